This is an optimization exercise on Yosys and OpenROAD, whose aim is small area and a short achievable clock period, not a production implementation.
Where RTL was checked, it was by simulation tests only, not by an equivalence proof against the original.
Order is by start time. A run may have started before the one above it ended, and the first run may already hold edits.
Not every run is shown, and edits may drop behaviour that the tests do not exercise.
Only the layout flow was run in runs 2 and 22; the RTL was not checked for function there.
The clock cells of runs 8 to 26 come from the design's own scripts or RTL, not from TritonCTS.
No driver is modelled on the clock port, so clock power and skew are understated where the tree is cut down; a real chip needs a root buffer or a tree.
Power and IR drop assume default switching activity.

## flow/config.mk

```make
export PLATFORM = sky130hd
export DESIGN_NAME = Extra2LPTop
export DESIGN_NICKNAME = Extra2LPTop
export VERILOG_FILES = /design/flow/design.v
export SDC_FILE = /design/flow/constraint.sdc
export NUM_CORES = 4
export LEC_CHECK = 0
export CAP_MARGIN = 20
export CORE_MARGIN = 2
export CORE_UTILIZATION = 40
export SLEW_MARGIN = 20
```

## flow/constraint.sdc

```tcl
create_clock -name core_clock -period 4.0 [get_ports {clk}]
set_input_delay 0.8000 -clock core_clock [delete_from_list [all_inputs] [get_ports {clk}]]
set_output_delay 0.8000 -clock core_clock [all_outputs]
set_load 0.01 [all_outputs]
```

## flow/design.v

```verilog
`timescale 1ns / 1ps
module Extra2LPTop(
     input clk,
    input rst,
    input [31:0] A_in,
    input [31:0] B_in,
    input [31:0] C_in,
    output [35:0] Q
    );
     reg [35:0] result, res1;
     reg [31:0] A, B, C, Cdelay;
	  reg [0:0] count;
     always @(posedge clk)
     begin
         A<= A_in; 
         B<= B_in;
         C<= C_in;
			Cdelay<=C;
			if (rst)
				count<=0;
			else
			case(count) 
			0:begin
				res1 <= {4'b0000,A}+{4'b0000,B};
				count<=1;
				result<=res1;
			end
			1: begin
				res1<=(res1<<2) + Cdelay;
				count<=0;
			end
			endcase
     end
     assign Q = result; 
endmodule
```

## flow/run.sh

```bash
#!/bin/bash
# synth_recipe.tcl (not shown) runs the flow's synth.tcl, then flattens the netlist and writes it again
# the make line also repeats each setting of config.mk as NAME=value (left out here)
make -C /OpenROAD-flow-scripts/flow DESIGN_CONFIG=/design/flow/config.mk WORK_HOME=/design/flow/orfs CLKGATE_MAP_FILE= SYNTH_SCRIPT=/design/flow/synth_recipe.tcl finish
```

==> run summary, run 1 <==
- In the synthesized netlist the dominant register cell turns out to be sky130_fd_sc_hd__dfxtp_1.
- The filler cell count is 1782.
- Of the total power, the clock network draws 36.6%.
- The number of distinct library cell variants in the gate-level netlist after synthesis is 54.
- The total setup violations reported at the end of the flow is 0.
- The synthesized design contains 201 register bits.
- The placeable core area is 20200 µm².
- The post-CTS repair timing setup buffer count is 0.
- The most frequent cell on the critical path is sky130_fd_sc_hd__a21oi_1.
- The pre-antenna-repair detailed-routing pass consisted of 5 iterations.
- The kind of cell with the highest combined delay along the critical path is compound AO/OA/AOI/OAI gates.
- The final count of hold timing violations came to 0.
- The core utilization of the finished layout is 52.6%.
- The deepest level of the CTS H-tree is 1.
- The worst reg2reg path startpoint is A[0].
- The die span in x is 147 µm.
- The start-to-end type of the worst setup path is reg -> reg.
- The CTS tree is yes.
- Hold repair after CTS inserted 0 buffers.
- The initial antenna violation count is 0.
- The number of cell instances on the worst register-to-register path is 11.
- The post-synthesis to final-layout area growth is 29.2%.
- The worst setup path is launched from a flip-flop.
- On the critical path, the stage with the largest delay is an instance of sky130_fd_sc_hd__a2111oi_0.
- The worst hold slack after final layout is 322 ps.
- The cell internal power dissipation is 4070 µW.
- The setup slack of the worst register-to-register path is 810 ps.
- The flow ran to the end and the layout has no timing, DRC or antenna violations.
- The endpoint identified for the worst register-to-register timing path is res1[32].
- In the routed layout, each cell is associated on average with a via count of 5.00.
- Setup repair after global routing left no endpoint under its margin.
- The buffer and inverter count on the worst path is 0.
- The worst pin sits at a relative slew slack of 45.7%.
- The type of the most critical hold path is reg -> reg.
- The leakage dissipation is 0.00424 µW.
- The most frequent standard cell in the layout excluding fill and tap cells is sky130_fd_sc_hd__clkdlybuf4s50_1.
- Gates resized during post-CTS repair numbered 0.
- The initial cell density of the core is 40.8%.
- The total global routing overflow is 0.
- The total area of multi-input combinational cells is 3380 µm².
- For this block, the initial DRC count from the detailed router was 379.
- Derived from the worst setup path, the maximum achievable clock frequency is 314 MHz.
- The count of vias placed by the detailed router is 5713.
- The max-slew violation total from the final report is 0.
- The required arrival time at the worst endpoint is 4220 ps.
- The power density of the placed cells is 518 nW/µm².
- Counting flops with a built-in enable in the synthesized netlist gives 72.
- The share of total power dissipated in sequential elements is 43.8%.
- The count of nets left with antenna violations after detail routing is 0.
- In this run the clock root is driven by a sky130_fd_sc_hd__clkbuf_16.
- In the layout the commonest cells are sky130_fd_sc_hd__clkdlybuf4s50_1 (133), sky130_fd_sc_hd__dfxtp_1 (128), sky130_fd_sc_hd__edfxtp_1 (72), sky130_fd_sc_hd__ha_1 (62), sky130_fd_sc_hd__a21oi_1 (59).
- Clock tree synthesis inserted a total of 22 buffers.
- The total routing resource utilization after global routing is 15.9%.
- Tracing the worst setup path back leads to its startpoint at A[0].
- Wires add up to 17300 µm.
- The register area is 4750 µm².
- The pin count of the biggest net entering global routing is 43.
- Summed over all failing endpoints, the final setup total negative slack is 0 ps.
- The count of clock tree sinks is 201.
- The average detailed-routed wire length per instance is 15.2 µm.
- After clock tree synthesis, the clock-pin slew on the worst setup and hold paths is 60 ps.
- The share of the Yosys chip area taken by registers is 57.7%.
- The fraction of final layout cells sized beyond drive strength 1 is 5.38%.
- The kind of end point of the critical path is a flip-flop.
- The initialized floorplan defines 52 standard-cell rows.
- Of all flip-flops after synthesis, the portion carrying an async set or reset was 0%.
- The data arrival time at the worst-slack endpoint is 3400 ps.
- The total DRC errors in the routed layout is 0.
- The die height is 147 µm.
- For the pin with the worst max-slew slack, the measured transition is 815 ps.
- At the end of the flow, the number of nets in the layout was 1019.
- The power spent charging and discharging nets is 1430 µW.
- The portion of total power attributed to combinational logic is 19.7%.
- When the netlist entered floorplanning its net count stood at 874.
- Counting along the longest clock path gives a buffer depth of 3.
- For this design the top-level I/O count stands at 134.
- The cell count after synthesis came out at 712.
- The antenna diode count is 0.
- The critical path crosses 11 cells after its start point.
- The routed design could run at a clock period as short as 3190 ps.
- The via count of the first global-routing pass is 5799.
- The final weighted congestion in routability-driven placement is 0.869.
- In this run switching power makes up 26.0% of total power.
- The worst-case IR drop observed on VDD is 0.334 mV.
- The worst-skew pair later-pin latency is 500 ps.
- The die area is 21700 µm².
- The critical path goes through ha_1 > fa_1 > a21oi_1 > o22ai_1 > or3_4 > a311oi_4 > o2111ai_1 > nand2_1 > o21ai_1 > a2111oi_0 > a21oi_1.
- The final period utilization is 79.7%.
- The first global-routing pass estimated 28100 µm of wire.
- The clock tree skew after final layout is 12.8 ps.
- Summing every instance area after synthesis gives 8220 µm².
- The largest fanout on the critical path is 4.
- The half-perimeter wire length of the detailed placement result is 13100 µm.
- Dividing the synthesized area by the synthesized cell count gives 11.5 µm².
- The critical path ends at res1[32].
- During placement, the flow inserted port buffers numbering 133.
- The reported max-cap violation count is 0.
- The number of warnings issued by yosys is 1.
- The maximum single-stage delay on the critical path is 430 ps.
-- flip-flops by register name, summed over array words and instances (netlist names) --
signal,cells
A,32
B,32
C,32
result,36
Cdelay,32
res1,36
count,1
-- Yosys cell counts (9+ instances only) --
cell type / instances / share of area (%)
sky130_fd_sc_hd__a211oi_1: 9 / 0.82
sky130_fd_sc_hd__a21o_1: 24 / 2.2
sky130_fd_sc_hd__a21oi_1: 59 / 3.6
sky130_fd_sc_hd__clkbuf_1: 12 / 0.55
sky130_fd_sc_hd__dfxtp_1: 129 / 31
sky130_fd_sc_hd__edfxtp_1: 72 / 26
sky130_fd_sc_hd__ha_1: 62 / 9.4
sky130_fd_sc_hd__inv_1: 13 / 0.59
sky130_fd_sc_hd__nand2_1: 50 / 2.3
sky130_fd_sc_hd__nand2b_1: 12 / 0.91
sky130_fd_sc_hd__nand3_1: 14 / 0.85
sky130_fd_sc_hd__nand4_1: 9 / 0.68
sky130_fd_sc_hd__nor2_1: 45 / 2.1
sky130_fd_sc_hd__nor2b_1: 12 / 0.91
sky130_fd_sc_hd__o21ai_0: 40 / 2.4
sky130_fd_sc_hd__o21ai_1: 15 / 0.91
sky130_fd_sc_hd__xnor2_1: 27 / 2.9
sky130_fd_sc_hd__xor2_1: 24 / 2.6
-- final cells by class --
type                    count  share of cell area [%]
well taps                 270                    3.18
inverters                  13                   0.460
multi-input cells         483                    31.8
repair buffers            136                    12.9
clock buffers              28                    5.89
clock inverters            12                    1.10
flip-flops and latches    201                    44.7
-- through the flow --
stage / power [µW] / cells / instance area (µm²) / worst slack [ps]
CTS: 5540 / 1142 / 10600 / 817
global placement: 3500 / 1102 / 9860 / 857
global route: 5770 / 1143 / 10600 / 491
finish: 5500 / 1143 / 10600 / 813
detailed placement: 3510 / 1102 / 9860 / 832
floorplan: 3140 / 712 / 8220 / 1120
-- kinds of logic (layout without fill, tap and decap cells) --
logic type | after synthesis | count (layout) | synth area share (%)
adders and majority gates | 64 | 64 | 9.92
xor gates and xnor gates | 51 | 51 | 5.43
DFF | 201 | 201 | 57.7
buffers and inverters | 28 | 189 | 1.28
AOI/OAI and AO/OA | 200 | 200 | 15.5
and+or+nand+nor | 164 | 164 | 9.57
muxes | 4 | 4 | 0.533
-- how the worst min path moves through the flow --
| stage | cells after the start | start | slack (ps) | endpoint |
|---|---|---|---|---|
| floorplan | 0 | C[0] | 310 | Cdelay[0] |
| global placement | 0 | C[7] | 310 | Cdelay[7] |
| detailed placement | 0 | C[26] | 310 | Cdelay[26] |
| CTS | 0 | C[26] | 320 | Cdelay[26] |
| global route | 0 | C[1] | 330 | Cdelay[1] |
| finish | 0 | C[26] | 320 | Cdelay[26] |
-- per-layer routing --
layer	vias up	global-route usage, %	wire [µm]
met2	201	24.4	7330
met1	2591	22.9	8380
li1	2887	-	-
met5	-	0	0
met4	0	5.00	400
met3	34	3.07	1210
-- power groups by stage --
| stage | Combinational, µW | Sequential [µW] | Clock (µW) |
|---|---|---|---|
| floorplan | 710 | 2430 | 0 |
| global placement | 1050 | 2450 | 0 |
| detailed placement | 1060 | 2450 | 0 |
| CTS | 1070 | 2410 | 2060 |
| global route | 1200 | 2420 | 2140 |
| finish | 1080 | 2410 | 2010 |
==> inputs of run 2 (changes only) <==
==> flow/design.v (replaced) <==
`timescale 1ns / 1ps
module Extra2LPTop(
    input clk,
    input rst,
    input [31:0] A_in,
    input [31:0] B_in,
    input [31:0] C_in,
    output [35:0] Q
    );
    wire [31:0] c_sh = {2'b00, C_in[31:2]};
    wire [31:0] s0 = A_in ^ B_in ^ c_sh;
    wire [31:0] k0 = (A_in & B_in) | (A_in & c_sh) | (B_in & c_sh);
    reg [31:0] s1, k1;
    reg [1:0]  cl1;
    always @(posedge clk) begin
        s1  <= s0;
        k1  <= k0;
        cl1 <= C_in[1:0];
    end
    wire [17:0] lo = {1'b0, s1[16:0]} + {1'b0, k1[15:0], 1'b0};
    wire [16:0] hi = {2'b00, s1[31:17]} + {1'b0, k1[31:16]};
    reg        ph;
    reg [16:0] lo2, hi2;
    reg        c2;
    reg [1:0]  cl2;
    reg [35:0] result;
    always @(posedge clk) begin
        if (rst) ph <= 1'b1;
        else     ph <= ~ph;
        if (ph) begin
            lo2    <= lo[16:0];
            c2     <= lo[17];
            hi2    <= hi;
            cl2    <= cl1;
            result <= {hi2 + {16'd0, c2}, lo2, cl2};
        end
    end
    assign Q = result;
endmodule
==> run summary, run 2 <==
- The via count normalized by instance count is 4.86.
- The die span in x is 126 µm.
- The register with the highest flop count is result.
- The via count of the first global-routing pass is 3725.
- The highest-utilization routing layer at the global route stage is met2.
- The buffer and inverter count on the worst path is 0.
- In this run the most critical hold path is launched from cl1[0].
- In the routed design, unresolved DRC markers number 0.
- The pin count of the biggest net entering global routing is 75.
- The final weighted congestion in routability-driven placement is 0.813.
- The maximum single-stage delay on the critical path is 530 ps.
- The kind of end point of the critical path is a flip-flop.
- The analysis attributes to cell leakage a power of 0.00313 µW.
- After routing, the total negative slack on setup checks comes to 0 ps.
- In this design, the largest share of critical-path delay is due to compound AO/OA/AOI/OAI gates.
- The final setup slack of the worst path is 1440 ps.
- Global routing consumed, on the met3 layer, 3.87% of the routing resources.
- The worst reg2reg path startpoint is s1[1].
- The number of buffers added by the clock tree synthesis step is 17.
- The synthesized instance count is 418.
- The flow ran to the end and the layout has no timing, DRC or antenna violations.
- Sequential cells were found to cover 59.7% of the synthesized design area.
- The max-slew violation total from the final report is 0.
- Post-CTS repair changed the size of 0 cells.
- For this run, the number of Yosys warnings is 1.
- The count of standard-cell rows is 44.
- The total overflow left after global routing is 0.
- The post-CTS repair timing setup buffer count is 0.
- The worst hold path passes through 0 cells.
- In this run the cell area of the synthesized design comes to 5920 µm².
- The CTS tree is yes.
- The post-synthesis cell type with the largest combined area is sky130_fd_sc_hd__edfxtp_1.
- The initial utilization of the core area, before any placement, comes to 40.9%.
- The worst hold slack after final layout is 405 ps.
- The most common cell in the synthesized netlist is sky130_fd_sc_hd__edfxtp_1.
- The final count of hold timing violations is 0.
- The average detailed-routed wire length per instance is 13.7 µm.
- The reported max-cap violation count is 0.
- The global-route wire length before repair is 17200 µm.
- The die covers 15800 µm².
- The total routing resource utilization after global routing is 13.9%.
- The most frequent standard cell in the layout excluding fill and tap cells is sky130_fd_sc_hd__clkdlybuf4s50_1.
- The type of the most critical hold path is reg -> reg.
- In the layout the commonest cells are sky130_fd_sc_hd__clkdlybuf4s50_1 (133), sky130_fd_sc_hd__edfxtp_1 (73), sky130_fd_sc_hd__dfxtp_1 (66), sky130_fd_sc_hd__ha_1 (35), sky130_fd_sc_hd__fa_1 (32).
- The number of input and output port buffers inserted is 133.
- Of all nets on the critical path, the largest fanout is 4.
- Data on the critical path is required at its endpoint by 4140 ps.
- On the critical path, the stage with the largest delay is an instance of sky130_fd_sc_hd__or4_1.
- The layout net count is 731.
- The area share of the leading cell type in the synthesized netlist is 37.0%.
- In the final layout, the share of cells above drive strength 1 is 5.71%.
- The initial antenna violation count is 0.
- The antenna diode count is 0.
- The worst-case IR drop observed on VDD is 0.332 mV.
- The flip-flop count of the largest register, all copies and words added is 36.
- The endpoint identified for the worst register-to-register timing path is lo2[15].
- The number of enable flip-flop cells after synthesis is 73.
- Static timing analysis puts the maximum clock frequency at 390 MHz.
- The worst slew margin relative to its limit is 38.9%.
- Global routing consumed, on the met2 layer, 21.1% of the routing resources.
- The setup slack of the worst register-to-register path is 1440 ps.
- Clock latency on the worst-skew pair, taken at its later pin, is 410 ps.
- For this design the ratio of total power to cell area is 567 nW/µm².
- The count of nets left with antenna violations after detail routing is 0.
- Setup violations remaining at the end of the flow were counted as 0.
- The data arrival time at the worst-slack endpoint is 2710 ps.
- The number of different library cells used by synthesis comes to 47.
- For this block, the initial DRC count from the detailed router was 212.
- The worst hold path terminates at cl2[0].
- Detailed routing inserted a total of 3706 vias.
- The fraction of registers with async set or reset after synthesis is 0%.
- Setup repair after global routing left no endpoint under its margin.
- The clock tree synthesis step divided the H-tree into 4 levels.
- The clock root buffer is sky130_fd_sc_hd__clkbuf_16.
- The start-to-end type of the worst setup path is reg -> reg.
- Ranked by instance count, the synthesized netlist is headed by sky130_fd_sc_hd__edfxtp_1 (73), sky130_fd_sc_hd__dfxtp_1 (67), sky130_fd_sc_hd__ha_1 (35).
- For this design the top-level I/O count stands at 134.
- The post-cts hold buffer count is 0.
- The slew of the pin with the lowest slew margin is 916 ps.
- On the final layout, the worst clock skew is 7.34 ps.
- The critical path launch point type is a flip-flop.
- The die height is 126 µm.
- Dividing the final minimum period by the clock period gives 64.1%.
- The synthesized area per cell is 14.2 µm².
- Traced cell by cell, the critical path runs through ha_1 > fa_1 > a21o_1 > a311o_1 > nand3_2 > mux2i_1 > or4_1.
- After clock tree synthesis, the clock-pin slew on the worst setup and hold paths is 60 ps.
- Compared with the post-synthesis result, the final layout area differs by 35.8%.
- The number of cell instances on the worst register-to-register path is 7.
- Sorting the synthesized cells by area gives the leading types as sky130_fd_sc_hd__edfxtp_1 (37%), sky130_fd_sc_hd__dfxtp_1 (23%), sky130_fd_sc_hd__fa_1 (11%).
- Before CTS, the worst setup slack after placement is 1470 ps.
- The time the worst path needs with I/O delays and setup is 2560 ps.
- The placeable core area is 14500 µm².
- Global routing consumed, on the met1 layer, 18.4% of the routing resources.
- The number of iterations in the first detailed-routing pass is 4.
- The half-perimeter wire length of the detailed placement result is 8090 µm.
- The prevailing post-synth register cell is sky130_fd_sc_hd__edfxtp_1.
- The post-synth net total is 583.
- For this block, the routed nets add up to 10400 µm of wire.
- The synthesized design contains 140 register bits.
- The count of clock tree sinks is 140.
- No sink is reached through more buffers than the 2 on the longest clock path.
-- run 2: cell types whose count changed in the layout (fill, tap and decap cells not counted), moves of 7 or more --
cell and change:
sky130_fd_sc_hd__o21ai_1 -15, sky130_fd_sc_hd__clkbuf_16 -7, sky130_fd_sc_hd__nor2_1 -30, sky130_fd_sc_hd__fa_1 +30
sky130_fd_sc_hd__o21ai_0 -24, sky130_fd_sc_hd__a21o_1 -15, sky130_fd_sc_hd__dfxtp_1 -62, sky130_fd_sc_hd__a21oi_1 -34
sky130_fd_sc_hd__ha_1 -27, sky130_fd_sc_hd__nand2_1 -24, sky130_fd_sc_hd__nand2b_1 -10, sky130_fd_sc_hd__nor2b_1 -11
-- run 2: worst max path at each step --
stage                     start      end  slack [ps]  cells past startpoint
after floorplan           s1[1]  lo2[15]        1650                      7
after global placement    s1[1]  lo2[15]        1540                      7
after detailed placement  s1[1]  lo2[15]        1470                      7
after CTS                 s1[1]  lo2[15]        1450                      7
after global routing      s1[1]  lo2[15]        1380                      7
final                     s1[1]  lo2[15]        1440                      7
-- run 2: layer usage --
metal,wire length [µm],vias up,share of wire (%)
met5,0,-,0
met4,171,0,1.6
met3,624,17,6.0
met2,4840,134,46
met1,4800,1721,46
li1,-,1834,-
-- run 2: kinds of logic after synthesis --
| logic type | after synthesis | synth area share, % |
|---|---|---|
| simple gates | 83 | 7.12 |
| flops | 140 | 59.7 |
| compound gates | 76 | 8.01 |
| fa+ha+maj | 67 | 18.2 |
| mux | 1 | 0.169 |
| buf+inv | 11 | 0.888 |
| xor+xnor | 40 | 5.92 |
-- run 2: power by group --
group	leakage (µW)	switching [µW]	internal (µW)
sequential	0.00130	139	1900
combinational	0.00155	483	524
clock	0.000277	551	968
-- run 2: cell type report --
cell class,instances,area [µm²]
fillers,1203,6440
flip-flops and latches,140,3540
multi-input cells,267,2330
repair buffers,133,1330
clock buffers,18,429
well taps,184,230
clock inverters,13,153
inverters,7,26.3
-- run 2: stage by stage --
step / util (%) / std cells / cell area (µm²) / power (µW)
2_1_floorplan: - / 418 / 5920 / 2600
3_3_place_gp: 51.5 / 731 / 7460 / 3060
3_5_place_dp: 51.5 / 731 / 7460 / 3080
4_1_cts: 55.5 / 762 / 8040 / 4610
5_1_grt: 55.5 / 762 / 8040 / 4800
6_report: 55.5 / 762 / 8040 / 4560
==> inputs of run 3 (changes only) <==
==> flow/design.v (replaced) <==
`timescale 1ns / 1ps
module Extra2LPTop(
    input clk,
    input rst,
    input [31:0] A_in,
    input [31:0] B_in,
    input [31:0] C_in,
    output [35:0] Q
    );
    localparam B1 = 12;    
    localparam B2 = 23;
    wire [31:0] c_sh = {2'b00, C_in[31:2]};
    wire [31:0] s0 = A_in ^ B_in ^ c_sh;
    wire [31:0] k0 = (A_in & B_in) | (A_in & c_sh) | (B_in & c_sh);
    wire [33:0] x0 = {2'b00, s0};
    wire [33:0] y0 = {1'b0, k0, 1'b0};
    wire [33:0] g0 = x0 & y0;
    wire [33:0] p0 = x0 ^ y0;
    reg [32:0] g1;           
    reg [33:0] p1;
    reg [1:0]  cl1;
    always @(posedge clk) begin
        g1  <= g0[32:0];
        p1  <= p0;
        cl1 <= C_in[1:0];
    end
    reg [33:0] gg, pp;       
    reg [33:0] cin;          
    reg [2:0]  cout;         
    integer i, l, st;
    always @(*) begin
        gg = {1'b0, g1};
        pp = p1;
        for (l = 1; l < 32; l = l * 2) begin
            for (i = 33; i >= 0; i = i - 1) begin
                st = (i >= B2) ? B2 : (i >= B1) ? B1 : 0;
                if (((i - st) & l) != 0 && ((i - st) & ~(l - 1)) - 1 + st >= st) begin
                    gg[i] = gg[i] | (pp[i] & gg[((i - st) & ~(2*l - 1)) + l - 1 + st]);
                    pp[i] = pp[i] & pp[((i - st) & ~(2*l - 1)) + l - 1 + st];
                end
            end
        end
        cin = 34'd0;
        for (i = 1; i < 34; i = i + 1)
            if (i != B1 && i != B2) cin[i] = gg[i-1];
        cout[0] = gg[B1-1];
        cout[1] = gg[B2-1];
    end
    wire [33:0] u1 = p1 ^ cin;
    reg        ph;
    reg [33:0] u2;
    reg [1:0]  co2;
    reg [1:0]  cl2;
    reg [35:0] result;
    wire c_b1 = co2[0];
    wire c_b2 = co2[1] | (co2[0] & (&u2[B2-1:B1]));
    reg [B2-B1-1:0] mid;
    reg [33-B2:0]   top;
    integer j;
    always @(*) begin
        for (j = B1; j < B2; j = j + 1)
            mid[j-B1] = u2[j] ^ (c_b1 & (&(u2 | ~(((34'd1 << j) - 34'd1) & ~((34'd1 << B1) - 34'd1)))));
        for (j = B2; j < 34; j = j + 1)
            top[j-B2] = u2[j] ^ (c_b2 & (&(u2 | ~(((34'd1 << j) - 34'd1) & ~((34'd1 << B2) - 34'd1)))));
    end
    always @(posedge clk) begin
        if (rst) ph <= 1'b1;
        else     ph <= ~ph;
        if (ph) begin
            u2     <= u1;
            co2    <= cout[1:0];
            cl2    <= cl1;
            result <= {top, mid, u2[B1-1:0], cl2};
        end
    end
    assign Q = result;
endmodule
==> flow/flow/run.sh (new file) <==
#!/bin/bash
# Standard ORFS layout (standard.sh, standard synthesis), with:
#  - port buffers of sky130_fd_sc_hd__buf_1 instead of the default delay buffer
#  - clock tree from clkbuf_4 cells, without dummy balancing loads
cp standard.sh standard_sh.log
export BUFFER_PORTS_ARGS="-buffer_cell sky130_fd_sc_hd__buf_1"
export CTS_ARGS="-sink_clustering_enable -repair_clock_nets -dont_use_dummy_load -buf_list sky130_fd_sc_hd__clkbuf_4"
bash standard.sh > standard.log 2>&1
==> flow/standard.sh (new file) <==
#!/bin/bash
# synth_recipe.tcl (not shown) runs the flow's synth.tcl, then flattens the netlist and writes it again
# the make line also repeats each setting of config.mk as NAME=value (left out here)
make -C /OpenROAD-flow-scripts/flow DESIGN_CONFIG=/design/flow/config.mk WORK_HOME=/design/flow/orfs CLKGATE_MAP_FILE= SYNTH_SCRIPT=/design/flow/synth_recipe.tcl "${@:-finish}"
--- a/flow/config.mk
+++ b/flow/config.mk
@@ -5,6 +5,7 @@
 export SDC_FILE = /design/flow/constraint.sdc
 export NUM_CORES = 4
 export LEC_CHECK = 0
+export ABC_AREA = 1
 export CAP_MARGIN = 20
 export CORE_MARGIN = 2
 export CORE_UTILIZATION = 40
removed: flow/run.sh
==> run summary, run 3 <==
- The final weighted congestion in routability-driven placement is 0.782.
- By count the netlist is led by sky130_fd_sc_hd__nand2_1 (110), sky130_fd_sc_hd__edfxtp_1 (74), sky130_fd_sc_hd__dfxtp_1 (67).
- The total routing resource utilization after global routing is 13.3%.
- The mapped netlist covers 5870 µm².
- Once layout is complete, the utilization of the core stands at 46.6%.
- Buffers inserted during clock tree synthesis total 17.
- The global-route wire length before repair is 16100 µm.
- At the worst endpoint, the arrival time is 1080 ps.
- Dividing total power by cell area gives a power density of 501 nW/µm².
- In this run, the number of DRC markers left after iteration 0 of detailed routing was 120.
- The critical path launch point type is a flip-flop.
- The final count of hold timing violations is 0.
- After synthesis, the largest family of logic cells by area is adder cells.
- TritonCTS built the clock tree.
- From bottom edge to top edge, the die measures 125 µm.
- The clock passes through at most 2 buffers.
- The routed design has 9610 µm of wire.
- The maximum single-stage delay on the critical path is 420 ps.
- The most common cell in the synthesized netlist is sky130_fd_sc_hd__nand2_1.
- The share of the yosys chip area belonging to registers is 60.7%.
- The total DRC errors in the routed layout is 0.
- In this run the worst path has a maximum fanout of 1.
- Of the cells placed in the final design, the portion with a size suffix greater than 1 is 4.40%.
- The total setup violations reported at the end of the flow is 0.
- The portion of synthesized area spent on multiplexers is 0%.
- From left edge to right edge, the die measures 125 µm.
- Counting every instance in the synthesized netlist gives 465.
- Leaving out fill and tap cells, the most frequent cells in the layout are sky130_fd_sc_hd__buf_1 (133), sky130_fd_sc_hd__nand2_1 (110), sky130_fd_sc_hd__edfxtp_1 (74), sky130_fd_sc_hd__dfxtp_1 (66), sky130_fd_sc_hd__inv_1 (47).
- The initial antenna violation count is 0.
- The signal on the critical path passes through buf_1.
- Max-cap violations in this run came to 0.
- For this design the static power due to leakage is 0.00288 µW.
- The flow ran to the end and the layout has no timing, DRC or antenna violations.
- The number of antenna diodes in the final layout is 0.
- The area share of the leading cell type in the synthesized netlist is 37.8%.
- The pin count of the biggest net entering global routing is 76.
- For the worst setup path, the data required time is 3200 ps.
- The number of warnings issued by yosys is 1.
- The number of distinct library cell variants in the gate-level netlist after synthesis is 21.
- The library cell used most frequently in the layout, excluding fill and tap cells, is sky130_fd_sc_hd__buf_1.
- The multi-input combinational cells in the finished layout cover a total of 2120 µm².
- The post-cts hold buffer count is 0.
- The flip-flop count of the largest register, all copies and words added is 36.
- The synthesized netlist devotes 1.11% of its cell area to compound gates.
- After global routing the overflow that remains totals 0.
- The post-synthesis share of cell area spent on full adders, half adders and majority gates is 20.0%.
- Timing would allow up to 531 MHz.
- Setup repair after global routing left no endpoint under its margin.
- CTS saw 141 sinks.
- The start-to-end type of the worst setup path is reg -> out.
- Detailed placement ended at an HPWL of 7540 µm.
- The highest ir drop seen on vdd is 0.188 mV.
- The prevailing post-synth register cell is sky130_fd_sc_hd__edfxtp_1.
- The max-slew violation total from the final report is 0.
- The final period utilization is 47.1%.
- Once the floorplan was initialized, standard cells occupied 40.7% of the core.
- For the finished layout, the period the worst path requires is 1880 ps.
- In the post-synthesis netlist, the biggest area contributors are sky130_fd_sc_hd__edfxtp_1 (38%), sky130_fd_sc_hd__dfxtp_1 (23%), sky130_fd_sc_hd__fa_1 (10%).
- The worst pin sits at a relative slew slack of 35.6%.
- After filler insertion, the fill cell instance count of the layout stands at 1378.
- The slowest library cell on the worst path is sky130_fd_sc_hd__edfxtp_1.
- For this run, the post-layout net count is 790.
- The kind of end point of the critical path is a primary output.
- More flip-flops sit in one register than any other, and that register is result.
- The placement-stage worst setup slack is 2120 ps.
- The tightest min-delay check is of the in -> reg type.
- Dividing the detail-routed wire length by the instance count gives 12.0 µm.
- The count of standard-cell rows is 44.
- The post-synth net total is 639.
- At the pin with the least slew margin, the transition time is 966 ps.
- The deepest level of the CTS H-tree is 4.
- The post-synthesis cell type with the largest combined area is sky130_fd_sc_hd__edfxtp_1.
- Together, buffers and inverters on the worst path number 1.
- In this run the post-CTS setup repair buffer count came out at 0.
- Summing over every cut layer, the via total after detailed routing is 3580.
- The synthesized area per cell is 12.6 µm².
- The post-synthesis register bit count is 141.
- Summing the areas of all and, or, nand and nor instances in the mapped netlist gives 12.1% of the synthesized area.
- The die area is 15700 µm².
- Across the whole layout, storage elements account for 3570 µm².
- The CTS clock-pin slew for the worst setup and hold paths is 100 ps.
- The count of nets left with antenna violations after detail routing is 0.
- The via count of the first global-routing pass was 3651.
- The power after layout is 3360 µW.
- The share of the synthesized netlist area taken by xor and xnor gates is 2.83%.
- For the final routed database, the setup TNS stands at 0 ps.
- The number of resized instances in the post-cts repair step is 0.
- After floorplanning, the core was sized to cover 14400 µm².
- The clock tree skew after final layout is 36.6 ps.
- In the post-route analysis, the smallest setup slack over all paths is 2120 ps.
- On the critical path the largest part of the delay comes from flip-flops.
- In the routed layout, each cell is associated on average with a via count of 4.49.
- For the worst-skew pair, the clock arrives at the later sink with an insertion delay of 540 ps.
- In this run the tool buffered the top-level ports with 133 buffer cells.
- The clock root buffer is sky130_fd_sc_hd__clkbuf_4.
- The number of iterations in the first detailed-routing pass is 4.
- Counting flops with a built-in enable in the synthesized netlist gives 74.
- The fraction of registers with async set or reset after synthesis is 0%.
- The post-synthesis to final-layout area growth is 14.4%.
- The I/O pin total is 134.
==> run 3: changes by cell type in the layout (fill, tap and decap cells not counted), moves of 12 or more <==
cell                              previous run  this run
sky130_fd_sc_hd__nand2_1                    26       110
sky130_fd_sc_hd__xor2_1                     19         7
sky130_fd_sc_hd__inv_1                       7        47
sky130_fd_sc_hd__clkbuf_16                  17         0
sky130_fd_sc_hd__buf_1                       0       133
sky130_fd_sc_hd__clkdlybuf4s50_1           133         0
sky130_fd_sc_hd__o21ai_0                    16         0
sky130_fd_sc_hd__a21oi_1                    25        10
sky130_fd_sc_hd__clkbuf_4                    0        17
==> run 3: power by group <==
group,internal [µW],switching [µW]
logic,276,376
registers,1930,184
clock network,194,406
total,2400,965
==> run 3: area by class of cell <==
cell class	count	share of cell area [%]
Inverter	48	2.68
Multi-Input combinational cell	275	31.5
Timing Repair Buffer	133	7.43
Sequential cell	141	53.1
Tap cell	184	3.43
Clock buffer	17	1.90
==> run 3: kinds of logic (layout without fill, tap and decap cells) <==
kind of cell / count (synthesis) / count (layout)
AOI/OAI and AO/OA: 12 / 12
adders and majority gates: 76 / 76
and+or+nand+nor: 168 / 168
xor gates and xnor gates: 19 / 19
DFF: 141 / 141
buffers and inverters: 49 / 198
==> run 3: path summary, 6_finish.rpt <==
path	from	endpoint	slack (ps)	cells past startpoint
hold / removal	C_in[1]	cl1[1]	360	1
setup reg to reg	p1[24]	u2[32]	2250	9
setup / recovery	result[6]	Q[6]	2120	1
hold reg to reg	cl1[1]	cl2[1]	420	0
==> run 3: metal layers <==
layer | up-vias | part of all wire [%] | GRT usage, %
li1 | 1811 | - | -
met1 | 1675 | 39 | 14.0
met2 | 79 | 53 | 23.5
met3 | 15 | 5.4 | 5.26
met4 | 0 | 2.1 | 6.01
met5 | - | 0 | 0
==> run 3: stage by stage <==
stage / cell area (µm²) / hold WS (ps) / std cells
CTS: 6720 / 290 / 798
global placement: 6590 / 387 / 781
detailed placement: 6590 / 391 / 781
floorplan: 5870 / 386 / 465
global route: 6720 / 293 / 798
finish: 6720 / 361 / 798
==> inputs of run 4 (changes only) <==
--- a/flow/design.v
+++ b/flow/design.v
@@ -70,8 +70,8 @@
             u2     <= u1;
             co2    <= cout[1:0];
             cl2    <= cl1;
-            result <= {top, mid, u2[B1-1:0], cl2};
         end
+        result <= result ^ ({36{ph}} & (result ^ {top, mid, u2[B1-1:0], cl2}));
     end
     assign Q = result;
 endmodule
==> flow/flow/run.sh (replaced) <==
#!/bin/bash
# Standard ORFS layout (standard.sh, standard synthesis), with:
#  - port buffers of sky130_fd_sc_hd__buf_1 instead of the default delay buffer
#  - clock tree of clkbuf_4 cells under a clkbuf_16 root, without dummy balancing loads
cp standard.sh standard_sh.log
export BUFFER_PORTS_ARGS="-buffer_cell sky130_fd_sc_hd__buf_1"
export CTS_ARGS="-sink_clustering_enable -repair_clock_nets -dont_use_dummy_load -buf_list sky130_fd_sc_hd__clkbuf_4 -root_buf sky130_fd_sc_hd__clkbuf_16"
bash standard.sh > standard.log 2>&1
--- a/flow/config.mk
+++ b/flow/config.mk
@@ -9,4 +9,5 @@
 export CAP_MARGIN = 20
 export CORE_MARGIN = 2
 export CORE_UTILIZATION = 40
+export SETUP_SLACK_MARGIN = 2.3
 export SLEW_MARGIN = 20
==> run summary, run 4 <==
- The worst setup path is captured at a primary output.
- The fraction of registers with async set or reset after synthesis is 0%.
- Walking the worst path, the cells encountered are clkbuf_2.
- The slew of the pin with the lowest slew margin is 962 ps.
- The total DRC errors in the routed layout is 0.
- The filler cell count is 1335.
- The final critical path takes up 43.2% of the cycle.
- In the final layout, flip-flops and latches occupy 3570 µm².
- The die height is 125 µm.
- The number of distinct library cell variants in the gate-level netlist after synthesis is 22.
- For this design the static power due to leakage is 0.00299 µW.
- The CTS clock-pin slew for the worst setup and hold paths is 90 ps.
- The type of the most critical hold path is reg -> reg.
- In this run the standard cell core region covers 14400 µm².
- The worst setup path is of the reg -> out kind.
- The highest ir drop seen on vdd is 0.195 mV.
- The area share of the leading cell type in the synthesized netlist is 37.9%.
- The time the worst path needs with I/O delays and setup is 1730 ps.
- The number of antenna diodes in the final layout is 0.
- In the layout the commonest cells are sky130_fd_sc_hd__buf_1 (103), sky130_fd_sc_hd__nand2_1 (101), sky130_fd_sc_hd__edfxtp_1 (74), sky130_fd_sc_hd__dfxtp_1 (66).
- The most frequent standard cell in the layout excluding fill and tap cells is sky130_fd_sc_hd__buf_1.
- In this design, the largest share of critical-path delay is due to flip-flops.
- The largest fanout on the critical path is 1.
- The design draws 3450 µW.
- The half-perimeter wire length of the detailed placement result is 7170 µm.
- Entering global routing, the biggest net connects 76 pins.
- The commonest cells after synthesis are sky130_fd_sc_hd__nand2_1 (103), sky130_fd_sc_hd__edfxtp_1 (74), sky130_fd_sc_hd__dfxtp_1 (67).
- The deepest level of the CTS H-tree is 4.
- The clock arrives with 35.7 ps of skew.
- The die covers 15600 µm².
- The count of nets left with antenna violations once routing finished came out at 0.
- Across all setup checks in the final design, the least slack found is 2270 ps.
- Across every metal layer, demand over resource in global routing totals 12.8%.
- The number of buffers added by the clock tree synthesis step is 17.
- Counting flops and latches in the post-synthesis netlist gives 141.
- The cell count after synthesis came out at 458.
- Relative to the synthesized area, the layout overhead comes to 16.7%.
- By instance count, the leading cell after synthesis is sky130_fd_sc_hd__nand2_1.
- The post-synth net total is 632.
- The buffer and inverter count on the worst path is 1.
- For this block, the routed nets add up to 9300 µm of wire.
- For the final routed database, the setup TNS stands at 0 ps.
- The fraction of final layout cells sized beyond drive strength 1 is 10.4%.
- The iteration-0 DRC count of the detailed router is 144.
- The flow ran to the end and the layout has no timing, DRC or antenna violations.
- The number of enable flip-flop cells after synthesis is 74.
- The layout net count is 789.
- Buffers placed on the I/O ports in this run total 133.
- The via count of the first global-routing pass is 3545.
- Using the TritonRoute via totals, the vias-per-cell ratio works out to 4.43.
- Summing the sequential cell areas from Yosys gives 60.8% of the chip area.
- The max-slew violation total from the final report came to 0.
- The clock passes through at most 2 buffers.
- The final weighted congestion in routability-driven placement is 0.830.
- The count of vias placed by the detailed router is 3531.
- The initial cell density of the core is 40.6%.
- Dividing the detail-routed wire length by the instance count gives 11.7 µm.
- The largest single stage delay on the critical path is 420 ps.
- In this run the count of I/O pins placed on the die edge is 134.
- The count of standard-cell rows is 44.
- The number of iterations in the first detailed-routing pass is 4.
- After synthesis, the cell types taking the most area are sky130_fd_sc_hd__edfxtp_1 (38%), sky130_fd_sc_hd__dfxtp_1 (23%), sky130_fd_sc_hd__fa_1 (10%).
- Data on the critical path is required at its endpoint by 3200 ps.
- The number of warnings issued by yosys is 1.
- The cell area after synthesis is 5860 µm².
- Derived from the worst setup path, the maximum achievable clock frequency is 579 MHz.
- After global routing the overflow that remains totals 0.
- The initial antenna violation count is 0.
- Setup repair after global routing could not meet its margin everywhere.
- The slowest library cell on the worst path is sky130_fd_sc_hd__edfxtp_1.
- The data arrival time at the worst-slack endpoint is 930 ps.
- The post-synthesis cell type with the largest combined area is sky130_fd_sc_hd__edfxtp_1.
- Measured against its own limit, the worst slew margin works out to 35.9%.
- The die span in x is 125 µm.
- The global-route wire length before repair is 15600 µm.
- The worst-skew pair later-pin latency is 380 ps.
- STA classifies the critical path startpoint as a flip-flop.
- The tool flagged a number of max-cap violations equal to 0.
- Setup violations remaining at the end of the flow were counted as 0.
- In this run the power density over the cells is 504 nW/µm².
- The multi-input combinational cells in the finished layout cover a total of 2130 µm².
- The synthesized area per cell is 12.8 µm².
- TritonCTS built the clock tree.
- Prior to clock tree synthesis, the placed netlist has a worst setup slack of 2160 ps.
- The setup check on the worst reg-to-reg path leaves a slack of 2320 ps.
- The clock root buffer is sky130_fd_sc_hd__clkbuf_16.
- The prevailing post-synth register cell is sky130_fd_sc_hd__edfxtp_1.
- The clock net in this run drives a total of 141 sinks.
- The final count of hold timing violations came to 0.
-- run 4: cell types whose count changed in the layout (fill, tap and decap cells not counted), moves of 2 or more --
cell                       previous run  this run
sky130_fd_sc_hd__buf_4                0         5
sky130_fd_sc_hd__clkbuf_2             0        24
sky130_fd_sc_hd__buf_1              133       103
sky130_fd_sc_hd__nor2_1              25        22
sky130_fd_sc_hd__buf_2                0         6
sky130_fd_sc_hd__nand2_1            110       101
sky130_fd_sc_hd__xor2_1               7         9
sky130_fd_sc_hd__nor3_1               1         3
-- run 4: logic make-up (layout without fill, tap and decap cells) --
logic type	Yosys count	in the layout	synth area share (%)
flip-flops	141	141	60.8
buffers and inverters	47	202	3.14
AND/OR/NAND/NOR	160	160	11.5
adder cells (fa/ha/maj)	76	76	20.1
AO/OA/AOI/OAI	14	14	1.52
XOR/XNOR	20	20	2.99
-- run 4: what timing repair did --
action | 4_1_cts | 5_1_grt
gates cloned | 0 | 0
endpoints found under the setup margin | 19 | 44
pin swaps | 1 | 2
gates resized for setup | 6 | 30
hold buffers | 0 | 0
setup buffers | 2 | 4
-- run 4: metrics by stage --
| stage | instance area, µm² | hold WS (ps) | instances | utilization [%] |
|---|---|---|---|---|
| after CTS | 6770 | 408 | 793 | 46.9 |
| after floorplan | 5860 | 386 | 458 | - |
| after global routing | 6840 | 428 | 797 | 47.4 |
| after detailed placement | 6590 | 390 | 774 | 45.7 |
| after global placement | 6590 | 386 | 774 | 45.7 |
| final | 6840 | 408 | 797 | 47.4 |
-- run 4: power breakdown --
group          internal [µW]  leakage, µW  switching [µW]
clock                    232    0.0000859             408
sequential              1930      0.00131             174
combinational            317      0.00160             389
total                   2480      0.00299             971
-- run 4: worst paths after layout --
check             from  endpoint  cells past startpoint
min reg2reg     p1[23]    u2[23]                      0
max          flip-flop     Q[32]                      1
min             p1[23]    u2[23]                      0
max reg2reg     p1[24]    u2[32]                      9
-- run 4: layout make-up --
class	count	area share, %
Clock buffer	17	2.12
Timing Repair Buffer	139	8.69
Inverter	46	2.52
Sequential cell	141	52.1
Multi-Input combinational cell	270	31.2
Tap cell	184	3.36
-- run 4: metal layers --
metal / up-vias / wire length, µm / track usage (%)
met3: 13 / 469 / 4.96
met2: 83 / 4830 / 22.3
li1: 1805 / - / -
met4: 0 / 229 / 5.82
met1: 1630 / 3770 / 13.9
met5: - / 0 / 0
==> inputs of run 5 (changes only) <==
--- a/flow/design.v
+++ b/flow/design.v
@@ -7,8 +7,8 @@
     input [31:0] C_in,
     output [35:0] Q
     );
-    localparam B1 = 12;    
-    localparam B2 = 23;
+    localparam B1 = 11;    
+    localparam B2 = 22;
     wire [31:0] c_sh = {2'b00, C_in[31:2]};
     wire [31:0] s0 = A_in ^ B_in ^ c_sh;
     wire [31:0] k0 = (A_in & B_in) | (A_in & c_sh) | (B_in & c_sh);
--- a/flow/config.mk
+++ b/flow/config.mk
@@ -8,6 +8,7 @@
 export ABC_AREA = 1
 export CAP_MARGIN = 20
 export CORE_MARGIN = 2
-export CORE_UTILIZATION = 40
-export SETUP_SLACK_MARGIN = 2.3
+export CORE_UTILIZATION = 60
+export PLACE_DENSITY = 0.75
+export SETUP_SLACK_MARGIN = 2.45
 export SLEW_MARGIN = 20
==> run summary, run 5 <==
- Pin placement for this block handled 134 I/O pins.
- The post-synthesis to final-layout area growth is 19.7%.
- After the last flow step, the layout net total stands at 801.
- The iteration-0 DRC count of the detailed router is 110.
- The core region is 9640 µm².
- The max-slew violation total from the final report was 0.
- The maximum clock frequency is 591 MHz.
- In this design, the largest share of critical-path delay is due to flip-flops.
- Setup violations remaining at the end of the flow were counted as 0.
- The total global routing overflow is 0.
- The worst setup path is launched from a flip-flop.
- The pin count of the biggest net entering global routing is 76.
- For this run, the leading register cell type out of synthesis is sky130_fd_sc_hd__edfxtp_1.
- The die area is 10600 µm².
- After routing, the total negative slack on setup checks comes to 0 ps.
- For this run, global-route usage on met3 was measured as 5.90%.
- The worst-skew pair later-pin latency is 370 ps.
- Measured along the x axis, the die boundary spans 103 µm.
- In the post-synthesis netlist, the biggest area contributors are sky130_fd_sc_hd__edfxtp_1 (38%), sky130_fd_sc_hd__dfxtp_1 (23%), sky130_fd_sc_hd__fa_1 (10%).
- The worst slew margin relative to its limit is 38.7%.
- The reported max-cap violation count is 0.
- The smallest clock period supported by the final layout is computed as 1690 ps.
- Together, buffers and inverters on the worst path number 1.
- The total detailed-routing wirelength is 9430 µm.
- The slew of the pin with the lowest slew margin is 919 ps.
- After detailed routing, the number of remaining DRC violations is 0.
- The worst hold path begins at p1[1].
- The post-cts hold buffer count is 0.
- The startpoint identified for the worst register-to-register timing path is u2[11].
- The worst hold path belongs to the class reg -> reg.
- The hold-critical path depth is 0.
- The leakage dissipation is 0.00312 µW.
- The finished layout cell area is 7050 µm².
- The count of nets left with antenna violations after detail routing is 0.
- By count the netlist is led by sky130_fd_sc_hd__nand2_1 (111), sky130_fd_sc_hd__edfxtp_1 (74), sky130_fd_sc_hd__dfxtp_1 (67).
- The number of input and output port buffers inserted is 133.
- The post-synthesis register bit count is 141.
- The average detailed-routed wire length per instance is 12.4 µm.
- The initial antenna violation count is 0.
- The critical path is of the reg -> out type.
- Traced cell by cell, the critical path runs through buf_2.
- The required arrival time at the worst endpoint is 3200 ps.
- The clock tree synthesis step divided the H-tree into 4 levels.
- Synthesis produced 464 cells.
- Counting cells, the worst reg-to-reg path comes to 9.
- The congestion estimate from routability-driven global placement came to 0.793.
- In the layout the commonest cells are sky130_fd_sc_hd__buf_1 (97), sky130_fd_sc_hd__nand2_1 (86), sky130_fd_sc_hd__edfxtp_1 (74), sky130_fd_sc_hd__dfxtp_1 (63), sky130_fd_sc_hd__inv_1 (48).
- The worst setup path is captured at a primary output.
- TritonCTS built the clock tree.
- Data on the critical path arrives at its endpoint at 890 ps.
- The synthesized design contains 74 enable-type register cells.
- The worst hold slack after final layout is 398 ps.
- The number of warnings issued by yosys is 1.
- After synthesis the cells add up to 5890 µm².
- Along the worst path, the maximum fanout reaches 1.
- For this run, the detailed router's first-pass iteration total came to 4.
- Power spread over the standard cell area amounts to 503 nW/µm².
- Once placement finished, the instance area stood at 6540 µm².
- The largest single stage delay on the critical path is 370 ps.
- Setup repair after global routing could not meet its margin everywhere.
- The final count of hold timing violations is 0.
- The fraction of registers with async set or reset after synthesis is 0%.
- The fraction of final layout cells sized beyond drive strength 1 is 18.6%.
- The most common cell in the synthesized netlist is sky130_fd_sc_hd__nand2_1.
- The cell count after placement is 728.
- The number of distinct library cell variants in the gate-level netlist after synthesis is 20.
- On the final layout, the worst clock skew is 36.1 ps.
- Clock tree synthesis selected as its root buffer the cell sky130_fd_sc_hd__clkbuf_16.
- After global routing, the most crowded layer is met2.
- Power comes to 3550 µW.
- The slowest library cell on the worst path is sky130_fd_sc_hd__edfxtp_1.
- The via count of the first global-routing pass is 3505.
- The post-synthesis cell type with the largest combined area is sky130_fd_sc_hd__edfxtp_1.
- The number of buffers added by the clock tree synthesis step is 17.
- The count of clock tree sinks is 141.
- The CTS clock-pin slew for the worst setup and hold paths is 120 ps.
- Once the floorplan was initialized, standard cells occupied 61.1% of the core.
- The die is 103 µm tall.
- The maximum buffer depth of the clock tree is 2.
- VDD sags by at most 0.207 mV.
- The area share of the leading cell type in the synthesized netlist is 37.7%.
- The count of standard-cell rows is 36.
- The antenna diode count is 0.
- The final period utilization is 42.3%.
- The worst register-to-register path has a setup slack of 2490 ps.
- The via count normalized by instance count is 4.82.
- Global routing used 18.6% of the available tracks across all layers.
- For met2 alone, demand over resource in global routing was 33.6%.
- The filler cell count is 674.
- The average instance in the mapped netlist occupies 12.7 µm².
- Leaving out filler cells and counting taps, the final layout contains 758.
- Global routing consumed, on the met1 layer, 19.1% of the routing resources.
- The most frequent standard cell in the layout excluding fill and tap cells is sky130_fd_sc_hd__buf_1.
- The first global-routing pass estimated 14600 µm of wire.
- The post-synth net total is 638.
- The flow ran to the end and the layout has no timing, DRC or antenna violations.
- The half-perimeter wire length of the detailed placement result is 6760 µm.
- Detailed routing inserted a total of 3656 vias.
- The sink of the worst hold path is u2[1].
- The share of the Yosys chip area taken by registers is 60.5%.
[run 5: cell count changes after synthesis, sizes merged, moves of 2 or more]
cell and delta:
nand3 -5, nand2 +8, inv +6, a21o -2, nor3 -2
[run 5: cells by family after synthesis]
group / after synthesis / synth area share (%)
compound gates: 13 / 1.34
xor+xnor: 21 / 3.12
fa+ha+maj: 76 / 20.0
buf+inv: 54 / 3.69
flops: 141 / 60.5
simple gates: 159 / 11.4
[run 5: repair_timing]
action	4_1_cts	5_1_grt
gates cloned	2	0
setup buffers	7	4
gates resized for setup	12	83
endpoints found under the hold margin	0	0
setup endpoints to repair	50	52
pin swaps	5	21
[run 5: cell type report]
cell class                      count  area [µm²]  share of cell area, %
Clock buffer                       17         145                   2.06
Inverter                           52         195                   2.77
Multi-Input combinational cell    270        2300                   32.6
Sequential cell                   141        3570                   50.6
Tap cell                          133         166                   2.36
Timing Repair Buffer              145         678                   9.62
[run 5: how the worst max path moves through the flow]
stage               startpoint     to  slack, ps  cells after the start
CTS                  flip-flop  Q[24]       2280                      1
detailed placement     A_in[5]  p1[5]       2130                      3
finish               flip-flop  Q[24]       2310                      1
floorplan              A_in[1]  p1[1]       2350                      2
global placement       A_in[5]  p1[5]       2120                      3
global route         flip-flop  Q[24]       2240                      1
[run 5: metal layers]
layer | routed length [µm] | vias to the layer above
met5 | 0 | -
li1 | - | 1831
met1 | 3570 | 1702
met3 | 498 | 19
met2 | 5160 | 104
met4 | 207 | 0
[run 5: metrics by stage]
stage	setup WS [ps]	utilization (%)
floorplan	2350	-
global placement	2120	67.8
detailed placement	2130	67.8
CTS	2280	70.7
global route	2240	73.2
finish	2310	73.2
[run 5: power by group]
part | leakage [µW] | total [µW] | switching (µW) | internal (µW)
registers | 0.00131 | 2130 | 191 | 1930
clock network | 0.0000859 | 629 | 396 | 232
logic | 0.00173 | 792 | 430 | 362
total | 0.00312 | 3550 | 1020 | 2530
==> inputs of run 6 (changes only) <==
--- a/flow/design.v
+++ b/flow/design.v
@@ -48,6 +48,7 @@
     end
     wire [33:0] u1 = p1 ^ cin;
     reg        ph;
+    reg        qa, qb;
     reg [33:0] u2;
     reg [1:0]  co2;
     reg [1:0]  cl2;
@@ -64,14 +65,21 @@
             top[j-B2] = u2[j] ^ (c_b2 & (&(u2 | ~(((34'd1 << j) - 34'd1) & ~((34'd1 << B2) - 34'd1)))));
     end
     always @(posedge clk) begin
-        if (rst) ph <= 1'b1;
-        else     ph <= ~ph;
+        if (rst) begin
+            ph <= 1'b1;
+            qa <= 1'b1;
+            qb <= 1'b0;
+        end else begin
+            ph <= ~ph;
+            qa <= ~qa;
+            qb <= ~qb;
+        end
         if (ph) begin
-            u2     <= u1;
-            co2    <= cout[1:0];
-            cl2    <= cl1;
+            u2  <= u1;
+            co2 <= cout[1:0];
+            cl2 <= cl1;
         end
-        result <= result ^ ({36{ph}} & (result ^ {top, mid, u2[B1-1:0], cl2}));
+        result <= ({top, mid, u2[B1-1:0], cl2} & {36{qa}}) | (result & {36{qb}});
     end
     assign Q = result;
 endmodule
--- a/flow/config.mk
+++ b/flow/config.mk
@@ -8,7 +8,6 @@
 export ABC_AREA = 1
 export CAP_MARGIN = 20
 export CORE_MARGIN = 2
-export CORE_UTILIZATION = 60
-export PLACE_DENSITY = 0.75
-export SETUP_SLACK_MARGIN = 2.45
+export CORE_UTILIZATION = 40
+export SETUP_SLACK_MARGIN = 2.3
 export SLEW_MARGIN = 20
==> run summary, run 6 <==
- The run finished with no timing, DRC or antenna violations.
- The post-cts hold buffer count is 0.
- The worst path uses 41.3% of the clock period.
- The maximum clock frequency is 606 MHz.
- Internal power comes to 2500 µW.
- The mapped netlist covers 5890 µm².
- In this run the worst hold path is classified as reg -> reg.
- The worst slew margin relative to its limit is 35.3%.
- 134 I/O pins were placed.
- In the synthesized netlist the async set-or-reset flop fraction comes to 0%.
- The core utilization of the finished layout is 47.4%.
- At the worst endpoint, the required time is 3200 ps.
- The slowest library cell on the worst path is sky130_fd_sc_hd__dfxtp_2.
- The CTS tree is yes.
- The die area is 15700 µm².
- The startpoint identified for the worst hold timing path is p1[11].
- The worst reg2reg path startpoint is u2[11].
- The register with the highest flop count is result.
- The most frequent standard cell in the layout excluding fill and tap cells is sky130_fd_sc_hd__nand2_1.
- The final non-filler cell total is 859.
- The number of buffers added by the clock tree synthesis step is 17.
- The core region is 14500 µm².
- The global-route wire length before repair is 17200 µm.
- A synthesized cell averages 11.2 µm².
- The die height is 125 µm.
- The largest fanout on the critical path is 2.
- The slew of the pin with the lowest slew margin is 970 ps.
- IR analysis of the VDD net gives a maximum drop of 0.190 mV.
- The flip-flop count of the largest register, all copies and words added is 36.
- The power density of the placed cells is 519 nW/µm².
- Walking the worst path, the cells encountered are clkbuf_2.
- In the synthesized netlist the dominant register cell turns out to be sky130_fd_sc_hd__dfxtp_1.
- For this run, the slowest stage of the critical path takes 370 ps.
- After detailed routing, the number of vias per cell comes to 4.58.
- The power after layout is 3560 µW.
- The half-perimeter wire length of the detailed placement result is 7460 µm.
- The final count of hold timing violations was 0.
- The setup path with the least slack is of type reg -> out.
- The congestion estimate from routability-driven global placement came to 0.740.
- In this run, synthesis produced a sequential element count of 143.
- For the worst setup path, the data arrival time is 850 ps.
- In the final design database the tool counted 851 nets.
- The antenna diode count is 0.
- The number of input and output port buffers inserted is 133.
- Counting instances in the post-synthesis netlist gives the leading cell types as sky130_fd_sc_hd__nand2_1 (127), sky130_fd_sc_hd__dfxtp_1 (105), sky130_fd_sc_hd__inv_1 (49).
- The number of iterations in the first detailed-routing pass is 4.
- The worst path in the final design needs a cycle of 1650 ps, including I/O delays and setup.
- Of the total power, combinational logic draws 23.2%.
- By area the synthesized netlist is led by sky130_fd_sc_hd__dfxtp_1 (36%), sky130_fd_sc_hd__edfxtp_1 (19%), sky130_fd_sc_hd__fa_1 (10%).
- The clock tree synthesis step divided the H-tree into 4 levels.
- The kind of end point of the critical path is a primary output.
- The total DRC errors in the routed layout is 0.
- The tool flagged a number of max-cap violations equal to 0.
- In this run the power spent charging and discharging nets is 1060 µW.
- Synthesis handed over a netlist of 527 instances.
- Global routing consumed, over all layers together, 13.8% of the routing resources.
- The tree built by TritonCTS fans out to 143 sinks.
- Summed over all instances, the cell type with the most area after synthesis is sky130_fd_sc_hd__dfxtp_1.
- The maximum buffer depth of the clock tree is 2.
- Summed over all cells, the static leakage comes to 0.00314 µW.
- The initial cell density of the core is 40.7%.
- The clock root buffer is sky130_fd_sc_hd__clkbuf_16.
- For this run the aggregate overflow at the end of global routing stands at 0.
- Relative to the synthesized area, the layout overhead comes to 16.5%.
- The max-slew violation total from the final report is 0.
- The aggregate negative setup slack is 0 ps.
- In this run the worst setup path begins at result[17].
- Between clock sinks in the finished design, the worst skew comes to 30.7 ps.
- Of the total power, the share spent switching nets is 29.8%.
- Setup repair after global routing could not meet its margin everywhere.
- The via count of the first global-routing pass came to 4009.
- The detailed router finished its first iteration with 135 violations.
- The fraction of final layout cells sized beyond drive strength 1 is 13.8%.
- The critical path launch point type is a flip-flop.
- The total detailed-routing wirelength is 9850 µm.
- The CTS clock-pin slew for the worst setup and hold paths is 110 ps.
- The number of warnings issued by yosys is 1.
- The worst-skew pair later-pin latency is 370 ps.
- The area share of the leading cell type in the synthesized netlist is 35.7%.
- Counting tap cells, the placed design contains a total of 837 instances.
- In this run the remaining antenna-violating nets after routing total 0.
- The synthesized netlist contains 27 unique library cells.
- Entering global routing, the biggest net connects 40 pins.
- In the final routed layout, each cell accounts on average for 11.5 µm.
- The clock network accounts for 18.1% of the total power.
- The share of the yosys chip area belonging to registers is 55.1%.
- The synthesized design contains 38 enable-type register cells.
- Registers are responsible for 58.8% of the overall power.
- The count of vias placed by the detailed router is 3932.
- The kind of cell adding the most delay to the critical path is flip-flops.
- The most common cell in the synthesized netlist is sky130_fd_sc_hd__nand2_1.
- Across all register-to-register paths, the minimum setup slack is 2360 ps.
- The post-synth net total is 701.
- The count of standard-cell rows is 44.
- The total setup violations reported at the end of the flow is 0.
- The worst hold slack after final layout is 404 ps.
- The top cell types in the final layout, fill and taps aside, are sky130_fd_sc_hd__nand2_1 (126), sky130_fd_sc_hd__buf_1 (97), sky130_fd_sc_hd__dfxtp_1 (86), sky130_fd_sc_hd__inv_1 (49), sky130_fd_sc_hd__ha_1 (45).
- The buffer and inverter count on the worst path is 1.
- The initial antenna violation count is 0.
- The die span in x is 125 µm.
run 6: cell count changes in the layout (fill, tap and decap cells not counted), sizes merged, moves of 3 or more:
cell / previous run / this run
nor2: 25 / 33
nand3b: 6 / 0
nand2: 112 / 132
xor2: 10 / 4
inv: 52 / 49
a22o: 0 / 15
o21ai: 0 / 3
buf: 117 / 126
dfxtp: 67 / 105
clkbuf: 45 / 31
nand3: 15 / 33
edfxtp: 74 / 38
run 6: metal layers:
metal,global-route usage (%),part of all wire (%)
met5,0,0
met4,5.49,1.6
met3,4.84,5.3
met2,23.7,50
met1,15.8,43
run 6: power by group through the flow:
stage | clock (µW) | combinational [µW] | sequential (µW)
after floorplan | 0 | 477 | 2120
after global placement | 0 | 750 | 2110
after detailed placement | 0 | 778 | 2120
after CTS | 683 | 823 | 2090
after global routing | 741 | 970 | 2140
final | 645 | 825 | 2090
run 6: final cells by class:
| class | instances | area (µm²) |
|---|---|---|
| clock buffer | 17 | 145 |
| fill | 1356 | 7620 |
| inverter | 49 | 184 |
| multi-input combinational | 326 | 2430 |
| sequential | 143 | 3270 |
| tap | 184 | 230 |
| timing repair buffer | 140 | 599 |
run 6: worst paths after layout:
path,end,depth (start not counted)
worst max-delay path,Q[17],1
worst min-delay path,u2[11],0
worst max register to register,result[25],7
worst min register to register,u2[11],0
run 6: logic make-up after synthesis:
family	Yosys count	share of synthesized area, %
flops	143	55.1
compound gates	35	4.27
simple gates	202	14.9
fa+ha+maj	76	20.0
xor+xnor	13	1.93
buf+inv	58	3.87
run 6: metrics by stage:
stage                     setup WS (ps)  area (µm²)
after floorplan                    2340        5890
after global placement             2200        6590
after detailed placement           2190        6590
after CTS                          2300        6800
after global routing               2280        6860
final                              2350        6860
run 6: repair_timing:
action | in CTS | in global routing
pin swaps | 1 | 1
resized for setup | 24 | 35
endpoints found under the setup margin | 24 | 30
buffers inserted | 4 | 1
==> inputs of run 7 (changes only) <==
--- a/flow/design.v
+++ b/flow/design.v
@@ -49,6 +49,7 @@
     wire [33:0] u1 = p1 ^ cin;
     reg        ph;
     reg        qa, qb;
+    reg        pn;       
     reg [33:0] u2;
     reg [1:0]  co2;
     reg [1:0]  cl2;
@@ -67,18 +68,16 @@
     always @(posedge clk) begin
         if (rst) begin
             ph <= 1'b1;
+            pn <= 1'b0;
             qa <= 1'b1;
             qb <= 1'b0;
         end else begin
             ph <= ~ph;
+            pn <= ~pn;
             qa <= ~qa;
             qb <= ~qb;
         end
-        if (ph) begin
-            u2  <= u1;
-            co2 <= cout[1:0];
-            cl2 <= cl1;
-        end
+        {co2, cl2, u2} <= ({cout[1:0], cl1, u1} & {38{ph}}) | ({co2, cl2, u2} & {38{pn}});
         result <= ({top, mid, u2[B1-1:0], cl2} & {36{qa}}) | (result & {36{qb}});
     end
     assign Q = result;
==> run summary, run 7 <==
- More flip-flops sit in one register than any other, and that register is result.
- The slew of the pin with the lowest slew margin is 738 ps.
- The run finished with no timing, DRC or antenna violations.
- The floorplan step defined a die boundary enclosing 16000 µm².
- Counting along the longest clock path gives a buffer depth of 2.
- For the worst setup path, the data required time is 3200 ps.
- The leakage dissipation is 0.00330 µW.
- The highest ir drop seen on vdd is 0.243 mV.
- Buffers inserted during clock tree synthesis total 17.
- The number of enable flip-flop cells after synthesis is 0.
- The cell count after placement is 944.
- In the final layout, the share of cells above drive strength 1 is 13.6%.
- For this design, the CTS-stage hold fixing added 0 buffers.
- The first global-routing pass estimated 20800 µm of wire.
- The count of buffers added on input and output ports is 133.
- The filler cell count is 1434.
- Of all nets on the critical path, the largest fanout is 2.
- The start-to-end type of the worst setup path is reg -> out.
- 134 I/O pins were placed.
- The via count of the first global-routing pass is 4594.
- Setup repair after global routing could not meet its margin everywhere.
- The routed layout has 4560 vias.
- Synthesis produced a netlist whose cell count is 640.
- At the end of routability-driven placement, the weighted congestion stood at 0.746.
- The tool flagged a number of max-cap violations equal to 0.
- The final count of hold timing violations was 0.
- In this run, synthesis produced a sequential element count of 144.
- After synthesis, the cell types taking the most area are sky130_fd_sc_hd__dfxtp_1 (48%), sky130_fd_sc_hd__nand2_1 (11%), sky130_fd_sc_hd__fa_1 (10%).
- The count of standard-cell rows is 44.
- The initial utilization of the core area, before any placement, comes to 41.1%.
- Setup violations remaining at the end of the flow were counted as 0.
- The worst-skew pair later-pin latency is 360 ps.
- The critical path launch point type is a flip-flop.
- The die is 126 µm tall.
- The flip-flop count of the largest register, all copies and words added is 36.
- The kind of end point of the critical path is a primary output.
- The share of the Yosys chip area taken by registers is 48.1%.
- The cell area after synthesis is 6000 µm².
- The core region is 14600 µm².
- The total routing resource utilization after global routing is 16.5%.
- The number of iterations in the first detailed-routing pass is 5.
- The pin count of the biggest net entering global routing is 26.
- The maximum single-stage delay on the critical path is 370 ps.
- Summed over all nets, the half-perimeter wirelength after detailed placement is 9320 µm.
- After global routing the overflow that remains totals 0.
- The time the worst path needs with I/O delays and setup is 1660 ps.
- The final critical path takes up 41.5% of the cycle.
- The root buffer cell chosen for the clock tree is sky130_fd_sc_hd__clkbuf_16.
- Walking the worst path, the cells encountered are buf_2.
- The die is 126 µm wide.
- The total DRC errors in the routed layout is 0.
- The post-synthesis cell type with the largest combined area is sky130_fd_sc_hd__dfxtp_1.
- The via count normalized by instance count is 4.73.
- The initial antenna violation count came to 0.
- Counting distinct cell types in the post-synthesis netlist gives 31.
- The type of the most critical hold path is reg -> reg.
- The buffer and inverter count on the worst path is 1.
- The maximum clock frequency is 603 MHz.
- The iteration-0 DRC count of the detailed router is 165.
- The aggregate negative setup slack is 0 ps.
- The layout net count is 956.
- Headroom to the max-slew limit came out at 50.8%.
- The average detailed-routed wire length per instance is 12.6 µm.
- The max-slew violation total from the final report is 0.
- The deepest level of the CTS H-tree is 4.
- The post-synthesis to final-layout area growth is 15.8%.
- The CTS clock-pin slew for the worst setup and hold paths is 90 ps.
- The library cells used most frequently in the layout, excluding fill and tap cells, are sky130_fd_sc_hd__nand2_1 (175), sky130_fd_sc_hd__dfxtp_1 (117), sky130_fd_sc_hd__buf_1 (100), sky130_fd_sc_hd__inv_1 (66), sky130_fd_sc_hd__ha_1 (45).
- For this run, the number of standard cells in the final layout without fillers is 964.
- The fraction of registers with async set or reset after synthesis is 0%.
- The library cell used most frequently in the layout, excluding fill and tap cells, is sky130_fd_sc_hd__nand2_1.
- The number of nets handed over by synthesis was 814.
- The prevailing post-synth register cell is sky130_fd_sc_hd__dfxtp_1.
- The clock net in this run drives a total of 144 sinks.
- The CTS tree is yes.
- For this run, the number of Yosys warnings is 1.
- By count the netlist is led by sky130_fd_sc_hd__nand2_1 (177), sky130_fd_sc_hd__dfxtp_1 (144), sky130_fd_sc_hd__inv_1 (67).
- The power density of the placed cells is 527 nW/µm².
- The synthesized area per cell is 9.37 µm².
- Yosys instantiated no cell more often than sky130_fd_sc_hd__nand2_1.
- For the final database, setup skew stands at 36.3 ps.
- The area share of the leading cell type in the synthesized netlist is 48.1%.
- The data arrival time at the worst-slack endpoint is 860 ps.
- Wires add up to 12200 µm.
- 0 antenna diodes ended up in the layout.
- The count of nets left with antenna violations after detail routing is 0.
- In this design, the largest share of critical-path delay is due to flip-flops.
- The slowest library cell on the worst path is sky130_fd_sc_hd__dfxtp_1.
-- run 7: changes by cell type after synthesis, sizes merged, moves of 7 or more --
cell	previous run	this run
nor2	33	23
xnor2	9	0
dfxtp	105	144
nand2	132	182
inv	49	73
o32ai	0	8
nor3	0	12
a22o	15	8
edfxtp	38	0
o21ai	3	29
o21a	0	8
-- run 7: cell families after synthesis --
family | count (synthesis) | share of synthesized area [%]
flip-flops | 144 | 48.1
AND/OR/NAND/NOR | 261 | 18.9
AO/OA/AOI/OAI | 71 | 7.70
adder cells (fa/ha/maj) | 76 | 19.6
buffers and inverters | 88 | 5.72
-- run 7: report_power, final --
| group | leakage, µW | internal, µW | switching (µW) |
|---|---|---|---|
| clock | 0.0000859 | 233 | 416 |
| sequential | 0.00121 | 1810 | 235 |
| combinational | 0.00200 | 418 | 546 |
| total | 0.00330 | 2460 | 1200 |
-- run 7: path summary, 6_finish.rpt --
path	startpoint	end	slack, ps	cells past startpoint
worst max-delay path	result[11]	Q[11]	2340	1
worst max register to register	u2[11]	result[25]	2400	7
worst min-delay path	u2[10]	result[12]	450	1
worst min register to register	u2[10]	result[12]	450	1
-- run 7: timing repair --
action / 4_1_cts / 5_1_grt
setup endpoints to repair: 42 / 30
resized for setup: 25 / 43
gates cloned: 1 / 0
pin swaps: 0 / 1
hold endpoints to repair: 0 / 0
buffers inserted: 0 / 2
-- run 7: routing by layer --
metal  GRT usage, %  wire length, µm
met5              0                0
met4           4.78              126
met3           5.02              688
met1           19.6             5250
met2           28.7             6130
-- run 7: layout make-up --
cell class                      instances  area [µm²]  share of cell area [%]
Sequential cell                       144        2920                    42.0
Clock buffer                           17         145                    2.09
Inverter                               73         278                    4.00
Timing Repair Buffer                  137         577                    8.30
Tap cell                              184         230                    3.31
Multi-Input combinational cell        408        2790                    40.2
Timing Repair inverter                  1        7.51                   0.108
-- run 7: through the flow --
stage / setup slack, ps / area (µm²) / util (%) / power (µW) / hold slack (ps)
after floorplan: 2340 / 6000 / - / 2640 / 406
after global placement: 2160 / 6670 / 45.7 / 2950 / 423
after detailed placement: 2160 / 6670 / 45.7 / 3000 / 436
after CTS: 2300 / 6860 / 47.0 / 3680 / 460
after global routing: 2260 / 6950 / 47.6 / 3970 / 474
final: 2340 / 6950 / 47.6 / 3660 / 454
==> inputs of run 8 (changes only) <==
--- a/flow/design.v
+++ b/flow/design.v
@@ -49,7 +49,6 @@
     wire [33:0] u1 = p1 ^ cin;
     reg        ph;
     reg        qa, qb;
-    reg        pn;       
     reg [33:0] u2;
     reg [1:0]  co2;
     reg [1:0]  cl2;
@@ -68,16 +67,18 @@
     always @(posedge clk) begin
         if (rst) begin
             ph <= 1'b1;
-            pn <= 1'b0;
             qa <= 1'b1;
             qb <= 1'b0;
         end else begin
             ph <= ~ph;
-            pn <= ~pn;
             qa <= ~qa;
             qb <= ~qb;
         end
-        {co2, cl2, u2} <= ({cout[1:0], cl1, u1} & {38{ph}}) | ({co2, cl2, u2} & {38{pn}});
+        if (ph) begin
+            u2  <= u1;
+            co2 <= cout[1:0];
+            cl2 <= cl1;
+        end
         result <= ({top, mid, u2[B1-1:0], cl2} & {36{qa}}) | (result & {36{qb}});
     end
     assign Q = result;
==> flow/flow/run.sh (replaced) <==
#!/bin/bash
# Standard ORFS layout (standard.sh, standard synthesis), with:
#  - port buffers of sky130_fd_sc_hd__buf_1 instead of the default delay buffer
#  - a one-level clock tree (flow/clocktree.tcl, run as the CTS step's PRE hook):
#    the clock port drives four clkbuf_16, each driving a quarter of the
#    flip-flops; the CTS step's timing repair and placement run as usual
cp standard.sh standard_sh.log
export BUFFER_PORTS_ARGS="-buffer_cell sky130_fd_sc_hd__buf_1"
export PRE_CTS_TCL="$PWD/flow/clocktree.tcl"
bash standard.sh > standard.log 2>&1
==> flow/flow/clocktree.tcl (new file) <==
# PRE_CTS_TCL hook: a one-level clock tree built by hand, in place of
# clock_tree_synthesis. The clock port drives NBUF clkbuf_16 cells; each drives
# one of NBUF equal groups of flip-flops, split by position (halves in x, then
# halves in y), and sits at its group's centroid. All flip-flops see the same
# buffer depth (one), so the tree adds no intended skew.
set nbuf 4
set block [ord::get_db_block]
set db [ord::get_db]
set master [$db findMaster sky130_fd_sc_hd__clkbuf_16]
set clknet [$block findNet clk]
set sinks {}
foreach it [$clknet getITerms] {
  if {[$it isInputSignal]} {
    set xy [$it getAvgXY]
    lappend sinks [list $it [lindex $xy 1] [lindex $xy 2]]
  }
}
puts "manual clock tree: [llength $sinks] sinks"
proc split_half {lst idx} {
  set s [lsort -real -index $idx $lst]
  set n [expr {[llength $s] / 2}]
  return [list [lrange $s 0 [expr {$n - 1}]] [lrange $s $n end]]
}
set groups {}
foreach hx [split_half $sinks 1] {
  foreach hy [split_half $hx 2] { lappend groups $hy }
}
set i 0
foreach g $groups {
  set sx 0; set sy 0
  foreach s $g { set sx [expr {$sx + [lindex $s 1]}]; set sy [expr {$sy + [lindex $s 2]}] }
  set cx [expr {int($sx / [llength $g])}]
  set cy [expr {int($sy / [llength $g])}]
  set inst [odb::dbInst_create $block $master "clkbuf_man_$i"]
  $inst setLocation $cx $cy
  $inst setPlacementStatus PLACED
  set net [odb::dbNet_create $block "clknet_man_$i"]
  $net setSigType CLOCK
  [$inst findITerm A] connect $clknet
  [$inst findITerm X] connect $net
  foreach s $g {
    set it [lindex $s 0]
    $it disconnect
    $it connect $net
  }
  puts "manual clock tree: buffer $i at ($cx, $cy) drives [llength $g] sinks"
  incr i
}
$clknet setSigType CLOCK
set_propagated_clock [all_clocks]
# the tree is built: skip the tool's own clock tree synthesis
rename clock_tree_synthesis clock_tree_synthesis_unused
proc clock_tree_synthesis {args} { puts "clock_tree_synthesis skipped (manual tree)" }
--- a/flow/config.mk
+++ b/flow/config.mk
@@ -9,5 +9,5 @@
 export CAP_MARGIN = 20
 export CORE_MARGIN = 2
 export CORE_UTILIZATION = 40
-export SETUP_SLACK_MARGIN = 2.3
+export SETUP_SLACK_MARGIN = 2.4
 export SLEW_MARGIN = 20
==> run summary, run 8 <==
- The share of synthesized area spent on multiplexers is 0%.
- The worst hold path was traced through 0 stages.
- The prevailing post-synth register cell is sky130_fd_sc_hd__dfxtp_1.
- The synthesized design contains 38 enable-type register cells.
- The total detailed-routing wirelength is 10100 µm.
- Setup repair after global routing could not meet its margin everywhere.
- The capturing element of the worst setup path is p1[7].
- The kind of cell adding the most delay to the critical path is adder cells.
- The maximum single-stage delay on the critical path is 520 ps.
- Ranked by flip-flop count, first place goes to result.
- The placement-stage worst setup slack is 2160 ps.
- Across the routed clock network, the largest skew measured is 13.4 ps.
- The final setup slack of the worst path is 2350 ps.
- The filler cell count is 1342.
- Power spread over the standard cell area amounts to 502 nW/µm².
- The data arrival time at the worst-slack endpoint is 1730 ps.
- The layout net count is 848.
- The aggregate negative setup slack is 0 ps.
- The endpoint identified for the worst register-to-register timing path is result[14].
- The post-synthesis cell type with the largest combined area is sky130_fd_sc_hd__dfxtp_1.
- Headroom to the max-slew limit came out at 37.8%.
- The clock reaches the later pin of the worst-skew pair after 190 ps.
- Summing all multi-input logic gate instances after layout gives 2470 µm².
- The pin count of the biggest net entering global routing is 40.
- The most frequent standard cell in the layout excluding fill and tap cells is sky130_fd_sc_hd__buf_1.
- From bottom edge to top edge, the die measures 125 µm.
- The max-slew violation total from the final report is 0.
- The critical path goes through buf_6 > fa_1 > ha_1.
- The basic-gate share of the synthesized area counting and, or, nand and nor cells is 14.9%.
- By area, the combinational part of the netlist is dominated by adder cells.
- The final count of hold timing violations came to 0.
- The initial utilization of the core area, before any placement, comes to 40.7%.
- The slew of the pin with the lowest slew margin is 933 ps.
- Along the worst path, the maximum fanout reaches 1.
- Clock-pin slew was measured on the worst setup and hold paths at 120 ps.
- The run finished with no timing, DRC or antenna violations.
- The worst hold slack after final layout is 423 ps.
- The final weighted congestion in routability-driven placement is 0.789.
- Static timing analysis puts the maximum clock frequency at 608 MHz.
- The number of warnings issued by yosys is 1.
- Summing every instance area after synthesis gives 5890 µm².
- The placeable core area is 14500 µm².
- The setup slack of the worst register-to-register path is 2450 ps.
- The start-to-end type of the worst setup path is in -> reg.
- The number of distinct library cell variants in the gate-level netlist after synthesis is 27.
- Sequential elements use 55.1% of the synthesized area.
- The post-synth net total is 701.
- The largest individual stage delay along the critical path comes from the cell sky130_fd_sc_hd__fa_1.
- Sorting the synthesized cells by area gives the leading types as sky130_fd_sc_hd__dfxtp_1 (36%), sky130_fd_sc_hd__edfxtp_1 (19%), sky130_fd_sc_hd__fa_1 (10%).
- In the post-synthesis netlist, the cell with the most instances is sky130_fd_sc_hd__nand2_1.
- The required arrival time at the worst endpoint is 4080 ps.
- The via count normalized by instance count is 4.53.
- Detailed routing inserted a total of 3875 vias.
- The fraction of registers with async set or reset after synthesis is 0%.
- Together, buffers and inverters on the worst path number 1.
- Compared with the post-synthesis result, the final layout area differs by 16.9%.
- The synthesized instance count is 527.
- Max-cap violations in this run came to 0.
- The number of cells on the critical path is 3.
- In the final layout, the share of cells above drive strength 1 is 7.44%.
- The worst path needs 1650 ps of the cycle, external delays included.
- The die area is 15700 µm².
- After global routing the overflow that remains totals 0.
- After floorplanning, the core was divided into 44 placement rows.
- The global-route wire length before repair is 17300 µm.
- The initial antenna violation count was 0.
- Port buffering added 133 buffers.
- The worst hold path belongs to the class reg -> reg.
- The leakage dissipation is 0.00306 µW.
- The via count of the first global-routing pass was 3899.
- The repair_antennas step left the layout with diodes totalling 0.
- The half-perimeter wire length of the detailed placement result is 7780 µm.
- After Yosys synthesis, XOR and XNOR cells account for 1.93% of the synthesized area.
- The iteration-0 DRC count of the detailed router is 142.
- The synthesized area per cell is 11.2 µm².
- The number of cell instances on the worst register-to-register path is 5.
- The critical path launch point type is a primary input.
- Once detail routing completed, the nets flagged for antenna violations numbered 0.
- The total DRC errors in the routed layout is 0.
- The placed instances occupy a cell area of 6610 µm².
- The die span in x is 125 µm.
- VDD sags by at most 0.264 mV.
- The I/O pin total is 134.
- The finished layout cell area is 6880 µm².
- The final period utilization is 41.1%.
- STA classifies the critical path endpoint as a flip-flop.
- In the layout the commonest cells are sky130_fd_sc_hd__buf_1 (128), sky130_fd_sc_hd__nand2_1 (120), sky130_fd_sc_hd__dfxtp_1 (102), sky130_fd_sc_hd__inv_1 (49), sky130_fd_sc_hd__ha_1 (45).
- The area share of the leading cell type in the synthesized netlist is 35.7%.
- Before antenna repair, the detailed router went through 4 iterations.
- The post-synthesis share of cell area spent on full adders, half adders and majority gates is 20.0%.
- The total setup violations reported at the end of the flow is 0.
- The register with the most flip-flops in the layout has 36 of them.
- The commonest cells after synthesis are sky130_fd_sc_hd__nand2_1 (127), sky130_fd_sc_hd__dfxtp_1 (105), sky130_fd_sc_hd__inv_1 (49).
- Across every metal layer, demand over resource in global routing totals 12.8%.
- The complex-gate fraction of the synthesized area is 4.27%.
- The post-cts hold buffer count is 0.
- Counting flops and latches in the post-synthesis netlist gives 143.
- Summing all flip-flop and latch instances after layout gives 3250 µm².
- The average detailed-routed wire length per instance is 11.8 µm.
- The worst reg2reg path startpoint is u2[11].
- The worst setup path startpoint is C_in[9].
run 8: cell count changes in the layout (fill, tap and decap cells not counted), moves of 13 or more:
cell and change:
sky130_fd_sc_hd__clkbuf_4 -16, sky130_fd_sc_hd__buf_4 +13, sky130_fd_sc_hd__dfxtp_2 -24, sky130_fd_sc_hd__dfxtp_1 -15, sky130_fd_sc_hd__nand2_1 -55, sky130_fd_sc_hd__inv_1 -17
sky130_fd_sc_hd__edfxtp_1 +38, sky130_fd_sc_hd__clkbuf_2 -15, sky130_fd_sc_hd__buf_1 +28, sky130_fd_sc_hd__buf_2 -15, sky130_fd_sc_hd__o21ai_0 -27
run 8: per-layer routing:
metal | GRT usage [%] | wire, µm | share of wire [%] | vias up
met3 | 1.84 | 499 | 4.9 | 6
met4 | 0.980 | 92 | 0.91 | 0
met2 | 24.8 | 5110 | 51 | 70
met5 | 0 | 0 | 0 | -
li1 | - | - | - | 2001
met1 | 15.6 | 4390 | 43 | 1798
run 8: cell families after synthesis:
logic type               after synthesis
adder cells (fa/ha/maj)               76
AND/OR/NAND/NOR                      202
flip-flops                           143
buffers and inverters                 58
XOR/XNOR                              13
AO/OA/AOI/OAI                         35
run 8: report_power, final:
| group | switching [µW] | internal, µW | total [µW] |
|---|---|---|---|
| clock network | 342 | 188 | 530 |
| logic | 458 | 376 | 834 |
| registers | 211 | 1880 | 2090 |
| total | 1010 | 2440 | 3450 |
run 8: how the worst min path moves through the flow:
stage	slack, ps	end	start
detailed placement	390	u2[0]	p1[0]
CTS	420	u2[0]	p1[0]
floorplan	390	cl2[0]	cl1[0]
global placement	390	u2[0]	p1[0]
global route	430	u2[0]	p1[0]
finish	420	u2[0]	p1[0]
run 8: layout make-up:
cell class | instances | share of cell area, %
plain buffers | 4 | 1.45
inverters | 49 | 2.67
multi-input cells | 326 | 35.9
flip-flops and latches | 143 | 47.2
well taps | 184 | 3.35
repair buffers | 150 | 9.47
run 8: timing repair:
action,in CTS,in global routing
pin swaps,1,13
buffers inserted,4,11
setup endpoints to repair,4,13
resized for setup,1,19
run 8: stage by stage:
stage,power (µW),utilization (%),std cells
5_1_grt,3700,47.5,856
2_1_floorplan,2600,-,527
6_report,3450,47.5,856
3_5_place_dp,2920,45.6,837
4_1_cts,3460,46.6,845
3_3_place_gp,2870,45.6,837
run 8: worst reg2reg max path, stage by stage (launching register included):
cell	delay, ps
sky130_fd_sc_hd__edfxtp_1	460
sky130_fd_sc_hd__buf_4	160
sky130_fd_sc_hd__buf_4	120
sky130_fd_sc_hd__ha_1	200
sky130_fd_sc_hd__or2_2	300
sky130_fd_sc_hd__a32o_1	220
==> inputs of run 9 (changes only) <==
--- a/flow/config.mk
+++ b/flow/config.mk
@@ -8,6 +8,7 @@
 export ABC_AREA = 1
 export CAP_MARGIN = 20
 export CORE_MARGIN = 2
-export CORE_UTILIZATION = 40
+export CORE_UTILIZATION = 60
+export PLACE_DENSITY = 0.75
 export SETUP_SLACK_MARGIN = 2.4
 export SLEW_MARGIN = 20
==> run summary, run 9 <==
- The layout net count is 840.
- Setup repair after global routing could not meet its margin everywhere.
- For this design the static power due to leakage is 0.00303 µW.
- The die height is 103 µm.
- The first global-routing pass estimated 15800 µm of wire.
- The worst register-to-register path ends at result[25].
- The detailed router put a total of 3990 µm of wire on met1.
- The data arrival time at the worst-slack endpoint is 1700 ps.
- The count of standard-cell rows is 36.
- Data on the critical path is required at its endpoint by 4070 ps.
- The total DRC errors in the routed layout is 0.
- Wire segments on met2 add up to 5120 µm in the final route.
- Summing the sequential cell areas from Yosys gives 55.1% of the chip area.
- In the synthesized netlist, the cells that appear most often are sky130_fd_sc_hd__nand2_1 (127), sky130_fd_sc_hd__dfxtp_1 (105), sky130_fd_sc_hd__inv_1 (49).
- Following the worst setup path forward leads to its endpoint at p1[3].
- The area share of the leading cell type in the synthesized netlist is 35.7%.
- The prevailing post-synth register cell is sky130_fd_sc_hd__dfxtp_1.
- The floorplan step defined a core boundary enclosing 9640 µm².
- The first TritonRoute pass finished after 4 iterations.
- The half-perimeter wire length of the detailed placement result is 7780 µm.
- The most common cell in the synthesized netlist is sky130_fd_sc_hd__nand2_1.
- In this run the most critical hold path is launched from p1[0].
- The cell area after synthesis is 5890 µm².
- Setup slack on the worst reg-to-reg path comes out at 2450 ps.
- The via count of the first global-routing pass is 3760.
- For this run, the number of Yosys warnings is 1.
- The library cells used most frequently in the layout, excluding fill and tap cells, are sky130_fd_sc_hd__buf_1 (126), sky130_fd_sc_hd__nand2_1 (121), sky130_fd_sc_hd__dfxtp_1 (101), sky130_fd_sc_hd__inv_1 (49), sky130_fd_sc_hd__ha_1 (43).
- At the end of routability-driven placement, the weighted congestion stood at 0.802.
- The critical path launch point type is a primary input.
- Adding up every negative setup slack in the final design gives 0 ps.
- In the final layout, the multi-input gates occupy 2480 µm².
- The worst setup path startpoint is C_in[5].
- The die area is 10600 µm².
- In the post-synthesis netlist, the biggest area contributors are sky130_fd_sc_hd__dfxtp_1 (36%), sky130_fd_sc_hd__edfxtp_1 (19%), sky130_fd_sc_hd__fa_1 (10%).
- The pin count of the biggest net entering global routing is 40.
- The count of vias placed by the detailed router is 3908.
- Across every metal layer, demand over resource in global routing totals 18.4%.
- The register area is 3250 µm².
- On the critical path, the stage with the largest delay is an instance of sky130_fd_sc_hd__fa_1.
- The highest ir drop seen on vdd is 0.402 mV.
- The floorplan step set the die width to 103 µm.
- The critical path goes through buf_6 > fa_1 > ha_1.
- The maximum single-stage delay on the critical path is 480 ps.
- For the worst flop-to-flop path, the logic depth is 7.
- The maximum clock frequency is 615 MHz.
- The fraction of final layout cells sized beyond drive strength 1 is 7.38%.
- On the final layout, the worst hold slack is 421 ps.
- The initial antenna violation count is 0.
- The detailed-routed wire length on met3 is 449 µm.
- The iteration-0 DRC count of the detailed router is 101.
- The post-synthesis to final-layout area growth is 15.2%.
- Signal routing reaches up to met4.
- The filler cells instantiated in the layout total 762.
- After synthesis, the mean cell area works out to 11.2 µm².
- The run finished with no timing, DRC or antenna violations.
- Setup slack closes at 2370 ps.
- The initial cell density of the core is 61.1%.
- The worst reg2reg path startpoint is u2[11].
- The final count of hold timing violations is 0.
- The post-synthesis cell type with the largest combined area is sky130_fd_sc_hd__dfxtp_1.
- Max-cap violations in this run came to 0.
- After layout, the minimum clock period comes to 1630 ps.
- Along the worst path, the maximum fanout reaches 1.
- The number of input and output port buffers inserted is 133.
- At the later pin of the worst-skew pair, clock insertion delay measures 180 ps.
- The worst pin sits at a relative slew slack of 38.8%.
- The total setup violations reported at the end of the flow is 0.
- The antenna diode count is 0.
- The synthesized design contains 38 enable-type register cells.
- The final non-filler cell total is 797.
- The CTS clock-pin slew for the worst setup and hold paths is 120 ps.
- Synthesis produced a netlist with a net count of 701.
- Dividing total power by cell area gives a power density of 507 nW/µm².
- The register with the highest flop count is result.
- The most frequent standard cell in the layout excluding fill and tap cells is sky130_fd_sc_hd__buf_1.
- The average detailed-routed wire length per instance is 12.3 µm.
- 134 I/O pins were placed.
- For this block, the routed nets add up to 9780 µm of wire.
- In this run the worst hold path is classified as reg -> reg.
- In the finished design, the share of the clock period the worst path needs comes to 40.6%.
- The number of distinct library cell variants in the gate-level netlist after synthesis is 27.
- The kind of end point of the critical path is a flip-flop.
- The slew of the pin with the lowest slew margin is 917 ps.
- The total global routing overflow is 0.
- The placement-stage worst setup slack is 2160 ps.
- In the routed layout, each cell is associated on average with a via count of 4.90.
- The start-to-end type of the worst setup path is in -> reg.
- The cell count after placement is 786.
- Cells fill 70.4% of the core in the end.
- Counting flops with an async set or reset pin after synthesis yields a share of 0%.
- The max-slew violation total from the final report is 0.
- The post-synthesis register bit count is 143.
- The clock tree skew after final layout is 11.1 ps.
- The count of nets left with antenna violations after detail routing is 0.
- The register with the most flip-flops in the layout has 36 of them.
- The synthesized instance count is 527.
## run 9: cell counts after synthesis
Identical to the previous run, type by type.
## run 9: worst min-delay path by stage
stage	endpoint	slack (ps)	depth (start not counted)
floorplan	cl2[0]	390	0
global placement	cl2[0]	390	0
detailed placement	u2[22]	400	0
CTS	cl2[0]	430	0
global route	cl2[1]	420	0
finish	u2[0]	420	0
## run 9: cell type report
cell class / instances / area share [%]
multi-input cells: 326 / 36.5
flip-flops and latches: 143 / 47.9
inverters: 49 / 2.71
plain buffers: 4 / 1.48
well taps: 133 / 2.45
repair buffers: 142 / 8.95
## run 9: power breakdown
part           total, µW  leakage (µW)  internal (µW)  switching (µW)
clock                524     0.0000493            188             336
sequential          2090       0.00127           1880             214
combinational        825       0.00172            368             456
## run 9: metrics by stage
stage	instance area [µm²]	total power, µW
floorplan	5910	2600
global route	6780	3690
detailed placement	6540	2910
CTS	6680	3440
finish	6780	3440
global placement	6540	2850
## run 9: repair_timing
| action | in CTS | in global routing |
|---|---|---|
| endpoints found under the setup margin | 6 | 18 |
| hold buffers | 0 | 0 |
| gates resized for setup | 4 | 27 |
| endpoints found under the hold margin | 0 | 0 |
| buffers inserted | 2 | 5 |
| pin swaps | 3 | 14 |
## run 9: logic make-up after synthesis
group                    share of synthesized area, %
buffers and inverters                            3.87
flip-flops                                       55.1
adder cells (fa/ha/maj)                          20.0
AO/OA/AOI/OAI                                    4.27
XOR/XNOR                                         1.93
AND/OR/NAND/NOR                                  14.9
## run 9: critical path, delay by kind of cell
kind / cells / cell delay, ps
fa+ha+maj: 2 / 800
buf+inv: 1 / 90
## run 9: per-layer routing
metal  vias to the layer above  track usage [%]
met5                         -                0
met4                         0             3.74
met3                        16             1.22
met2                        92             35.8
met1                      1820             22.3
li1                       1980                -
==> inputs of run 10 (changes only) <==
--- a/flow/config.mk
+++ b/flow/config.mk
@@ -8,7 +8,7 @@
 export ABC_AREA = 1
 export CAP_MARGIN = 20
 export CORE_MARGIN = 2
-export CORE_UTILIZATION = 60
-export PLACE_DENSITY = 0.75
+export CORE_UTILIZATION = 70
+export PLACE_DENSITY = 0.85
 export SETUP_SLACK_MARGIN = 2.4
 export SLEW_MARGIN = 20
==> run summary, run 10 <==
- The flip-flop count of the largest register, all copies and words added is 36.
- IR analysis of the VDD net gives a maximum drop of 0.377 mV.
- The cell area after synthesis is 5890 µm².
- For this run, the number of Yosys warnings is 1.
- The register with the highest flop count is result.
- The largest single stage delay on the critical path is 590 ps.
- Setup violations remaining at the end of the flow were counted as 0.
- The max-slew violation total from the final report was 0.
- The time the worst path needs with I/O delays and setup is 1650 ps.
- In the routed layout, each cell is associated on average with a via count of 5.21.
- 0 antenna diodes ended up in the layout.
- The netlist uses 27 different library cells.
- Ranked by total cell area, the synthesized netlist is headed by sky130_fd_sc_hd__dfxtp_1 (36%), sky130_fd_sc_hd__edfxtp_1 (19%), sky130_fd_sc_hd__fa_1 (10%).
- Routability-driven placement finished with a final weighted congestion of 0.800.
- The run finished with no timing, DRC or antenna violations.
- After synthesis, the share of flip-flops with an asynchronous set or reset is 0%.
- The final count of hold timing violations is 0.
- In the synthesized netlist the dominant register cell turns out to be sky130_fd_sc_hd__dfxtp_1.
- In the finished design, the share of the clock period the worst path needs comes to 41.1%.
- The die is 95.7 µm tall.
- Timing analysis after detailed placement gives a worst setup slack of 2150 ps.
- The via count of the first global-routing pass came to 4002.
- The synthesized area per cell is 11.2 µm².
- After technology mapping, the gate count stands at 527.
- The placeable core area is 8180 µm².
- For this block, the routed nets add up to 10400 µm of wire.
- In the final design database the tool counted 841 nets.
- The post-cts hold buffer count is 0.
- The clock tree skew after final layout is 16.2 ps.
- The CTS clock-pin slew for the worst setup and hold paths is 120 ps.
- Measured on the finished design, the core utilization comes to 82.4%.
- The worst path meets setup with 2350 ps of slack.
- The tool flagged a number of max-cap violations equal to 0.
- The required arrival time at the worst endpoint is 4080 ps.
- In this run the worst path has a maximum fanout of 1.
- The count of vias placed by the detailed router is 4010.
- Counting flops and latches in the post-synthesis netlist gives 143.
- In the final routed layout, each cell accounts on average for 13.6 µm.
- The largest total area in the synthesized netlist belongs to sky130_fd_sc_hd__dfxtp_1.
- Yosys mapped a number of flops with a built-in enable equal to 38.
- The total routing resource utilization after global routing is 22.4%.
- The design draws 3460 µW.
- The type of the most critical hold path is reg -> reg.
- The initial utilization of the core area, before any placement, comes to 72.0%.
- Leaving out fill and tap cells, the most frequent cell in the layout is sky130_fd_sc_hd__buf_1.
- The initial antenna violation count came to 0.
- The slowest library cell on the worst path is sky130_fd_sc_hd__fa_1.
- The die area is 9160 µm².
- Sorting the synthesized cells by how often they occur yields sky130_fd_sc_hd__nand2_1 (127), sky130_fd_sc_hd__dfxtp_1 (105), sky130_fd_sc_hd__inv_1 (49).
- The area share of the leading cell type in the synthesized netlist is 35.7%.
- At the pin with the least slew margin, the transition time is 895 ps.
- The iteration-0 DRC count of the detailed router is 114.
- The fraction of final layout cells sized beyond drive strength 1 is 6.77%.
- In this run the remaining antenna-violating nets after routing total 0.
- Setup repair after global routing could not meet its margin everywhere.
- Port buffering added 133 buffers.
- The most common cell in the synthesized netlist is sky130_fd_sc_hd__nand2_1.
- From left edge to right edge, the die measures 95.7 µm.
- The critical path launch point type is a primary input.
- The instance area at placement is 6510 µm².
- The library cells used most frequently in the layout, excluding fill and tap cells, are sky130_fd_sc_hd__buf_1 (129), sky130_fd_sc_hd__nand2_1 (119), sky130_fd_sc_hd__dfxtp_1 (102), sky130_fd_sc_hd__inv_1 (49), sky130_fd_sc_hd__ha_1 (44).
- After detailed routing, the number of remaining DRC violations is 0.
- The total global routing overflow is 0.
- The aggregate negative setup slack is 0 ps.
- Traced cell by cell, the critical path runs through buf_1 > fa_1 > ha_1.
- After floorplanning, the core was divided into 33 placement rows.
- The pin count of the biggest net entering global routing is 40.
- Summed over all cells, the static leakage comes to 0.00302 µW.
- The post-synthesis to final-layout area growth is 14.4%.
- The maximum clock frequency is 608 MHz.
- The post-synth net total is 701.
- At the worst endpoint, the arrival time is 1720 ps.
- The worst-skew pair later-pin latency is 180 ps.
- Summing all non-filler instances in the final layout gives an area of 6740 µm².
- Sequential elements use 55.1% of the synthesized area.
- STA classifies the critical path endpoint as a flip-flop.
- Power spread over the standard cell area amounts to 514 nW/µm².
- The half-perimeter wire length of the detailed placement result is 8040 µm.
- The worst pin sits at a relative slew slack of 40.4%.
- The global-route wire length before repair is 16400 µm.
- The start-to-end type of the worst setup path is in -> reg.
- The number of iterations in the first detailed-routing pass is 4.
- The I/O pin total is 134.
[run 10: cell counts after synthesis]
No cell type changed its count.
[run 10: metrics by stage]
stage	instances	hold slack, ps
floorplan	527	386
CTS	766	420
global placement	758	387
finish	770	421
global route	770	432
detailed placement	758	391
[run 10: per-layer routing]
metal / vias up / GRT usage (%) / wire [µm]
met2: 107 / 45.3 / 5790
li1: 1992 / - / -
met4: 0 / 5.71 / 212
met3: 19 / 1.96 / 519
met1: 1892 / 24.9 / 3920
met5: - / 0 / 0
[run 10: power breakdown]
part           total (µW)  leakage [µW]  internal, µW  switching (µW)
combinational         850       0.00171           371             479
clock                 518     0.0000493           188             331
sequential           2090       0.00127          1880             217
total                3460       0.00302          2440            1030
[run 10: final timing paths]
| check | startpoint | endpoint | slack, ps | cells after the start |
|---|---|---|---|---|
| setup / recovery | C_in[12] | p1[10] | 2350 | 3 |
| hold / removal | p1[0] | u2[0] | 420 | 0 |
| setup reg to reg | co2[0] | result[25] | 2440 | 7 |
| hold reg to reg | p1[0] | u2[0] | 420 | 0 |
[run 10: repair_timing]
item	in CTS	in global routing
endpoints found under the setup margin	8	15
gates resized for setup	4	19
setup buffers	4	4
pin swaps	7	12
[run 10: critical path, delay by kind of cell]
family                     cells  cell delay, ps
adders and majority gates      2             830
buffers and inverters          1              90
[run 10: cells by family after synthesis]
kind of cell | after synthesis | synth area share, %
compound gates | 35 | 4.27
fa+ha+maj | 76 | 20.0
simple gates | 202 | 14.9
xor+xnor | 13 | 1.93
flops | 143 | 55.1
buf+inv | 58 | 3.87
[run 10: cell type report]
cell class,count,area (µm²)
Timing Repair Buffer,143,596
Tap cell,105,131
Sequential cell,143,3250
Fill cell,502,1440
Buffer,4,100
Multi-Input combinational cell,326,2480
Inverter,49,184
==> inputs of run 11 (changes only) <==
==> flow/flow/run.sh (replaced) <==
#!/bin/bash
# Standard ORFS layout (standard.sh, standard synthesis), with:
#  - port buffers of sky130_fd_sc_hd__buf_1 instead of the default delay buffer
#  - a two-level clock tree (flow/clocktree.tcl, run as the CTS step's PRE hook):
#    the clock port drives four clkbuf_16, each driving two clkbuf_8 that drive
#    an eighth of the flip-flops each; the CTS step's timing repair and placement
#    run as usual
cp standard.sh standard_sh.log
export BUFFER_PORTS_ARGS="-buffer_cell sky130_fd_sc_hd__buf_1"
export PRE_CTS_TCL="$PWD/flow/clocktree.tcl"
bash standard.sh > standard.log 2>&1
==> flow/flow/clocktree.tcl (replaced) <==
# PRE_CTS_TCL hook: a two-level clock tree built by hand, in place of
# clock_tree_synthesis. The clock port drives four top buffers; each drives
# the leaf buffers of one quarter of the flip-flops (split at the median x,
# then the median y); each leaf buffer drives an equal share of its quarter
# (split again at medians) and sits at its group's centroid. Every
# flip-flop is two buffers from the port, so the tree adds no intended skew.
set top_cell  sky130_fd_sc_hd__clkbuf_16
set leaf_cell sky130_fd_sc_hd__clkbuf_8
set nleaf 2                   ;# leaf buffers per quarter: 1, 2 or 4
set block [ord::get_db_block]
set db [ord::get_db]
set clknet [$block findNet clk]
set sinks {}
foreach it [$clknet getITerms] {
  if {[$it isInputSignal]} {
    set xy [$it getAvgXY]
    lappend sinks [list $it [lindex $xy 1] [lindex $xy 2]]
  }
}
puts "manual clock tree: [llength $sinks] sinks"
proc split_half {lst idx} {
  set s [lsort -real -index $idx $lst]
  set n [expr {[llength $s] / 2}]
  return [list [lrange $s 0 [expr {$n - 1}]] [lrange $s $n end]]
}
# split along the wider side of the group's bounding box
proc split_wide {lst} {
  set xs [lsort -real [lmap s $lst {lindex $s 1}]]
  set ys [lsort -real [lmap s $lst {lindex $s 2}]]
  if {[lindex $xs end] - [lindex $xs 0] >= [lindex $ys end] - [lindex $ys 0]} {
    return [split_half $lst 1]
  }
  return [split_half $lst 2]
}
proc centroid {lst} {
  set sx 0; set sy 0
  foreach s $lst { set sx [expr {$sx + [lindex $s 1]}]; set sy [expr {$sy + [lindex $s 2]}] }
  return [list [expr {int($sx / [llength $lst])}] [expr {int($sy / [llength $lst])}]]
}
proc add_buffer {cell name loc innet} {
  set block [ord::get_db_block]
  set db [ord::get_db]
  set inst [odb::dbInst_create $block [$db findMaster $cell] $name]
  $inst setLocation [lindex $loc 0] [lindex $loc 1]
  $inst setPlacementStatus PLACED
  set net [odb::dbNet_create $block "${name}_net"]
  $net setSigType CLOCK
  [$inst findITerm A] connect $innet
  [$inst findITerm X] connect $net
  return $net
}
set quarters {}
foreach hx [split_half $sinks 1] {
  foreach hy [split_half $hx 2] { lappend quarters $hy }
}
set q 0
foreach g $quarters {
  set leaves [list $g]
  while {[llength $leaves] < $nleaf} {
    set next {}
    foreach l $leaves { lappend next {*}[split_wide $l] }
    set leaves $next
  }
  set topnet [add_buffer $top_cell "clkbuf_man_$q" [centroid $g] $clknet]
  set k 0
  foreach l $leaves {
    set net [add_buffer $leaf_cell "clkbuf_man_${q}_$k" [centroid $l] $topnet]
    foreach s $l {
      set it [lindex $s 0]
      $it disconnect
      $it connect $net
    }
    puts "manual clock tree: leaf buffer ${q}_$k drives [llength $l] sinks"
    incr k
  }
  incr q
}
$clknet setSigType CLOCK
set_propagated_clock [all_clocks]
# the tree is built: skip the tool's own clock tree synthesis
rename clock_tree_synthesis clock_tree_synthesis_unused
proc clock_tree_synthesis {args} { puts "clock_tree_synthesis skipped (manual tree)" }
--- a/flow/config.mk
+++ b/flow/config.mk
@@ -8,7 +8,7 @@
 export ABC_AREA = 1
 export CAP_MARGIN = 20
 export CORE_MARGIN = 2
-export CORE_UTILIZATION = 70
-export PLACE_DENSITY = 0.85
+export CORE_UTILIZATION = 40
+export PLACE_DENSITY = 0.55
 export SETUP_SLACK_MARGIN = 2.4
 export SLEW_MARGIN = 20
==> run summary, run 11 <==
- Cells with a size suffix above 1 make up 17.4% of the layout.
- Static timing analysis puts the maximum clock frequency at 638 MHz.
- At the end of the flow, the number of nets in the layout was 856.
- Across the run, the number of max-cap violations was 0.
- The startpoint identified for the worst register-to-register timing path is u2[11].
- The via count normalized by instance count is 4.53.
- Setup repair after global routing could not meet its margin everywhere.
- The register with the highest flop count is result.
- The total global routing overflow is 0.
- The first global-routing pass estimated 17300 µm of wire.
- The commonest cells after synthesis are sky130_fd_sc_hd__nand2_1 (127), sky130_fd_sc_hd__dfxtp_1 (105), sky130_fd_sc_hd__inv_1 (49).
- The via count of the first global-routing pass is 3858.
- The initial cell density of the core is 40.7%.
- The highest ir drop seen on vdd is 0.231 mV.
- The filler cells instantiated in the layout total 1391.
- The fraction of registers with async set or reset after synthesis is 0%.
- Detailed placement finished with a half-perimeter wire length of 7660 µm.
- After technology mapping, the gate count stands at 527.
- At the placement stage, the worst setup path has a slack of 2160 ps.
- Averaged over all synthesized cells, the footprint is 11.2 µm².
- At the later pin of the worst-skew pair, clock insertion delay measures 280 ps.
- The final count of hold timing violations is 0.
- Across all setup checks in the final design, the least slack found is 2430 ps.
- Once detail routing completed, the nets flagged for antenna violations numbered 0.
- The initial antenna violation count is 0.
- The total DRC errors in the routed layout is 0.
- The required arrival time at the worst endpoint is 3200 ps.
- The die covers 15700 µm².
- The maximum single-stage delay on the critical path is 350 ps.
- For the pin with the worst max-slew slack, the measured transition is 957 ps.
- The die span in x is 125 µm.
- The synthesized design contains 143 register bits.
- For this design the static power due to leakage is 0.00321 µW.
- The count of standard-cell rows is 44.
- Power spread over the standard cell area amounts to 528 nW/µm².
- Walking the worst path, the cells encountered are buf_4.
- From synthesis to final layout, the design area changed by 20.1%.
- Cells fill 48.8% of the core in the end.
- The routed design has 10200 µm of wire.
- The slowest library cell on the worst path is sky130_fd_sc_hd__dfxtp_1.
- The number of enable flip-flop cells after synthesis is 38.
- The worst setup path is captured at a primary output.
- Sequential cells were found to cover 55.1% of the synthesized design area.
- Leaving out fill and tap cells, the most frequent cell in the layout is sky130_fd_sc_hd__nand2_1.
- The completed layout was analyzed and its total power is 3730 µW.
- The prevailing post-synth register cell is sky130_fd_sc_hd__dfxtp_1.
- The number of iterations in the first detailed-routing pass is 4.
- The count of buffers added on input and output ports is 133.
- The largest fanout on the critical path is 2.
- In the layout the commonest cells are sky130_fd_sc_hd__nand2_1 (120), sky130_fd_sc_hd__buf_1 (97), sky130_fd_sc_hd__dfxtp_1 (77), sky130_fd_sc_hd__inv_1 (49), sky130_fd_sc_hd__ha_1 (43).
- The pin count of the biggest net entering global routing is 40.
- At the end of routability-driven placement, the weighted congestion stood at 0.755.
- The post-synth net total is 701.
- The most common cell in the synthesized netlist is sky130_fd_sc_hd__nand2_1.
- Among cell families on the critical path, the largest total delay comes from flip-flops.
- The buffer and inverter count on the worst path is 1.
- The count of vias placed by the detailed router is 3910.
- The time the worst path needs with I/O delays and setup is 1570 ps.
- After detailed routing, the average wire length per cell comes to 11.8 µm.
- The cell area after synthesis is 5890 µm².
- The total setup violations reported at the end of the flow is 0.
- The die height is 125 µm.
- For this run, the number of Yosys warnings is 1.
- Synthesis instantiated 27 different standard cells from the library.
- Sorting the synthesized cells by area gives the leading types as sky130_fd_sc_hd__dfxtp_1 (36%), sky130_fd_sc_hd__edfxtp_1 (19%), sky130_fd_sc_hd__fa_1 (10%).
- The critical path launch point type is a flip-flop.
- The aggregate negative setup slack is 0 ps.
- The area share of the leading cell type in the synthesized netlist is 35.7%.
- The clock tree skew after final layout is 10.9 ps.
- The flow ran to the end and the layout has no timing, DRC or antenna violations.
- The placeable core area is 14500 µm².
- After layout, the worst path uses 39.2% of the clock period.
- The register with the most flip-flops in the layout has 36 of them.
- The antenna diode count is 0.
- Global routing consumed, over all layers together, 13.0% of the routing resources.
- Including well taps, the total number of placed cells is 837.
- The worst slew margin relative to its limit is 36.2%.
- The synthesized design spends more area on one cell type than any other, namely sky130_fd_sc_hd__dfxtp_1.
- The final non-filler cell total is 864.
- Buffers inserted to repair hold after CTS numbered 0.
- The iteration-0 DRC count of the detailed router is 182.
- The worst hold path begins at p1[0].
- The I/O pin total is 134.
- The worst setup path startpoint is result[25].
- The type of the most critical hold path is reg -> reg.
- Clock-pin slew was measured on the worst setup and hold paths at 100 ps.
- The max-slew violation total from the final report came to 0.
- STA puts the critical path data arrival time at 770 ps.
- The critical path is of the reg -> out type.
[run 11: cell counts after synthesis]
Identical to the previous run, type by type.
[run 11: logic make-up after synthesis]
family / count (synthesis) / share of synthesized area [%]
flops: 143 / 55.1
simple gates: 202 / 14.9
buf+inv: 58 / 3.87
xor+xnor: 13 / 1.93
fa+ha+maj: 76 / 20.0
compound gates: 35 / 4.27
[run 11: final cells by class]
class	count	area [µm²]	area share (%)
multi-input cells	326	2490	35.2
inverters	49	184	2.60
repair buffers	150	682	9.64
plain buffers	12	210	2.97
well taps	184	230	3.26
flip-flops and latches	143	3280	46.4
[run 11: per-layer routing]
metal,share of wire (%),vias to the layer above,track usage [%]
li1,-,2014,-
met1,43,1808,16.3
met2,51,76,24.4
met3,4.3,12,1.45
met4,1.3,0,1.90
met5,0,-,0
[run 11: final timing paths]
kind,slack [ps],end,depth (start not counted)
setup / recovery,2430,Q[25],1
hold / removal,410,u2[0],0
setup reg to reg,2440,result[14],5
hold reg to reg,410,u2[0],0
[run 11: per-stage QoR]
| stage | area, µm² | hold WS, ps |
|---|---|---|
| floorplan | 5910 | 386 |
| global placement | 6610 | 390 |
| detailed placement | 6610 | 391 |
| CTS | 6880 | 417 |
| global route | 7070 | 421 |
| finish | 7070 | 413 |
[run 11: power breakdown]
part | internal (µW) | switching [µW] | total (µW)
clock | 357 | 394 | 751
sequential | 1890 | 200 | 2090
combinational | 422 | 466 | 888
[run 11: timing repair]
item                                    4_1_cts  5_1_grt
pin swaps                                     1        5
setup buffers                                 2       13
gates cloned                                  0        0
gates resized for setup                      35       47
endpoints found under the setup margin       33       34
==> inputs of run 12 (changes only) <==
--- a/flow/config.mk
+++ b/flow/config.mk
@@ -8,7 +8,7 @@
 export ABC_AREA = 1
 export CAP_MARGIN = 20
 export CORE_MARGIN = 2
-export CORE_UTILIZATION = 40
-export PLACE_DENSITY = 0.55
+export CORE_UTILIZATION = 60
+export PLACE_DENSITY = 0.75
 export SETUP_SLACK_MARGIN = 2.4
 export SLEW_MARGIN = 20
==> run summary, run 12 <==
- The flow ran to the end and the layout has no timing, DRC or antenna violations.
- Leaving out fill and tap cells, the most frequent cells in the layout are sky130_fd_sc_hd__nand2_1 (121), sky130_fd_sc_hd__buf_1 (97), sky130_fd_sc_hd__dfxtp_1 (77), sky130_fd_sc_hd__inv_1 (49), sky130_fd_sc_hd__ha_1 (45).
- The data arrival time at the worst-slack endpoint is 770 ps.
- The via count normalized by instance count is 4.93.
- In this run the most critical hold path is launched from p1[22].
- By count the netlist is led by sky130_fd_sc_hd__nand2_1 (127), sky130_fd_sc_hd__dfxtp_1 (105), sky130_fd_sc_hd__inv_1 (49).
- The critical path launch point type is a flip-flop.
- Along the worst path, the maximum fanout reaches 2.
- The design draws 3700 µW.
- The kind of end point of the critical path is a primary output.
- Traced cell by cell, the critical path runs through buf_2.
- The most common cell in the synthesized netlist is sky130_fd_sc_hd__nand2_1.
- The layout net count is 848.
- The required arrival time at the worst endpoint is 3200 ps.
- The worst-case IR drop observed on VDD is 0.307 mV.
- The maximum single-stage delay on the critical path is 350 ps.
- The half-perimeter wire length of the detailed placement result is 7780 µm.
- The leakage dissipation is 0.00317 µW.
- Entering global routing, the biggest net connects 40 pins.
- Between clock sinks in the finished design, the worst skew comes to 8.77 ps.
- The critical path is of the reg -> out type.
- Setup violations remaining at the end of the flow were counted as 0.
- For this design the ratio of total power to cell area is 535 nW/µm².
- The antenna diode count is 0.
- The reported max-cap violation count is 0.
- Clock-pin slew was measured on the worst setup and hold paths at 100 ps.
- The kind of cell adding the most delay to the critical path is flip-flops.
- The iteration-0 DRC count of the detailed router is 82.
- The buffer and inverter count on the worst path is 1.
- Across every metal layer, demand over resource in global routing totals 18.8%.
- Setup repair after global routing could not meet its margin everywhere.
- After synthesis, the mean cell area works out to 11.2 µm².
- Summed over all instances, the cell type with the most area after synthesis is sky130_fd_sc_hd__dfxtp_1.
- The synthesized design devotes to its leading area cell type 35.7% of total area.
- For the pin with the worst max-slew slack, the measured transition is 910 ps.
- The count of nets left with antenna violations after detail routing is 0.
- The total detailed-routing wirelength is 10100 µm.
- The fraction of final layout cells sized beyond drive strength 1 is 15.9%.
- The post-synthesis register bit count is 143.
- The final period utilization is 39.2%.
- The post-synthesis to final-layout area growth is 17.6%.
- The die covers 10600 µm².
- The aggregate negative setup slack is 0 ps.
- The flip-flop count of the largest register, all copies and words added is 36.
- The number of warnings issued by yosys is 1.
- The cell count after synthesis came out at 527.
- After synthesis, flip-flops and latches occupy 55.1% of the total area.
- With fillers left out, the area of the finished cells amounts to 6920 µm².
- The prevailing post-synth register cell is sky130_fd_sc_hd__dfxtp_1.
- The maximum clock frequency is 637 MHz.
- In the synthesized netlist the async set-or-reset flop fraction comes to 0%.
- Ranked by total cell area, the synthesized netlist is headed by sky130_fd_sc_hd__dfxtp_1 (36%), sky130_fd_sc_hd__edfxtp_1 (19%), sky130_fd_sc_hd__fa_1 (10%).
- The final count of hold timing violations came to 0.
- The worst-skew pair later-pin latency is 280 ps.
- Timing analysis after detailed placement gives a worst setup slack of 2160 ps.
- The time the worst path needs with I/O delays and setup is 1570 ps.
- The cell area after synthesis is 5890 µm².
- The final route contains 3965 vias.
- In the final routed layout, each cell accounts on average for 12.5 µm.
- The count of standard-cell rows is 36.
- The first global-routing pass estimated 16100 µm of wire.
- The worst setup path startpoint is result[32].
- The initial antenna violation count is 0.
- Routability-driven placement finished with a final weighted congestion of 0.802.
- Counting distinct cell types in the post-synthesis netlist gives 27.
- The max-slew violation total from the final report came to 0.
- Buffers inserted to repair hold after CTS numbered 0.
- The I/O pin total is 134.
- Setup slack closes at 2430 ps.
- The via count of the first global-routing pass was 3828.
- Input and output buffers added on the ports amount to 133.
- The placeable core area is 9640 µm².
- The register with the highest flop count is result.
- The type of the most critical hold path is reg -> reg.
- Once the floorplan was initialized, standard cells occupied 61.1% of the core.
- The most frequent standard cell in the layout excluding fill and tap cells is sky130_fd_sc_hd__nand2_1.
- The instance area at placement is 6540 µm².
- The worst pin sits at a relative slew slack of 39.3%.
- The worst reg2reg path startpoint is p1[12].
- Summed over all layers, the global routing overflow is 0.
- The number of nets in the synthesized netlist is 701.
- The die height is 103 µm.
- The slowest library cell on the worst path is sky130_fd_sc_hd__dfxtp_1.
- The number of enable flip-flop cells after synthesis is 38.
- The die span in x is 103 µm.
- The number of iterations in the first detailed-routing pass is 4.
- After detailed routing, the number of remaining DRC violations is 0.
## run 12: cell count changes in the layout (fill, tap and decap cells not counted), sizes merged
cell	before	now
clkbuf	16	23
buf	146	131
## run 12: repair_timing
| action | in CTS | in global routing |
|---|---|---|
| hold endpoints to repair | 0 | 0 |
| pin swaps | 0 | 3 |
| resized for setup | 28 | 46 |
| setup endpoints to repair | 27 | 36 |
| cloned | 0 | 0 |
| buffers inserted | 1 | 6 |
## run 12: kinds of logic after synthesis
group,count (synthesis),synth area share [%]
and+or+nand+nor,202,14.9
DFF,143,55.1
adders and majority gates,76,20.0
buffers and inverters,58,3.87
AOI/OAI and AO/OA,35,4.27
xor gates and xnor gates,13,1.93
## run 12: final timing paths
| check | slack [ps] | depth (start not counted) | end |
|---|---|---|---|
| setup / recovery | 2430 | 1 | Q[32] |
| hold / removal | 420 | 0 | u2[22] |
| setup reg to reg | 2450 | 10 | u2[20] |
| hold reg to reg | 420 | 0 | u2[22] |
## run 12: report_power, final
part | leakage [µW] | switching (µW) | internal, µW
combinational | 0.00180 | 456 | 395
clock | 0.000107 | 388 | 357
sequential | 0.00127 | 213 | 1890
## run 12: per-stage QoR
stage               hold WS [ps]  std cells  utilization, %
finish                       416        805            71.8
global route                 427        805            71.8
CTS                          420        799            70.5
detailed placement           396        786            67.9
global placement             388        786            67.9
floorplan                    386        527               -
## run 12: cell type report
class / instances / area, µm²
Sequential cell: 143 / 3280
Fill cell: 746 / 2720
Multi-Input combinational cell: 326 / 2470
Timing Repair Buffer: 142 / 614
Buffer: 12 / 210
Inverter: 49 / 184
Tap cell: 133 / 166
## run 12: routing by layer
metal | global-route usage [%] | routed length [µm] | up-vias
met1 | 22.3 | 4020 | 1843
li1 | - | - | 1998
met2 | 36.0 | 5280 | 101
met5 | 0 | 0 | -
met3 | 1.83 | 520 | 23
met4 | 4.96 | 265 | 0
==> inputs of run 13 (changes only) <==
--- a/flow/design.v
+++ b/flow/design.v
@@ -14,16 +14,16 @@
     wire [31:0] k0 = (A_in & B_in) | (A_in & c_sh) | (B_in & c_sh);
     wire [33:0] x0 = {2'b00, s0};
     wire [33:0] y0 = {1'b0, k0, 1'b0};
-    wire [33:0] g0 = x0 & y0;
     wire [33:0] p0 = x0 ^ y0;
-    reg [32:0] g1;           
+    reg [32:1] y1;           
     reg [33:0] p1;
     reg [1:0]  cl1;
     always @(posedge clk) begin
-        g1  <= g0[32:0];
+        y1  <= y0[32:1];
         p1  <= p0;
         cl1 <= C_in[1:0];
     end
+    wire [32:0] g1 = {y1, 1'b0} & ~p1[32:0];
     reg [33:0] gg, pp;       
     reg [33:0] cin;          
     reg [2:0]  cout;         
--- a/flow/config.mk
+++ b/flow/config.mk
@@ -10,5 +10,5 @@
 export CORE_MARGIN = 2
 export CORE_UTILIZATION = 60
 export PLACE_DENSITY = 0.75
-export SETUP_SLACK_MARGIN = 2.4
+export SETUP_SLACK_MARGIN = 2.45
 export SLEW_MARGIN = 20
==> run summary, run 13 <==
- The flow ran to the end and the layout has no timing, DRC or antenna violations.
- The reported max-cap violation count is 0.
- For the worst setup path, the data arrival time is 760 ps.
- The first global-routing pass estimated 18300 µm of wire.
- The flip-flop count of the largest register, all copies and words added is 36.
- In the layout the commonest cells are sky130_fd_sc_hd__nand2_1 (154), sky130_fd_sc_hd__buf_1 (97), sky130_fd_sc_hd__dfxtp_1 (65), sky130_fd_sc_hd__inv_1 (62), sky130_fd_sc_hd__xor2_1 (45).
- The die height is 104 µm.
- The max-slew violation total from the final report is 0.
- Summed over all cells, the static leakage comes to 0.00332 µW.
- The total DRC errors in the routed layout is 0.
- The setup slack of the worst register-to-register path is 2510 ps.
- The count of nets left with antenna violations after detail routing is 0.
- The cell area that synthesis handed to floorplanning was 6040 µm².
- The slowest library cell on the worst path is sky130_fd_sc_hd__dfxtp_2.
- In this run, synthesis inferred 38 flip-flops with an integrated enable.
- Setup repair after global routing could not meet its margin everywhere.
- The first detailed-routing pass ran for 5 iterations.
- The aggregate negative setup slack is 0 ps.
- The clock period could shrink to 1560 ps.
- Across the VDD grid, the largest voltage drop is 0.300 mV.
- The synthesized design contains 143 register bits.
- The wire-length estimate of the detail-placed layout is 8250 µm.
- In this run, distinct cell masters in the synthesized netlist total 35.
- The type of the most critical hold path is reg -> reg.
- In this run the most critical hold path is launched from cl1[0].
- Overall power consumption after layout is estimated at 4150 µW.
- In this run the power density over the cells is 564 nW/µm².
- The worst hold slack after final layout is 417 ps.
- Sorting the synthesized cells by area gives the leading types as sky130_fd_sc_hd__dfxtp_1 (35%), sky130_fd_sc_hd__edfxtp_1 (19%), sky130_fd_sc_hd__fa_1 (9.9%).
- The critical path goes through buf_6.
- The register area is 3290 µm².
- Timing would allow up to 640 MHz.
- At the end of routability-driven placement, the weighted congestion stood at 0.826.
- In this run the horizontal extent of the chip is 104 µm.
- The die area is 10900 µm².
- The total routing resource utilization after global routing is 19.7%.
- The required arrival time at the worst endpoint is 3200 ps.
- The count of vias placed by the detailed router is 4331.
- The total global routing overflow is 0.
- The kind of cell adding the most delay to the critical path is flip-flops.
- The synthesized area per cell is 10.3 µm².
- The CTS clock-pin slew for the worst setup and hold paths is 110 ps.
- For this run, the slowest stage of the critical path takes 370 ps.
- The core utilization of the finished layout is 75.4%.
- Leaving out fill and tap cells, the most frequent cell in the layout is sky130_fd_sc_hd__nand2_1.
- For the pin with the worst max-slew slack, the measured transition is 907 ps.
- The filler cell count is 691.
- The initial utilization of the core area, before any placement, comes to 61.8%.
- The multi-input combinational cells in the finished layout cover a total of 2560 µm².
- The buffer and inverter count on the worst path is 1.
- Measured against its own limit, the worst slew margin works out to 39.5%.
- Clock latency on the worst-skew pair, taken at its later pin, is 280 ps.
- The cell count after placement is 847.
- The fraction of final layout cells sized beyond drive strength 1 is 18.8%.
- Buffers inserted to repair hold after CTS numbered 0.
- After synthesis, the share of flip-flops with an asynchronous set or reset is 0%.
- The number of input and output port buffers inserted is 133.
- The layout net count is 874.
- For this block, the initial DRC count from the detailed router was 194.
- The kind of end point of the critical path is a primary output.
- The final count of hold timing violations is 0.
- Of all cell types, the one taking the most synthesized area is sky130_fd_sc_hd__dfxtp_1.
- For this run, the number of Yosys warnings is 1.
- The pin count of the biggest net entering global routing is 40.
- The via count normalized by instance count is 4.96.
- The critical path is of the reg -> out type.
- Tracing the worst setup path back leads to its startpoint at result[15].
- The register with the highest flop count is result.
- The most common cell in the synthesized netlist is sky130_fd_sc_hd__nand2_1.
- By count the netlist is led by sky130_fd_sc_hd__nand2_1 (159), sky130_fd_sc_hd__dfxtp_1 (105), sky130_fd_sc_hd__inv_1 (62).
- The final period utilization is 39.1%.
- The floorplan has 36 rows.
- The worst reg2reg path startpoint is co2[0].
- The prevailing post-synth register cell is sky130_fd_sc_hd__dfxtp_1.
- The post-synth net total is 719.
- The floorplan step defined a core boundary enclosing 9770 µm².
- In this run the worst path has a maximum fanout of 2.
- The I/O pin total is 134.
- The clock tree skew after final layout is 10.9 ps.
- The antenna diode count is 0.
- The final non-filler cell total is 873.
- The initial antenna violation count is 0.
- The area share of the leading cell type in the synthesized netlist is 34.8%.
- The via count of the first global-routing pass is 4419.
- The total setup violations reported at the end of the flow is 0.
- Dividing the detail-routed wire length by the instance count gives 12.7 µm.
- Synthesis produced 587 cells.
- The final layout contains routed wiring with a total length of 11100 µm.
- The critical path launch point type is a flip-flop.
- The share of the yosys chip area belonging to registers is 53.7%.
- Relative to the synthesized area, the layout overhead comes to 22.0%.
## run 13: changes by cell type after synthesis, sizes merged, moves of 8 or more
cell	change
ha	-42
or2	+8
nor2	-11
o21ai	+13
nand2	+30
inv	+13
xor2	+41
## run 13: worst paths after layout
path,endpoint,cells past startpoint
worst max-delay path,Q[15],1
worst min-delay path,cl2[0],0
worst max register to register,result[25],7
worst min register to register,cl2[0],0
## run 13: timing repair
item / in CTS / in global routing
setup buffers: 6 / 8
pin swaps: 2 / 3
endpoints found under the setup margin: 38 / 46
gates resized for setup: 91 / 28
## run 13: area by class of cell
class                      count  area share, %
sequential                   143           44.7
multi-input combinational    374           34.7
timing repair buffer         149           12.3
tap                          133           2.26
inverter                      62           3.16
buffer                        12           2.85
## run 13: through the flow
| stage | cell area, µm² | setup slack [ps] |
|---|---|---|
| 2_1_floorplan | 6050 | 2420 |
| 3_3_place_gp | 6690 | 2330 |
| 3_5_place_dp | 6690 | 2290 |
| 4_1_cts | 7170 | 2420 |
| 5_1_grt | 7370 | 2420 |
| 6_report | 7370 | 2440 |
## run 13: power breakdown
group          switching, µW  total, µW  internal (µW)
Combinational            596       1230            636
Clock                    388        745            357
Sequential               259       2180           1920
Total                   1240       4150           2910
## run 13: routing by layer
layer	GRT usage, %	vias to the layer above	share of wire [%]
li1	-	2177	-
met1	23.1	2008	41
met5	0	-	0
met3	1.82	22	4.3
met2	38.3	124	53
met4	4.73	0	1.8
## run 13: logic make-up (layout without fill, tap and decap cells)
logic type / after synthesis / after routing / share of synthesized area (%)
AOI/OAI and AO/OA: 53 / 53 / 6.32
xor gates and xnor gates: 50 / 50 / 7.25
adders and majority gates: 34 / 34 / 10.8
buffers and inverters: 70 / 223 / 4.64
DFF: 143 / 143 / 53.7
and+or+nand+nor: 237 / 237 / 17.3
==> inputs of run 14 (changes only) <==
--- a/flow/design.v
+++ b/flow/design.v
@@ -14,16 +14,16 @@
     wire [31:0] k0 = (A_in & B_in) | (A_in & c_sh) | (B_in & c_sh);
     wire [33:0] x0 = {2'b00, s0};
     wire [33:0] y0 = {1'b0, k0, 1'b0};
+    wire [33:0] g0 = x0 & y0;
     wire [33:0] p0 = x0 ^ y0;
-    reg [32:1] y1;           
+    reg [32:0] g1;           
     reg [33:0] p1;
     reg [1:0]  cl1;
     always @(posedge clk) begin
-        y1  <= y0[32:1];
+        g1  <= g0[32:0];
         p1  <= p0;
         cl1 <= C_in[1:0];
     end
-    wire [32:0] g1 = {y1, 1'b0} & ~p1[32:0];
     reg [33:0] gg, pp;       
     reg [33:0] cin;          
     reg [2:0]  cout;         
--- a/flow/config.mk
+++ b/flow/config.mk
@@ -8,7 +8,7 @@
 export ABC_AREA = 1
 export CAP_MARGIN = 20
 export CORE_MARGIN = 2
-export CORE_UTILIZATION = 60
-export PLACE_DENSITY = 0.75
-export SETUP_SLACK_MARGIN = 2.45
+export CORE_UTILIZATION = 70
+export PLACE_DENSITY = 0.85
+export SETUP_SLACK_MARGIN = 2.4
 export SLEW_MARGIN = 20
==> run summary, run 14 <==
- Measured against its own limit, the worst slew margin works out to 40.0%.
- The leakage dissipation is 0.00318 µW.
- The layout net count is 850.
- In the global route stage, overall resource usage came out at 23.9%.
- The highest ir drop seen on vdd is 0.380 mV.
- 134 I/O pins were placed.
- The share of the yosys chip area belonging to registers is 55.1%.
- By area the synthesized netlist is led by sky130_fd_sc_hd__dfxtp_1 (36%), sky130_fd_sc_hd__edfxtp_1 (19%), sky130_fd_sc_hd__fa_1 (10%).
- The synthesized area per cell is 11.2 µm².
- The flip-flop count of the largest register, all copies and words added is 36.
- The largest single stage delay on the critical path is 370 ps.
- By area, the combinational part of the netlist is dominated by adder cells.
- For this run, the number of Yosys warnings is 1.
- At the later pin of the worst-skew pair, clock insertion delay measures 280 ps.
- The via count of the first global-routing pass is 4121.
- The CTS clock-pin slew for the worst setup and hold paths is 110 ps.
- The run finished with no timing, DRC or antenna violations.
- Static timing analysis puts the maximum clock frequency at 632 MHz.
- The kind of end point of the critical path is a primary output.
- The global-route wire length before repair is 17300 µm.
- Entering global routing, the biggest net connects 40 pins.
- The critical path goes through buf_2.
- The power after layout is 3740 µW.
- Along the worst path, the maximum fanout reaches 2.
- The power density of the placed cells is 540 nW/µm².
- For this run the aggregate overflow at the end of global routing stands at 0.
- The final count of hold timing violations came to 0.
- Wires add up to 10900 µm.
- The most used flip-flop cell after synthesis is sky130_fd_sc_hd__dfxtp_1.
- The kind of cell with the highest combined delay along the critical path is flip-flops.
- The data arrival time at the worst-slack endpoint is 780 ps.
- After synthesis the netlist holds a flip-flop and latch count of 143.
- The largest individual stage delay along the critical path comes from the cell sky130_fd_sc_hd__dfxtp_2.
- The total setup violations reported at the end of the flow is 0.
- In the layout the commonest cells are sky130_fd_sc_hd__nand2_1 (121), sky130_fd_sc_hd__buf_1 (97), sky130_fd_sc_hd__dfxtp_1 (74), sky130_fd_sc_hd__inv_1 (49), sky130_fd_sc_hd__ha_1 (44).
- The die covers 9160 µm².
- The biggest area contributor in the post-synthesis netlist is sky130_fd_sc_hd__dfxtp_1.
- After layout, the worst path uses 39.5% of the clock period.
- The filler cell count is 465.
- The synthesized instance count is 527.
- Setup repair after global routing could not meet its margin everywhere.
- The area share of the leading cell type in the synthesized netlist is 35.7%.
- By count the netlist is led by sky130_fd_sc_hd__nand2_1 (127), sky130_fd_sc_hd__dfxtp_1 (105), sky130_fd_sc_hd__inv_1 (49).
- The start-to-end type of the worst setup path is reg -> out.
- The initial antenna violation count is 0.
- The area growth from synthesis to layout is 17.4%.
- The portion of synthesized area spent on multiplexers is 0%.
- The number of distinct library cell variants in the gate-level netlist after synthesis is 27.
- The iteration-0 DRC count of the detailed router is 116.
- In this run the cell area of the synthesized design comes to 5890 µm².
- The fraction of final layout cells sized beyond drive strength 1 is 16.9%.
- Buffers placed on the I/O ports in this run total 133.
- STA classifies the critical path startpoint as a flip-flop.
- In the routed layout, each cell is associated on average with a via count of 5.25.
- The share of the synthesized netlist area taken by xor and xnor gates is 1.93%.
- The die height is 95.7 µm.
- The region available for standard cell placement spans 8180 µm².
- For this run, design rule violations remaining after detail routing come to 0.
- The average detailed-routed wire length per instance is 14.0 µm.
- The repair_antennas step left the layout with diodes totalling 0.
- The aggregate negative setup slack is 0 ps.
- Summed over all nets, the half-perimeter wirelength after detailed placement is 8040 µm.
- Among all cell types in the netlist, the one instantiated most often is sky130_fd_sc_hd__nand2_1.
- The synthesized design contains 38 enable-type register cells.
- The final setup slack of the worst path is 2420 ps.
- The basic-gate share of the synthesized area counting and, or, nand and nor cells is 14.9%.
- In the synthesized netlist the async set-or-reset flop fraction comes to 0%.
- The count of standard-cell rows is 33.
- The post-synth net total is 701.
- The post-synthesis share of cell area spent on full adders, half adders and majority gates is 20.0%.
- The tool flagged a number of max-cap violations equal to 0.
- Summing the areas of all compound-gate instances in the mapped netlist gives 4.27% of the synthesized area.
- At the placement stage, the worst setup path has a slack of 2150 ps.
- The initial cell density of the core is 72.0%.
- Across the routed clock network, the largest skew measured is 10.6 ps.
- The most frequent standard cell in the layout excluding fill and tap cells is sky130_fd_sc_hd__nand2_1.
- The count of vias placed by the detailed router is 4089.
- Once detail routing completed, the nets flagged for antenna violations numbered 0.
- The final weighted congestion in routability-driven placement is 0.800.
- The max-slew violation total from the final report is 0.
- The buffer and inverter count on the worst path is 1.
- The slew of the pin with the lowest slew margin is 900 ps.
- The type of the most critical hold path is reg -> reg.
- The die span in x is 95.7 µm.
- Data on the critical path is required at its endpoint by 3200 ps.
- The first detailed-routing pass took 4 iterations.
- result holds more flip-flops than any other register.
- The time the worst path needs with I/O delays and setup is 1580 ps.
[run 14: cell types whose count changed after synthesis, moves of 6 or more]
cell | previous run | this run
sky130_fd_sc_hd__ha_1 | 4 | 46
sky130_fd_sc_hd__xor2_1 | 45 | 4
sky130_fd_sc_hd__nand2_1 | 159 | 127
sky130_fd_sc_hd__inv_1 | 62 | 49
sky130_fd_sc_hd__nor2_1 | 18 | 31
sky130_fd_sc_hd__o21ai_0 | 12 | 1
sky130_fd_sc_hd__or2_2 | 8 | 2
[run 14: layout make-up]
class | count | area (µm²) | area share [%]
tap | 105 | 131 | 1.90
sequential | 143 | 3280 | 47.5
multi-input combinational | 326 | 2480 | 35.8
inverter | 49 | 184 | 2.66
timing repair buffer | 144 | 629 | 9.10
buffer | 12 | 210 | 3.04
[run 14: metrics by stage]
stage / cell area (µm²) / std cells / hold WS [ps] / utilization [%]
floorplan: 5910 / 527 / 386 / -
global placement: 6510 / 758 / 387 / 79.6
detailed placement: 6510 / 758 / 391 / 79.6
CTS: 6790 / 774 / 414 / 83.0
global route: 6910 / 779 / 430 / 84.6
finish: 6910 / 779 / 413 / 84.6
[run 14: layer usage]
layer / routed length (µm) / part of all wire, % / track usage (%) / vias to the layer above
li1: - / - / - / 2007
met5: 0 / 0 / 0 / -
met4: 272 / 2.5 / 6.79 / 0
met2: 6110 / 56 / 47.0 / 108
met3: 519 / 4.7 / 3.05 / 30
met1: 4030 / 37 / 26.7 / 1944
[run 14: report_power, final]
part / internal, µW / leakage [µW] / switching, µW
clock: 357 / 0.000107 / 383
combinational: 403 / 0.00181 / 480
sequential: 1900 / 0.00127 / 217
total: 2660 / 0.00318 / 1080
[run 14: kinds of logic after synthesis]
group                      count (synthesis)
and+or+nand+nor                          202
adders and majority gates                 76
AOI/OAI and AO/OA                         35
xor gates and xnor gates                  13
DFF                                      143
buffers and inverters                     58
[run 14: worst register-to-register path, stage by stage (launching register included)]
cell	delay, ps
sky130_fd_sc_hd__dfxtp_2	340
sky130_fd_sc_hd__ha_1	190
sky130_fd_sc_hd__inv_1	60
sky130_fd_sc_hd__nand2_2	70
sky130_fd_sc_hd__nand3_2	70
sky130_fd_sc_hd__nand2_2	80
sky130_fd_sc_hd__buf_4	140
sky130_fd_sc_hd__ha_1	160
sky130_fd_sc_hd__nor2_1	130
sky130_fd_sc_hd__xnor2_1	80
[run 14: repair_timing]
action                                  CTS  global route
pin swaps                                 2             6
hold buffers                              0             0
buffers inserted                          4             5
gates resized for setup                  27            52
endpoints found under the hold margin     0             0
endpoints found under the setup margin   25            38
[run 14: worst paths after layout]
path / startpoint / to / slack (ps) / cells after the start
hold reg to reg: p1[0] / u2[0] / 410 / 0
setup reg to reg: p1[12] / u2[16] / 2440 / 9
setup / recovery: result[3] / Q[3] / 2420 / 1
hold / removal: p1[0] / u2[0] / 410 / 0
==> inputs of run 15 (changes only) <==
--- a/flow/config.mk
+++ b/flow/config.mk
@@ -8,7 +8,7 @@
 export ABC_AREA = 1
 export CAP_MARGIN = 20
 export CORE_MARGIN = 2
-export CORE_UTILIZATION = 70
-export PLACE_DENSITY = 0.85
-export SETUP_SLACK_MARGIN = 2.4
+export CORE_UTILIZATION = 60
+export PLACE_DENSITY = 0.75
+export SETUP_SLACK_MARGIN = 2.45
 export SLEW_MARGIN = 20
==> run summary, run 15 <==
- Setup repair after global routing could not meet its margin everywhere.
- The final count of hold timing violations came to 0.
- 0 antenna diodes ended up in the layout.
- Counting flops with a built-in enable in the synthesized netlist gives 38.
- The initial antenna violation count was 0.
- The total setup violations reported at the end of the flow is 0.
- The floorplan has 36 rows.
- The number of input and output port buffers inserted is 133.
- The final period utilization is 39.7%.
- The run finished with no timing, DRC or antenna violations.
- The area share of the leading cell type in the synthesized netlist is 35.7%.
- Dividing total power by cell area gives a power density of 541 nW/µm².
- In the synthesized netlist, the cells that appear most often are sky130_fd_sc_hd__nand2_1 (127), sky130_fd_sc_hd__dfxtp_1 (105), sky130_fd_sc_hd__inv_1 (49).
- The max-slew violation total from the final report is 0.
- The final weighted congestion in routability-driven placement is 0.802.
- In the routed design, unresolved DRC markers number 0.
- In the synthesized netlist, the number of instances is 527.
- The count of nets left with antenna violations after detail routing is 0.
- The post-synth net total is 701.
- Across all register-to-register paths, the minimum setup slack is 2410 ps.
- In this design, the stage delay of the slowest critical-path cell is 450 ps.
- The tightest hold path in the finished design has a slack of 415 ps.
- The total routing resource utilization after global routing is 19.7%.
- The post-synthesis register bit count is 143.
- The time the worst path needs with I/O delays and setup is 1590 ps.
- The worst setup path is captured at a flip-flop.
- By instance count, the leading cell after synthesis is sky130_fd_sc_hd__nand2_1.
- The worst slew margin relative to its limit is 39.7%.
- Among all flip-flop cells after synthesis, the most frequent one is sky130_fd_sc_hd__dfxtp_1.
- On the critical path, the stage with the largest delay is an instance of sky130_fd_sc_hd__edfxtp_1.
- Data on the critical path arrives at its endpoint at 1760 ps.
- The via count normalized by instance count is 4.93.
- At the pin with the least slew margin, the transition time is 905 ps.
- The power spent charging and discharging nets is 1120 µW.
- For this configuration, the core starts out at a cell density of 61.1%.
- The net switching share of the total power is 28.3%.
- The pin count of the biggest net entering global routing is 40.
- More flip-flops sit in one register than any other, and that register is result.
- The start-to-end type of the worst setup path is reg -> reg.
- For the final routed database, the setup TNS stands at 0 ps.
- The post-synthesis cell type with the largest combined area is sky130_fd_sc_hd__dfxtp_1.
- The cell internal power dissipation is 2830 µW.
- After synthesis, the netlist uses 27 different library cells.
- The total global routing overflow is 0.
- In the layout the commonest cells are sky130_fd_sc_hd__nand2_1 (120), sky130_fd_sc_hd__buf_1 (97), sky130_fd_sc_hd__dfxtp_1 (65), sky130_fd_sc_hd__inv_1 (48), sky130_fd_sc_hd__ha_1 (43).
- The critical path contains buffers and inverters numbering 2 combined.
- The leakage dissipation is 0.00332 µW.
- Combinational logic is responsible for 27.1% of the overall power.
- In the post-route analysis, the smallest setup slack over all paths is 2410 ps.
- At the later pin of the worst-skew pair, clock insertion delay measures 280 ps.
- The I/O pin total is 134.
- The fraction of final layout cells sized beyond drive strength 1 is 20.2%.
- The floorplan step set the die width to 103 µm.
- Per report_power, the sequential group accounts for 54.1% of the total.
- The die area is 10600 µm².
- The register with the most flip-flops in the layout has 36 of them.
- The placeable core area is 9640 µm².
- The count of vias placed by the detailed router is 4056.
- The largest fanout on the critical path is 2.
- The placement-stage worst setup slack is 2160 ps.
- The first global-routing pass estimated 16900 µm of wire.
- The finished layout cell area is 7320 µm².
- The half-perimeter wire length of the detailed placement result is 7780 µm.
- For this run, asynchronously set or reset flops after synthesis account for 0%.
- The reported max-cap violation count is 0.
- Based on the critical path, the design can be clocked at up to 630 MHz.
- The kind of cell adding the most delay to the critical path is flip-flops.
- The instance area at placement is 6540 µm².
- The total detailed-routing wirelength is 10800 µm.
- The tightest min-delay check is of the reg -> reg type.
- The number of warnings issued by yosys is 1.
- The clock arrives with 10.6 ps of skew.
- The cell area that synthesis handed to floorplanning was 5890 µm².
- The synthesized area per cell is 11.2 µm².
- The die height is 103 µm.
- The signal on the critical path passes through buf_4 > buf_4 > ha_1 > or2_2 > a32o_1.
- Sequential elements use 55.1% of the synthesized area.
- The worst reg2reg path startpoint is u2[11].
- The startpoint identified for the worst hold timing path is p1[22].
- The CTS clock-pin slew for the worst setup and hold paths is 100 ps.
- The layout net count is 865.
- The critical path launch point type is a flip-flop.
- VDD sags by at most 0.308 mV.
- The most frequent cell on the critical path is sky130_fd_sc_hd__buf_4.
- The post-cts hold buffer count is 0.
- The first detailed-routing pass ran for 4 iterations.
- The worst setup path startpoint is u2[11].
- The required arrival time at the worst endpoint is 4170 ps.
- The most frequent standard cell in the layout excluding fill and tap cells is sky130_fd_sc_hd__nand2_1.
- The relative contribution of the clock network to total power is 18.8%.
- In the post-synthesis netlist, the biggest area contributors are sky130_fd_sc_hd__dfxtp_1 (36%), sky130_fd_sc_hd__edfxtp_1 (19%), sky130_fd_sc_hd__fa_1 (10%).
- The average detailed-routed wire length per instance is 13.1 µm.
- The via count of the first global-routing pass came to 3993.
- The post-synthesis to final-layout area growth is 24.2%.
- The iteration-0 DRC count of the detailed router is 85.
==> run 15: cell counts after synthesis <==
Identical to the previous run, type by type.
==> run 15: repair_timing <==
item | 4_1_cts | 5_1_grt
hold endpoints to repair | 0 | 0
resized for setup | 101 | 29
endpoints found under the setup margin | 40 | 54
pin swaps | 6 | 6
buffers inserted | 14 | 10
==> run 15: path summary, 6_finish.rpt <==
path	cells after the start	endpoint
setup / recovery	5	result[14]
hold / removal	0	u2[22]
setup reg to reg	5	result[14]
hold reg to reg	0	u2[22]
==> run 15: power groups by stage <==
stage | Combinational, µW | Clock [µW] | Sequential, µW
after detailed placement | 790 | 0 | 2130
after floorplan | 481 | 0 | 2120
after CTS | 973 | 764 | 2120
final | 1070 | 744 | 2140
after global routing | 1210 | 819 | 2180
after global placement | 739 | 0 | 2110
==> run 15: final cells by class <==
class | count | area, µm²
inverters | 49 | 184
plain buffers | 12 | 210
fillers | 663 | 2320
repair buffers | 159 | 968
well taps | 133 | 166
multi-input cells | 326 | 2490
flip-flops and latches | 143 | 3290
==> run 15: stage by stage <==
stage | std cells | total power [µW] | util (%)
after floorplan | 527 | 2600 | -
after global placement | 786 | 2850 | 67.9
after detailed placement | 786 | 2910 | 67.9
after CTS | 812 | 3860 | 73.8
after global routing | 822 | 4210 | 75.9
final | 822 | 3950 | 75.9
==> run 15: cell families after synthesis <==
group	after synthesis	synth area share [%]
fa+ha+maj	76	20.0
simple gates	202	14.9
buf+inv	58	3.87
compound gates	35	4.27
xor+xnor	13	1.93
flops	143	55.1
==> run 15: routing by layer <==
layer / up-vias / GRT usage [%] / routed length (µm)
met4: 0 / 5.26 / 340
met3: 27 / 1.97 / 425
met1: 1892 / 22.9 / 4240
li1: 2032 / - / -
met5: - / 0 / 0
met2: 105 / 38.4 / 5760
==> inputs of run 16 (changes only) <==
--- a/flow/config.mk
+++ b/flow/config.mk
@@ -10,5 +10,5 @@
 export CORE_MARGIN = 2
 export CORE_UTILIZATION = 60
 export PLACE_DENSITY = 0.75
-export SETUP_SLACK_MARGIN = 2.45
+export SETUP_SLACK_MARGIN = 2.35
 export SLEW_MARGIN = 20
==> run summary, run 16 <==
- STA classifies the critical path endpoint as a primary output.
- The routing usage on met2 is 36.7%.
- Routability-driven placement finished with a final weighted congestion of 0.797.
- Headroom to the max-slew limit came out at 38.5%.
- The slowest stage of the critical path is the sky130_fd_sc_hd__dfxtp_1 cell.
- The final count of hold timing violations was 0.
- The time the worst path needs with I/O delays and setup is 1610 ps.
- The worst hold slack after final layout is 413 ps.
- The data arrival time at the worst-slack endpoint is 810 ps.
- Global routing consumed, on the met1 layer, 23.0% of the routing resources.
- The antenna diode count is 0.
- On the worst path, the slowest cell contributes a delay of 340 ps.
- The commonest cells after synthesis are sky130_fd_sc_hd__nand2_1 (127), sky130_fd_sc_hd__dfxtp_1 (105), sky130_fd_sc_hd__inv_1 (49).
- Across every metal layer, demand over resource in global routing totals 19.1%.
- For the pin with the worst max-slew slack, the measured transition is 923 ps.
- In this run the vertical extent of the chip is 103 µm.
- The layout net count is 848.
- The number of warnings issued by yosys is 1.
- The global-route wire length before repair is 16500 µm.
- Summed over all nets, the half-perimeter wirelength after detailed placement is 7660 µm.
- The most used flip-flop cell after synthesis is sky130_fd_sc_hd__dfxtp_1.
- After synthesis, flip-flops and latches occupy 55.1% of the total area.
- The library cell used most frequently in the layout, excluding fill and tap cells, is sky130_fd_sc_hd__nand2_1.
- The pin count of the biggest net entering global routing is 40.
- The CTS clock-pin slew for the worst setup and hold paths is 100 ps.
- The critical path launch point type is a flip-flop.
- The count of nets left with antenna violations after detail routing is 0.
- The iteration-0 DRC count of the detailed router is 79.
- The highest-utilization routing layer at the global route stage is met2.
- For flop-to-flop paths, the worst setup slack is 2430 ps.
- Counting flops and latches in the post-synthesis netlist gives 143.
- The start-to-end type of the worst setup path is reg -> out.
- Setup repair after global routing could not meet its margin everywhere.
- For this run, asynchronously set or reset flops after synthesis account for 0%.
- Power spread over the standard cell area amounts to 534 nW/µm².
- The post-route netlist has 7.89% of its cells at a drive strength greater than 1.
- The average detailed-routed wire length per instance is 12.5 µm.
- The number of enable flip-flop cells after synthesis is 38.
- By area the synthesized netlist is led by sky130_fd_sc_hd__dfxtp_1 (36%), sky130_fd_sc_hd__edfxtp_1 (19%), sky130_fd_sc_hd__fa_1 (10%).
- The count of standard-cell rows is 36.
- The synthesized instance count is 527.
- The clock arrives with 11.3 ps of skew.
- Counting flops per register, the top entry is result.
- The type of the most critical hold path is reg -> reg.
- The cell area after synthesis is 5890 µm².
- Buffers placed on the I/O ports in this run total 133.
- The number of iterations in the first detailed-routing pass is 4.
- For met3 alone, demand over resource in global routing was 1.76%.
- The reported max-cap violation count is 0.
- The register with the most flip-flops in the layout has 36 of them.
- For this run, the top clock speed supported by timing is 620 MHz.
- The via count of the first global-routing pass is 3893.
- Of all nets on the critical path, the largest fanout is 2.
- The worst-skew pair later-pin latency is 280 ps.
- Leaving out fill and tap cells, the most frequent cells in the layout are sky130_fd_sc_hd__nand2_1 (125), sky130_fd_sc_hd__buf_1 (119), sky130_fd_sc_hd__dfxtp_1 (103), sky130_fd_sc_hd__inv_1 (49), sky130_fd_sc_hd__ha_1 (45).
- The synthesized area per cell is 11.2 µm².
- The final layout contains routed wiring with a total length of 10000 µm.
- At the worst endpoint, the required time is 3200 ps.
- The post-synth net total is 701.
- The highest ir drop seen on vdd is 0.263 mV.
- The initial antenna violation count is 0.
- The kind of cell adding the most delay to the critical path is flip-flops.
- The core region is 9640 µm².
- The I/O pin total is 134.
- The final critical path takes up 40.3% of the cycle.
- The post-cts hold buffer count is 0.
- The flow ran to the end and the layout has no timing, DRC or antenna violations.
- Walking the worst path, the cells encountered are buf_1.
- Using the TritonRoute via totals, the vias-per-cell ratio works out to 4.85.
- The number of distinct library cell variants in the gate-level netlist after synthesis is 27.
- Together, buffers and inverters on the worst path number 1.
- The total setup violations reported at the end of the flow is 0.
- The total DRC errors in the routed layout is 0.
- The total global routing overflow is 0.
- For this design the static power due to leakage is 0.00310 µW.
- The initial cell density of the core is 61.1%.
- Cells fill 70.8% of the core in the end.
- The floorplan step set the die width to 103 µm.
- Yosys instantiated no cell more often than sky130_fd_sc_hd__nand2_1.
- The share of synthesized area in the top cell type comes to 35.7%.
- Compared with the post-synthesis result, the final layout area differs by 16.0%.
- The max-slew violation total from the final report came to 0.
- The routed layout has 3907 vias.
- The post-synthesis cell type with the largest combined area is sky130_fd_sc_hd__dfxtp_1.
- The die area is 10600 µm².
- In the final timing run, aggregate negative setup slack is 0 ps.
## run 16: cell counts after synthesis
Identical to the previous run, type by type.
## run 16: timing repair
action / 4_1_cts / 5_1_grt
endpoints found under the setup margin: 1 / 17
gates resized for setup: 2 / 18
buffers inserted: 5 / 2
pin swaps: 2 / 2
## run 16: worst reg2reg max path, delay by kind of cell (launching register included)
kind / cells / cell delay, ps
DFF: 1 / 830
AOI/OAI and AO/OA: 1 / 230
buffers and inverters: 2 / 430
## run 16: stage by stage
| step | instances | power, µW | setup WS (ps) | area (µm²) |
|---|---|---|---|---|
| after detailed placement | 786 | 2900 | 2170 | 6530 |
| after global routing | 805 | 3910 | 2300 | 6830 |
| after global placement | 786 | 2840 | 2210 | 6530 |
| after CTS | 803 | 3670 | 2350 | 6790 |
| after floorplan | 527 | 2600 | 2350 | 5890 |
| final | 805 | 3650 | 2390 | 6830 |
## run 16: metal layers
layer  vias up  wire length [µm]
met2       111              5220
met5         -                 0
met3        15               490
li1       2002                 -
met4         0               248
met1      1779              4070
## run 16: area by class of cell
cell class | count | area, µm²
inverters | 49 | 184
repair buffers | 142 | 584
flip-flops and latches | 143 | 3250
fillers | 759 | 2810
multi-input cells | 326 | 2440
plain buffers | 12 | 210
well taps | 133 | 166
## run 16: logic make-up after synthesis
| kind of cell | count (synthesis) | share of synthesized area (%) |
|---|---|---|
| xor+xnor | 13 | 1.93 |
| flops | 143 | 55.1 |
| compound gates | 35 | 4.27 |
| simple gates | 202 | 14.9 |
| fa+ha+maj | 76 | 20.0 |
| buf+inv | 58 | 3.87 |
## run 16: worst paths after layout
check,endpoint,depth (start not counted),startpoint
max,Q[19],1,result[19]
min,cl2[1],0,cl1[1]
max reg2reg,result[16],3,qa
min reg2reg,cl2[1],0,cl1[1]
## run 16: power by group
group / switching, µW / internal (µW) / leakage, µW
sequential: 207 / 1880 / 0.00127
combinational: 458 / 367 / 0.00173
clock: 381 / 357 / 0.000107
total: 1050 / 2600 / 0.00310
==> inputs of run 17 (changes only) <==
--- a/flow/design.v
+++ b/flow/design.v
@@ -14,16 +14,16 @@
     wire [31:0] k0 = (A_in & B_in) | (A_in & c_sh) | (B_in & c_sh);
     wire [33:0] x0 = {2'b00, s0};
     wire [33:0] y0 = {1'b0, k0, 1'b0};
-    wire [33:0] g0 = x0 & y0;
     wire [33:0] p0 = x0 ^ y0;
-    reg [32:0] g1;           
+    reg [32:1] y1;           
     reg [33:0] p1;
     reg [1:0]  cl1;
     always @(posedge clk) begin
-        g1  <= g0[32:0];
+        y1  <= y0[32:1];
         p1  <= p0;
         cl1 <= C_in[1:0];
     end
+    wire [32:0] g1 = {y1, 1'b0} & ~p1[32:0];
     reg [33:0] gg, pp;       
     reg [33:0] cin;          
     reg [2:0]  cout;         
--- a/flow/flow/run.sh
+++ b/flow/flow/run.sh
@@ -2,7 +2,7 @@
 # Standard ORFS layout (standard.sh, standard synthesis), with:
 #  - port buffers of sky130_fd_sc_hd__buf_1 instead of the default delay buffer
 #  - a two-level clock tree (flow/clocktree.tcl, run as the CTS step's PRE hook):
-#    the clock port drives four clkbuf_16, each driving two clkbuf_8 that drive
+#    the clock port drives four clkbuf_16, each driving two clkbuf_16 that drive
 #    an eighth of the flip-flops each; the CTS step's timing repair and placement
 #    run as usual
 cp standard.sh standard_sh.log
--- a/flow/flow/clocktree.tcl
+++ b/flow/flow/clocktree.tcl
@@ -5,7 +5,7 @@
 # (split again at medians) and sits at its group's centroid. Every
 # flip-flop is two buffers from the port, so the tree adds no intended skew.
 set top_cell  sky130_fd_sc_hd__clkbuf_16
-set leaf_cell sky130_fd_sc_hd__clkbuf_8
+set leaf_cell sky130_fd_sc_hd__clkbuf_16
 set nleaf 2                   ;# leaf buffers per quarter: 1, 2 or 4
 set block [ord::get_db_block]
 set db [ord::get_db]
--- a/flow/config.mk
+++ b/flow/config.mk
@@ -10,5 +10,5 @@
 export CORE_MARGIN = 2
 export CORE_UTILIZATION = 60
 export PLACE_DENSITY = 0.75
-export SETUP_SLACK_MARGIN = 2.35
+export SETUP_SLACK_MARGIN = 2.4
 export SLEW_MARGIN = 20
==> run summary, run 17 <==
- Clock-pin slew was measured on the worst setup and hold paths at 70 ps.
- Power spread over the standard cell area amounts to 579 nW/µm².
- The aggregate negative setup slack is 0 ps.
- The floorplan step defined a die boundary enclosing 10900 µm².
- The max-slew violation total from the final report came to 0.
- The congestion estimate from routability-driven global placement came to 0.831.
- In this run the static leakage power is 0.00324 µW.
- 134 I/O pins were placed.
- After the first detailed-routing iteration, the DRC count stood at 198.
- The number of distinct library cell variants in the gate-level netlist after synthesis is 35.
- The share of total power dissipated in combinational logic is 25.5%.
- The layout net count is 870.
- The critical path launch point type is a flip-flop.
- The register with the most flip-flops in the layout has 36 of them.
- The maximum clock frequency is 634 MHz.
- The number of warnings issued by yosys is 1.
- In this run the horizontal extent of the chip is 104 µm.
- IR analysis of the VDD net gives a maximum drop of 0.341 mV.
- The type of the most critical hold path is reg -> reg.
- For this configuration, the core starts out at a cell density of 61.8%.
- The half-perimeter wire length of the detailed placement result is 8160 µm.
- The largest fanout on the critical path is 2.
- The maximum single-stage delay on the critical path is 350 ps.
- The post-cts hold buffer count is 0.
- The fraction of final layout cells sized beyond drive strength 1 is 11.5%.
- Of the total power, the clock network draws 22.8%.
- The worst setup path is captured at a primary output.
- The most common cell in the synthesized netlist is sky130_fd_sc_hd__nand2_1.
- The critical path goes through buf_1.
- The antenna diode count is 0.
- The top cell type by area accounts for 34.8% of the synthesized area.
- The clock tree skew after final layout is 4.47 ps.
- After detailed routing, the number of remaining DRC violations is 0.
- For the pin with the worst max-slew slack, the measured transition is 934 ps.
- The net switching share of the total power is 29.8%.
- Among all flip-flop cells after synthesis, the most frequent one is sky130_fd_sc_hd__dfxtp_1.
- Counting flops with an async set or reset pin after synthesis yields a share of 0%.
- The post-synthesis register bit count is 143.
- The critical path in this run is classified as reg -> out.
- The initial antenna violation count is 0.
- The power after layout is 4130 µW.
- The count of vias placed by the detailed router is 4305.
- Hold is met by 407 ps.
- After floorplanning, the core was sized to cover 9770 µm².
- In the finished design, the share of the clock period the worst path needs comes to 39.4%.
- The flow ran to the end and the layout has no timing, DRC or antenna violations.
- The number of enable flip-flop cells after synthesis is 38.
- The register with the highest flop count is result.
- The library cell used most frequently in the layout, excluding fill and tap cells, is sky130_fd_sc_hd__nand2_1.
- The post-synthesis cell type with the largest combined area is sky130_fd_sc_hd__dfxtp_1.
- The die height is 104 µm.
- The total global routing overflow is 0.
- From synthesis to final layout, the design area changed by 18.1%.
- The worst-skew pair later-pin latency is 270 ps.
- The synthesized area per cell is 10.3 µm².
- The number of buffers and inverters on the critical path is 1.
- Setup repair after global routing left no endpoint under its margin.
- The final count of hold timing violations is 0.
- The commonest cells after synthesis are sky130_fd_sc_hd__nand2_1 (159), sky130_fd_sc_hd__dfxtp_1 (105), sky130_fd_sc_hd__inv_1 (62).
- Sequential elements use 53.7% of the synthesized area.
- The reported max-cap violation count is 0.
- The cell area after synthesis is 6040 µm².
- Measured against its own limit, the worst slew margin works out to 37.8%.
- On the critical path the largest part of the delay comes from flip-flops.
- The slowest stage of the critical path is the sky130_fd_sc_hd__dfxtp_1 cell.
- In this run the remaining antenna-violating nets after routing total 0.
- The total setup violations reported at the end of the flow is 0.
- After detailed routing, the average wire length per cell comes to 12.5 µm.
- After technology mapping, the gate count stands at 587.
- After detailed routing, the number of vias per cell comes to 4.95.
- Per report_power, the sequential group accounts for 51.6% of the total.
- By area the synthesized netlist is led by sky130_fd_sc_hd__dfxtp_1 (35%), sky130_fd_sc_hd__edfxtp_1 (19%), sky130_fd_sc_hd__fa_1 (9.9%).
- At the worst endpoint, the required time is 3200 ps.
- The pin count of the biggest net entering global routing is 40.
- In the layout the commonest cells are sky130_fd_sc_hd__nand2_1 (155), sky130_fd_sc_hd__buf_1 (108), sky130_fd_sc_hd__dfxtp_1 (101), sky130_fd_sc_hd__inv_1 (62), sky130_fd_sc_hd__xor2_1 (45).
- The cell count after placement is 847.
- The number of iterations in the first detailed-routing pass is 7.
- The first global-routing pass estimated 18000 µm of wire.
- The final non-filler cell total is 869.
- The power spent charging and discharging nets is 1230 µW.
- The count of standard-cell rows is 36.
- The via count of the first global-routing pass is 4133.
- The total detailed-routing wirelength is 10900 µm.
- The post-synth net total is 719.
- Global routing consumed, over all layers together, 19.5% of the routing resources.
- The time the worst path needs with I/O delays and setup is 1580 ps.
- Input and output buffers added on the ports amount to 133.
- The data arrival time at the worst-slack endpoint is 780 ps.
- The cell internal power dissipation is 2900 µW.
## run 17: area by class of cell
| cell class | instances | area, µm² |
|---|---|---|
| Inverter | 62 | 233 |
| Timing Repair Buffer | 145 | 633 |
| Tap cell | 133 | 166 |
| Fill cell | 753 | 2650 |
| Multi-Input combinational cell | 374 | 2550 |
| Sequential cell | 143 | 3250 |
| Buffer | 12 | 300 |
## run 17: kinds of logic after synthesis
group / count (synthesis) / share of synthesized area, %
fa+ha+maj: 34 / 10.8
flops: 143 / 53.7
xor+xnor: 50 / 7.25
buf+inv: 70 / 4.64
compound gates: 53 / 6.32
simple gates: 237 / 17.3
## run 17: layer usage
layer	track usage [%]	up-vias	part of all wire, %
li1	-	2176	-
met1	24.1	1976	41
met2	37.0	138	53
met3	1.38	15	5.0
met4	4.25	0	1.6
met5	0	-	0
## run 17: through the flow
step                util [%]  area [µm²]  setup WS [ps]
CTS                     71.9        7030           2400
finish                  72.9        7130           2420
global route            72.9        7130           2400
floorplan                  -        6050           2400
detailed placement      68.4        6690           2270
global placement        68.4        6690           2330
## run 17: power groups by stage
stage / combinational, µW / clock (µW) / sequential, µW
global route: 1180 / 1020 / 2180
floorplan: 657 / 0 / 2160
detailed placement: 974 / 0 / 2160
CTS: 1000 / 965 / 2130
finish: 1050 / 942 / 2130
global placement: 927 / 0 / 2140
## run 17: path summary, 6_finish.rpt
| check | start | endpoint | slack (ps) | cells past startpoint |
|---|---|---|---|---|
| worst max-delay path | result[14] | Q[14] | 2420 | 1 |
| worst min-delay path | cl1[1] | cl2[1] | 410 | 0 |
| worst max register to register | u2[13] | result[25] | 2490 | 7 |
| worst min register to register | cl1[1] | cl2[1] | 410 | 0 |
## run 17: repair_timing
item	4_1_cts	5_1_grt
cloned	0	0
buffers inserted	3	7
endpoints found under the hold margin	0	0
setup endpoints to repair	8	23
pin swaps	1	3
gates resized for setup	7	25
==> inputs of run 18 (changes only) <==
--- a/flow/design.v
+++ b/flow/design.v
@@ -14,16 +14,16 @@
     wire [31:0] k0 = (A_in & B_in) | (A_in & c_sh) | (B_in & c_sh);
     wire [33:0] x0 = {2'b00, s0};
     wire [33:0] y0 = {1'b0, k0, 1'b0};
+    wire [33:0] g0 = x0 & y0;
     wire [33:0] p0 = x0 ^ y0;
-    reg [32:1] y1;           
+    reg [32:0] g1;           
     reg [33:0] p1;
     reg [1:0]  cl1;
     always @(posedge clk) begin
-        y1  <= y0[32:1];
+        g1  <= g0[32:0];
         p1  <= p0;
         cl1 <= C_in[1:0];
     end
-    wire [32:0] g1 = {y1, 1'b0} & ~p1[32:0];
     reg [33:0] gg, pp;       
     reg [33:0] cin;          
     reg [2:0]  cout;         
==> run summary, run 18 <==
- VDD sags by at most 0.334 mV.
- The fraction of final layout cells sized beyond drive strength 1 is 12.3%.
- The maximum clock frequency is 636 MHz.
- The library cells used most frequently in the layout, excluding fill and tap cells, are sky130_fd_sc_hd__nand2_1 (120), sky130_fd_sc_hd__buf_1 (103), sky130_fd_sc_hd__dfxtp_1 (99), sky130_fd_sc_hd__inv_1 (49), sky130_fd_sc_hd__ha_1 (45).
- The sequential cells in the finished layout cover a total of 3250 µm².
- The count of vias placed by the detailed router is 3954.
- The total area of multi-input combinational cells is 2470 µm².
- The prevailing post-synth register cell is sky130_fd_sc_hd__dfxtp_1.
- The post-synthesis to final-layout area growth is 18.9%.
- The via count normalized by instance count is 4.89.
- The register with the most flip-flops in the layout has 36 of them.
- At the worst endpoint, the arrival time is 770 ps.
- In this run the core area contains 36 standard-cell rows.
- Setup total negative slack on the finished layout was measured at 0 ps.
- The average detailed-routed wire length per instance is 12.6 µm.
- The reported max-cap violation count is 0.
- The number of enable flip-flop cells after synthesis is 38.
- The register with the highest flop count is result.
- The pin count of the biggest net entering global routing is 40.
- For this design the static power due to leakage is 0.00321 µW.
- The repair_antennas step left the layout with diodes totalling 0.
- The startpoint identified for the worst register-to-register timing path is p1[12].
- The buffer and inverter count on the worst path is 1.
- The time the worst path needs with I/O delays and setup is 1570 ps.
- The cell count after synthesis came out at 527.
- After layout, the design draws a total of 3900 µW.
- The final weighted congestion in routability-driven placement is 0.802.
- Of the post-synthesis cell area, the dominant cell type holds 35.7%.
- The initial antenna violation count is 0.
- A synthesized cell averages 11.2 µm².
- The worst slew margin relative to its limit is 39.0%.
- The via count of the first global-routing pass came to 3910.
- The filler cell count is 730.
- The share of the Yosys chip area taken by registers is 55.1%.
- The type of the most critical hold path is reg -> reg.
- Once layout is done, the placed cells without fillers occupy 7000 µm².
- For this design, the slowest cell found on the critical path is sky130_fd_sc_hd__dfxtp_1.
- The total detailed-routing wirelength is 10200 µm.
- The post-synthesis register bit count is 143.
- After detailed routing, the number of remaining DRC violations is 0.
- The CTS clock-pin slew for the worst setup and hold paths is 70 ps.
- The floorplan step defined a die boundary enclosing 10600 µm².
- Counting flops with an async set or reset pin after synthesis yields a share of 0%.
- After the first detailed-routing iteration, the DRC count stood at 89.
- On the worst path, the slowest cell contributes a delay of 350 ps.
- At the later pin of the worst-skew pair, clock insertion delay measures 270 ps.
- The I/O pin total is 134.
- After detailed placement, the total cell area comes to 6540 µm².
- Ranked by instance count, the synthesized netlist is headed by sky130_fd_sc_hd__nand2_1 (127), sky130_fd_sc_hd__dfxtp_1 (105), sky130_fd_sc_hd__inv_1 (49).
- The number of warnings issued by yosys is 1.
- In this run the vertical extent of the chip is 103 µm.
- The total routing resource utilization after global routing is 19.2%.
- The kind of cell adding the most delay to the critical path is flip-flops.
- The total setup violations reported at the end of the flow is 0.
- The most frequent standard cell in the layout excluding fill and tap cells is sky130_fd_sc_hd__nand2_1.
- The worst hold slack after final layout is 407 ps.
- The worst setup path is launched from a flip-flop.
- The mapped netlist covers 5890 µm².
- STA classifies the critical path endpoint as a primary output.
- The region available for standard cell placement spans 9640 µm².
- The run finished with no timing, DRC or antenna violations.
- The total global routing overflow is 0.
- The half-perimeter wire length of the detailed placement result is 7780 µm.
- The number of iterations in the first detailed-routing pass is 4.
- The number of distinct library cell variants in the gate-level netlist after synthesis is 27.
- By instance count, the leading cell after synthesis is sky130_fd_sc_hd__nand2_1.
- The final period utilization is 39.3%.
- The initial utilization of the core area, before any placement, comes to 61.1%.
- Across all setup checks in the final design, the least slack found is 2430 ps.
- The max-slew violation total from the final report is 0.
- The final count of hold timing violations is 0.
- Of all nets on the critical path, the largest fanout is 2.
- The signal on the critical path passes through buf_1.
- The worst setup path startpoint is result[23].
- The required arrival time at the worst endpoint is 3200 ps.
- The post-synthesis cell type with the largest combined area is sky130_fd_sc_hd__dfxtp_1.
- After clock tree synthesis, the flow added hold-fix buffers numbering 0.
- Setup repair after global routing could not meet its margin everywhere.
- The die is 103 µm wide.
- When the netlist entered floorplanning its net count stood at 701.
- At the pin with the least slew margin, the transition time is 915 ps.
- The startpoint of the tightest hold check path is p1[22].
- Before CTS, the worst setup slack after placement is 2160 ps.
- The worst setup path is of the reg -> out kind.
- The final layout contains 851 nets.
- The count of nets left with antenna violations once routing finished came out at 0.
- During placement, the flow inserted port buffers numbering 133.
- The first global-routing pass estimated 16500 µm of wire.
- After synthesis, the cell types taking the most area are sky130_fd_sc_hd__dfxtp_1 (36%), sky130_fd_sc_hd__edfxtp_1 (19%), sky130_fd_sc_hd__fa_1 (10%).
- Dividing total power by cell area gives a power density of 557 nW/µm².
- Between clock sinks in the finished design, the worst skew comes to 8.61 ps.
[run 18: kinds of logic after synthesis]
group           Yosys count  share of synthesized area [%]
simple gates            202                           14.9
flops                   143                           55.1
fa+ha+maj                76                           20.0
buf+inv                  58                           3.87
compound gates           35                           4.27
xor+xnor                 13                           1.93
[run 18: final timing paths]
| path | cells after the start | to | slack [ps] |
|---|---|---|---|
| hold reg to reg | 0 | u2[22] | 410 |
| hold / removal | 0 | u2[22] | 410 |
| setup / recovery | 1 | Q[23] | 2430 |
| setup reg to reg | 10 | u2[20] | 2450 |
[run 18: stage by stage]
stage	cells	util, %
6_report	808	72.6
5_1_grt	808	72.6
2_1_floorplan	527	-
3_3_place_gp	786	67.9
3_5_place_dp	786	67.9
4_1_cts	800	71.3
[run 18: power by group]
part / switching (µW) / internal [µW]
clock: 408 / 532
sequential: 215 / 1880
combinational: 465 / 399
[run 18: final cells by class]
cell class | count | share of cell area, %
Buffer | 12 | 4.29
Inverter | 49 | 2.63
Multi-Input combinational cell | 326 | 35.3
Sequential cell | 143 | 46.4
Tap cell | 133 | 2.38
Timing Repair Buffer | 145 | 8.95
[run 18: repair_timing]
item,CTS,global route
endpoints found under the setup margin,7,35
pin swaps,0,3
gates resized for setup,7,39
buffers inserted,2,8
[run 18: per-layer routing]
| metal | up-vias | global-route usage (%) | share of wire [%] |
|---|---|---|---|
| li1 | 2006 | - | - |
| met1 | 1840 | 22.8 | 40 |
| met2 | 88 | 37.0 | 53 |
| met3 | 20 | 2.10 | 4.6 |
| met4 | 0 | 4.96 | 2.3 |
| met5 | - | 0 | 0 |
==> inputs of run 19 (changes only) <==
--- a/flow/flow/run.sh
+++ b/flow/flow/run.sh
@@ -2,7 +2,7 @@
 # Standard ORFS layout (standard.sh, standard synthesis), with:
 #  - port buffers of sky130_fd_sc_hd__buf_1 instead of the default delay buffer
 #  - a two-level clock tree (flow/clocktree.tcl, run as the CTS step's PRE hook):
-#    the clock port drives four clkbuf_16, each driving two clkbuf_16 that drive
+#    the clock port drives four clkbuf_16, each driving two clkbuf_8 that drive
 #    an eighth of the flip-flops each; the CTS step's timing repair and placement
 #    run as usual
 cp standard.sh standard_sh.log
--- a/flow/flow/clocktree.tcl
+++ b/flow/flow/clocktree.tcl
@@ -5,7 +5,7 @@
 # (split again at medians) and sits at its group's centroid. Every
 # flip-flop is two buffers from the port, so the tree adds no intended skew.
 set top_cell  sky130_fd_sc_hd__clkbuf_16
-set leaf_cell sky130_fd_sc_hd__clkbuf_16
+set leaf_cell sky130_fd_sc_hd__clkbuf_8
 set nleaf 2                   ;# leaf buffers per quarter: 1, 2 or 4
 set block [ord::get_db_block]
 set db [ord::get_db]
--- a/flow/config.mk
+++ b/flow/config.mk
@@ -8,7 +8,7 @@
 export ABC_AREA = 1
 export CAP_MARGIN = 20
 export CORE_MARGIN = 2
-export CORE_UTILIZATION = 60
-export PLACE_DENSITY = 0.75
+export CORE_UTILIZATION = 50
+export PLACE_DENSITY = 0.65
 export SETUP_SLACK_MARGIN = 2.4
 export SLEW_MARGIN = 20
==> run summary, run 19 <==
- The flow ran to the end and the layout has no timing, DRC or antenna violations.
- The aggregate negative setup slack is 0 ps.
- The fraction of registers with async set or reset after synthesis is 0%.
- The via count of the first global-routing pass is 3907.
- The type of the most critical hold path is reg -> reg.
- On the critical path, the stage with the largest delay is an instance of sky130_fd_sc_hd__dfxtp_1.
- The library cell used most frequently in the layout, excluding fill and tap cells, is sky130_fd_sc_hd__nand2_1.
- The worst slew margin relative to its limit is 37.7%.
- The time the worst path needs with I/O delays and setup is 1570 ps.
- Setup repair after global routing could not meet its margin everywhere.
- The reported max-cap violation count is 0.
- The maximum single-stage delay on the critical path is 360 ps.
- The total global routing overflow is 0.
- In this run the worst path has a maximum fanout of 2.
- The layout net count is 850.
- The post-route netlist has 15.0% of its cells at a drive strength greater than 1.
- The total routing resource utilization after global routing is 15.5%.
- The final count of hold timing violations came to 0.
- The highest ir drop seen on vdd is 0.408 mV.
- The half-perimeter wire length of the detailed placement result is 7580 µm.
- The kind of end point of the critical path is a primary output.
- The kind of cell adding the most delay to the critical path is flip-flops.
- The register with the most flip-flops in the layout has 36 of them.
- Once routing completed, OpenROAD measured the worst setup slack at 2430 ps.
- After detailed routing, the number of remaining DRC violations is 0.
- Timing would allow up to 637 MHz.
- The prevailing post-synth register cell is sky130_fd_sc_hd__dfxtp_1.
- In this run, synthesis produced a sequential element count of 143.
- Port buffering added 133 buffers.
- At the end of routability-driven placement, the weighted congestion stood at 0.778.
- After detailed routing, the number of vias per cell comes to 4.82.
- The most common cell in the synthesized netlist is sky130_fd_sc_hd__nand2_1.
- The worst-skew pair later-pin latency is 280 ps.
- The initialized floorplan defines 39 standard-cell rows.
- The first detailed-routing pass took 4 iterations.
- When the netlist entered floorplanning its net count stood at 701.
- Power spread over the standard cell area amounts to 531 nW/µm².
- The post-synthesis to final-layout area growth is 18.1%.
- After floorplanning, the core was sized to cover 11500 µm².
- The required arrival time at the worst endpoint is 3200 ps.
- The repair_antennas step left the layout with diodes totalling 0.
- The worst setup path is launched from a flip-flop.
- The largest total area in the synthesized netlist belongs to sky130_fd_sc_hd__dfxtp_1.
- The number of warnings issued by yosys is 1.
- By area the synthesized netlist is led by sky130_fd_sc_hd__dfxtp_1 (36%), sky130_fd_sc_hd__edfxtp_1 (19%), sky130_fd_sc_hd__fa_1 (10%).
- The die area is 12700 µm².
- Entering global routing, the biggest net connects 40 pins.
- The initial antenna violation count is 0.
- The CTS clock-pin slew for the worst setup and hold paths is 100 ps.
- In the layout the commonest cells are sky130_fd_sc_hd__nand2_1 (122), sky130_fd_sc_hd__buf_1 (98), sky130_fd_sc_hd__dfxtp_1 (84), sky130_fd_sc_hd__inv_1 (49), sky130_fd_sc_hd__ha_1 (45).
- The buffer and inverter count on the worst path is 1.
- The worst path uses 39.2% of the clock period.
- Timing analysis after detailed placement gives a worst setup slack of 2160 ps.
- The total detailed-routing wirelength is 9890 µm.
- The max-slew violation total from the final report came to 0.
- The leakage dissipation is 0.00318 µW.
- Traced cell by cell, the critical path runs through buf_2.
- The total setup violations reported at the end of the flow is 0.
- The die span in x is 113 µm.
- The count of nets left with antenna violations after detail routing is 0.
- The number of enable flip-flop cells after synthesis is 38.
- The cell area after synthesis is 5890 µm².
- In this run the mean area of a mapped cell was 11.2 µm².
- Ranked by flip-flop count, first place goes to result.
- In this run the count of I/O pins placed on the die edge is 134.
- After detailed routing, the average wire length per cell comes to 12.1 µm.
- The number of distinct library cell variants in the gate-level netlist after synthesis is 27.
- The area share of the leading cell type in the synthesized netlist is 35.7%.
- The data arrival time at the worst-slack endpoint is 770 ps.
- The die height is 113 µm.
- The clock tree skew after final layout is 11.7 ps.
- Once the floorplan was initialized, standard cells occupied 51.3% of the core.
- The first global-routing pass estimated 16600 µm of wire.
- The worst setup path is of the reg -> out kind.
- Synthesis produced 527 cells.
- In the synthesized netlist, the cells that appear most often are sky130_fd_sc_hd__nand2_1 (127), sky130_fd_sc_hd__dfxtp_1 (105), sky130_fd_sc_hd__inv_1 (49).
- The count of vias placed by the detailed router is 3939.
- The share of the yosys chip area belonging to registers is 55.1%.
- At the pin with the least slew margin, the transition time is 934 ps.
- After the first detailed-routing iteration, the DRC count stood at 160.
run 19: cell count changes in the layout (fill, tap and decap cells not counted), moves of 2 or more:
cell / previous run / this run
sky130_fd_sc_hd__dfxtp_1: 99 / 84
sky130_fd_sc_hd__dfxtp_2: 6 / 21
sky130_fd_sc_hd__buf_1: 103 / 98
sky130_fd_sc_hd__clkbuf_16: 12 / 4
sky130_fd_sc_hd__clkbuf_2: 25 / 7
sky130_fd_sc_hd__nand2_1: 120 / 122
sky130_fd_sc_hd__buf_2: 5 / 26
sky130_fd_sc_hd__nand2_2: 11 / 9
sky130_fd_sc_hd__clkbuf_8: 0 / 8
run 19: timing repair:
action / in CTS / in global routing
hold buffers: 0 / 0
endpoints found under the hold margin: 0 / 0
resized for setup: 30 / 37
pin swaps: 0 / 6
endpoints found under the setup margin: 29 / 34
cloned: 0 / 0
buffers inserted: 1 / 8
run 19: worst paths after layout:
| check | from | to | slack, ps | depth (start not counted) |
|---|---|---|---|---|
| max reg2reg | u2[12] | result[25] | 2440 | 7 |
| min reg2reg | p1[0] | u2[0] | 410 | 0 |
| max | result[5] | Q[5] | 2430 | 1 |
| min | p1[0] | u2[0] | 410 | 0 |
run 19: cell families after synthesis:
family                   after synthesis  synth area share [%]
AND/OR/NAND/NOR                      202                  14.9
AO/OA/AOI/OAI                         35                  4.27
adder cells (fa/ha/maj)               76                  20.0
buffers and inverters                 58                  3.87
flip-flops                           143                  55.1
XOR/XNOR                              13                  1.93
run 19: area by class of cell:
type	instances	area, µm²
Buffer	12	210
Multi-Input combinational cell	326	2470
Fill cell	954	4510
Tap cell	143	179
Timing Repair Buffer	144	643
Sequential cell	143	3270
Inverter	49	184
run 19: report_power, final:
group | switching, µW | total [µW] | leakage (µW) | internal, µW
clock | 384 | 741 | 0.000107 | 357
sequential | 210 | 2100 | 0.00127 | 1890
combinational | 452 | 858 | 0.00181 | 406
run 19: through the flow:
stage / cell area (µm²) / hold slack (ps) / util, % / power (µW) / std cells
3_5_place_dp: 6560 / 391 / 57.2 / 2910 / 796
2_1_floorplan: 5910 / 386 / - / 2600 / 527
4_1_cts: 6810 / 417 / 59.4 / 3670 / 809
3_3_place_gp: 6560 / 389 / 57.2 / 2860 / 796
5_1_grt: 6960 / 421 / 60.7 / 3940 / 817
6_report: 6960 / 414 / 60.7 / 3700 / 817
run 19: layer usage:
metal	track usage [%]	wire, µm
met1	18.2	4100
met2	30.1	5060
met3	2.32	540
met4	2.60	189
met5	0	0
==> inputs of run 20 (changes only) <==
--- a/flow/config.mk
+++ b/flow/config.mk
@@ -8,7 +8,7 @@
 export ABC_AREA = 1
 export CAP_MARGIN = 20
 export CORE_MARGIN = 2
-export CORE_UTILIZATION = 50
+export CORE_UTILIZATION = 60
 export PLACE_DENSITY = 0.65
 export SETUP_SLACK_MARGIN = 2.4
 export SLEW_MARGIN = 20
==> run summary, run 20 <==
- The run finished with no timing, DRC or antenna violations.
- Max-cap violations in this run came to 0.
- The via count of the first global-routing pass is 3733.
- The count of nets left with antenna violations after detail routing is 0.
- In this run the core area contains 36 standard-cell rows.
- The power spent charging and discharging nets is 1050 µW.
- The setup slack of the worst register-to-register path is 2450 ps.
- The final count of hold timing violations is 0.
- The clock tree skew after final layout is 12.4 ps.
- The worst-skew pair later-pin latency is 280 ps.
- The buffer and inverter count on the worst path is 1.
- result holds more flip-flops than any other register.
- After synthesis, the share of flip-flops with an asynchronous set or reset is 0%.
- Walking the worst path, the cells encountered are buf_2.
- For this run, the leading register cell type out of synthesis is sky130_fd_sc_hd__dfxtp_1.
- The post-cts hold buffer count is 0.
- The slew of the pin with the lowest slew margin is 950 ps.
- Dividing the detail-routed via count by the number of cells gives 4.89.
- For this design, the slowest cell found on the critical path is sky130_fd_sc_hd__dfxtp_1.
- The largest total area in the synthesized netlist belongs to sky130_fd_sc_hd__dfxtp_1.
- The net count of the finished layout is 852.
- After synthesis, the cell types taking the most area are sky130_fd_sc_hd__dfxtp_1 (36%), sky130_fd_sc_hd__edfxtp_1 (19%), sky130_fd_sc_hd__fa_1 (10%).
- The count of vias placed by the detailed router is 3954.
- The initial utilization of the core area, before any placement, comes to 61.1%.
- The aggregate negative setup slack is 0 ps.
- The die is 103 µm wide.
- The pin count of the biggest net entering global routing is 40.
- The average instance in the mapped netlist occupies 11.2 µm².
- STA classifies the critical path endpoint as a primary output.
- The worst register-to-register path begins at u2[12].
- The register with the most flip-flops in the layout has 36 of them.
- The number of enable flip-flop cells after synthesis is 38.
- The critical path ends at Q[25].
- Derived from the worst setup path, the maximum achievable clock frequency is 635 MHz.
- In this run the number of cells on the critical path is 1.
- The share of the yosys chip area belonging to registers is 55.1%.
- The area share of the leading cell type in the synthesized netlist is 35.7%.
- The initial antenna violation count was 0.
- In this run the critical register-to-register path is captured at result[25].
- In the layout the commonest cells are sky130_fd_sc_hd__nand2_1 (123), sky130_fd_sc_hd__buf_1 (97), sky130_fd_sc_hd__dfxtp_1 (80), sky130_fd_sc_hd__inv_1 (49), sky130_fd_sc_hd__ha_1 (44).
- The power density of the placed cells is 533 nW/µm².
- The average detailed-routed wire length per instance is 12.1 µm.
- The half-perimeter wire length of the detailed placement result is 7280 µm.
- The die covers 10600 µm².
- For this block, the initial DRC count from the detailed router was 104.
- The cell internal power dissipation is 2650 µW.
- The maximum single-stage delay on the critical path is 350 ps.
- For this design the static power due to leakage is 0.00319 µW.
- After floorplanning, the core was sized to cover 9640 µm².
- Subtracting the final worst setup slack from the clock period gives 1570 ps.
- The cell area after synthesis is 5890 µm².
- Net switching is 28.4% of the power.
- By count the netlist is led by sky130_fd_sc_hd__nand2_1 (127), sky130_fd_sc_hd__dfxtp_1 (105), sky130_fd_sc_hd__inv_1 (49).
- After detailed routing, the number of remaining DRC violations is 0.
- For the worst setup path, the data arrival time is 770 ps.
- The fraction of final layout cells sized beyond drive strength 1 is 15.5%.
- Setup repair after global routing could not meet its margin everywhere.
- Synthesis instantiated 27 different standard cells from the library.
- The total routing resource utilization after global routing is 18.2%.
- The most frequent standard cell in the layout excluding fill and tap cells is sky130_fd_sc_hd__nand2_1.
- The worst slew margin relative to its limit is 36.7%.
- The critical path launch point type is a flip-flop.
- The required arrival time at the worst endpoint is 3200 ps.
- Among cell families on the critical path, the largest total delay comes from flip-flops.
- The worst register-to-register path has a depth of 7.
- The total detailed-routing wirelength is 9760 µm.
- The number of warnings issued by yosys is 1.
- By instance count, the leading cell after synthesis is sky130_fd_sc_hd__nand2_1.
- The total setup violations reported at the end of the flow is 0.
- The highest ir drop seen on vdd is 0.291 mV.
- The die is 103 µm tall.
- The type of the most critical hold path is reg -> reg.
- The max-slew violation total from the final report is 0.
- Of the total power, registers draw 56.8%.
- In the finished design, the share of the clock period the worst path needs comes to 39.3%.
- Buffers placed on the I/O ports in this run total 133.
- Hold timing on the final database bottoms out at a slack of 415 ps.
- Compared with the post-synthesis result, the final layout area differs by 17.9%.
- The global-route wire length before repair is 15800 µm.
- At the end of routability-driven placement, the weighted congestion stood at 0.736.
- The share of total power dissipated in combinational logic is 23.1%.
- The antenna diode count is 0.
- Summed over all layers, the global routing overflow is 0.
- The synthesized instance count is 527.
- The synthesized design contains 143 register bits.
- In this run, the clock network consumes 20.1% of the power.
- After clock tree synthesis, the clock-pin slew on the worst setup and hold paths is 110 ps.
- The I/O pin total is 134.
- The post-synth net total is 701.
- The largest fanout on the critical path is 2.
- The first detailed-routing pass ran for 4 iterations.
- The worst setup path startpoint is result[25].
- By startpoint and endpoint, the worst setup path is classified as reg -> out.
==> run 20: cell counts after synthesis <==
No cell type changed its count.
==> run 20: worst min-delay path by stage <==
stage | start | end | cells after the start
finish | cl1[0] | cl2[0] | 0
floorplan | cl1[0] | cl2[0] | 0
global placement | p1[0] | u2[0] | 0
CTS | cl1[0] | cl2[0] | 0
global route | cl1[1] | cl2[1] | 0
detailed placement | cl1[0] | cl2[0] | 0
==> run 20: power by group through the flow <==
| stage | logic, µW | clock network (µW) | registers, µW |
|---|---|---|---|
| after floorplan | 481 | 0 | 2120 |
| after global placement | 747 | 0 | 2110 |
| after detailed placement | 783 | 0 | 2120 |
| after CTS | 822 | 765 | 2080 |
| after global routing | 998 | 811 | 2140 |
| final | 855 | 742 | 2100 |
==> run 20: timing repair <==
item	4_1_cts	5_1_grt
gates resized for setup	24	44
hold endpoints to repair	0	0
pin swaps	1	4
endpoints found under the setup margin	24	35
setup buffers	2	9
==> run 20: cell families (layout without fill, tap and decap cells) <==
| group | count (synthesis) | in the layout | synth area share (%) |
|---|---|---|---|
| adder cells (fa/ha/maj) | 76 | 76 | 20.0 |
| AND/OR/NAND/NOR | 202 | 202 | 14.9 |
| buffers and inverters | 58 | 207 | 3.87 |
| XOR/XNOR | 13 | 13 | 1.93 |
| AO/OA/AOI/OAI | 35 | 35 | 4.27 |
| flip-flops | 143 | 143 | 55.1 |
==> run 20: final cells by class <==
class                           instances  area [µm²]
Sequential cell                       143        3270
Inverter                               49         184
Tap cell                              133         166
Buffer                                 12         210
Multi-Input combinational cell        326        2460
Fill cell                             737        2700
Timing Repair Buffer                  146         644
==> run 20: layer usage <==
layer	part of all wire, %	vias to the layer above	track usage, %
li1	-	2002	-
met1	41	1838	21.7
met2	52	95	35.1
met3	5.0	19	1.76
met4	2.4	0	4.05
met5	0	-	0
==> run 20: stage by stage <==
step	setup WS (ps)	cell area (µm²)	instances	utilization, %	power [µW]
5_1_grt	2390	6940	809	72.0	3950
2_1_floorplan	2350	5910	527	-	2600
3_5_place_dp	2160	6540	786	67.9	2900
6_report	2430	6940	809	72.0	3700
4_1_cts	2360	6800	800	70.5	3670
3_3_place_gp	2180	6540	786	67.9	2860
==> inputs of run 21 (changes only) <==
==> flow/design.v (replaced) <==
`timescale 1ns / 1ps
module Extra2LPTop(
    input clk,
    input rst,
    input [31:0] A_in,
    input [31:0] B_in,
    input [31:0] C_in,
    output [35:0] Q
    );
    wire [31:0] c_sh = {2'b00, C_in[31:2]};
    wire [31:0] s0 = A_in ^ B_in ^ c_sh;
    wire [31:0] k0 = (A_in & B_in) | (A_in & c_sh) | (B_in & c_sh);
    wire [33:0] x0 = {2'b00, s0};
    wire [33:0] y0 = {1'b0, k0, 1'b0};
    reg [1:0]  cl1;
    reg [33:0] g1, p1;
    always @(posedge clk) begin
        g1  <= x0 & y0;
        p1  <= x0 ^ y0;
        cl1 <= C_in[1:0];
    end
    wire gl0_1 = g1[1] | (p1[1] & g1[0]);
    wire pl0_1 = p1[1] & p1[0];
    wire gl0_3 = g1[3] | (p1[3] & g1[2]);
    wire pl0_3 = p1[3] & p1[2];
    wire gl0_5 = g1[5] | (p1[5] & g1[4]);
    wire pl0_5 = p1[5] & p1[4];
    wire gl0_7 = g1[7] | (p1[7] & g1[6]);
    wire pl0_7 = p1[7] & p1[6];
    wire gl0_9 = g1[9] | (p1[9] & g1[8]);
    wire pl0_9 = p1[9] & p1[8];
    wire gl0_12 = g1[12] | (p1[12] & g1[11]);
    wire pl0_12 = p1[12] & p1[11];
    wire gl0_14 = g1[14] | (p1[14] & g1[13]);
    wire pl0_14 = p1[14] & p1[13];
    wire gl0_16 = g1[16] | (p1[16] & g1[15]);
    wire pl0_16 = p1[16] & p1[15];
    wire gl0_18 = g1[18] | (p1[18] & g1[17]);
    wire pl0_18 = p1[18] & p1[17];
    wire gl0_20 = g1[20] | (p1[20] & g1[19]);
    wire pl0_20 = p1[20] & p1[19];
    wire gl0_23 = g1[23] | (p1[23] & g1[22]);
    wire pl0_23 = p1[23] & p1[22];
    wire gl0_25 = g1[25] | (p1[25] & g1[24]);
    wire pl0_25 = p1[25] & p1[24];
    wire gl0_27 = g1[27] | (p1[27] & g1[26]);
    wire pl0_27 = p1[27] & p1[26];
    wire gl0_29 = g1[29] | (p1[29] & g1[28]);
    wire pl0_29 = p1[29] & p1[28];
    wire gl0_31 = g1[31] | (p1[31] & g1[30]);
    wire pl0_31 = p1[31] & p1[30];
    wire gl0_33 = g1[33] | (p1[33] & g1[32]);
    wire pl0_33 = p1[33] & p1[32];
    wire gl1_2 = g1[2] | (p1[2] & gl0_1);
    wire pl1_2 = p1[2] & pl0_1;
    wire gl1_3 = gl0_3 | (pl0_3 & gl0_1);
    wire pl1_3 = pl0_3 & pl0_1;
    wire gl1_6 = g1[6] | (p1[6] & gl0_5);
    wire pl1_6 = p1[6] & pl0_5;
    wire gl1_7 = gl0_7 | (pl0_7 & gl0_5);
    wire pl1_7 = pl0_7 & pl0_5;
    wire gl1_10 = g1[10] | (p1[10] & gl0_9);
    wire pl1_10 = p1[10] & pl0_9;
    wire gl1_13 = g1[13] | (p1[13] & gl0_12);
    wire pl1_13 = p1[13] & pl0_12;
    wire gl1_14 = gl0_14 | (pl0_14 & gl0_12);
    wire pl1_14 = pl0_14 & pl0_12;
    wire gl1_17 = g1[17] | (p1[17] & gl0_16);
    wire pl1_17 = p1[17] & pl0_16;
    wire gl1_18 = gl0_18 | (pl0_18 & gl0_16);
    wire pl1_18 = pl0_18 & pl0_16;
    wire gl1_21 = g1[21] | (p1[21] & gl0_20);
    wire pl1_21 = p1[21] & pl0_20;
    wire gl1_24 = g1[24] | (p1[24] & gl0_23);
    wire pl1_24 = p1[24] & pl0_23;
    wire gl1_25 = gl0_25 | (pl0_25 & gl0_23);
    wire pl1_25 = pl0_25 & pl0_23;
    wire gl1_28 = g1[28] | (p1[28] & gl0_27);
    wire pl1_28 = p1[28] & pl0_27;
    wire gl1_29 = gl0_29 | (pl0_29 & gl0_27);
    wire pl1_29 = pl0_29 & pl0_27;
    wire gl1_32 = g1[32] | (p1[32] & gl0_31);
    wire pl1_32 = p1[32] & pl0_31;
    wire gl1_33 = gl0_33 | (pl0_33 & gl0_31);
    wire pl1_33 = pl0_33 & pl0_31;
    wire gl2_4 = g1[4] | (p1[4] & gl1_3);
    wire pl2_4 = p1[4] & pl1_3;
    wire gl2_5 = gl0_5 | (pl0_5 & gl1_3);
    wire pl2_5 = pl0_5 & pl1_3;
    wire gl2_6 = gl1_6 | (pl1_6 & gl1_3);
    wire pl2_6 = pl1_6 & pl1_3;
    wire gl2_7 = gl1_7 | (pl1_7 & gl1_3);
    wire pl2_7 = pl1_7 & pl1_3;
    wire gl2_15 = g1[15] | (p1[15] & gl1_14);
    wire pl2_15 = p1[15] & pl1_14;
    wire gl2_16 = gl0_16 | (pl0_16 & gl1_14);
    wire pl2_16 = pl0_16 & pl1_14;
    wire gl2_17 = gl1_17 | (pl1_17 & gl1_14);
    wire pl2_17 = pl1_17 & pl1_14;
    wire gl2_18 = gl1_18 | (pl1_18 & gl1_14);
    wire pl2_18 = pl1_18 & pl1_14;
    wire gl2_26 = g1[26] | (p1[26] & gl1_25);
    wire pl2_26 = p1[26] & pl1_25;
    wire gl2_27 = gl0_27 | (pl0_27 & gl1_25);
    wire pl2_27 = pl0_27 & pl1_25;
    wire gl2_28 = gl1_28 | (pl1_28 & gl1_25);
    wire pl2_28 = pl1_28 & pl1_25;
    wire gl2_29 = gl1_29 | (pl1_29 & gl1_25);
    wire pl2_29 = pl1_29 & pl1_25;
    wire gl3_8 = g1[8] | (p1[8] & gl2_7);
    wire pl3_8 = p1[8] & pl2_7;
    wire gl3_9 = gl0_9 | (pl0_9 & gl2_7);
    wire pl3_9 = pl0_9 & pl2_7;
    wire gl3_10 = gl1_10 | (pl1_10 & gl2_7);
    wire pl3_10 = pl1_10 & pl2_7;
    wire gl3_19 = g1[19] | (p1[19] & gl2_18);
    wire pl3_19 = p1[19] & pl2_18;
    wire gl3_20 = gl0_20 | (pl0_20 & gl2_18);
    wire pl3_20 = pl0_20 & pl2_18;
    wire gl3_21 = gl1_21 | (pl1_21 & gl2_18);
    wire pl3_21 = pl1_21 & pl2_18;
    wire gl3_30 = g1[30] | (p1[30] & gl2_29);
    wire pl3_30 = p1[30] & pl2_29;
    wire gl3_31 = gl0_31 | (pl0_31 & gl2_29);
    wire pl3_31 = pl0_31 & pl2_29;
    wire gl3_32 = gl1_32 | (pl1_32 & gl2_29);
    wire pl3_32 = pl1_32 & pl2_29;
    wire gl3_33 = gl1_33 | (pl1_33 & gl2_29);
    wire pl3_33 = pl1_33 & pl2_29;
    wire [33:0] c1;          
    assign c1[0] = 1'b0;
    assign c1[1] = g1[0];
    assign c1[2] = gl0_1;
    assign c1[3] = gl1_2;
    assign c1[4] = gl1_3;
    assign c1[5] = gl2_4;
    assign c1[6] = gl2_5;
    assign c1[7] = gl2_6;
    assign c1[8] = gl2_7;
    assign c1[9] = gl3_8;
    assign c1[10] = gl3_9;
    assign c1[11] = 1'b0;
    assign c1[12] = g1[11];
    assign c1[13] = gl0_12;
    assign c1[14] = gl1_13;
    assign c1[15] = gl1_14;
    assign c1[16] = gl2_15;
    assign c1[17] = gl2_16;
    assign c1[18] = gl2_17;
    assign c1[19] = gl2_18;
    assign c1[20] = gl3_19;
    assign c1[21] = gl3_20;
    assign c1[22] = 1'b0;
    assign c1[23] = g1[22];
    assign c1[24] = gl0_23;
    assign c1[25] = gl1_24;
    assign c1[26] = gl1_25;
    assign c1[27] = gl2_26;
    assign c1[28] = gl2_27;
    assign c1[29] = gl2_28;
    assign c1[30] = gl2_29;
    assign c1[31] = gl3_30;
    assign c1[32] = gl3_31;
    assign c1[33] = gl3_32;
    wire [1:0] co1;         
    assign co1[0] = gl3_10;
    assign co1[1] = gl3_21;
    wire [33:0] u1 = p1 ^ c1;
    reg        ph, qa, qb;
    reg [33:0] u2;
    reg [1:0]  co2;
    reg [1:0]  cl2;
    reg [35:0] result;
    wire [2:0] pall;        
    assign pall[0] = &u2[10:0];
    assign pall[1] = &u2[21:11];
    assign pall[2] = &u2[33:22];
    wire [2:0] cb;          
    assign cb[0] = 1'b0;
    assign cb[1] = (co2[0]);
    assign cb[2] = (co2[0] & pall[1]) | (co2[1]);
    wire [33:0] v;
    assign v[0] = u2[0];
    assign v[1] = u2[1];
    assign v[2] = u2[2];
    assign v[3] = u2[3];
    assign v[4] = u2[4];
    assign v[5] = u2[5];
    assign v[6] = u2[6];
    assign v[7] = u2[7];
    assign v[8] = u2[8];
    assign v[9] = u2[9];
    assign v[10] = u2[10];
    assign v[11] = u2[11] ^ cb[1];
    assign v[12] = u2[12] ^ (cb[1] & (&u2[11:11]));
    assign v[13] = u2[13] ^ (cb[1] & (&u2[12:11]));
    assign v[14] = u2[14] ^ (cb[1] & (&u2[13:11]));
    assign v[15] = u2[15] ^ (cb[1] & (&u2[14:11]));
    assign v[16] = u2[16] ^ (cb[1] & (&u2[15:11]));
    assign v[17] = u2[17] ^ (cb[1] & (&u2[16:11]));
    assign v[18] = u2[18] ^ (cb[1] & (&u2[17:11]));
    assign v[19] = u2[19] ^ (cb[1] & (&u2[18:11]));
    assign v[20] = u2[20] ^ (cb[1] & (&u2[19:11]));
    assign v[21] = u2[21] ^ (cb[1] & (&u2[20:11]));
    assign v[22] = u2[22] ^ cb[2];
    assign v[23] = u2[23] ^ (cb[2] & (&u2[22:22]));
    assign v[24] = u2[24] ^ (cb[2] & (&u2[23:22]));
    assign v[25] = u2[25] ^ (cb[2] & (&u2[24:22]));
    assign v[26] = u2[26] ^ (cb[2] & (&u2[25:22]));
    assign v[27] = u2[27] ^ (cb[2] & (&u2[26:22]));
    assign v[28] = u2[28] ^ (cb[2] & (&u2[27:22]));
    assign v[29] = u2[29] ^ (cb[2] & (&u2[28:22]));
    assign v[30] = u2[30] ^ (cb[2] & (&u2[29:22]));
    assign v[31] = u2[31] ^ (cb[2] & (&u2[30:22]));
    assign v[32] = u2[32] ^ (cb[2] & (&u2[31:22]));
    assign v[33] = u2[33] ^ (cb[2] & (&u2[32:22]));
    always @(posedge clk) begin
        if (rst) begin
            ph <= 1'b1;
            qa <= 1'b1;
            qb <= 1'b0;
        end else begin
            ph <= ~ph;
            qa <= ~qa;
            qb <= ~qb;
        end
        if (ph) begin
            u2  <= u1;
            co2 <= co1;
            cl2 <= cl1;
        end
        result <= ({v, cl2} & {36{qa}}) | (result & {36{qb}});
    end
    assign Q = result;
endmodule
--- a/flow/config.mk
+++ b/flow/config.mk
@@ -9,6 +9,6 @@
 export CAP_MARGIN = 20
 export CORE_MARGIN = 2
 export CORE_UTILIZATION = 60
-export PLACE_DENSITY = 0.65
+export PLACE_DENSITY = 0.75
 export SETUP_SLACK_MARGIN = 2.4
 export SLEW_MARGIN = 20
==> run summary, run 21 <==
- The count of vias placed by the detailed router is 3907.
- The final count of hold timing violations is 0.
- The max-slew violation total from the final report was 0.
- The portion of total power attributed to combinational logic is 22.7%.
- For this configuration, the core starts out at a cell density of 60.9%.
- After synthesis the netlist holds a flip-flop and latch count of 143.
- The maximum clock frequency is 639 MHz.
- The buffer and inverter count on the worst path is 1.
- After clock tree synthesis, the flow added hold-fix buffers numbering 0.
- Internal power comes to 2630 µW.
- In this run, synthesis inferred 38 flip-flops with an integrated enable.
- The iteration-0 DRC count of the detailed router is 134.
- The type of the most critical hold path is reg -> reg.
- The worst-skew pair later-pin latency is 280 ps.
- Compared with the post-synthesis result, the final layout area differs by 16.8%.
- Entering global routing, the biggest net connects 40 pins.
- The die height is 103 µm.
- The filler cell count is 750.
- In this run the count of I/O pins placed on the die edge is 134.
- The global-route wire length before repair is 16200 µm.
- In this run the critical register-to-register path is launched from p1[23].
- The data arrival time at the worst-slack endpoint is 760 ps.
- Setup repair after global routing could not meet its margin everywhere.
- After detailed routing, the number of remaining DRC violations is 0.
- The critical path is of the reg -> out type.
- The flow ran to the end and the layout has no timing, DRC or antenna violations.
- In the post-synthesis netlist, the biggest area contributors are sky130_fd_sc_hd__dfxtp_1 (36%), sky130_fd_sc_hd__edfxtp_1 (19%), sky130_fd_sc_hd__fa_1 (10%).
- The kind of end point of the critical path is a primary output.
- In the layout the commonest cells are sky130_fd_sc_hd__nand2_1 (122), sky130_fd_sc_hd__buf_1 (97), sky130_fd_sc_hd__dfxtp_1 (76), sky130_fd_sc_hd__inv_1 (49), sky130_fd_sc_hd__ha_1 (46).
- The number of distinct library cell variants in the gate-level netlist after synthesis is 28.
- The kind of cell adding the most delay to the critical path is flip-flops.
- The total setup violations reported at the end of the flow is 0.
- Dividing the detail-routed via count by the number of cells gives 4.87.
- The via count of the first global-routing pass was 3773.
- The count of standard-cell rows is 36.
- The worst pin sits at a relative slew slack of 38.0%.
- The worst path in the final design needs a cycle of 1560 ps, including I/O delays and setup.
- For the worst setup path, the data required time is 3200 ps.
- The most common cell in the synthesized netlist is sky130_fd_sc_hd__nand2_1.
- The count of buffers added on input and output ports is 133.
- The highest ir drop seen on vdd is 0.249 mV.
- The largest fanout on the critical path is 2.
- The relative contribution of the clock network to total power is 20.1%.
- The slowest stage of the critical path is the sky130_fd_sc_hd__dfxtp_2 cell.
- Counting flops with an async set or reset pin after synthesis yields a share of 0%.
- Dividing the detail-routed wire length by the instance count gives 12.5 µm.
- In the synthesized netlist, the cells that appear most often are sky130_fd_sc_hd__nand2_1 (126), sky130_fd_sc_hd__dfxtp_1 (105), sky130_fd_sc_hd__inv_1 (49).
- The critical path starts at result[23].
- In the global route stage, overall resource usage came out at 18.9%.
- Ranked by flip-flop count, first place goes to result.
- The flip-flop count of the largest register, all copies and words added is 36.
- The total detailed-routing wirelength is 10100 µm.
- The share of the yosys chip area belonging to registers is 55.3%.
- The synthesized design spends more area on one cell type than any other, namely sky130_fd_sc_hd__dfxtp_1.
- The area share of the leading cell type in the synthesized netlist is 35.8%.
- On the worst path, the slowest cell contributes a delay of 360 ps.
- The mapped netlist covers 5870 µm².
- The floorplan step set the die width to 103 µm.
- Of the total power, registers draw 57.2%.
- The core utilization of the finished layout is 71.1%.
- 0 antenna diodes ended up in the layout.
- In this run the remaining antenna-violating nets after routing total 0.
- Synthesis produced a netlist whose cell count is 526.
- For this run, the number of standard cells in the final layout without fillers is 802.
- The prevailing post-synth register cell is sky130_fd_sc_hd__dfxtp_1.
- At the pin with the least slew margin, the transition time is 930 ps.
- For this run, the number of Yosys warnings is 1.
- For the final routed database, the setup TNS stands at 0 ps.
- The first detailed-routing pass ran for 6 iterations.
- Walking the worst path, the cells encountered are buf_2.
- The total global routing overflow is 0.
- After clock tree synthesis, the clock-pin slew on the worst setup and hold paths is 100 ps.
- The power spent charging and discharging nets is 1040 µW.
- The post-route netlist has 15.4% of its cells at a drive strength greater than 1.
- The net switching share of the total power is 28.3%.
- A synthesized cell averages 11.2 µm².
- For this design the ratio of total power to cell area is 535 nW/µm².
- The leakage dissipation is 0.00314 µW.
- The initial antenna violation count is 0.
- Across the routed clock network, the largest skew measured is 10.1 ps.
- STA classifies the critical path startpoint as a flip-flop.
- For this run, the post-layout net count is 845.
- The final weighted congestion in routability-driven placement is 0.800.
- The cell count after placement is 785.
- The die area is 10600 µm².
- The post-synth net total is 700.
- The startpoint of the tightest hold check path is cl1[0].
- The most frequent standard cell in the layout excluding fill and tap cells is sky130_fd_sc_hd__nand2_1.
- The floorplan step defined a core boundary enclosing 9640 µm².
- The design draws 3670 µW.
- The final period utilization is 39.1%.
- The tool flagged a number of max-cap violations equal to 0.
- The half-perimeter wire length of the detailed placement result is 7750 µm.
-- run 21: cell count changes after synthesis, sizes merged, moves of 2 or more --
cell	change
buf	+2
nor2	-2
nand3	-2
clkbuf	-2
xnor2	+2
-- run 21: routing by layer --
metal	vias to the layer above	global-route usage, %	wire length, µm
met5	-	0	0
met4	0	3.14	160
met3	11	1.63	457
met2	96	34.8	5230
met1	1807	24.9	4220
li1	1993	-	-
-- run 21: worst paths after layout --
path              endpoint  slack, ps  cells past startpoint
hold reg to reg     cl2[0]        410                      0
hold / removal      cl2[0]        410                      0
setup reg to reg    u2[31]       2490                     10
setup / recovery     Q[23]       2440                      1
-- run 21: final cells by class --
| type | instances | area, µm² | share of cell area [%] |
|---|---|---|---|
| Buffer | 12 | 210 | 3.07 |
| Inverter | 49 | 184 | 2.68 |
| Multi-Input combinational cell | 325 | 2420 | 35.3 |
| Sequential cell | 143 | 3280 | 47.8 |
| Tap cell | 133 | 166 | 2.43 |
| Timing Repair Buffer | 140 | 597 | 8.71 |
-- run 21: metrics by stage --
stage                     setup WS (ps)  hold WS, ps  cell area (µm²)
after floorplan                    2350          386             5870
after global placement             2210          388             6500
after detailed placement           2180          389             6500
after CTS                          2400          415             6740
after global routing               2370          436             6850
final                              2440          414             6850
-- run 21: repair_timing --
item | CTS | global route
pin swaps | 0 | 1
gates resized for setup | 20 | 51
endpoints found under the setup margin | 19 | 34
setup buffers | 0 | 5
-- run 21: power groups by stage --
| stage | Combinational, µW | Sequential [µW] | Clock, µW |
|---|---|---|---|
| final | 835 | 2100 | 737 |
| after global routing | 968 | 2140 | 812 |
| after CTS | 811 | 2090 | 759 |
| after detailed placement | 786 | 2120 | 0 |
| after global placement | 735 | 2100 | 0 |
| after floorplan | 475 | 2120 | 0 |
-- run 21: cell families after synthesis --
logic type | synth area share (%)
adder cells (fa/ha/maj) | 20.0
buffers and inverters | 4.01
AND/OR/NAND/NOR | 14.3
flip-flops | 55.3
AO/OA/AOI/OAI | 4.28
XOR/XNOR | 2.09
==> inputs of run 22 (changes only) <==
==> flow/design.v (replaced) <==
`timescale 1ns / 1ps
module Extra2LPTop(
    input clk,
    input rst,
    input [31:0] A_in,
    input [31:0] B_in,
    input [31:0] C_in,
    output [35:0] Q
    );
    wire [31:0] c_sh = {2'b00, C_in[31:2]};
    wire [31:0] s0 = A_in ^ B_in ^ c_sh;
    wire [31:0] k0 = (A_in & B_in) | (A_in & c_sh) | (B_in & c_sh);
    wire [33:0] x0 = {2'b00, s0};
    wire [33:0] y0 = {1'b0, k0, 1'b0};
    reg [1:0]  cl1;
    reg [33:0] g1, p1;
    always @(posedge clk) begin
        g1  <= x0 & y0;
        p1  <= x0 ^ y0;
        cl1 <= C_in[1:0];
    end
    wire gn0 = g1[1] | (p1[1] & g1[0]);
    wire pn0 = p1[1] & p1[0];
    wire gn1 = g1[3] | (p1[3] & g1[2]);
    wire pn1 = p1[3] & p1[2];
    wire gn2 = g1[5] | (p1[5] & g1[4]);
    wire pn2 = p1[5] & p1[4];
    wire gn3 = g1[7] | (p1[7] & g1[6]);
    wire pn3 = p1[7] & p1[6];
    wire gn4 = g1[9] | (p1[9] & g1[8]);
    wire pn4 = p1[9] & p1[8];
    wire gn5 = g1[11] | (p1[11] & g1[10]);
    wire pn5 = p1[11] & p1[10];
    wire gn6 = g1[13] | (p1[13] & g1[12]);
    wire pn6 = p1[13] & p1[12];
    wire gn7 = g1[15] | (p1[15] & g1[14]);
    wire pn7 = p1[15] & p1[14];
    wire gn8 = g1[17] | (p1[17] & g1[16]);
    wire pn8 = p1[17] & p1[16];
    wire gn9 = g1[19] | (p1[19] & g1[18]);
    wire pn9 = p1[19] & p1[18];
    wire gn10 = g1[22] | (p1[22] & g1[21]);
    wire pn10 = p1[22] & p1[21];
    wire gn11 = g1[24] | (p1[24] & g1[23]);
    wire pn11 = p1[24] & p1[23];
    wire gn12 = g1[26] | (p1[26] & g1[25]);
    wire pn12 = p1[26] & p1[25];
    wire gn13 = g1[28] | (p1[28] & g1[27]);
    wire pn13 = p1[28] & p1[27];
    wire gn14 = g1[30] | (p1[30] & g1[29]);
    wire pn14 = p1[30] & p1[29];
    wire gn15 = g1[32] | (p1[32] & g1[31]);
    wire pn15 = p1[32] & p1[31];
    wire gn16 = g1[2] | (p1[2] & gn0);
    wire pn16 = p1[2] & pn0;
    wire gn17 = gn1 | (pn1 & gn0);
    wire pn17 = pn1 & pn0;
    wire gn18 = g1[6] | (p1[6] & gn2);
    wire pn18 = p1[6] & pn2;
    wire gn19 = gn3 | (pn3 & gn2);
    wire pn19 = pn3 & pn2;
    wire gn20 = g1[12] | (p1[12] & gn5);
    wire pn20 = p1[12] & pn5;
    wire gn21 = gn6 | (pn6 & gn5);
    wire pn21 = pn6 & pn5;
    wire gn22 = g1[16] | (p1[16] & gn7);
    wire pn22 = p1[16] & pn7;
    wire gn23 = gn8 | (pn8 & gn7);
    wire pn23 = pn8 & pn7;
    wire gn24 = g1[20] | (p1[20] & gn9);
    wire pn24 = p1[20] & pn9;
    wire gn25 = g1[23] | (p1[23] & gn10);
    wire pn25 = p1[23] & pn10;
    wire gn26 = gn11 | (pn11 & gn10);
    wire pn26 = pn11 & pn10;
    wire gn27 = g1[27] | (p1[27] & gn12);
    wire pn27 = p1[27] & pn12;
    wire gn28 = gn13 | (pn13 & gn12);
    wire pn28 = pn13 & pn12;
    wire gn29 = g1[31] | (p1[31] & gn14);
    wire pn29 = p1[31] & pn14;
    wire gn30 = gn15 | (pn15 & gn14);
    wire pn30 = pn15 & pn14;
    wire gn31 = g1[4] | (p1[4] & gn17);
    wire pn31 = p1[4] & pn17;
    wire gn32 = gn2 | (pn2 & gn17);
    wire pn32 = pn2 & pn17;
    wire gn33 = gn18 | (pn18 & gn17);
    wire pn33 = pn18 & pn17;
    wire gn34 = gn19 | (pn19 & gn17);
    wire pn34 = pn19 & pn17;
    wire gn35 = g1[14] | (p1[14] & gn21);
    wire pn35 = p1[14] & pn21;
    wire gn36 = gn7 | (pn7 & gn21);
    wire pn36 = pn7 & pn21;
    wire gn37 = gn22 | (pn22 & gn21);
    wire pn37 = pn22 & pn21;
    wire gn38 = gn23 | (pn23 & gn21);
    wire pn38 = pn23 & pn21;
    wire gn39 = g1[25] | (p1[25] & gn26);
    wire pn39 = p1[25] & pn26;
    wire gn40 = gn12 | (pn12 & gn26);
    wire pn40 = pn12 & pn26;
    wire gn41 = gn27 | (pn27 & gn26);
    wire pn41 = pn27 & pn26;
    wire gn42 = gn28 | (pn28 & gn26);
    wire pn42 = pn28 & pn26;
    wire gn43 = g1[33] | (p1[33] & gn30);
    wire pn43 = p1[33] & pn30;
    wire gn44 = g1[8] | (p1[8] & gn34);
    wire pn44 = p1[8] & pn34;
    wire gn45 = gn4 | (pn4 & gn34);
    wire pn45 = pn4 & pn34;
    wire gn46 = g1[18] | (p1[18] & gn38);
    wire pn46 = p1[18] & pn38;
    wire gn47 = gn9 | (pn9 & gn38);
    wire pn47 = pn9 & pn38;
    wire gn48 = gn24 | (pn24 & gn38);
    wire pn48 = pn24 & pn38;
    wire gn49 = g1[29] | (p1[29] & gn42);
    wire pn49 = p1[29] & pn42;
    wire gn50 = gn14 | (pn14 & gn42);
    wire pn50 = pn14 & pn42;
    wire gn51 = gn29 | (pn29 & gn42);
    wire pn51 = pn29 & pn42;
    wire gn52 = gn30 | (pn30 & gn42);
    wire pn52 = pn30 & pn42;
    wire gn53 = gn43 | (pn43 & gn42);
    wire pn53 = pn43 & pn42;
    wire [33:0] c1;          
    assign c1[0] = 1'b0;
    assign c1[1] = g1[0];
    assign c1[2] = gn0;
    assign c1[3] = gn16;
    assign c1[4] = gn17;
    assign c1[5] = gn31;
    assign c1[6] = gn32;
    assign c1[7] = gn33;
    assign c1[8] = gn34;
    assign c1[9] = gn44;
    assign c1[10] = 1'b0;
    assign c1[11] = g1[10];
    assign c1[12] = gn5;
    assign c1[13] = gn20;
    assign c1[14] = gn21;
    assign c1[15] = gn35;
    assign c1[16] = gn36;
    assign c1[17] = gn37;
    assign c1[18] = gn38;
    assign c1[19] = gn46;
    assign c1[20] = gn47;
    assign c1[21] = 1'b0;
    assign c1[22] = g1[21];
    assign c1[23] = gn10;
    assign c1[24] = gn25;
    assign c1[25] = gn26;
    assign c1[26] = gn39;
    assign c1[27] = gn40;
    assign c1[28] = gn41;
    assign c1[29] = gn42;
    assign c1[30] = gn49;
    assign c1[31] = gn50;
    assign c1[32] = gn51;
    assign c1[33] = gn52;
    wire [1:0] co1;         
    assign co1[0] = gn45;
    assign co1[1] = gn48;
    wire [33:0] u1 = p1 ^ c1;
    reg        ph, qa, qb;
    reg [33:0] u2;
    reg [1:0]  co2;
    reg [1:0]  cl2;
    reg [35:0] result;
    wire [2:0] pall;        
    assign pall[0] = &u2[9:0];
    assign pall[1] = &u2[20:10];
    assign pall[2] = &u2[33:21];
    wire [2:0] cb;          
    assign cb[0] = 1'b0;
    assign cb[1] = (co2[0]);
    assign cb[2] = (co2[0] & pall[1]) | (co2[1]);
    wire [33:0] v;
    assign v[0] = u2[0];
    assign v[1] = u2[1];
    assign v[2] = u2[2];
    assign v[3] = u2[3];
    assign v[4] = u2[4];
    assign v[5] = u2[5];
    assign v[6] = u2[6];
    assign v[7] = u2[7];
    assign v[8] = u2[8];
    assign v[9] = u2[9];
    assign v[10] = u2[10] ^ cb[1];
    assign v[11] = u2[11] ^ (cb[1] & (&u2[10:10]));
    assign v[12] = u2[12] ^ (cb[1] & (&u2[11:10]));
    assign v[13] = u2[13] ^ (cb[1] & (&u2[12:10]));
    assign v[14] = u2[14] ^ (cb[1] & (&u2[13:10]));
    assign v[15] = u2[15] ^ (cb[1] & (&u2[14:10]));
    assign v[16] = u2[16] ^ (cb[1] & (&u2[15:10]));
    assign v[17] = u2[17] ^ (cb[1] & (&u2[16:10]));
    assign v[18] = u2[18] ^ (cb[1] & (&u2[17:10]));
    assign v[19] = u2[19] ^ (cb[1] & (&u2[18:10]));
    assign v[20] = u2[20] ^ (cb[1] & (&u2[19:10]));
    assign v[21] = u2[21] ^ cb[2];
    assign v[22] = u2[22] ^ (cb[2] & (&u2[21:21]));
    assign v[23] = u2[23] ^ (cb[2] & (&u2[22:21]));
    assign v[24] = u2[24] ^ (cb[2] & (&u2[23:21]));
    assign v[25] = u2[25] ^ (cb[2] & (&u2[24:21]));
    assign v[26] = u2[26] ^ (cb[2] & (&u2[25:21]));
    assign v[27] = u2[27] ^ (cb[2] & (&u2[26:21]));
    assign v[28] = u2[28] ^ (cb[2] & (&u2[27:21]));
    assign v[29] = u2[29] ^ (cb[2] & (&u2[28:21]));
    assign v[30] = u2[30] ^ (cb[2] & (&u2[29:21]));
    assign v[31] = u2[31] ^ (cb[2] & (&u2[30:21]));
    assign v[32] = u2[32] ^ (cb[2] & (&u2[31:21]));
    assign v[33] = u2[33] ^ (cb[2] & (&u2[32:21]));
    always @(posedge clk) begin
        if (rst) begin
            ph <= 1'b1;
            qa <= 1'b1;
            qb <= 1'b0;
        end else begin
            ph <= ~ph;
            qa <= ~qa;
            qb <= ~qb;
        end
        if (ph) begin
            u2  <= u1;
            co2 <= co1;
            cl2 <= cl1;
        end
        result <= ({v, cl2} & {36{qa}}) | (result & {36{qb}});
    end
    assign Q = result;
endmodule
==> run summary, run 22 <==
- In the routed layout, each cell is associated on average with a via count of 4.77.
- The total detailed-routing wirelength is 9130 µm.
- The via count of the first global-routing pass was 3525.
- 0 antenna diodes ended up in the layout.
- Synthesis produced a netlist whose cell count is 534.
- For the worst setup path, the data required time is 3200 ps.
- Counting flops per register, the top entry is result.
- In this run the worst setup path terminates at Q[15].
- After synthesis, the share of flip-flops with an asynchronous set or reset is 0%.
- Sorting the synthesized cells by how often they occur yields sky130_fd_sc_hd__nand2_1 (126), sky130_fd_sc_hd__dfxtp_1 (105), sky130_fd_sc_hd__inv_1 (48).
- The flow ran to the end and the layout has no timing, DRC or antenna violations.
- Measured on the finished design, the core utilization comes to 71.2%.
- For this run, the slowest stage of the critical path takes 360 ps.
- The floorplan step defined a die boundary enclosing 10600 µm².
- The worst reg2reg path startpoint is u2[11].
- The worst slew margin relative to its limit is 40.7%.
- For the worst-skew pair, the clock arrives at the later sink with an insertion delay of 280 ps.
- The most frequent standard cell in the layout excluding fill and tap cells is sky130_fd_sc_hd__nand2_1.
- The data arrival time at the worst-slack endpoint is 780 ps.
- Internal power comes to 2610 µW.
- The post-synthesis register bit count is 143.
- Derived from the worst setup path, the maximum achievable clock frequency is 635 MHz.
- The count of nets left with antenna violations after detail routing is 0.
- Routability-driven placement finished with a final weighted congestion of 0.777.
- For this run the aggregate overflow at the end of global routing stands at 0.
- Traced cell by cell, the critical path runs through clkbuf_2.
- The buffer and inverter count on the worst path is 1.
- The start-to-end type of the worst setup path is reg -> out.
- The most common cell in the synthesized netlist is sky130_fd_sc_hd__nand2_1.
- The slew of the pin with the lowest slew margin is 890 ps.
- After synthesis, the cell types taking the most area are sky130_fd_sc_hd__dfxtp_1 (36%), sky130_fd_sc_hd__edfxtp_1 (19%), sky130_fd_sc_hd__fa_1 (10%).
- The number of distinct library cell variants in the gate-level netlist after synthesis is 30.
- The initial antenna violation count came to 0.
- The worst setup path is captured at a primary output.
- The total DRC errors in the routed layout is 0.
- The power spent charging and discharging nets is 1000 µW.
- Counting flops with a built-in enable in the synthesized netlist gives 38.
- The die span in x is 103 µm.
- The initial cell density of the core is 61.2%.
- STA classifies the critical path startpoint as a flip-flop.
- The placeable core area is 9640 µm².
- The filler cell count is 699.
- Among all stages on the critical path, the largest delay is contributed by sky130_fd_sc_hd__dfxtp_1.
- For the final database, setup skew stands at 7.52 ps.
- The aggregate negative setup slack is 0 ps.
- The post-synthesis to final-layout area growth is 16.2%.
- Across the VDD grid, the largest voltage drop is 0.249 mV.
- The routed layout has 3851 vias.
- The half-perimeter wire length of the detailed placement result is 7040 µm.
- Synthesis produced a netlist with a net count of 708.
- In the layout the commonest cells are sky130_fd_sc_hd__nand2_1 (122), sky130_fd_sc_hd__buf_1 (97), sky130_fd_sc_hd__dfxtp_1 (83), sky130_fd_sc_hd__inv_1 (48), sky130_fd_sc_hd__ha_1 (45).
- Max-cap violations in this run came to 0.
- The terminus of the critical flop-to-flop path is result[23].
- The number of cell instances on the worst register-to-register path is 6.
- The total routing resource utilization after global routing is 16.8%.
- The layout net count is 850.
- The max-slew violation total from the final report is 0.
- The leakage dissipation is 0.00315 µW.
- The pin count of the biggest net entering global routing is 40.
- The net switching share of the total power is 27.8%.
- The routed design could run at a clock period as short as 1580 ps.
- Of the available clock period, the critical path in the final layout requires 39.4%.
- Summing every instance area after synthesis gives 5900 µm².
- Setup violations remaining at the end of the flow were counted as 0.
- Dividing total power by cell area gives a power density of 527 nW/µm².
- Clock-pin slew was measured on the worst setup and hold paths at 100 ps.
- The I/O pin total is 134.
- The portion of total power attributed to combinational logic is 22.2%.
- Among all flip-flop cells after synthesis, the most frequent one is sky130_fd_sc_hd__dfxtp_1.
- Among cell families on the critical path, the largest total delay comes from flip-flops.
- The count of standard-cell rows is 36.
- Setup slack on the worst reg-to-reg path comes out at 2460 ps.
- The area share of the leading cell type in the synthesized netlist is 35.6%.
- The relative contribution of the clock network to total power is 20.1%.
- Summed over all instances, the cell type with the most area after synthesis is sky130_fd_sc_hd__dfxtp_1.
- The die height is 103 µm.
- The flip-flop count of the largest register, all copies and words added is 36.
- The sequential cell fraction of total power is 57.7%.
- Averaged over all synthesized cells, the footprint is 11.1 µm².
- The first global-routing pass estimated 14700 µm of wire.
- For this block, the initial DRC count from the detailed router was 77.
- The number of cells on the critical path is 1.
- The critical path starts at result[15].
- The number of warnings issued by yosys is 1.
- The average detailed-routed wire length per instance is 11.3 µm.
- The number of input and output port buffers inserted is 133.
- The type of the most critical hold path is reg -> reg.
- The largest fanout on the critical path is 2.
- The share of the yosys chip area belonging to registers is 54.9%.
- For this run, the detailed router's first-pass iteration total came to 4.
- Of the cells placed in the final design, the portion with a size suffix greater than 1 is 13.8%.
- The final count of hold timing violations was 0.
- Setup repair after global routing could not meet its margin everywhere.
[run 22: changes by cell type after synthesis, moves of 3 or more]
cell                      before  now
sky130_fd_sc_hd__buf_1         1    4
sky130_fd_sc_hd__o21ai_0       4   10
sky130_fd_sc_hd__nor2_1       28   32
sky130_fd_sc_hd__xnor2_1      11    8
sky130_fd_sc_hd__nand3_1      30   27
sky130_fd_sc_hd__a21o_1        0    3
sky130_fd_sc_hd__a21oi_1      10   14
[run 22: cell type report]
type	count	area, µm²	area share, %
tap	133	166	2.43
buffer	12	210	3.06
inverter	48	180	2.63
multi-input combinational	334	2450	35.7
timing repair buffer	137	581	8.46
sequential	143	3270	47.7
[run 22: metrics by stage]
stage	instance area (µm²)	setup WS, ps	total power [µW]	hold slack [ps]	cells
6_report	6860	2420	3620	412	807
5_1_grt	6860	2350	3870	421	807
4_1_cts	6760	2400	3600	415	805
3_5_place_dp	6530	2180	2870	389	793
3_3_place_gp	6530	2180	2820	388	793
2_1_floorplan	5900	2350	2590	386	534
[run 22: repair_timing]
| item | CTS | global route |
|---|---|---|
| gates resized for setup | 15 | 50 |
| hold endpoints to repair | 0 | 0 |
| gates cloned | 0 | 0 |
| hold buffers | 0 | 0 |
| endpoints found under the setup margin | 15 | 40 |
| pin swaps | 0 | 4 |
| setup buffers | 0 | 2 |
[run 22: how the worst min path moves through the flow]
| stage | from | to | slack (ps) | cells after the start |
|---|---|---|---|---|
| 2_1_floorplan | cl1[0] | cl2[0] | 390 | 0 |
| 3_3_place_gp | p1[1] | u2[1] | 390 | 0 |
| 3_5_place_dp | cl1[0] | cl2[0] | 390 | 0 |
| 4_1_cts | p1[1] | u2[1] | 410 | 0 |
| 5_1_grt | p1[0] | u2[0] | 420 | 0 |
| 6_report | p1[1] | u2[1] | 410 | 0 |
[run 22: cells by family after synthesis]
| kind of cell | Yosys count | share of synthesized area, % |
|---|---|---|
| xor+xnor | 12 | 1.78 |
| fa+ha+maj | 76 | 19.9 |
| flops | 143 | 54.9 |
| compound gates | 46 | 5.07 |
| buf+inv | 57 | 3.94 |
| simple gates | 200 | 14.3 |
[run 22: worst register-to-register path: stages, from the launching register on]
cell and delay [ps]:
sky130_fd_sc_hd__edfxtp_1 410, sky130_fd_sc_hd__nand3_2 150, sky130_fd_sc_hd__nor2_4 200, sky130_fd_sc_hd__nand3_4 120, sky130_fd_sc_hd__nand2_8 130, sky130_fd_sc_hd__ha_1 240, sky130_fd_sc_hd__a22o_1 190
[run 22: power groups by stage]
stage	Combinational, µW	Clock (µW)	Sequential, µW
final	802	727	2090
after global routing	938	798	2130
after CTS	783	746	2080
after detailed placement	760	0	2110
after global placement	726	0	2100
after floorplan	478	0	2110
[run 22: routing by layer]
layer | track usage (%) | vias to the layer above | part of all wire, %
met1 | 21.8 | 1721 | 44
met4 | 3.34 | 0 | 2.0
li1 | - | 2013 | -
met5 | 0 | - | 0
met2 | 30.4 | 102 | 49
met3 | 2.15 | 15 | 5.6
==> inputs of run 23 (changes only) <==
==> flow/design.v: back to that of run 21 <==
--- a/flow/config.mk
+++ b/flow/config.mk
@@ -9,6 +9,7 @@
 export CAP_MARGIN = 20
 export CORE_MARGIN = 2
 export CORE_UTILIZATION = 60
+export GPL_TIMING_DRIVEN = 0
 export PLACE_DENSITY = 0.75
 export SETUP_SLACK_MARGIN = 2.4
 export SLEW_MARGIN = 20
==> run summary, run 23 <==
- The flow ran to the end and the layout has no timing, DRC or antenna violations.
- The clock tree skew after final layout is 6.98 ps.
- The slowest library cell on the worst path is sky130_fd_sc_hd__dfxtp_1.
- For this design the total switching power over the nets is 1050 µW.
- The net switching share of the total power is 28.2%.
- The global-route wire length before repair is 16000 µm.
- The required arrival time at the worst endpoint is 3200 ps.
- The antenna diode count is 0.
- In the final routed layout, each cell accounts on average for 12.3 µm.
- The most common cell in the synthesized netlist is sky130_fd_sc_hd__nand2_1.
- The half-perimeter wire length of the detailed placement result is 7720 µm.
- The via count of the first global-routing pass came to 3674.
- Summed over all layers, the global routing overflow is 0.
- The number of input and output port buffers inserted is 133.
- The final count of hold timing violations is 0.
- The cell area after synthesis is 5870 µm².
- The layout net count is 862.
- The clock network burns 19.9% of the power.
- The data arrival time at the worst-slack endpoint is 770 ps.
- The maximum single-stage delay on the critical path is 360 ps.
- The max-slew violation total from the final report is 0.
- The worst setup path is captured at a primary output.
- The placeable core area is 9640 µm².
- Hold is met by 412 ps.
- In this run, synthesis produced a sequential element count of 143.
- The count of standard-cell rows is 36.
- The register with the highest flop count is result.
- Dividing the synthesized area by the synthesized cell count gives 11.2 µm².
- The detailed router finished its first iteration with 110 violations.
- The pin count of the biggest net entering global routing is 32.
- The leakage dissipation is 0.00321 µW.
- Setup violations remaining at the end of the flow were counted as 0.
- The global routing stage identified its most utilized layer as met2.
- The highest ir drop seen on vdd is 0.305 mV.
- The startpoint of the tightest hold check path is p1[11].
- The area share of the leading cell type in the synthesized netlist is 35.8%.
- Counting flops with an async set or reset pin after synthesis yields a share of 0%.
- After layout, the minimum clock period comes to 1570 ps.
- The synthesized design spends more area on one cell type than any other, namely sky130_fd_sc_hd__dfxtp_1.
- The final period utilization is 39.2%.
- Traced cell by cell, the critical path runs through clkbuf_2.
- The die height is 103 µm.
- The maximum clock frequency is 637 MHz.
- The filler cell count is 709.
- The worst hold path terminates at u2[11].
- For this run, the number of Yosys warnings is 1.
- Per report_power, the sequential group accounts for 55.9% of the total.
- The pre-antenna-repair detailed-routing pass consisted of 4 iterations.
- The tool flagged a number of max-cap violations equal to 0.
- Combinational cells account for 24.2% of the total power.
- The share of the yosys chip area belonging to registers is 55.3%.
- The setup slack of the worst register-to-register path is 2480 ps.
- The initial antenna violation count came to 0.
- The slew of the pin with the lowest slew margin is 516 ps.
- The synthesized instance count is 526.
- The aggregate negative setup slack is 0 ps.
- The clock reaches the later pin of the worst-skew pair after 280 ps.
- The routing usage on met2 is 33.4%.
- The total area of multi-input combinational cells is 2420 µm².
- Pin placement for this block handled 134 I/O pins.
- The internal power of the cells totals 2670 µW.
- Routability-driven placement finished with a final weighted congestion of 0.794.
- The power density of the placed cells is 533 nW/µm².
- The die span in x is 103 µm.
- Cells with a size suffix above 1 make up 16.8% of the layout.
- The count of vias placed by the detailed router is 3963.
- The critical path in this run is classified as reg -> out.
- For the worst flop-to-flop path, the logic depth is 7.
- The count of nets left with antenna violations once routing finished came out at 0.
- The initial cell density of the core is 60.9%.
- The number of enable flip-flop cells after synthesis is 38.
- The flip-flop count of the largest register, all copies and words added is 36.
- For met3 alone, demand over resource in global routing was 2.58%.
- The terminus of the critical flop-to-flop path is result[24].
- The post-synthesis to final-layout area growth is 18.8%.
- On the critical path the largest part of the delay comes from flip-flops.
- The met1 layer usage reported by global route is 24.6%.
- The total detailed-routing wirelength is 10100 µm.
- The die covers 10600 µm².
- Global routing consumed, over all layers together, 18.8% of the routing resources.
- Of all nets on the critical path, the largest fanout is 2.
- Setup repair after global routing could not meet its margin everywhere.
- Counting both buffers and inverters, the worst setup path holds a total of 1.
- Among all flip-flop cells after synthesis, the most frequent one is sky130_fd_sc_hd__dfxtp_1.
- Across the whole layout, storage elements account for 3280 µm².
- The library cell used most frequently in the layout, excluding fill and tap cells, is sky130_fd_sc_hd__nand2_1.
- The number of distinct library cell variants in the gate-level netlist after synthesis is 28.
- The commonest cells after synthesis are sky130_fd_sc_hd__nand2_1 (126), sky130_fd_sc_hd__dfxtp_1 (105), sky130_fd_sc_hd__inv_1 (49).
- The CTS clock-pin slew for the worst setup and hold paths is 110 ps.
- Yosys attributes the largest share of cell area to sky130_fd_sc_hd__dfxtp_1 (36%), sky130_fd_sc_hd__edfxtp_1 (19%), sky130_fd_sc_hd__fa_1 (10%).
- The worst hold path belongs to the class reg -> reg.
- Counting instances, the worst hold path has a depth of 0.
- The total DRC errors in the routed layout is 0.
- In this run the critical register-to-register path is launched from co2[0].
- The worst setup path is launched from a flip-flop.
- The worst slew margin relative to its limit is 65.6%.
- Synthesis produced a netlist with a net count of 700.
- The via count normalized by instance count is 4.84.
- In the layout the commonest cells are sky130_fd_sc_hd__nand2_1 (122), sky130_fd_sc_hd__buf_1 (98), sky130_fd_sc_hd__dfxtp_1 (78), sky130_fd_sc_hd__inv_1 (49), sky130_fd_sc_hd__ha_1 (45).
==> run 23: cell count changes after synthesis, moves of 2 or more <==
cell / delta
sky130_fd_sc_hd__o21ai_0: -6
sky130_fd_sc_hd__a21oi_1: -4
sky130_fd_sc_hd__nor2_1: -4
sky130_fd_sc_hd__a21o_1: -3
sky130_fd_sc_hd__buf_1: -3
sky130_fd_sc_hd__nand3_1: +3
sky130_fd_sc_hd__xnor2_1: +3
sky130_fd_sc_hd__a32o_1: +2
sky130_fd_sc_hd__clkbuf_1: +2
==> run 23: area by class of cell <==
cell class	instances	share of cell area [%]
Buffer	21	3.75
Inverter	49	2.64
Multi-Input combinational cell	325	34.6
Sequential cell	143	47.0
Tap cell	133	2.39
Timing Repair Buffer	148	9.60
==> run 23: worst max path at each step <==
stage / end / slack, ps / depth (start not counted) / from
4_1_cts: Q[10] / 2400 / 1 / result[10]
6_report: Q[27] / 2430 / 1 / result[27]
5_1_grt: u2[31] / 2330 / 10 / p1[23]
3_5_place_dp: p1[3] / 2180 / 3 / A_in[3]
2_1_floorplan: p1[1] / 2350 / 2 / A_in[1]
3_3_place_gp: co2[1] / 2120 / 0 / ph
==> run 23: power groups by stage <==
stage	Clock, µW	Sequential, µW	Combinational, µW
after global routing	812	2120	1030
final	738	2080	901
after global placement	0	2090	756
after detailed placement	0	2100	811
after floorplan	0	2120	475
after CTS	754	2060	834
==> run 23: stage by stage <==
stage / total power (µW) / instances / utilization [%] / instance area [µm²] / setup WS [ps]
global placement: 2850 / 792 / 67.8 / 6540 / 2120
CTS: 3650 / 805 / 70.4 / 6790 / 2400
finish: 3710 / 819 / 72.4 / 6970 / 2430
floorplan: 2590 / 526 / - / 5870 / 2350
detailed placement: 2910 / 793 / 68.0 / 6560 / 2180
global route: 3960 / 819 / 72.4 / 6970 / 2330
==> run 23: kinds of logic after synthesis <==
| kind of cell | synth area share (%) |
|---|---|
| XOR/XNOR | 2.09 |
| AO/OA/AOI/OAI | 4.28 |
| flip-flops | 55.3 |
| buffers and inverters | 4.01 |
| adder cells (fa/ha/maj) | 20.0 |
| AND/OR/NAND/NOR | 14.3 |
==> run 23: metal layers <==
metal  part of all wire, %  routed length (µm)
met3                   5.6                 569
met2                    49                4960
met1                    44                4400
met4                   1.6                 163
met5                     0                   0
==> run 23: what timing repair did <==
action	in CTS	in global routing
hold buffers	0	0
hold endpoints to repair	0	0
buffers inserted	0	14
setup endpoints to repair	16	38
pin swaps	0	4
gates resized for setup	16	54
==> inputs of run 24 (changes only) <==
--- a/flow/config.mk
+++ b/flow/config.mk
@@ -9,7 +9,7 @@
 export CAP_MARGIN = 20
 export CORE_MARGIN = 2
 export CORE_UTILIZATION = 60
-export GPL_TIMING_DRIVEN = 0
+export GPL_ROUTABILITY_DRIVEN = 0
 export PLACE_DENSITY = 0.75
 export SETUP_SLACK_MARGIN = 2.4
 export SLEW_MARGIN = 20
==> run summary, run 24 <==
- Traced cell by cell, the critical path runs through buf_2.
- The critical path launch point type is a flip-flop.
- Global routing consumed, on the met3 layer, 1.63% of the routing resources.
- In the final design database the tool counted 845 nets.
- The max-slew violation total from the final report is 0.
- After legalization and detailed placement, the total HPWL measured 7750 µm.
- Clock-pin slew was measured on the worst setup and hold paths at 100 ps.
- The via count of the first global-routing pass is 3773.
- The post-synthesis cell type with the largest combined area is sky130_fd_sc_hd__dfxtp_1.
- The register with the highest flop count is result.
- The share of the yosys chip area belonging to registers is 55.3%.
- By area the synthesized netlist is led by sky130_fd_sc_hd__dfxtp_1 (36%), sky130_fd_sc_hd__edfxtp_1 (19%), sky130_fd_sc_hd__fa_1 (10%).
- The finished layout cell area is 6850 µm².
- The repair_antennas step left the layout with diodes totalling 0.
- The die span in x is 103 µm.
- The type of the most critical hold path is reg -> reg.
- The placeable core area is 9640 µm².
- The leakage dissipation is 0.00314 µW.
- The multi-input combinational cells in the finished layout cover a total of 2420 µm².
- A synthesized cell averages 11.2 µm².
- The routed layout has 3907 vias.
- For this run, the share of the core covered by cells in the final layout is 71.1%.
- The pin count of the biggest net entering global routing is 40.
- The number of cells on the worst reg-to-reg path is 10.
- The highest ir drop seen on vdd is 0.249 mV.
- The cell area that synthesis handed to floorplanning was 5870 µm².
- The first routing iteration left 134 violations.
- The worst hold path was traced through 0 stages.
- The run finished with no timing, DRC or antenna violations.
- Global routing finished with a remaining overflow of 0.
- The area share of the leading cell type in the synthesized netlist is 35.8%.
- The largest fanout on the critical path is 2.
- In the layout the commonest cells are sky130_fd_sc_hd__nand2_1 (122), sky130_fd_sc_hd__buf_1 (97), sky130_fd_sc_hd__dfxtp_1 (76), sky130_fd_sc_hd__inv_1 (49), sky130_fd_sc_hd__ha_1 (46).
- The kind of end point of the critical path is a primary output.
- For met2 alone, demand over resource in global routing was 34.8%.
- Dividing the final minimum period by the clock period gives 39.1%.
- In this run the number of cells on the critical path is 1.
- From synthesis to final layout, the design area changed by 16.8%.
- The critical path in this run is classified as reg -> out.
- The register with the most flip-flops in the layout has 36 of them.
- The number of buffers and inverters on the critical path is 1.
- For this run, the number of Yosys warnings is 1.
- The global-route wire length before repair is 16200 µm.
- In this design, the stage delay of the slowest critical-path cell is 360 ps.
- The post-cts hold buffer count is 0.
- The fraction of registers with async set or reset after synthesis is 0%.
- The most common cell in the synthesized netlist is sky130_fd_sc_hd__nand2_1.
- In the routed layout, each cell is associated on average with a via count of 4.87.
- The final count of hold timing violations is 0.
- At the pin with the least slew margin, the transition time is 930 ps.
- The prevailing post-synth register cell is sky130_fd_sc_hd__dfxtp_1.
- The required arrival time at the worst endpoint is 3200 ps.
- By count the netlist is led by sky130_fd_sc_hd__nand2_1 (126), sky130_fd_sc_hd__dfxtp_1 (105), sky130_fd_sc_hd__inv_1 (49).
- The reported max-cap violation count is 0.
- For this configuration, the core starts out at a cell density of 60.9%.
- The number of input and output port buffers inserted is 133.
- The maximum clock frequency is 639 MHz.
- The time the worst path needs with I/O delays and setup is 1560 ps.
- The die height is 103 µm.
- The number of distinct library cell variants in the gate-level netlist after synthesis is 28.
- The number of iterations in the first detailed-routing pass is 6.
- The largest individual stage delay along the critical path comes from the cell sky130_fd_sc_hd__dfxtp_2.
- The initial antenna violation count is 0.
- Setup violations remaining at the end of the flow were counted as 0.
- The instance area at placement is 6500 µm².
- The filler cell count is 750.
- The number of enable flip-flop cells after synthesis is 38.
- The post-synthesis register bit count is 143.
- The clock tree skew after final layout is 10.1 ps.
- For the worst setup path, the data arrival time is 760 ps.
- Dividing the detail-routed wire length by the instance count gives 12.5 µm.
- The floorplan has 36 rows.
- The count of nets left with antenna violations after detail routing is 0.
- During I/O placement, the number of pins put on the boundary was 134.
- The total routing resource utilization after global routing is 18.9%.
- Summing all flip-flop and latch instances after layout gives 3280 µm².
- The die area is 10600 µm².
- The post-synth net total is 700.
- The worst slew margin relative to its limit is 38.0%.
- The power density of the placed cells is 535 nW/µm².
- The routed design has 10100 µm of wire.
- The kind of cell adding the most delay to the critical path is flip-flops.
- Setup repair after global routing could not meet its margin everywhere.
- The fraction of final layout cells sized beyond drive strength 1 is 15.4%.
- Setup total negative slack on the finished layout was measured at 0 ps.
- Global routing used 24.9% of the available met1 tracks.
- Synthesis handed over a netlist of 526 instances.
- The most frequent standard cell in the layout excluding fill and tap cells is sky130_fd_sc_hd__nand2_1.
- Clock latency on the worst-skew pair, taken at its later pin, is 280 ps.
- For this run, design rule violations remaining after detail routing come to 0.
- The highest-utilization routing layer at the global route stage is met2.
-- run 24: cell counts after synthesis --
No cell type changed its count.
-- run 24: per-stage QoR --
step                      hold WS [ps]  std cells  total power, µW  setup WS, ps
after detailed placement           389        785             2910          2180
after global placement             388        785             2840          2210
after CTS                          415        797             3660          2400
final                              414        802             3670          2440
after global routing               436        802             3920          2370
after floorplan                    386        526             2590          2350
-- run 24: routing by layer --
metal  part of all wire [%]  vias to the layer above  wire, µm
met2                     52                       96      5230
met3                    4.5                       11       457
met4                    1.6                        0       160
met5                      0                        -         0
met1                     42                     1807      4220
li1                       -                     1993         -
-- run 24: cell families after synthesis --
logic type	Yosys count	synth area share (%)
AND/OR/NAND/NOR	200	14.3
flip-flops	143	55.3
adder cells (fa/ha/maj)	76	20.0
buffers and inverters	58	4.01
AO/OA/AOI/OAI	35	4.28
XOR/XNOR	14	2.09
-- run 24: timing repair --
item / in CTS / in global routing
cloned: 0 / 0
buffers inserted: 0 / 5
gates resized for setup: 20 / 51
pin swaps: 0 / 1
setup endpoints to repair: 19 / 34
-- run 24: layout make-up --
type                    instances  area share (%)
inverters                      49            2.68
flip-flops and latches        143            47.8
plain buffers                  12            3.07
well taps                     133            2.43
repair buffers                140            8.71
multi-input cells             325            35.3
-- run 24: where the power goes --
group | switching, µW | internal, µW | total, µW
sequential | 203 | 1890 | 2100
combinational | 452 | 382 | 835
clock | 381 | 357 | 737
total | 1040 | 2630 | 3670
-- run 24: final timing paths --
path	startpoint	to	slack (ps)
hold / removal	cl1[0]	cl2[0]	410
hold reg to reg	cl1[0]	cl2[0]	410
setup / recovery	result[23]	Q[23]	2440
setup reg to reg	p1[23]	u2[31]	2490
==> inputs of run 25 (changes only) <==
--- a/flow/flow/run.sh
+++ b/flow/flow/run.sh
@@ -2,7 +2,7 @@
 # Standard ORFS layout (standard.sh, standard synthesis), with:
 #  - port buffers of sky130_fd_sc_hd__buf_1 instead of the default delay buffer
 #  - a two-level clock tree (flow/clocktree.tcl, run as the CTS step's PRE hook):
-#    the clock port drives four clkbuf_16, each driving two clkbuf_8 that drive
+#    the clock port drives four clkbuf_4, each driving two clkbuf_8 that drive
 #    an eighth of the flip-flops each; the CTS step's timing repair and placement
 #    run as usual
 cp standard.sh standard_sh.log
--- a/flow/flow/clocktree.tcl
+++ b/flow/flow/clocktree.tcl
@@ -4,7 +4,7 @@
 # then the median y); each leaf buffer drives an equal share of its quarter
 # (split again at medians) and sits at its group's centroid. Every
 # flip-flop is two buffers from the port, so the tree adds no intended skew.
-set top_cell  sky130_fd_sc_hd__clkbuf_16
+set top_cell  sky130_fd_sc_hd__clkbuf_4
 set leaf_cell sky130_fd_sc_hd__clkbuf_8
 set nleaf 2                   ;# leaf buffers per quarter: 1, 2 or 4
 set block [ord::get_db_block]
--- a/flow/config.mk
+++ b/flow/config.mk
@@ -9,7 +9,6 @@
 export CAP_MARGIN = 20
 export CORE_MARGIN = 2
 export CORE_UTILIZATION = 60
-export GPL_ROUTABILITY_DRIVEN = 0
 export PLACE_DENSITY = 0.75
 export SETUP_SLACK_MARGIN = 2.4
 export SLEW_MARGIN = 20
==> run summary, run 25 <==
- The run finished with no timing, DRC or antenna violations.
- The initial antenna violation count is 0.
- The tool flagged a number of max-cap violations equal to 0.
- The worst pin sits at a relative slew slack of 37.6%.
- The largest fanout on the critical path is 2.
- The buffer and inverter count on the worst path is 1.
- The count of nets left with antenna violations after detail routing is 0.
- The highest ir drop seen on vdd is 0.250 mV.
- The die is 103 µm tall.
- The type of the most critical hold path is reg -> reg.
- The number of cells on the critical path is 1.
- In this run, distinct cell masters in the synthesized netlist total 28.
- Buffers placed on the I/O ports in this run total 133.
- The floorplan has 36 rows.
- The aggregate negative setup slack is 0 ps.
- STA classifies the critical path startpoint as a flip-flop.
- In this run the cell area measured after placement is 6500 µm².
- After clock tree synthesis, the flow added hold-fix buffers numbering 0.
- The signal on the critical path passes through buf_6.
- The slew of the pin with the lowest slew margin is 937 ps.
- Setup repair after global routing could not meet its margin everywhere.
- The clock period could shrink to 1570 ps.
- For this design the ratio of total power to cell area is 527 nW/µm².
- The iteration-0 DRC count of the detailed router is 124.
- The post-synth net total is 700.
- The layout net count is 849.
- The filler cell count is 726.
- The routed layout has 3972 vias.
- The placement-stage worst setup slack is 2180 ps.
- The average detailed-routed wire length per instance is 12.6 µm.
- After global routing the overflow that remains totals 0.
- The die span in x is 103 µm.
- Entering global routing, the biggest net connects 40 pins.
- For this design, the slowest cell found on the critical path is sky130_fd_sc_hd__dfxtp_2.
- The clock tree skew after final layout is 16.6 ps.
- The kind of cell adding the most delay to the critical path is flip-flops.
- At the end of routability-driven placement, the weighted congestion stood at 0.800.
- The repair_antennas step left the layout with diodes totalling 0.
- Cells with a size suffix above 1 make up 17.2% of the layout.
- The later pin in the worst-skew pair is clocked with a latency of 310 ps.
- The cell area that synthesis handed to floorplanning was 5870 µm².
- The most frequent standard cell in the layout excluding fill and tap cells is sky130_fd_sc_hd__nand2_1.
- Measured in cells, the most critical reg-to-reg path has a length of 10.
- The finished layout cell area is 7000 µm².
- By instance count, the leading cell after synthesis is sky130_fd_sc_hd__nand2_1.
- The largest total area in the synthesized netlist belongs to sky130_fd_sc_hd__dfxtp_1.
- The total setup violations reported at the end of the flow is 0.
- The number of enable flip-flop cells after synthesis is 38.
- Hold is met by 414 ps.
- The floorplan step defined a die boundary enclosing 10600 µm².
- The final count of hold timing violations was 0.
- The top cell types in the final layout, fill and taps aside, are sky130_fd_sc_hd__nand2_1 (121), sky130_fd_sc_hd__buf_1 (97), sky130_fd_sc_hd__dfxtp_1 (68), sky130_fd_sc_hd__inv_1 (49), sky130_fd_sc_hd__ha_1 (46).
- The CTS clock-pin slew for the worst setup and hold paths is 100 ps.
- After detailed routing, the number of vias per cell comes to 4.93.
- The leakage dissipation is 0.00318 µW.
- The via count of the first global-routing pass was 3784.
- The area share of the leading cell type in the synthesized netlist is 35.8%.
- STA puts the critical path data required time at 3200 ps.
- After synthesis, the share of flip-flops with an asynchronous set or reset is 0%.
- The number of iterations in the first detailed-routing pass is 4.
- Synthesis produced a netlist whose cell count is 526.
- The register with the most flip-flops in the layout has 36 of them.
- For this run, the number of Yosys warnings is 1.
- The share of the yosys chip area belonging to registers is 55.3%.
- After synthesis, the cell types taking the most area are sky130_fd_sc_hd__dfxtp_1 (36%), sky130_fd_sc_hd__edfxtp_1 (19%), sky130_fd_sc_hd__fa_1 (10%).
- Counting instances in the post-synthesis netlist gives the leading cell types as sky130_fd_sc_hd__nand2_1 (126), sky130_fd_sc_hd__dfxtp_1 (105), sky130_fd_sc_hd__inv_1 (49).
- Setup slack on the critical path of the routed design comes to 2430 ps.
- The worst setup path is captured at a primary output.
- Global routing used 18.9% of the available tracks.
- The half-perimeter wire length of the detailed placement result is 7750 µm.
- The total DRC errors in the routed layout is 0.
- The max-slew violation total from the final report is 0.
- Along the worst hold path, the cell count comes to 0.
- The maximum single-stage delay on the critical path is 360 ps.
- Compared with the post-synthesis result, the final layout area differs by 19.3%.
- The maximum clock frequency is 636 MHz.
- The global-route wire length before repair is 16200 µm.
- The most used flip-flop cell after synthesis is sky130_fd_sc_hd__dfxtp_1.
- The placeable core area is 9640 µm².
- The post-synthesis register bit count is 143.
- The data arrival time at the worst-slack endpoint is 770 ps.
- Across the whole layout, storage elements account for 3290 µm².
- The final period utilization is 39.3%.
- The start-to-end type of the worst setup path is reg -> out.
- Summing all multi-input logic gate instances after layout gives 2420 µm².
- Once the floorplan was initialized, standard cells occupied 60.9% of the core.
- The I/O pin total is 134.
- After detailed routing, the total wire length is 10200 µm.
- The average instance in the mapped netlist occupies 11.2 µm².
- Ranked by flip-flop count, first place goes to result.
## run 25: cell counts after synthesis
No cell type changed its count.
## run 25: per-stage QoR
| stage | power (µW) | instances | utilization, % |
|---|---|---|---|
| floorplan | 2590 | 526 | - |
| global placement | 2840 | 785 | 67.4 |
| detailed placement | 2910 | 785 | 67.4 |
| CTS | 3550 | 797 | 69.6 |
| global route | 3940 | 806 | 72.6 |
| finish | 3690 | 806 | 72.6 |
## run 25: report_power, final
part | internal (µW) | leakage [µW] | switching [µW] | total (µW)
logic | 497 | 0.00184 | 462 | 959
registers | 1900 | 0.00127 | 222 | 2120
clock network | 230 | 0.0000759 | 382 | 612
total | 2630 | 0.00318 | 1060 | 3690
## run 25: path summary, 6_finish.rpt
| check | start | end | slack (ps) |
|---|---|---|---|
| setup / recovery | result[22] | Q[22] | 2430 |
| hold / removal | cl1[0] | cl2[0] | 410 |
| setup reg to reg | p1[23] | u2[31] | 2510 |
| hold reg to reg | cl1[0] | cl2[0] | 410 |
## run 25: logic make-up after synthesis
| family | share of synthesized area (%) |
|---|---|
| compound gates | 4.28 |
| buf+inv | 4.01 |
| simple gates | 14.3 |
| xor+xnor | 2.09 |
| flops | 55.3 |
| fa+ha+maj | 20.0 |
## run 25: worst register-to-register path, cell delays in order, from the launching register on
cell,delay [ps]
sky130_fd_sc_hd__dfxtp_1,320
sky130_fd_sc_hd__ha_1,180
sky130_fd_sc_hd__inv_1,50
sky130_fd_sc_hd__nand2_1,60
sky130_fd_sc_hd__nand3_1,80
sky130_fd_sc_hd__nand2_2,70
sky130_fd_sc_hd__nand2_1,80
sky130_fd_sc_hd__nand2_2,70
sky130_fd_sc_hd__ha_1,190
sky130_fd_sc_hd__nor2_2,100
sky130_fd_sc_hd__xnor2_1,70
## run 25: cell type report
class | count | area share (%)
Sequential cell | 143 | 47.0
Multi-Input combinational cell | 325 | 34.6
Timing Repair Buffer | 144 | 11.5
Inverter | 49 | 2.63
Tap cell | 133 | 2.38
Buffer | 12 | 2.00
## run 25: per-layer routing
layer	wire length (µm)	track usage, %	vias to the layer above
met5	0	0	-
met1	4220	24.8	1823
met4	191	3.14	0
met2	5170	34.7	135
li1	-	-	1998
met3	595	1.76	16
## run 25: what timing repair did
item                       CTS  global route
pin swaps                    0             3
buffers inserted             0             9
resized for setup           49            64
setup endpoints to repair   36            40
==> inputs of run 26 (changes only) <==
--- a/flow/flow/run.sh
+++ b/flow/flow/run.sh
@@ -2,7 +2,7 @@
 # Standard ORFS layout (standard.sh, standard synthesis), with:
 #  - port buffers of sky130_fd_sc_hd__buf_1 instead of the default delay buffer
 #  - a two-level clock tree (flow/clocktree.tcl, run as the CTS step's PRE hook):
-#    the clock port drives four clkbuf_4, each driving two clkbuf_8 that drive
+#    the clock port drives four clkbuf_8, each driving two clkbuf_8 that drive
 #    an eighth of the flip-flops each; the CTS step's timing repair and placement
 #    run as usual
 cp standard.sh standard_sh.log
--- a/flow/flow/clocktree.tcl
+++ b/flow/flow/clocktree.tcl
@@ -4,7 +4,7 @@
 # then the median y); each leaf buffer drives an equal share of its quarter
 # (split again at medians) and sits at its group's centroid. Every
 # flip-flop is two buffers from the port, so the tree adds no intended skew.
-set top_cell  sky130_fd_sc_hd__clkbuf_4
+set top_cell  sky130_fd_sc_hd__clkbuf_8
 set leaf_cell sky130_fd_sc_hd__clkbuf_8
 set nleaf 2                   ;# leaf buffers per quarter: 1, 2 or 4
 set block [ord::get_db_block]
==> run summary, run 26 <==
- Leaving out fill and tap cells, the most frequent cell in the layout is sky130_fd_sc_hd__nand2_1.
- The largest fanout on the critical path is 2.
- The via count normalized by instance count is 4.88.
- In this run, the number of DRC markers left after iteration 0 of detailed routing was 113.
- The initial cell density of the core is 60.9%.
- Registers take 3290 µm².
- The number of cell instances on the worst register-to-register path is 10.
- Leaving out fill and tap cells, the most frequent cells in the layout are sky130_fd_sc_hd__nand2_1 (121), sky130_fd_sc_hd__buf_1 (97), sky130_fd_sc_hd__dfxtp_1 (71), sky130_fd_sc_hd__inv_1 (49), sky130_fd_sc_hd__ha_1 (46).
- For this run, the leading register cell type out of synthesis is sky130_fd_sc_hd__dfxtp_1.
- The most common cell in the synthesized netlist is sky130_fd_sc_hd__nand2_1.
- The synthesized instance count is 526.
- At the worst endpoint, the required time is 3200 ps.
- The I/O pin total is 134.
- IR analysis of the VDD net gives a maximum drop of 0.250 mV.
- More flip-flops sit in one register than any other, and that register is result.
- From synthesis to final layout, the design area changed by 16.2%.
- The worst setup path is captured at a primary output.
- Along the worst hold path, the cell count comes to 0.
- The startpoint of the tightest hold check path is cl1[0].
- The synthesized area per cell is 11.2 µm².
- The number of input and output port buffers inserted is 133.
- Synthesis instantiated 28 different standard cells from the library.
- The start-to-end type of the worst setup path is reg -> out.
- After synthesis, flip-flops and latches occupy 55.3% of the total area.
- The count of nets left with antenna violations after detail routing is 0.
- After synthesis, the largest area contributor takes up 35.8% of total cell area.
- The floorplan has 36 rows.
- The count of vias placed by the detailed router is 3916.
- Clock-pin slew was measured on the worst setup and hold paths at 100 ps.
- The run finished with no timing, DRC or antenna violations.
- Counting flops and latches in the post-synthesis netlist gives 143.
- The largest single stage delay on the critical path is 340 ps.
- In this run the horizontal extent of the chip is 103 µm.
- The time the worst path needs with I/O delays and setup is 1560 ps.
- The cell area after synthesis is 5870 µm².
- The worst-skew pair later-pin latency is 280 ps.
- The pin count of the biggest net entering global routing is 40.
- The path with the worst hold slack has its endpoint at cl2[0].
- Measured against its own limit, the worst slew margin works out to 38.3%.
- After detailed routing, the wire length on met1 is 4270 µm.
- Counting instances in the post-synthesis netlist gives the leading cell types as sky130_fd_sc_hd__nand2_1 (126), sky130_fd_sc_hd__dfxtp_1 (105), sky130_fd_sc_hd__inv_1 (49).
- The final layout contains 845 nets.
- After layout, the worst setup slack is 2440 ps.
- The antenna diode count is 0.
- The total area of multi-input combinational cells is 2420 µm².
- The slew of the pin with the lowest slew margin is 925 ps.
- The die area is 10600 µm².
- The fraction of final layout cells sized beyond drive strength 1 is 16.3%.
- The initial antenna violation count was 0.
- The average detailed-routed wire length per instance is 12.5 µm.
- Global routing used 18.8% of the available tracks.
- The detailed-routed wire length on met3 is 471 µm.
- The fraction of registers with async set or reset after synthesis is 0%.
- The placeable core area is 9640 µm².
- The post-cts hold buffer count is 0.
- The half-perimeter wire length of the detailed placement result is 7750 µm.
- The filler cell count is 754.
- The congestion estimate from routability-driven global placement came to 0.800.
- STA classifies the critical path startpoint as a flip-flop.
- The terminus of the critical flop-to-flop path is u2[31].
- The post-synth net total is 700.
- The data arrival time at the worst-slack endpoint is 760 ps.
- The maximum clock frequency is 639 MHz.
- The number of enable flip-flop cells after synthesis is 38.
- The type of the most critical hold path is reg -> reg.
- The number of warnings issued by yosys is 1.
- The max-slew violation total from the final report is 0.
- Setup violations remaining at the end of the flow were counted as 0.
- Summed over all layers, the global routing overflow is 0.
- The highest layer touched by signal routing is met4.
- Summed over all instances, the cell type with the most area after synthesis is sky130_fd_sc_hd__dfxtp_1.
- The aggregate negative setup slack is 0 ps.
- Yosys attributes the largest share of cell area to sky130_fd_sc_hd__dfxtp_1 (36%), sky130_fd_sc_hd__edfxtp_1 (19%), sky130_fd_sc_hd__fa_1 (10%).
- Walking the worst path, the cells encountered are buf_2.
- The total detailed-routing wirelength is 10000 µm.
- Setup repair after global routing could not meet its margin everywhere.
- The flip-flop count of the largest register, all copies and words added is 36.
- The detailed-routed wire length on met2 is 5100 µm.
- The die height is 103 µm.
- The first detailed-routing pass took 4 iterations.
- Across all register-to-register paths, the minimum setup slack is 2480 ps.
- The buffer and inverter count on the worst path is 1.
- The final count of hold timing violations is 0.
- The power density of the placed cells is 526 nW/µm².
- Between clock sinks in the finished design, the worst skew comes to 13.2 ps.
- The first global-routing pass estimated 16100 µm of wire.
- Summed over all cells, the static leakage comes to 0.00312 µW.
- The kind of cell adding the most delay to the critical path is flip-flops.
- The power after layout is 3590 µW.
- The total DRC errors in the routed layout is 0.
- The worst reg2reg path startpoint is p1[23].
- Timing analysis after detailed placement gives a worst setup slack of 2180 ps.
- Across the run, the number of max-cap violations was 0.
- The largest individual stage delay along the critical path comes from the cell sky130_fd_sc_hd__dfxtp_1.
- The via count of the first global-routing pass is 3768.
- The final period utilization is 39.1%.
-- run 26: how the worst max path moves through the flow --
stage,to,cells past startpoint,slack (ps),startpoint
3_5_place_dp,p1[26],3,2180,A_in[26]
2_1_floorplan,p1[1],2,2350,A_in[1]
4_1_cts,Q[35],1,2400,result[35]
5_1_grt,u2[31],10,2370,p1[23]
3_3_place_gp,p1[22],3,2210,A_in[22]
6_report,Q[21],1,2440,result[21]
-- run 26: what timing repair did --
| item | in CTS | in global routing |
|---|---|---|
| setup endpoints to repair | 22 | 36 |
| buffers inserted | 0 | 5 |
| resized for setup | 25 | 53 |
| pin swaps | 0 | 2 |
-- run 26: cells by family after synthesis --
logic type | count (synthesis) | synth area share [%]
simple gates | 200 | 14.3
flops | 143 | 55.3
fa+ha+maj | 76 | 20.0
buf+inv | 58 | 4.01
compound gates | 35 | 4.28
xor+xnor | 14 | 2.09
-- run 26: final cells by class --
type	count	share of cell area, %
sequential	143	48.2
multi-input combinational	325	35.5
timing repair buffer	140	8.79
inverter	49	2.70
tap	133	2.44
buffer	12	2.42
-- run 26: power breakdown --
group / switching (µW) / leakage [µW] / total [µW] / internal [µW]
Sequential: 202 / 0.00127 / 2100 / 1900
Clock: 382 / 0.0000863 / 653 / 272
Combinational: 452 / 0.00177 / 836 / 384
Total: 1040 / 0.00312 / 3590 / 2550
-- run 26: per-layer routing --
| layer | track usage (%) | vias to the layer above |
|---|---|---|
| met3 | 1.69 | 13 |
| met2 | 34.2 | 104 |
| li1 | - | 1992 |
| met5 | 0 | - |
| met4 | 3.14 | 0 |
| met1 | 25.0 | 1807 |
-- run 26: stage by stage --
step	util (%)	hold slack, ps	std cells	instance area (µm²)
6_report	70.8	414	802	6820
5_1_grt	70.8	436	802	6820
4_1_cts	69.5	415	797	6700
3_5_place_dp	67.4	389	785	6500
3_3_place_gp	67.4	388	785	6500
2_1_floorplan	-	386	526	5870

-- static timing again, ports no longer ideal --
The flow's constraints put no driver on any port. The routed layouts listed below were extracted and timed again, unchanged, in two steps. Step 1 (the two cells are an assumption about what drives the block):
set clk [get_ports {clk}]
set_driving_cell -lib_cell sky130_fd_sc_hd__clkbuf_16 $clk
set_driving_cell -lib_cell sky130_fd_sc_hd__buf_2 [delete_from_list [all_inputs] $clk]
Step 2 times the ports against the registers' clock, not the clock port: input delays grow and output delays shrink by t, the midpoint of the rising clock arrivals with the driver on. a / b / c = ideal ports / drivers / drivers and shift; a / b = the first two.
run | t (ns) | slack for setup (ns) | worst register clock-pin slew, ns | worst slew at a driven data input, ns
run 1 | 0.537 | 0.813 / 0.813 / 0.813 | 0.06 / 0.06 | 0.04
run 2 | 0.443 | 1.437 / 1.437 / 1.437 | 0.06 / 0.06 | 0.04
run 3 | 0.555 | 2.116 / 2.083 / 2.132 | 0.12 / 0.12 | 0.04
run 4 | 0.396 | 2.274 / 2.235 / 2.140 | 0.12 / 0.12 | 0.04
run 5 | 0.386 | 2.307 / 2.268 / 2.135 | 0.12 / 0.12 | 0.04
run 6 | 0.393 | 2.349 / 2.309 / 2.191 | 0.11 / 0.11 | 0.04
run 7 | 0.384 | 2.341 / 2.302 / 2.171 | 0.11 / 0.11 | 0.05
run 8 | 0.265 | 2.354 / 2.349 / 2.144 | 0.12 / 0.12 | 0.05
run 9 | 0.258 | 2.375 / 2.373 / 2.154 | 0.12 / 0.12 | 0.05
run 10 | 0.258 | 2.354 / 2.367 / 2.152 | 0.12 / 0.12 | 0.05
run 11 | 0.362 | 2.433 / 2.347 / 2.167 | 0.11 / 0.11 | 0.06
run 12 | 0.354 | 2.431 / 2.351 / 2.178 | 0.11 / 0.11 | 0.05
run 13 | 0.360 | 2.438 / 2.354 / 2.295 | 0.11 / 0.11 | 0.05
run 14 | 0.356 | 2.418 / 2.335 / 2.152 | 0.11 / 0.11 | 0.05
run 15 | 0.354 | 2.413 / 2.370 / 2.170 | 0.10 / 0.10 | 0.05
run 16 | 0.355 | 2.388 / 2.306 / 2.180 | 0.10 / 0.10 | 0.04
run 17 | 0.345 | 2.422 / 2.344 / 2.260 | 0.07 / 0.07 | 0.04
run 18 | 0.342 | 2.429 / 2.349 / 2.162 | 0.07 / 0.07 | 0.06
run 19 | 0.354 | 2.431 / 2.350 / 2.183 | 0.11 / 0.11 | 0.05
run 20 | 0.357 | 2.426 / 2.345 / 2.156 | 0.11 / 0.11 | 0.04
run 21 | 0.353 | 2.435 / 2.354 / 2.198 | 0.11 / 0.11 | 0.05
run 22 | 0.354 | 2.424 / 2.342 / 2.170 | 0.10 / 0.10 | 0.04
run 23 | 0.357 | 2.430 / 2.348 / 2.174 | 0.11 / 0.11 | 0.05
run 24 | 0.353 | 2.435 / 2.354 / 2.198 | 0.11 / 0.11 | 0.05
run 25 | 0.355 | 2.427 / 2.370 / 2.197 | 0.11 / 0.11 | 0.05
run 26 | 0.342 | 2.435 / 2.370 / 2.197 | 0.10 / 0.10 | 0.05
After both steps setup and hold are still met in every run listed. For run 20, which loses most, drivers alone change the setup slack by -0.081 ns; drivers and shift together by -0.270 ns.
